This is an optimization exercise on Yosys and OpenROAD, whose aim is small area, a short achievable clock period and few clock cycles per item, not a production implementation. RTL that was checked went through simulation tests only; none was proved equivalent to the original. Runs are listed by start time; runs that overlapped did not see each other's results, and the first one shown may already differ from the original design. The series may have gaps, and a smaller design here may also do less where the tests do not look. No functional check of the RTL was part of runs 6, 9, 10, 15, 16, 21 and 25. Power figures rest on the tool's default switching activity, not on a simulated workload.

==> design.v <==
module full_adder (
  input  in1,
  input  in2,
  input  cin,
  output sum,
  output cout
);
  assign sum  = in1 ^ in2 ^ cin;
  assign cout = (in1 & in2) | (in1 & cin) | (in2 & cin);
endmodule
module ripple_carry_adder #(
  parameter BUS_WIDTH = 32
) (
  input                  add_sub_b,
  input                  sign,
  input  [BUS_WIDTH-1:0] in1,
  input  [BUS_WIDTH-1:0] in2,
  output [BUS_WIDTH-1:0] out,
  output                 z,
  output                 n,
  output                 c,
  output                 v
);
  wire [BUS_WIDTH:0] carry;
  assign carry[0] = add_sub_b;
  assign z        = ~(|out);
  assign n        = (sign) ? out[BUS_WIDTH-1] : 1'b0;
  assign c        = carry[BUS_WIDTH];
  assign v        = (sign) ? carry[BUS_WIDTH] ^ carry[BUS_WIDTH-1] : 1'b0;
  genvar i;
  generate
    for (i = 0; i < BUS_WIDTH; i = i + 1) begin : rca_slice
      full_adder fa (
        .cin (carry[i]),
        .in1 (in1[i]),
        .in2 (in2[i] ^ add_sub_b),
        .sum (out[i]),
        .cout(carry[i+1])
      );
    end
  endgenerate
endmodule
module restoring_divider #(
  parameter DIV_WIDTH = 16
) (
  input                      clk,
  input                      rst_n,
  input                      start,
  input                      sign,
  input      [DIV_WIDTH-1:0] in1,
  input      [DIV_WIDTH-1:0] in2,
  output     [DIV_WIDTH-1:0] q,
  output     [DIV_WIDTH-1:0] r,
  output reg                 ready
);
  localparam IDLE = 'd0, STARTING = 'd1, LOADING = 'd2, RUNNING = 'd3;
  reg  [DIV_WIDTH-1:0] a_reg;
  reg  [DIV_WIDTH-1:0] b_reg;
  reg  [DIV_WIDTH-1:0] q_cnt;
  wire [DIV_WIDTH-1:0] a_mux;
  wire [DIV_WIDTH-1:0] sub_out;
  wire sub_flag_z, sub_flag_n, sub_flag_c, sub_flag_v;
  wire in1_sign, in2_sign;
  reg [1:0] state, next_state;
  reg a_sel;
  reg a_reg_en, b_reg_en;
  wire add_sub;
  reg q_cnt_en, q_cnt_rst;
  wire q_neg;
  reg  stop;
  ripple_carry_adder #(
    .BUS_WIDTH(DIV_WIDTH)
  ) rca (
    .add_sub_b(~add_sub),
    .sign     (sign),
    .in1      (a_reg),
    .in2      (b_reg),
    .out      (sub_out),
    .z        (sub_flag_z),
    .n        (sub_flag_n),
    .c        (sub_flag_c),
    .v        (sub_flag_v)
  );
  assign a_mux    = a_sel ? in1 : sub_out;
  assign in1_sign = in1[DIV_WIDTH-1];
  assign in2_sign = in2[DIV_WIDTH-1];
  assign q        = q_neg ? ~(q_cnt) + 1 : q_cnt;
  assign r        = a_reg;
  always @(posedge clk) begin
    if (a_reg_en) a_reg <= a_mux;
    if (b_reg_en) b_reg <= in2;
    if (q_cnt_en) q_cnt <= q_cnt + 1;
    if (q_cnt_rst) q_cnt <= 'd0;
    if (rst_n == 'b0) begin
      a_reg <= 0;
      b_reg <= 0;
      q_cnt <= 0;
    end
  end
  assign add_sub = (sign) ? (in1_sign ^ in2_sign) : 'b0;
  assign q_neg   = (sign) ? (in1_sign ^ in2_sign) : 'b0;
  always @(*) begin
    stop      = 1;
    ready     = 0;
    a_sel     = 0;
    a_reg_en  = 0;
    b_reg_en  = 0;
    q_cnt_rst = 0;
    q_cnt_en  = 0;
    case (state)
      IDLE: begin
        stop      = 1;
        ready     = 1;
        a_sel     = 0;
        a_reg_en  = 0;
        b_reg_en  = 0;
        q_cnt_rst = 0;
        q_cnt_en  = 0;
      end
      STARTING: begin
        q_cnt_rst = 1;
        ready     = 0;
      end
      LOADING: begin
        a_sel     = 1;
        a_reg_en  = 1;
        b_reg_en  = 1;
        q_cnt_rst = 0;
      end
      RUNNING: begin
        b_reg_en = 0;
        a_sel    = 0;
        stop     = (sign) ? (in1_sign ? (sub_flag_v | (~sub_flag_n & ~sub_flag_z)) : sub_flag_n) : ~sub_flag_c;
        ready    = stop;
        q_cnt_en = ~stop;
        a_reg_en = ~stop;
      end
    endcase
  end
  always @(posedge clk) begin
    state <= next_state;
    if (rst_n == 'b0) begin
      state <= IDLE;
    end
  end
  always @(*) begin
    next_state = state;
    case (state)
      IDLE: begin
        if (start) next_state = STARTING;
      end
      STARTING: begin
        if (start == 'b0) next_state = LOADING;
      end
      LOADING: begin
        next_state = RUNNING;
      end
      RUNNING: begin
        if (ready) next_state = IDLE;
      end
    endcase
  end
endmodule
==> run.sh <==
#!/bin/bash
# synth_recipe.tcl (not shown) runs the flow's synth.tcl, then flattens the netlist and writes it again
# the make line also repeats each setting of config.mk as NAME=value (left out here)
make -C /OpenROAD-flow-scripts/flow DESIGN_CONFIG=/design/flow/config.mk WORK_HOME=/design/flow/orfs CLKGATE_MAP_FILE= SYNTH_SCRIPT=/design/flow/synth_recipe.tcl finish
==> config.mk <==
export PLATFORM = sky130hd
export DESIGN_NAME = restoring_divider
export DESIGN_NICKNAME = restoring_divider
export VERILOG_FILES = /design/flow/design.v
export SDC_FILE = /design/flow/constraint.sdc
export NUM_CORES = 4
export LEC_CHECK = 0
export CAP_MARGIN = 20
export CORE_MARGIN = 2
export CORE_UTILIZATION = 40
export SLEW_MARGIN = 20
==> constraint.sdc <==
create_clock -name core_clock -period 15.0 [get_ports {clk}]
set_input_delay 3.0000 -clock core_clock [delete_from_list [all_inputs] [get_ports {clk}]]
set_output_delay 3.0000 -clock core_clock [all_outputs]
set_load 0.01 [all_outputs]
==> run_results.csv, run 1 <==
group,metric,value,unit
grt,antenna_found_initial,0,
cts,cts_tree,"built",
timing,tns,0,ps
grt,grt_usage,17.6,%
cts,insertion_delay,310,ps
synthesis,ys_types,46,
setup_path,start_kind,"input port",
die,row_count,33,
setup_path,slowest_stage,"clkdlybuf4s50_1",
synthesis,synth-seq-cells,50,
pwr,p_leak,1.43,nW
synthesis,synth_warnings,1,
timing,relSlewSlack,39.6,%
setup_path,critPathTopFamily,"adder cells",
pwr,power,0.539,mW
routing,avgRoutedWirePerCell,15.1,µm
timing,rsz0062_at_grt,"no",
setup_path,endpoint_kind,"output pin",
run_status,status,"timing/DRC/antenna clean",
die,pin_count,69,
setup_path,critPathKind,"in -> out",
grt,grt_max_degree,61,
setup_path,crit_fanout,26,
pwr,powerDensity,130,mW/mm²
final_layout,drive_gt1_share,4.77,%
synthesis,syn_inst,407,
synthesis,synth-main-ff-cell,"dfxtp_1",
pwr,ir_drop,66.0,µV
timing,finalCriticalPeriod,14200,ps
run,cap_violations,0,
cts,path_clk_slew,90,ps
timing,drv_slew,0,
cts,clockBufferDepth,2,
timing,final_hold_viol_count,0,
setup_path,arrival,11200,ps
synthesis,async_flop_share,0,%
cts,cts.sinks,50,
setup_path,worstPathRequired,12000,ps
timing,tightest_slew,905,ps
cts,htreeDepth,2,
routing,via_count,2986,
synthesis,syn_area,0.00345,mm²
placement,gp_congestion,0.840,
final_layout,finalInstanceArea,0.00414,mm²
setup_path,path_buf_inv,5,
cts,cts_setup_buffers,0,
synthesis,synth_edf_count,0,
routing,viasPerCell,5.48,
placement,postPlaceCellArea,0.00406,mm²
die,die_h,96.9,µm
final_layout,fin_nets,498,
grt,grt_pass1_wl,13.6,mm
timing,fmax,70.4,MHz
die,dieArea,0.00940,mm²
final_layout,fillers,820,
final_layout,n_antenna_cell,0,
timing,whs,495,ps
setup_path,cp_slowest_stage_delay,570,ps
grt,overflow,0,
timing,final.period_utilization,94.7,%
die,initial_utilization,41.6,%
cts,cts-root-buf,"clkbuf_8",
min_path,hold_path.class,"reg -> reg",
timing,finalSetupViolations,0,
timing,skew,12.1,ps
routing,drt_wl_total,8.23,mm
synthesis,seq_area_frac_synth,29.0,%
placement,port_buffers,68,
routing,antenna_left,0,
cts,cts_hold_buffers,0,
routing,route.detailed.drc,0,
routing,firstDrtPassIters,4,
synthesis,avgSynthCellArea,8.49,µm²
die,die_x,96.9,µm
placement,dp_hpwl,5.94,mm
cts,cts_made_buffers,5,
grt,grt_pass1_vias,2871,
final_layout,syn_to_final_growth,19.8,%
setup_path,worst_path_most_repeated_cell,"fa_1",
routing,drt_iter0_drc,131,
die,core_area,0.00830,mm²
cts,ctsResizeCount,0,
## worst paths after layout
check                                from   endpoint  slack (ps)  cells after the start
worst max-delay path              in1[15]      ready         800                     26
worst min-delay path            q_cnt[15]  q_cnt[15]         490                      2
worst max register to register   b_reg[0]   q_cnt[3]        7100                     23
worst min register to register  q_cnt[15]  q_cnt[15]         490                      2
## cell families after synthesis
family,count (synthesis),synth area share [%]
AOI/OAI and AO/OA,70,13.8
xor gates and xnor gates,32,8.11
adders and majority gates,21,10.9
buffers and inverters,71,10.1
DFF,50,29.0
muxes,20,5.83
and+or+nand+nor,143,22.3
## synth_stat cells (all sizes together) (8+ instances only)
master,count,share of area (%)
a21oi,11,1.6
buf,21,4.6
clkbuf,27,2.9
dfxtp,50,29
fa,15,8.7
inv,22,2.4
mux2i,19,5.5
nand2,19,2.1
nand3,34,4.9
nand4,16,2.9
nor2,25,2.9
nor2b,18,3.3
o211ai,12,2.6
o21ai,16,2.3
o31ai,8,1.7
or4,10,2.2
xnor2,24,6.1
xor2,8,2.0
## layer usage
layer | share of wire (%) | global-route usage, % | wire length (µm)
met5 | 0 | 0 | 0
met4 | 1.2 | 5.20 | 97
met3 | 3.6 | 2.96 | 293
met2 | 49 | 31.1 | 4070
met1 | 46 | 22.1 | 3770
## area by class of cell
type	instances	area (µm²)	area share [%]
Clock buffer	6	82.6	2.00
Tap cell	105	131	3.18
Inverter	23	86.3	2.09
Multi-Input combinational cell	286	2110	51.0
Timing Repair Buffer	75	728	17.6
Sequential cell	50	1000	24.2
## stage by stage
step / setup slack [ps] / util (%) / cells
6_report: 797 / 49.9 / 545
2_1_floorplan: 1640 / - / 407
3_3_place_gp: 896 / 48.9 / 539
4_1_cts: 753 / 49.9 / 545
3_5_place_dp: 763 / 48.9 / 539
5_1_grt: 427 / 49.9 / 545
## worst register-to-register path: cells and delay by family, from the launching register on
family          cells  cell delay [ps]
fa+ha+maj          14             5170
flops               1              380
compound gates      3              900
mux                 1              240
simple gates        2              630
buf+inv             3              480
## power breakdown
part	total [mW]	switching, mW	leakage, nW	internal, mW
Clock	0.0800	0.0443	0.0431	0.0357
Combinational	0.286	0.160	0.979	0.127
Sequential	0.173	0.0196	0.405	0.153
Total	0.539	0.223	1.43	0.316
## layout by cell type, fill, tap and decap left out, types with 7 or more instances in the layout
cell type        count
mux2i_1             19
o211ai_1            12
xor2_1               8
o31ai_1              8
nand3_1             34
dfxtp_1             50
or4_1               10
nor2_1              24
o21ai_0             14
clkdlybuf4s50_1     67
inv_1               22
xnor2_1             24
a21oi_1             11
nand2_1             19
nor2b_1             18
fa_1                15
buf_4                7
nand4_1             16
Testbench counts, summed over its fixed seeds: cycles 939,129, items 1,600.
==> inputs of run 2 (changes only) <==
==> design.v (replaced) <==
module full_adder (
  input  in1,
  input  in2,
  input  cin,
  output sum,
  output cout
);
  assign sum  = in1 ^ in2 ^ cin;
  assign cout = (in1 & in2) | (in1 & cin) | (in2 & cin);
endmodule
module ripple_carry_adder #(
  parameter BUS_WIDTH = 32
) (
  input                  add_sub_b,
  input                  sign,
  input  [BUS_WIDTH-1:0] in1,
  input  [BUS_WIDTH-1:0] in2,
  output [BUS_WIDTH-1:0] out,
  output                 z,
  output                 n,
  output                 c,
  output                 v
);
  wire [BUS_WIDTH:0] carry;
  assign carry[0] = add_sub_b;
  assign z        = ~(|out);
  assign n        = (sign) ? out[BUS_WIDTH-1] : 1'b0;
  assign c        = carry[BUS_WIDTH];
  assign v        = (sign) ? carry[BUS_WIDTH] ^ carry[BUS_WIDTH-1] : 1'b0;
  genvar i;
  generate
    for (i = 0; i < BUS_WIDTH; i = i + 1) begin : rca_slice
      full_adder fa (
        .cin (carry[i]),
        .in1 (in1[i]),
        .in2 (in2[i] ^ add_sub_b),
        .sum (out[i]),
        .cout(carry[i+1])
      );
    end
  endgenerate
endmodule
module restoring_divider #(
  parameter DIV_WIDTH = 16
) (
  input                      clk,
  input                      rst_n,
  input                      start,
  input                      sign,
  input      [DIV_WIDTH-1:0] in1,
  input      [DIV_WIDTH-1:0] in2,
  output     [DIV_WIDTH-1:0] q,
  output     [DIV_WIDTH-1:0] r,
  output reg                 ready
);
  reg  [15:0] d_reg;      
  reg         aneg, bneg;
  reg  [15:0] r_reg;      
  reg  [15:0] a_reg;      
  reg  [4:0]  cnt;        
  reg         run, fix;
  reg         f_reg;      
  wire qneg = aneg ^ bneg;
  wire [18:0] x3 = {r_reg, a_reg[15:13]};
  reg  [15:0] tmask;
  integer j;
  always @(*) begin
    for (j = 0; j < 16; j = j + 1)
      tmask[j] = (j >= 14) ? 1'b1 : ~|(d_reg >> (j + 2));
  end
  wire skip = ~|x3[18:16] & ~|(x3[15:0] & tmask) & |d_reg[15:1] & (cnt <= 5'd12);
  wire [16:0] x   = skip ? {r_reg[12:0], a_reg[15:12]} : {r_reg, a_reg[15]};
  wire [17:0] z   = {1'b0, x} + {2'b11, ~d_reg} + {17'd0, ~bneg};
  wire        qb  = ~z[17];
  wire [4:0]  cnt_n = cnt + (skip ? 5'd4 : 5'd1);
  wire        z_ones = &z[16:0];
  wire        sp  = aneg & f_reg;
  always @(posedge clk) begin
    d_reg <= in2 ^ {16{sign & in2[15]}};
    aneg  <= sign & in1[15];
    bneg  <= sign & in2[15];
    if (!rst_n) begin
      ready <= 1'b1;
      run   <= 1'b0;
      fix   <= 1'b0;
    end else if (ready) begin
      if (start) begin
        ready <= 1'b0;
        run   <= 1'b1;
        cnt   <= 5'd0;
        r_reg <= 16'd0;
        a_reg <= in1 ^ {16{sign & in1[15]}};
      end
    end else if (run) begin
      r_reg <= qb ? z[15:0] : x[15:0];
      a_reg <= skip ? {a_reg[11:0], {3{qneg}}, qb ^ qneg} : {a_reg[14:0], qb ^ qneg};
      f_reg <= z_ones | (f_reg & x[0] & ~skip);
      cnt   <= cnt_n;
      if (cnt_n[4]) begin
        run   <= 1'b0;
        fix   <= aneg | bneg;
        ready <= ~(aneg | bneg);
      end
    end else if (fix) begin
      if (aneg) r_reg <= sp ? 16'd0 : ~r_reg;
      a_reg <= a_reg + {15'd0, sp ^ qneg};
      fix   <= 1'b0;
      ready <= 1'b1;
    end
  end
  assign q = a_reg;
  assign r = r_reg;
endmodule
==> run 2 against run 1 <==
Effect of this change:
- largest power group is now registers
- synthesized area rose by 29%
- worst hold slack improved by 8.8 ps
- utilization rose by 0.39 points
- cell area rose by 32%
- flip-flop and latch count rose by 9
- cell count rose by 31%
- sequential power rose by about 20%
- still clean on timing, DRC and antenna
- worst setup slack improved by 8700 ps
- global-route usage rose by 4.0 points
- critical path type is now reg -> reg
- non-clock buffer count fell by 4
- wire length rose by 49%
- die area rose by 28%
==> run_results.csv, run 2 <==
group,metric,value,unit
run_status,status,"timing/DRC/antenna clean",
cts,clockBufferDepth,2,
die,die_x,109,µm
timing,relSlewSlack,32.4,%
routing,viasPerCell,5.67,
placement,gp_congestion,0.889,
timing,final_hold_viol_count,0,
setup_path,endpoint_kind,"register",
synthesis,synth_warnings,1,
grt,grt_usage,21.7,%
timing,skew,6.58,ps
synthesis,synth-seq-cells,59,
synthesis,syn_inst,510,
final_layout,drive_gt1_share,7.13,%
synthesis,ys_types,59,
synthesis,synth-main-ff-cell,"edfxtp_1",
grt,grt_max_degree,32,
setup_path,crit_fanout,29,
cts,cts_hold_buffers,0,
timing,tightest_slew,1010,ps
timing,finalSetupViolations,0,
cts,ctsResizeCount,0,
synthesis,syn_area,0.00445,mm²
die,initial_utilization,41.0,%
timing,drv_slew,0,
cts,htreeDepth,3,
grt,antenna_found_initial,0,
timing,final.period_utilization,37.0,%
run,cap_violations,0,
setup_path,path_buf_inv,2,
final_layout,n_antenna_cell,0,
die,dieArea,0.0120,mm²
cts,cts_tree,"built",
final_layout,fillers,1041,
min_path,hold_path.class,"reg -> reg",
timing,whs,504,ps
die,core_area,0.0108,mm²
synthesis,synth_common_cells,"nand2_1 (59), edfxtp_1 (38), nor2_1 (35)",
cts,cts_setup_buffers,0,
setup_path,cp_slowest_stage_delay,890,ps
setup_path,slowest_stage,"o211a_1",
cts,cts.sinks,59,
routing,via_count,4054,
pwr,powerDensity,98.4,mW/mm²
cts,path_clk_slew,70,ps
setup_path,r2r_cells,17,
setup_path,arrival,5660,ps
synthesis,seq_area_frac_synth,35.1,%
timing,tns,0,ps
routing,route.detailed.drc,0,
routing,drt_iter0_drc,285,
pwr,p_leak,2.15,nW
setup_path,critPathKind,"reg -> reg",
grt,grt_pass1_wl,19.8,mm
die,row_count,38,
timing,finalCriticalPeriod,5550,ps
min_path,worstHoldStart,"fix",
final_layout,syn_to_final_growth,22.4,%
setup_path,crit_chain,"nor2b_1 -> o21ai_0 -> a21o_1 -> a211oi_1 -> o211a_1 -> inv_2 -> mux2i_1 -> inv_1 -> ha_1 -> nor2b_1 -> o31a_1 -> o21ai_2 -> a21oi_2 -> nor3b_1 -> nor2_1 -> and3_1 -> a211o_2",
setup_path,worstSetupStartpoint,"a_reg[13]",
die,die_h,109,µm
setup_path,r2r-start,"a_reg[13]",
cts,cts_made_buffers,9,
setup_path,worstPathRequired,15110,ps
setup_path,worst_path_most_repeated_cell,"nor2b_1",
pwr,ir_drop,48.3,µV
final_layout,fin_nets,629,
timing,rsz0062_at_grt,"no",
setup_path,critPathTopFamily,"compound AO/OA/AOI/OAI gates",
final_layout,layout_commonest_cell,"clkdlybuf4s50_1",
min_path,hold_depth,2,
routing,avgRoutedWirePerCell,17.2,µm
synthesis,yosys.area.top_type_share,25.7,%
routing,firstDrtPassIters,5,
synthesis,yosysMostFrequentCell,"nand2_1",
synthesis,avgSynthCellArea,8.72,µm²
routing,drt_wl_total,12.3,mm
routing,antenna_left,0,
synthesis,synth.area.top_cells,"edfxtp_1 (26%), dfxtp_1 (9.5%), xnor2_1 (6.7%)",
grt,grt_pass1_vias,3802,
synthesis,async_flop_share,0,%
die,pin_count,69,
synthesis,synth_edf_count,38,
grt,overflow,0,
cts,cts-root-buf,"clkbuf_8",
cts,insertion_delay,350,ps
synthesis,yosysTopAreaCell,"edfxtp_1",
setup_path,worstSetupPathDepth,17,
setup_path,start_kind,"register",
placement,port_buffers,68,
final_layout,layout_common_cells,"clkdlybuf4s50_1 (68), nand2_1 (59), edfxtp_1 (38)",
timing,fmax,180,MHz
placement,dp_hpwl,9.04,mm
==> run 2: cell types whose count changed after synthesis, moves of 14 or more <==
| cell | previous run | this run |
|---|---|---|
| edfxtp_1 | 0 | 38 |
| nand3_1 | 34 | 13 |
| buf_4 | 17 | 2 |
| dfxtp_1 | 50 | 21 |
| ha_1 | 6 | 21 |
| a21oi_1 | 11 | 31 |
| nand2_1 | 19 | 59 |
| clkbuf_1 | 27 | 13 |
| mux2i_1 | 19 | 4 |
==> run 2: kinds of logic (layout without fill, tap and decap cells) <==
| logic type | after synthesis | after routing | synth area share, % |
|---|---|---|---|
| mux | 12 | 12 | 2.93 |
| xor+xnor | 55 | 55 | 10.8 |
| buf+inv | 56 | 121 | 5.15 |
| fa+ha+maj | 23 | 23 | 6.81 |
| compound gates | 137 | 137 | 21.3 |
| flops | 59 | 59 | 35.1 |
| simple gates | 168 | 168 | 17.9 |
==> run 2: layout make-up <==
class                           count  area, µm²  area share [%]
Multi-Input combinational cell    395       2660            48.9
Clock inverter                      7       92.6            1.70
Tap cell                          140        175            3.22
Inverter                           34        128            2.34
Timing Repair Buffer               71        703            12.9
Sequential cell                    59       1560            28.7
Clock buffer                        9        124            2.27
==> run 2: final timing paths <==
kind	end	slack [ps]
max	r_reg[8]	9450
min	fix	500
max reg2reg	r_reg[8]	9450
min reg2reg	fix	500
==> run 2: through the flow <==
stage	total power, mW	worst slack [ps]	instances	util [%]	cell area, µm²
after detailed placement	0.372	9560	699	48.2	5230
after floorplan	0.316	10160	510	-	4450
after global routing	0.565	9050	715	50.2	5450
after CTS	0.537	9520	715	50.2	5450
after global placement	0.370	9710	699	48.2	5230
final	0.536	9450	715	50.2	5450
==> run 2: report_power, final <==
part	switching, mW	internal, mW	total [mW]
Sequential	0.0169	0.190	0.207
Combinational	0.0891	0.0746	0.164
Clock	0.0725	0.0929	0.165
Total	0.178	0.357	0.536
==> run 2: worst register-to-register path, delay by kind of cell (launching register included) <==
kind | cells | cell delay, ps
compound gates | 8 | 2400
fa+ha+maj | 1 | 280
buf+inv | 2 | 550
flops | 1 | 510
mux | 1 | 410
simple gates | 5 | 1170
==> run 2: layer usage <==
metal,share of wire (%),GRT usage [%]
met3,6.3,3.91
met5,0,0
met2,46,33.9
met4,1.5,6.42
met1,46,30.6
Testbench counts for the RTL of run 2, summed over its fixed seeds: cycles 18,668, items 1,600.
==> inputs of run 3 (changes only) <==
==> flow/run.sh (new file) <==
#!/bin/bash
# Standard ORFS layout, with timing repair aiming for 10 ns of setup slack
# (a tighter target than the 15 ns clock needs); the SDC is unchanged.
set -uo pipefail
bash standard.sh SETUP_SLACK_MARGIN=10 finish > flow_make.log 2>&1
==> standard.sh (new file) <==
#!/bin/bash
# synth_recipe.tcl (not shown) runs the flow's synth.tcl, then flattens the netlist and writes it again
# the make line also repeats each setting of config.mk as NAME=value (left out here)
make -C /OpenROAD-flow-scripts/flow DESIGN_CONFIG=/design/flow/config.mk WORK_HOME=/design/flow/orfs CLKGATE_MAP_FILE= SYNTH_SCRIPT=/design/flow/synth_recipe.tcl "${@:-finish}"
removed: run.sh
==> run 3 against run 2 <==
Effect of this change:
- via count increased by 1.4%
- clock power about the same
- clock skew about the same
- combinational power about the same
- largest cell class unchanged
- largest power group unchanged
==> run_results.csv, run 3 <==
group,metric,value,unit
placement,port_buffers,68,
synthesis,syn_area,0.00445,mm²
synthesis,synth_warnings,1,
final_layout,fin_util,50.5,%
timing,final.period_utilization,31.0,%
pwr,powerDensity,98.3,mW/mm²
die,core_area,0.0108,mm²
setup_path,worstPathRequired,15110,ps
cts,cts.sinks,59,
placement,gp_congestion,0.889,
synthesis,synth_common_cells,"nand2_1 (59), edfxtp_1 (38), nor2_1 (35)",
grt,overflow,0,
cts,insertion_delay,360,ps
synthesis,seq_area_frac_synth,35.1,%
synthesis,yosysMostFrequentCell,"nand2_1",
timing,rsz0062_at_grt,"no",
routing,firstDrtPassIters,5,
grt,grt_pass1_wl,19.8,mm
grt,antenna_found_initial,0,
final_layout,finalNonFillerCells,716,
final_layout,fin_nets,630,
final_layout,syn_to_final_growth,23.2,%
cts,htreeDepth,3,
cts,path_clk_slew,70,ps
final_layout,layout_common_cells,"clkdlybuf4s50_1 (68), nand2_1 (59), edfxtp_1 (38)",
final_layout,drive_gt1_share,8.16,%
placement,dp.cells,699,
routing,drt_iter0_drc,316,
die,initial_utilization,41.0,%
routing,via_count,4112,
timing,skew,6.79,ps
routing,drt_wl_total,12.6,mm
final_layout,layout_commonest_cell,"clkdlybuf4s50_1",
synthesis,ys_types,59,
timing,finalCriticalPeriod,4650,ps
synthesis,synth_edf_count,38,
synthesis,yosysTopAreaCell,"edfxtp_1",
timing,tns,0,ps
cts,cts_setup_buffers,0,
timing,relSlewSlack,32.7,%
routing,route.detailed.drc,0,
setup_path,crit_fanout,22,
run,cap_violations,0,
synthesis,synth-main-ff-cell,"edfxtp_1",
synthesis,synth-seq-cells,59,
setup_path,arrival,4760,ps
cts,cts_tree,"built",
grt,grt_usage,21.7,%
min_path,hold_path.class,"reg -> reg",
setup_path,critPathKind,"reg -> reg",
timing,fmax,215,MHz
timing,finalSetupViolations,0,
routing,antenna_left,0,
synthesis,async_flop_share,0,%
synthesis,synth.area.top_cells,"edfxtp_1 (26%), dfxtp_1 (9.5%), xnor2_1 (6.7%)",
routing,avgRoutedWirePerCell,17.6,µm
setup_path,endpoint_kind,"register",
die,row_count,38,
die,die_h,109,µm
cts,cts_made_buffers,9,
pwr,p_leak,2.16,nW
pwr,ir_drop,49.7,µV
die,die_x,109,µm
grt,grt_max_degree,32,
cts,clockBufferDepth,2,
synthesis,yosys.area.top_type_share,25.7,%
final_layout,n_antenna_cell,0,
die,dieArea,0.0120,mm²
grt,grt_pass1_vias,3799,
cts,cts-root-buf,"clkbuf_8",
run_status,status,"timing/DRC/antenna clean",
placement,dp_hpwl,9.04,mm
routing,viasPerCell,5.74,
timing,final_hold_viol_count,0,
synthesis,syn_inst,510,
setup_path,start_kind,"register",
synthesis,avgSynthCellArea,8.72,µm²
timing,drv_slew,0,
timing,tightest_slew,1010,ps
die,pin_count,69,
## run 3: worst max-delay path, cell delays in order (launching register included)
cell	delay [ps]
edfxtp_1	510
nor2b_1	150
o21ai_0	80
a21o_1	190
a211oi_2	360
o211a_4	340
inv_2	240
mux2i_1	350
inv_1	80
ha_1	280
nor2b_1	140
o31a_1	330
o21ai_2	240
a21oi_2	120
or3b_4	440
nand2_4	140
nor4_1	70
a211o_2	330
## run 3: repair_timing
| action | in CTS | in global routing |
|---|---|---|
| pin swaps | 0 | 1 |
| gates resized for setup | 2 | 5 |
| gates cloned | 0 | 1 |
| hold buffers | 0 | 0 |
| endpoints found under the setup margin | 18 | 17 |
## run 3: layout make-up
class,instances,area [µm²]
flip-flops and latches,59,1560
clock buffers,9,124
fillers,1036,5360
multi-input cells,396,2700
well taps,140,175
repair buffers,71,703
clock inverters,7,92.6
inverters,34,128
## run 3: logic make-up after synthesis
| kind of cell | after synthesis | synth area share (%) |
|---|---|---|
| and+or+nand+nor | 168 | 17.9 |
| AOI/OAI and AO/OA | 137 | 21.3 |
| DFF | 59 | 35.1 |
| buffers and inverters | 56 | 5.15 |
| xor gates and xnor gates | 55 | 10.8 |
| adders and majority gates | 23 | 6.81 |
| muxes | 12 | 2.93 |
## run 3: power by group
| part | switching, mW | internal, mW |
|---|---|---|
| clock network | 0.0732 | 0.0929 |
| logic | 0.0903 | 0.0753 |
| registers | 0.0170 | 0.190 |
| total | 0.181 | 0.358 |
## run 3: final timing paths
path / cells past startpoint / end / start / slack (ps)
hold / removal: 2 / fix / fix / 500
hold reg to reg: 2 / fix / fix / 500
setup / recovery: 17 / r_reg[9] / a_reg[13] / 10350
setup reg to reg: 17 / r_reg[9] / a_reg[13] / 10350
## run 3: layer usage
| layer | vias to the layer above | track usage (%) | share of wire [%] |
|---|---|---|---|
| met5 | - | 0 | 0 |
| met4 | 0 | 6.42 | 1.4 |
| met3 | 20 | 3.91 | 5.3 |
| met2 | 147 | 33.8 | 47 |
| met1 | 1967 | 30.6 | 47 |
| li1 | 1978 | - | - |
## run 3: through the flow
step           hold WS [ps]  worst slack, ps  instance area, µm²  power (mW)
3_5_place_dp            489             9560                5230       0.372
3_3_place_gp            478             9710                5230       0.370
4_1_cts                 498            10060                5450       0.537
6_report                502            10350                5480       0.539
2_1_floorplan           463            10160                4450       0.316
5_1_grt                 576            10070                5480       0.566
==> inputs of run 4 (changes only) <==
==> flow/run.sh (replaced) <==
#!/bin/bash
# Standard ORFS layout, with timing repair aiming for 11 ns of setup slack
# (a tighter target than the 15 ns clock needs); the SDC is unchanged.
set -uo pipefail
bash standard.sh SETUP_SLACK_MARGIN=11 finish > flow_make.log 2>&1
==> run 4 against run 3 <==
Effect of this change:
- still clean
- sequential power down 3%
- cell count up 13%
- synthesized area unchanged
- first-iteration DRC count up 24%
- flip-flop and latch count unchanged
- count of clock-buffer cells in the layout unchanged
- total power up 8.8%
==> run_results.csv, run 4 <==
group,metric,value,unit
timing,skew,14.3,ps
routing,route.detailed.drc,0,
final_layout,fin_nets,724,
die,pin_count,69,
timing,finalSetupViolations,0,
final_layout,layout_commonest_cell,"buf_4",
setup_path,start_kind,"register",
pwr,power,0.586,mW
synthesis,synth-compound-area-share,21.3,%
setup_path,worstPathRequired,15110,ps
setup_path,critPathKind,"reg -> reg",
setup_path,arrival,4450,ps
timing,final_hold_viol_count,0,
die,core_area,0.0108,mm²
run_status,status,"timing/DRC/antenna clean",
synthesis,synth-adder-area-share,6.81,%
final_layout,fin_util,60.9,%
cts,cts_tree,"built",
synthesis,yosys.area.top_type_share,25.7,%
synthesis,async_flop_share,0,%
grt,grt_max_degree,32,
die,die_x,109,µm
placement,pre_cts_slack,10040,ps
pwr,p_leak,2.79,nW
run,cap_violations,0,
die,dieArea,0.0120,mm²
cts,path_clk_slew,80,ps
grt,grt_usage,24.3,%
synthesis,synth.area.top_cells,"edfxtp_1 (26%), dfxtp_1 (9.5%), xnor2_1 (6.7%)",
setup_path,endpoint_kind,"register",
final_layout,fillers,932,
synthesis,synth-seq-cells,59,
synthesis,ys_types,59,
synthesis,synth_common_cells,"nand2_1 (59), edfxtp_1 (38), nor2_1 (35)",
timing,final.period_utilization,29.0,%
synthesis,seq_area_frac_synth,35.1,%
synthesis,synth-simple-area-share,17.9,%
routing,drt_wl_total,14.6,mm
setup_path,crit_chain,"buf_4 -> nor2b_2 -> o21ai_2 -> a21o_1 -> a211oi_2 -> o211a_1 -> buf_12 -> clkinv_16 -> mux2i_4 -> inv_1 -> ha_1 -> nor2b_4 -> o31a_1 -> o21ai_4 -> a21oi_4 -> or3b_4 -> nand2_8 -> buf_6 -> nor2_1 -> a211o_2",
timing,tightest_slew,1070,ps
setup_path,path_buf_inv,5,
die,initial_utilization,41.0,%
synthesis,yosysTopAreaCell,"edfxtp_1",
die,row_count,38,
pwr,ir_drop,43.1,µV
die,die_h,109,µm
routing,firstDrtPassIters,7,
timing,timing.final.ws_setup,10650,ps
cts,clockBufferDepth,2,
routing,antenna_left,0,
synthesis,avgSynthCellArea,8.72,µm²
routing,avgRoutedWirePerCell,18.1,µm
routing,viasPerCell,5.62,
synthesis,synth-xor-area-share,10.8,%
cts,cts_made_buffers,9,
placement,gp_congestion,0.902,
placement,port_buffers,68,
cts,cts-root-buf,"clkbuf_8",
grt,overflow,0,
setup_path,cp_slowest_stage_delay,480,ps
cts,insertion_delay,360,ps
cts,cts.sinks,59,
pwr,powerDensity,88.8,mW/mm²
min_path,hold_path.class,"reg -> reg",
routing,via_count,4551,
timing,rsz0062_at_grt,"yes",
final_layout,layout_common_cells,"buf_4 (74), nand2_1 (56), edfxtp_1 (38)",
synthesis,synth.mux.area_fraction,2.93,%
final_layout,drive_gt1_share,32.7,%
grt,grt_pass1_wl,22.4,mm
synthesis,synth_top_family_by_area,"compound AO/OA/AOI/OAI gates",
final_layout,n_antenna_cell,0,
setup_path,critPathTopFamily,"compound AO/OA/AOI/OAI gates",
synthesis,yosysMostFrequentCell,"nand2_1",
synthesis,syn_inst,510,
final_layout,syn_to_final_growth,48.5,%
timing,drv_slew,0,
placement,dp_hpwl,8.88,mm
setup_path,slowest_stage,"or3b_4",
synthesis,syn_area,0.00445,mm²
synthesis,synth-main-ff-cell,"edfxtp_1",
synthesis,synth_warnings,1,
timing,relSlewSlack,28.3,%
timing,tns,0,ps
synthesis,synth_edf_count,38,
setup_path,crit_fanout,6,
cts,htreeDepth,3,
timing,finalCriticalPeriod,4350,ps
timing,fmax,230,MHz
routing,drt_iter0_drc,392,
grt,antenna_found_initial,0,
grt,grt_pass1_vias,4351,
[run 4: cell counts after synthesis]
Identical to the previous run, type by type.
[run 4: timing repair]
action,4_1_cts,5_1_grt
setup buffers,67,24
hold buffers,0,0
resized for setup,183,58
setup endpoints to repair,118,46
gates cloned,5,0
pin swaps,17,33
[run 4: through the flow]
stage / hold slack (ps) / instances / instance area, µm²
after floorplan: 463 / 510 / 4470
after global placement: 485 / 698 / 5240
after detailed placement: 489 / 698 / 5240
after CTS: 498 / 786 / 6250
after global routing: 529 / 810 / 6610
final: 504 / 810 / 6610
[run 4: worst min-delay path, delay by kind of cell (launching register included)]
| family | cells | cell delay, ps |
|---|---|---|
| flops | 1 | 340 |
| simple gates | 1 | 60 |
| compound gates | 1 | 50 |
[run 4: path summary, 6_finish.rpt]
path                            slack [ps]  cells past startpoint      start        to
worst max-delay path                 10650                     20  a_reg[13]  r_reg[4]
worst min-delay path                   500                      2        fix       fix
worst max register to register       10650                     20  a_reg[13]  r_reg[4]
worst min register to register         500                      2        fix       fix
[run 4: where the power goes]
part           switching, mW  internal [mW]  leakage [nW]  total [mW]
Combinational          0.123          0.114          2.16       0.238
Sequential            0.0103          0.190         0.537       0.200
Clock                 0.0725         0.0761        0.0966       0.149
Total                  0.206          0.380          2.79       0.586
[run 4: cell families (layout without fill, tap and decap cells)]
family,Yosys count,count (layout)
simple gates,168,169
compound gates,137,137
flops,59,59
buf+inv,56,215
xor+xnor,55,55
fa+ha+maj,23,23
mux,12,12
[run 4: routing by layer]
layer | share of wire (%) | global-route usage (%) | routed length, µm | up-vias
met2 | 47 | 39.5 | 6940 | 186
met3 | 6.4 | 2.49 | 933 | 27
met5 | 0 | 0 | 0 | -
met4 | 2.1 | 7.50 | 306 | 0
li1 | - | - | - | 2160
met1 | 44 | 33.9 | 6470 | 2178
[run 4: area by class of cell]
cell class	count	area (µm²)	share of cell area, %
Sequential cell	59	1560	23.7
Timing Repair inverter	1	8.76	0.133
Clock buffer	9	124	1.88
Inverter	34	156	2.37
Tap cell	140	175	2.65
Multi-Input combinational cell	396	3040	46.0
Timing Repair Buffer	164	1470	22.2
Clock inverter	7	68.8	1.04
==> inputs of run 5 (changes only) <==
--- a/design.v
+++ b/design.v
@@ -61,15 +61,17 @@
   reg         run, fix;
   reg         f_reg;      
   wire qneg = aneg ^ bneg;
-  wire [18:0] x3 = {r_reg, a_reg[15:13]};
-  reg  [15:0] tmask;
+  wire [19:0] x4 = {r_reg, a_reg[15:12]};
+  reg  [15:0] tmask;      
   integer j;
   always @(*) begin
     for (j = 0; j < 16; j = j + 1)
-      tmask[j] = (j >= 14) ? 1'b1 : ~|(d_reg >> (j + 2));
+      tmask[j] = ~|(d_reg >> (j + 1));
   end
-  wire skip = ~|x3[18:16] & ~|(x3[15:0] & tmask) & |d_reg[15:1] & (cnt <= 5'd12);
-  wire [16:0] x   = skip ? {r_reg[12:0], a_reg[15:12]} : {r_reg, a_reg[15]};
+  wire hi_set  = |x4[19:16] | |(x4[15:0] & tmask);
+  wire lo_ones = &(x4[15:0] | tmask);
+  wire skip    = ~hi_set & ~lo_ones & ~cnt[4] & ~(cnt[3] & cnt[2] & (cnt[1] | cnt[0]));
+  wire [16:0] x   = {r_reg, a_reg[15]};
   wire [17:0] z   = {1'b0, x} + {2'b11, ~d_reg} + {17'd0, ~bneg};
   wire        qb  = ~z[17];
   wire [4:0]  cnt_n = cnt + (skip ? 5'd4 : 5'd1);
@@ -92,10 +94,16 @@
         a_reg <= in1 ^ {16{sign & in1[15]}};
       end
     end else if (run) begin
-      r_reg <= qb ? z[15:0] : x[15:0];
-      a_reg <= skip ? {a_reg[11:0], {3{qneg}}, qb ^ qneg} : {a_reg[14:0], qb ^ qneg};
-      f_reg <= z_ones | (f_reg & x[0] & ~skip);
-      cnt   <= cnt_n;
+      if (skip) begin
+        r_reg <= x4[15:0];
+        a_reg <= {a_reg[11:0], {4{qneg}}};
+        f_reg <= 1'b0;
+      end else begin
+        r_reg <= qb ? z[15:0] : x[15:0];
+        a_reg <= {a_reg[14:0], qb ^ qneg};
+        f_reg <= z_ones | (f_reg & x[0]);
+      end
+      cnt <= cnt_n;
       if (cnt_n[4]) begin
         run   <= 1'b0;
         fix   <= aneg | bneg;
==> flow/run.sh (replaced) <==
#!/bin/bash
# Standard ORFS layout, with timing repair aiming for 10.5 ns of setup slack
# (a tighter target than the 15 ns clock needs); the SDC is unchanged.
set -uo pipefail
bash standard.sh SETUP_SLACK_MARGIN=10.5 finish > flow_make.log 2>&1
==> run 5 against run 4 <==
Effect of this change:
- synthesized cell count down 8.6%
- clock skew about the same
- worst hold slack better by 5.4 ps
- wire length down 13%
- combinational power down 29%
- worst setup slack worse by 140 ps
- synthesized area down 3.7%
- highest routed layer unchanged
- still clean
- largest cell class unchanged
- non-clock buffer count down 67
- total power down 9.9%
==> run_results.csv, run 5 <==
group,metric,value,unit
setup_path,path_buf_inv,1,
routing,antenna_left,0,
cts,cts-root-buf,"clkbuf_8",
cts,cts.sinks,59,
cts,path_clk_slew,90,ps
cts,clockBufferDepth,2,
die,initial_utilization,41.3,%
setup_path,crit_fanout,7,
placement,dp_hpwl,8.73,mm
pwr,powerDensity,95.7,mW/mm²
grt,grt_usage,21.5,%
grt,grt_pass1_wl,19.5,mm
grt,antenna_found_initial,0,
synthesis,synth-seq-cells,59,
cts,htreeDepth,3,
synthesis,synth-xor-area-share,12.7,%
synthesis,synth.area.top_cells,"edfxtp_1 (27%), dfxtp_1 (9.8%), xnor2_1 (9.2%)",
final_layout,drive_gt1_share,11.6,%
final_layout,fin_nets,616,
timing,finalSetupViolations,0,
synthesis,async_flop_share,0,%
cts,cts_tree,"built",
pwr,p_leak,2.11,nW
synthesis,synth-adder-area-share,7.07,%
routing,viasPerCell,5.74,
die,dieArea,0.0116,mm²
final_layout,layout_common_cells,"clkdlybuf4s50_1 (67), xnor2_1 (45), edfxtp_1 (38)",
synthesis,synth-compound-area-share,21.1,%
synthesis,synth.mux.area_fraction,4.99,%
synthesis,yosysMostFrequentCell,"xnor2_1",
final_layout,n_antenna_cell,0,
timing,tightest_slew,1040,ps
setup_path,critPathTopFamily,"buffers and inverters",
synthesis,ys_types,62,
run_status,status,"timing/DRC/antenna clean",
synthesis,seq_area_frac_synth,36.4,%
die,die_h,108,µm
timing,tns,0,ps
placement,gp_congestion,0.881,
min_path,hold_path.class,"reg -> reg",
routing,drt_iter0_drc,270,
run,cap_violations,0,
final_layout,layout_commonest_cell,"clkdlybuf4s50_1",
setup_path,start_kind,"register",
synthesis,synth-main-ff-cell,"edfxtp_1",
cts,insertion_delay,350,ps
synthesis,syn_inst,466,
placement,dp.cells,654,
timing,relSlewSlack,30.4,%
setup_path,arrival,1480,ps
synthesis,yosys.area.top_type_share,26.6,%
grt,grt_max_degree,31,
final_layout,fin_util,53.2,%
synthesis,synth-simple-area-share,13.3,%
routing,via_count,4008,
timing,fmax,223,MHz
die,core_area,0.0104,mm²
pwr,ir_drop,56.5,µV
final_layout,syn_to_final_growth,28.8,%
synthesis,syn_area,0.00429,mm²
synthesis,avgSynthCellArea,9.20,µm²
timing,final_hold_viol_count,0,
setup_path,slowest_stage,"clkdlybuf4s50_1",
timing,rsz0062_at_grt,"no",
routing,route.detailed.drc,0,
cts,cts_hold_buffers,0,
synthesis,synth_edf_count,38,
die,row_count,37,
setup_path,endpoint_kind,"output pin",
routing,avgRoutedWirePerCell,18.3,µm
synthesis,synth_warnings,1,
die,pin_count,69,
placement,port_buffers,68,
routing,firstDrtPassIters,6,
synthesis,synth_top_family_by_area,"compound AO/OA/AOI/OAI gates",
routing,drt_wl_total,12.8,mm
synthesis,synth_common_cells,"xnor2_1 (45), edfxtp_1 (38), o21ai_0 (34)",
timing,final.period_utilization,29.9,%
cts,cts_made_buffers,9,
setup_path,cp_slowest_stage_delay,610,ps
setup_path,worstPathRequired,12000,ps
final_layout,finalNonFillerCells,698,
grt,overflow,0,
die,die_x,108,µm
timing,whs,509,ps
timing,skew,14.1,ps
timing,drv_slew,0,
setup_path,crit_chain,"clkdlybuf4s50_1",
synthesis,yosysTopAreaCell,"edfxtp_1",
setup_path,critPathKind,"reg -> out",
timing,finalCriticalPeriod,4480,ps
grt,grt_pass1_vias,3661,
run 5: kinds of logic (layout without fill, tap and decap cells):
group / count (synthesis) / in the layout
AO/OA/AOI/OAI: 139 / 140
AND/OR/NAND/NOR: 116 / 116
XOR/XNOR: 62 / 62
flip-flops: 59 / 59
buffers and inverters: 46 / 141
adder cells (fa/ha/maj): 23 / 23
multiplexers: 21 / 21
run 5: what timing repair did:
item / in CTS / in global routing
cloned: 0 / 1
setup buffers: 7 / 20
pin swaps: 1 / 0
setup endpoints to repair: 33 / 10
gates resized for setup: 3 / 1
run 5: layer usage:
metal	track usage, %	routed length, µm
met2	34.1	5910
met3	3.09	806
met4	6.32	240
met1	30.5	5820
met5	0	0
run 5: cell type report:
| class | count | area [µm²] |
|---|---|---|
| fillers | 977 | 4850 |
| multi-input cells | 362 | 2560 |
| flip-flops and latches | 59 | 1570 |
| repair buffers | 97 | 920 |
| well taps | 136 | 170 |
| clock buffers | 9 | 124 |
| inverters | 28 | 105 |
| clock inverters | 7 | 76.3 |
run 5: power breakdown:
group          internal [mW]  switching, mW  total, mW
Combinational         0.0817         0.0872      0.169
Clock                 0.0779         0.0757      0.154
Sequential             0.190         0.0163      0.206
Total                  0.349          0.179      0.529
run 5: final timing paths:
kind	from	end	slack [ps]	cells past startpoint
worst max register to register	r_reg[1]	fix	10960	16
worst min-delay path	fix	fix	510	2
worst max-delay path	a_reg[7]	q[7]	10520	1
worst min register to register	fix	fix	510	2
run 5: per-stage QoR:
step	total power, mW	setup slack, ps	instance area [µm²]
after detailed placement	0.366	10040	5080
after global placement	0.364	9850	5070
after CTS	0.522	10500	5350
after global routing	0.553	10500	5520
final	0.529	10520	5520
after floorplan	0.313	10690	4290
Testbench counts for the RTL of run 5, summed over its fixed seeds: cycles 18,830, items 1,600.
==> inputs of run 6 (changes only) <==
--- a/design.v
+++ b/design.v
@@ -53,34 +53,38 @@
   output     [DIV_WIDTH-1:0] r,
   output reg                 ready
 );
-  reg  [15:0] d_reg;      
+  reg  [15:0] b_reg;      
   reg         aneg, bneg;
   reg  [15:0] r_reg;      
   reg  [15:0] a_reg;      
-  reg  [4:0]  cnt;        
+  reg  [3:0]  cnt;        
   reg         run, fix;
   reg         f_reg;      
   wire qneg = aneg ^ bneg;
-  wire [19:0] x4 = {r_reg, a_reg[15:12]};
+  wire [15:0] d = b_reg;    
+  wire [19:0] x4 = {r_reg, a_reg[15:12] ^ {4{aneg}}};
   reg  [15:0] tmask;      
   integer j;
   always @(*) begin
     for (j = 0; j < 16; j = j + 1)
-      tmask[j] = ~|(d_reg >> (j + 1));
+      tmask[j] = ~|(d >> (j + 1));
   end
   wire hi_set  = |x4[19:16] | |(x4[15:0] & tmask);
   wire lo_ones = &(x4[15:0] | tmask);
-  wire skip    = ~hi_set & ~lo_ones & ~cnt[4] & ~(cnt[3] & cnt[2] & (cnt[1] | cnt[0]));
-  wire [16:0] x   = {r_reg, a_reg[15]};
-  wire [17:0] z   = {1'b0, x} + {2'b11, ~d_reg} + {17'd0, ~bneg};
+  wire skip    = ~hi_set & ~lo_ones & ~(cnt[3] & cnt[2] & (cnt[1] | cnt[0]));
+  wire [16:0] x   = {r_reg, a_reg[15] ^ aneg};
+  wire [17:0] z   = {1'b0, x} + {2'b11, ~d} + {17'd0, ~bneg};
   wire        qb  = ~z[17];
-  wire [4:0]  cnt_n = cnt + (skip ? 5'd4 : 5'd1);
+  wire [4:0]  cnt_n = {1'b0, cnt} + (skip ? 5'd4 : 5'd1);
   wire        z_ones = &z[16:0];
   wire        sp  = aneg & f_reg;
+  wire        needfix = aneg | bneg;
   always @(posedge clk) begin
-    d_reg <= in2 ^ {16{sign & in2[15]}};
+    b_reg <= in2 ^ {16{sign & in2[15]}};
     aneg  <= sign & in1[15];
     bneg  <= sign & in2[15];
+  end
+  always @(posedge clk) begin
     if (!rst_n) begin
       ready <= 1'b1;
       run   <= 1'b0;
@@ -89,11 +93,27 @@
       if (start) begin
         ready <= 1'b0;
         run   <= 1'b1;
-        cnt   <= 5'd0;
-        r_reg <= 16'd0;
-        a_reg <= in1 ^ {16{sign & in1[15]}};
       end
     end else if (run) begin
+      if (cnt_n[4]) begin
+        run   <= 1'b0;
+        fix   <= needfix;
+        ready <= ~needfix;
+      end
+    end else begin
+      fix   <= 1'b0;
+      ready <= 1'b1;
+    end
+  end
+  always @(posedge clk) begin
+    if (ready) begin
+      if (start) begin
+        cnt   <= 4'd0;
+        r_reg <= 16'd0;
+        a_reg <= in1;
+      end
+    end else if (run) begin
+      cnt <= cnt_n[3:0];
       if (skip) begin
         r_reg <= x4[15:0];
         a_reg <= {a_reg[11:0], {4{qneg}}};
@@ -103,17 +123,9 @@
         a_reg <= {a_reg[14:0], qb ^ qneg};
         f_reg <= z_ones | (f_reg & x[0]);
       end
-      cnt <= cnt_n;
-      if (cnt_n[4]) begin
-        run   <= 1'b0;
-        fix   <= aneg | bneg;
-        ready <= ~(aneg | bneg);
-      end
-    end else if (fix) begin
+    end else begin
       if (aneg) r_reg <= sp ? 16'd0 : ~r_reg;
       a_reg <= a_reg + {15'd0, sp ^ qneg};
-      fix   <= 1'b0;
-      ready <= 1'b1;
     end
   end
   assign q = a_reg;
==> run 6 against run 5 <==
Effect of this change:
- critical endpoint is now r[4]
- cell area up 1.1%
- count of clock-buffer cells in the layout grew 3
- clock skew rose by 1.0 ps
- worst hold slack better by 2.4 ps
- sequential share of layout area is 1.3 points lower
- largest cell class unchanged
- global-route usage is 1.3 points higher
- wire length rose by 2.6%
==> run_results.csv, run 6 <==
group,metric,value,unit
timing,rsz0062_at_grt,"no",
grt,grt_usage,22.8,%
routing,antenna_left,0,
grt,overflow,0,
synthesis,synth-xor-area-share,8.83,%
routing,drt_iter0_drc,320,
setup_path,path_buf_inv,1,
placement,dp_hpwl,9.47,mm
grt,antenna_found_initial,0,
synthesis,synth_warnings,1,
synthesis,synth.area.top_cells,"edfxtp_1 (25%), dfxtp_1 (9.0%), xnor2_1 (6.7%)",
final_layout,fin_util,51.3,%
min_path,hold_path.class,"reg -> reg",
routing,avgRoutedWirePerCell,18.1,µm
cts,cts-root-buf,"clkbuf_8",
timing,final.period_utilization,30.0,%
cts,clockBufferDepth,2,
timing,finalSetupViolations,0,
final_layout,n_antenna_cell,0,
synthesis,synth-compound-area-share,24.3,%
synthesis,yosysMostFrequentCell,"edfxtp_1",
timing,finalCriticalPeriod,4490,ps
final_layout,fillers,1055,
cts,htreeDepth,3,
synthesis,synth-main-ff-cell,"edfxtp_1",
setup_path,worstPathRequired,12000,ps
cts,cts_made_buffers,9,
synthesis,seq_area_frac_synth,33.9,%
final_layout,layout_common_cells,"clkdlybuf4s50_1 (68), edfxtp_1 (37), a21oi_1 (35)",
routing,drt_wl_total,13.1,mm
final_layout,syn_to_final_growth,25.1,%
pwr,ir_drop,42.6,µV
final_layout,layout_commonest_cell,"clkdlybuf4s50_1",
synthesis,synth-seq-cells,57,
timing,drv_slew,0,
synthesis,synth_edf_count,37,
synthesis,avgSynthCellArea,8.82,µm²
synthesis,synth_common_cells,"edfxtp_1 (37), a21oi_1 (35), nor2_1 (34), xnor2_1 (34), nand2_1 (31)",
grt,grt_max_degree,38,
die,die_x,110,µm
routing,firstDrtPassIters,5,
setup_path,cp_slowest_stage_delay,610,ps
synthesis,syn_inst,506,
timing,relSlewSlack,42.7,%
placement,gp_congestion,0.941,
die,die_h,110,µm
setup_path,crit_fanout,7,
synthesis,async_flop_share,0,%
synthesis,yosysTopAreaCell,"edfxtp_1",
grt,grtUsageMet2,37.7,%
synthesis,syn_area,0.00446,mm²
placement,port_buffers,68,
setup_path,start_kind,"register",
pwr,p_leak,2.10,nW
setup_path,critPathTopFamily,"buffers and inverters",
die,dieArea,0.0120,mm²
synthesis,synth-adder-area-share,6.78,%
final_layout,drive_gt1_share,8.90,%
synthesis,ys_types,72,
grt,gr-usage-met3,3.14,%
synthesis,synth_top_family_by_area,"compound AO/OA/AOI/OAI gates",
die,pin_count,69,
timing,final_hold_viol_count,0,
grt,busiest_layer,"met2",
run,cap_violations,0,
run_status,status,"timing/DRC/antenna clean",
final_layout,register_area,0.00151,mm²
die,initial_utilization,41.0,%
grt,grt_pass1_wl,21.2,mm
die,core_area,0.0109,mm²
timing,fmax,223,MHz
setup_path,critPathKind,"reg -> out",
cts,insertion_delay,340,ps
cts,cts.sinks,57,
die,row_count,38,
timing,skew,15.1,ps
timing,tightest_slew,854,ps
routing,viasPerCell,5.82,
setup_path,slowest_stage,"clkdlybuf4s50_1",
cts,cts_tree,"built",
setup_path,endpoint_kind,"output pin",
pwr,powerDensity,108,mW/mm²
final_layout,fin_nets,638,
setup_path,crit_chain,"clkdlybuf4s50_1",
routing,route.detailed.drc,0,
cts,path_clk_slew,70,ps
grt,use_met1,30.4,%
synthesis,synth.mux.area_fraction,3.17,%
synthesis,synth-simple-area-share,18.0,%
routing,via_count,4214,
final_layout,multi_input_area,0.00274,mm²
timing,tns,0,ps
setup_path,arrival,1490,ps
grt,grt_pass1_vias,4139,
synthesis,yosys.area.top_type_share,24.9,%
-- run 6: cell count changes after synthesis, sizes merged, moves of 6 or more --
cell / change
nand3: +14
a21o: -9
a211o: +6
a31oi: +12
o211ai: +8
xor2: -6
xnor2: -11
clkbuf: +7
o21ai: -10
-- run 6: area by class of cell --
| class | instances | area share [%] |
|---|---|---|
| clock buffers | 12 | 3.18 |
| clock inverters | 4 | 0.538 |
| inverters | 25 | 1.68 |
| multi-input cells | 397 | 49.1 |
| flip-flops and latches | 57 | 27.1 |
| well taps | 140 | 3.14 |
| repair buffers | 89 | 15.2 |
-- run 6: kinds of logic after synthesis --
| group | Yosys count |
|---|---|
| compound gates | 161 |
| xor+xnor | 45 |
| fa+ha+maj | 23 |
| buf+inv | 52 |
| flops | 57 |
| mux | 14 |
| simple gates | 154 |
-- run 6: tightest hold or removal path: cells and delay by family (launching register included) --
kind | cells | cell delay (ps)
flip-flops | 1 | 330
AND/OR/NAND/NOR | 1 | 70
AO/OA/AOI/OAI | 1 | 70
-- run 6: per-stage QoR --
stage                     power, mW  cells  instance area, µm²  setup WS (ps)  hold slack [ps]
after detailed placement      0.440    688                5200           9680              496
after floorplan               0.365    506                4470          10540              466
after CTS                     0.594    711                5470          10500              508
final                         0.600    724                5580          10510              512
after global placement        0.438    688                5200           9710              491
after global routing          0.637    724                5580          10500              525
-- run 6: what timing repair did --
item / in CTS / in global routing
endpoints found under the setup margin: 24 / 23
hold buffers: 0 / 0
gates resized for setup: 3 / 0
buffers inserted: 7 / 13
-- run 6: where the power goes --
part           switching, mW  internal [mW]  total (mW)  leakage [nW]
clock network         0.0678         0.0812       0.149         0.108
logic                  0.130          0.109       0.238          1.45
registers             0.0251          0.188       0.213         0.541
-- run 6: per-layer routing --
metal / vias to the layer above / part of all wire [%]
met4: 0 / 2.9
met1: 2004 / 47
li1: 2073 / -
met5: - / 0
met3: 24 / 3.4
met2: 113 / 47
-- run 6: worst paths after layout --
check / start / endpoint / slack [ps] / cells past startpoint
hold reg to reg: run / run / 510 / 2
setup reg to reg: aneg / r_reg[7] / 10940 / 10
setup / recovery: r_reg[4] / r[4] / 10510 / 1
hold / removal: run / run / 510 / 2
==> inputs of run 7 (changes only) <==
==> design.v: back to that of run 5 <==
==> flow/run.sh (replaced) <==
#!/bin/bash
# Standard ORFS layout (standard.sh, standard synthesis), with two
# layout choices: plain buf_1 cells as the port buffers, and timing repair
# aiming for 10.5 ns of setup slack (a tighter target than the 15 ns clock
# needs). The SDC and clock period are unchanged. make's output goes to
# flow_make.log; each ORFS step keeps its own log under orfs/logs.
set -uo pipefail
bash standard.sh "BUFFER_PORTS_ARGS=-buffer_cell sky130_fd_sc_hd__buf_1" SETUP_SLACK_MARGIN=10.5  finish > flow_make.log 2>&1
==> run 7 against run 6 <==
Effect of this change:
- total power shrank 20%
- die area down 3.9%
- worst setup slack better by 300 ps
- largest power group is now registers
==> run_results.csv, run 7 <==
group,metric,value,unit
run_status,status,"timing/DRC/antenna clean",
synthesis,avgSynthCellArea,9.20,µm²
synthesis,seq_area_frac_synth,36.4,%
setup_path,start_kind,"register",
routing,drt_wl_total,12.3,mm
routing,firstDrtPassIters,5,
setup_path,cp-endpoint,"ready",
setup_path,critPathTopFamily,"flip-flops",
setup_path,endpoint_kind,"output pin",
grt,grt_max_degree,31,
pwr,power,0.480,mW
cts,ctsResizeCount,0,
timing,final_hold_viol_count,0,
timing,tightest_slew,890,ps
min_path,hold_path.class,"reg -> reg",
placement,port_buffers,68,
timing,finalCriticalPeriod,4190,ps
synthesis,synth_edf_count,38,
setup_path,worstSetupPathDepth,1,
setup_path,arrival,1190,ps
die,die_h,108,µm
timing,rsz0062_at_grt,"no",
synthesis,ys_types,62,
die,dieArea,0.0116,mm²
final_layout,fin_nets,590,
run,cap_violations,0,
grt,antenna_found_initial,0,
timing,whs,510,ps
routing,drt_iter0_drc,283,
pwr,p_leak,1.76,nW
grt,use_met1,29.8,%
grt,overflow,0,
synthesis,synth-main-ff-cell,"edfxtp_1",
final_layout,syn_to_final_growth,12.6,%
timing,skew,7.57,ps
routing,route.detailed.drc,0,
timing,fmax,239,MHz
timing,relSlewSlack,40.5,%
grt,busiest_layer,"met2",
final_layout,drive_gt1_share,6.53,%
routing,via_count,3859,
cts,insertion_delay,360,ps
synthesis,yosysTopAreaCell,"edfxtp_1",
synthesis,synth.area.top_cells,"edfxtp_1 (27%), dfxtp_1 (9.8%), xnor2_1 (9.2%)",
cts,cts.sinks,59,
die,core_area,0.0104,mm²
setup_path,path_buf_inv,1,
cts,htreeDepth,3,
setup_path,worstPathRequired,12000,ps
setup_path,critPathKind,"reg -> out",
cts,cts-root-buf,"clkbuf_8",
pwr,powerDensity,99.4,mW/mm²
die,pin_count,69,
grt,gr-usage-met3,3.39,%
setup_path,crit_fanout,25,
routing,avgRoutedWirePerCell,18.3,µm
cts,cts_tree,"built",
cts,cts_setup_buffers,0,
grt,grtUsageMet2,33.3,%
setup_path,slowest_stage,"dfxtp_2",
min_path,hold_depth,2,
pwr,ir_drop,45.3,µV
timing,final.period_utilization,28.0,%
die,die_x,108,µm
cts,path_clk_slew,70,ps
setup_path,r2r_slack,10990,ps
die,initial_utilization,41.3,%
cts,cts_hold_buffers,0,
final_layout,layout_common_cells,"buf_1 (68), xnor2_1 (45), edfxtp_1 (38)",
grt,grt_usage,21.6,%
cts,clockBufferDepth,2,
synthesis,synth_warnings,1,
final_layout,layout_commonest_cell,"buf_1",
final_layout,n_antenna_cell,0,
setup_path,r2r-end,"fix",
die,row_count,37,
timing,finalSetupViolations,0,
placement,gp_congestion,0.869,
timing,tns,0,ps
placement,dp_hpwl,8.68,mm
synthesis,syn_area,0.00429,mm²
cts,cts_made_buffers,9,
synthesis,synth-seq-cells,59,
synthesis,yosysMostFrequentCell,"xnor2_1",
setup_path,cp_slowest_stage_delay,640,ps
grt,grt_pass1_wl,19.4,mm
routing,antenna_left,0,
synthesis,syn_inst,466,
synthesis,yosys.area.top_type_share,26.6,%
synthesis,synth_common_cells,"xnor2_1 (45), edfxtp_1 (38), o21ai_0 (34)",
grt,grt_pass1_vias,3745,
setup_path,r2r-start,"d_reg[14]",
routing,viasPerCell,5.74,
timing,drv_slew,0,
setup_path,r2r_cells,15,
synthesis,async_flop_share,0,%
setup_path,crit_chain,"buf_1",
setup_path,worstSetupStartpoint,"ready",
[run 7: cell types whose count changed after synthesis, moves of 4 or more]
cell      before  now
nand3_1       27   13
a31oi_1       16    4
xnor2_1       34   45
a21o_1         1   10
o211ai_1      11    3
o21ai_0       26   34
clkbuf_1      18   11
a211o_1        6    0
nor3_1         7    1
xor2_1        11   17
inv_1         22   27
mux2i_1       13   18
a31o_2         1    5
o22ai_1       16   12
[run 7: how the worst min path moves through the flow]
stage	start	end	slack, ps
6_report	fix	fix	510
5_1_grt	fix	fix	560
4_1_cts	fix	fix	510
3_5_place_dp	fix	fix	500
3_3_place_gp	fix	fix	490
2_1_floorplan	fix	fix	470
[run 7: logic make-up (layout without fill, tap and decap cells)]
group / after synthesis / count (layout) / synth area share (%)
AO/OA/AOI/OAI: 139 / 140 / 21.1
AND/OR/NAND/NOR: 116 / 116 / 13.3
XOR/XNOR: 62 / 62 / 12.7
flip-flops: 59 / 59 / 36.4
buffers and inverters: 46 / 115 / 4.41
adder cells (fa/ha/maj): 23 / 23 / 7.07
multiplexers: 21 / 21 / 4.99
[run 7: final cells by class]
cell class / count / area, µm²
fill: 1044 / 5540
multi-input combinational: 362 / 2550
sequential: 59 / 1560
timing repair buffer: 71 / 278
tap: 136 / 170
clock buffer: 10 / 128
inverter: 28 / 105
clock inverter: 6 / 32.5
[run 7: metal layers]
metal,up-vias,share of wire [%]
met3,19,6.2
met4,0,1.8
met1,1859,46
met2,134,46
li1,1847,-
met5,-,0
[run 7: metrics by stage]
| step | utilization (%) | setup WS [ps] | instances | instance area (µm²) |
|---|---|---|---|---|
| after global routing | 46.5 | 10640 | 672 | 4830 |
| final | 46.5 | 10810 | 672 | 4830 |
| after detailed placement | 44.9 | 10440 | 655 | 4650 |
| after global placement | 44.9 | 10480 | 655 | 4650 |
| after CTS | 46.4 | 10510 | 671 | 4810 |
| after floorplan | - | 10690 | 466 | 4290 |
[run 7: where the power goes]
group,leakage (nW),switching [mW],internal (mW),total [mW]
logic,1.15,0.0805,0.0609,0.141
clock network,0.0771,0.0695,0.0582,0.128
registers,0.536,0.0206,0.190,0.211
total,1.76,0.171,0.309,0.480
Testbench counts for the RTL of run 7, summed over its fixed seeds: cycles 18,830, items 1,600.
==> inputs of run 8 (changes only) <==
==> flow/run.sh (replaced) <==
#!/bin/bash
# Standard ORFS layout (standard.sh, standard synthesis), with two
# layout choices: plain buf_1 cells as the port buffers, and timing repair
# aiming for 11 ns of setup slack (a tighter target than the 15 ns clock
# needs). The SDC and clock period are unchanged. make's output goes to
# flow_make.log; each ORFS step keeps its own log under orfs/logs.
set -uo pipefail
bash standard.sh "BUFFER_PORTS_ARGS=-buffer_cell sky130_fd_sc_hd__buf_1" SETUP_SLACK_MARGIN=11  finish > flow_make.log 2>&1
==> run 8 against run 7 <==
Effect of this change:
- still clean on timing, DRC and antenna
- wire length rose by 6.4%
- count of clock-buffer cells in the layout did not move
- sequential power fell by 5%
- first-iteration DRC count rose by 53%
- worst setup slack improved by 180 ps
- critical path type is now in -> reg
- critical endpoint is now a_reg[11]
- highest routed layer unchanged
==> run_results.csv, run 8 <==
group,metric,value,unit
run_status,status,"timing/DRC/antenna clean",
timing,drv_slew,0,
synthesis,synth_edf_count,38,
routing,antenna_left,0,
synthesis,seq_area_frac_synth,36.4,%
placement,port_buffers,68,
min_path,whs_endpoint,"fix",
timing,finalSetupViolations,0,
timing,timing.final.ws_setup,10990,ps
min_path,worstHoldStart,"fix",
pwr,ir_drop,65.2,µV
timing,tns,0,ps
synthesis,yosysTopAreaCell,"edfxtp_1",
placement,gp_congestion,0.839,
synthesis,yosysMostFrequentCell,"xnor2_1",
synthesis,synth.area.top_cells,"edfxtp_1 (27%), dfxtp_1 (9.8%), xnor2_1 (9.2%)",
timing,fmax,249,MHz
timing,final_hold_viol_count,0,
min_path,hold_path.class,"reg -> reg",
die,pin_count,69,
final_layout,layout_commonest_cell,"buf_1",
synthesis,synth-main-ff-cell,"edfxtp_1",
grt,overflow,0,
timing,tightest_slew,957,ps
routing,avgRoutedWirePerCell,18.5,µm
setup_path,r2r-start,"d_reg[14]",
synthesis,ys_types,62,
final_layout,layout_common_cells,"buf_1 (66), xnor2_1 (45), buf_4 (39)",
setup_path,start_kind,"input port",
cts,cts_tree,"built",
die,initial_utilization,41.3,%
die,core_area,0.0104,mm²
grt,grt_pass1_wl,20.1,mm
cts,insertion_delay,340,ps
run,cap_violations,0,
grt,grt_pass1_vias,3717,
die,die_h,108,µm
synthesis,synth-seq-cells,59,
routing,firstDrtPassIters,8,
pwr,powerDensity,102,mW/mm²
setup_path,critPathKind,"in -> reg",
routing,via_count,4020,
setup_path,worstPathRequired,15070,ps
timing,finalCriticalPeriod,4010,ps
timing,rsz0062_at_grt,"yes",
routing,route.detailed.drc,0,
min_path,hold_depth,2,
die,dieArea,0.0116,mm²
grt,antenna_found_initial,0,
synthesis,avgSynthCellArea,9.20,µm²
cts,cts_made_buffers,9,
cts,clockBufferDepth,2,
timing,final.period_utilization,26.7,%
cts,htreeDepth,3,
setup_path,endpoint_kind,"register",
setup_path,r2r-end,"fix",
timing,skew,14.1,ps
final_layout,n_antenna_cell,0,
grt,grt_usage,22.5,%
timing,relSlewSlack,36.0,%
synthesis,syn_area,0.00429,mm²
routing,viasPerCell,5.66,
setup_path,arrival,4080,ps
cts,cts-root-buf,"clkbuf_8",
cts,cts.sinks,59,
synthesis,async_flop_share,0,%
synthesis,syn_inst,466,
placement,dp_hpwl,8.52,mm
setup_path,r2r_cells,15,
synthesis,synth_common_cells,"xnor2_1 (45), edfxtp_1 (38), o21ai_0 (34)",
grt,grt_max_degree,26,
die,die_x,108,µm
pwr,p_leak,1.99,nW
final_layout,drive_gt1_share,13.9,%
placement,pre_cts_slack,10640,ps
setup_path,r2r_slack,11150,ps
die,row_count,37,
final_layout,fin_nets,628,
cts,path_clk_slew,80,ps
routing,drt_iter0_drc,433,
synthesis,synth_warnings,1,
synthesis,yosys.area.top_type_share,26.6,%
routing,drt_wl_total,13.1,mm
setup_path,crit_fanout,16,
final_layout,syn_to_final_growth,21.6,%
[run 8: cell counts after synthesis]
Identical to the previous run, type by type.
[run 8: worst max path at each step]
stage | cells past startpoint | from | slack (ps) | to
3_3_place_gp | 3 | rst_n | 10650 | a_reg[1]
4_1_cts | 1 | ready | 10930 | ready
2_1_floorplan | 2 | start | 11050 | r_reg[0]
5_1_grt | 5 | sign | 10910 | a_reg[11]
3_5_place_dp | 3 | rst_n | 10640 | a_reg[7]
6_report | 5 | sign | 10990 | a_reg[11]
[run 8: critical path, stage by stage]
cell	delay, ps
buf_1	190
nand2_2	350
xnor2_1	230
a22oi_1	180
o21ai_0	120
[run 8: what timing repair did]
| action | 4_1_cts | 5_1_grt |
|---|---|---|
| buffers inserted | 27 | 13 |
| gates resized for setup | 3 | 4 |
| hold buffers | 0 | 0 |
| endpoints found under the setup margin | 35 | 34 |
| cloned | 1 | 0 |
| pin swaps | 1 | 1 |
[run 8: kinds of logic after synthesis]
group                    count (synthesis)  synth area share [%]
XOR/XNOR                                62                  12.7
AO/OA/AOI/OAI                          139                  21.1
flip-flops                              59                  36.4
buffers and inverters                   46                  4.41
AND/OR/NAND/NOR                        116                  13.3
adder cells (fa/ha/maj)                 23                  7.07
multiplexers                            21                  4.99
[run 8: area by class of cell]
type,count,area (µm²)
multi-input cells,362,2570
clock buffers,10,128
repair buffers,109,582
clock inverters,6,88.8
inverters,28,108
flip-flops and latches,59,1570
fillers,1005,5160
well taps,136,170
[run 8: through the flow]
stage                     std cells  hold slack (ps)  power [mW]  cell area, µm²  utilization (%)
after global placement          653              491       0.350            4660             44.9
after detailed placement        653              512       0.353            4660             44.9
after CTS                       697              523       0.525            5090             49.1
after global routing            710              538       0.559            5210             50.3
final                           710              530       0.532            5210             50.3
after floorplan                 466              471       0.314            4320                -
[run 8: layer usage]
layer  global-route usage (%)  vias up  wire length (µm)  share of wire, %
met5                        0        -                 0                 0
met4                     8.42        0               323               2.5
met3                     4.18       25               809               6.2
met2                     34.9      147              6020                46
met1                     31.1     1928              5960                45
li1                         -     1920                 -                 -
[run 8: power breakdown]
part	total, mW	internal, mW	switching [mW]
registers	0.200	0.190	0.0107
logic	0.167	0.0713	0.0960
clock network	0.164	0.0939	0.0705
total	0.532	0.355	0.177
==> inputs of run 9 (changes only) <==
--- a/design.v
+++ b/design.v
@@ -57,11 +57,11 @@
   reg         aneg, bneg;
   reg  [15:0] r_reg;      
   reg  [15:0] a_reg;      
-  reg  [4:0]  cnt;        
+  reg  [3:0]  cnt;        
   reg         run, fix;
   reg         f_reg;      
   wire qneg = aneg ^ bneg;
-  wire [19:0] x4 = {r_reg, a_reg[15:12]};
+  wire [19:0] x4 = {r_reg, a_reg[15:12] ^ {4{aneg}}};
   reg  [15:0] tmask;      
   integer j;
   always @(*) begin
@@ -70,13 +70,15 @@
   end
   wire hi_set  = |x4[19:16] | |(x4[15:0] & tmask);
   wire lo_ones = &(x4[15:0] | tmask);
-  wire skip    = ~hi_set & ~lo_ones & ~cnt[4] & ~(cnt[3] & cnt[2] & (cnt[1] | cnt[0]));
-  wire [16:0] x   = {r_reg, a_reg[15]};
+  wire cnt_le12 = ~(cnt[3] & cnt[2] & (cnt[1] | cnt[0]));
+  wire skip    = ~hi_set & ~lo_ones & cnt_le12;
+  wire done    = skip ? (cnt == 4'd12) : (cnt == 4'd15);
+  wire [16:0] x   = {r_reg, a_reg[15] ^ aneg};
   wire [17:0] z   = {1'b0, x} + {2'b11, ~d_reg} + {17'd0, ~bneg};
   wire        qb  = ~z[17];
-  wire [4:0]  cnt_n = cnt + (skip ? 5'd4 : 5'd1);
   wire        z_ones = &z[16:0];
   wire        sp  = aneg & f_reg;
+  wire        needfix = aneg | bneg;
   always @(posedge clk) begin
     d_reg <= in2 ^ {16{sign & in2[15]}};
     aneg  <= sign & in1[15];
@@ -89,25 +91,26 @@
       if (start) begin
         ready <= 1'b0;
         run   <= 1'b1;
-        cnt   <= 5'd0;
+        cnt   <= 4'd0;
         r_reg <= 16'd0;
-        a_reg <= in1 ^ {16{sign & in1[15]}};
+        a_reg <= in1;
       end
     end else if (run) begin
       if (skip) begin
         r_reg <= x4[15:0];
         a_reg <= {a_reg[11:0], {4{qneg}}};
         f_reg <= 1'b0;
+        cnt   <= cnt + 4'd4;
       end else begin
         r_reg <= qb ? z[15:0] : x[15:0];
         a_reg <= {a_reg[14:0], qb ^ qneg};
         f_reg <= z_ones | (f_reg & x[0]);
+        cnt   <= cnt + 4'd1;
       end
-      cnt <= cnt_n;
-      if (cnt_n[4]) begin
+      if (done) begin
         run   <= 1'b0;
-        fix   <= aneg | bneg;
-        ready <= ~(aneg | bneg);
+        fix   <= needfix;
+        ready <= ~needfix;
       end
     end else if (fix) begin
       if (aneg) r_reg <= sp ? 16'd0 : ~r_reg;
==> flow/run.sh (replaced) <==
#!/bin/bash
# Standard ORFS layout (standard.sh, standard synthesis), with two
# layout choices: plain buf_1 cells as the port buffers, and timing repair
# aiming for 10.5 ns of setup slack (a tighter target than the 15 ns clock
# needs). The SDC and clock period are unchanged. make's output goes to
# flow_make.log; each ORFS step keeps its own log under orfs/logs.
set -uo pipefail
bash standard.sh "BUFFER_PORTS_ARGS=-buffer_cell sky130_fd_sc_hd__buf_1" SETUP_SLACK_MARGIN=10.5  finish > flow_make.log 2>&1
==> run 9 against run 8 <==
Effect of this change:
- still clean on timing, DRC and antenna
- sequential power grew 2%
- count of clock-buffer cells in the layout grew 3
- via count shrank 0.82%
- synthesized area grew 3.3%
- synthesized cell count grew 5.4%
- maximum frequency shrank 5.2%
- highest routed layer unchanged
==> run_results.csv, run 9 <==
group,metric,value,unit
run_status,status,"timing/DRC/antenna clean",
synthesis,synth_warnings,1,
timing,tns,0,ps
pwr,power,0.478,mW
setup_path,crit_chain,"buf_1",
cts,ctsResizeCount,0,
synthesis,async_flop_share,0,%
timing,finalCriticalPeriod,4230,ps
synthesis,ys_types,69,
pwr,p_leak,1.86,nW
grt,grt_usage,20.6,%
synthesis,synth-seq-cells,58,
pwr,pwr-share-clk,27.0,%
routing,viasPerCell,5.70,
synthesis,synth.area.top_cells,"edfxtp_1 (25%), dfxtp_1 (9.5%), xnor2_1 (6.7%)",
cts,cts_setup_buffers,0,
placement,dp_hpwl,8.76,mm
routing,antenna_left,0,
routing,route.detailed.drc,0,
grt,antenna_found_initial,0,
die,pin_count,69,
die,dieArea,0.0119,mm²
routing,drt_iter0_drc,265,
cts,cts_hold_buffers,0,
synthesis,synth_edf_count,37,
timing,fmax,236,MHz
setup_path,critPathTopFamily,"flip-flops",
die,die_h,109,µm
synthesis,seq_area_frac_synth,34.6,%
grt,grt_max_degree,30,
die,die_x,109,µm
pwr,p_comb_share,30.1,%
grt,overflow,0,
final_layout,fillers,1106,
final_layout,drive_gt1_share,6.61,%
setup_path,arrival,1230,ps
routing,drt_wl_total,11.8,mm
timing,final_hold_viol_count,0,
setup_path,start_kind,"register",
routing,firstDrtPassIters,5,
final_layout,syn_to_final_growth,12.5,%
synthesis,avgSynthCellArea,9.02,µm²
grt,use_met1,28.3,%
timing,finalSetupViolations,0,
setup_path,crit_fanout,15,
setup_path,cp_slowest_stage_delay,690,ps
synthesis,synth-main-ff-cell,"edfxtp_1",
final_layout,fin_nets,614,
setup_path,slowest_stage,"dfxtp_1",
placement,gp_congestion,0.829,
die,row_count,38,
pwr,p_sw,0.163,mW
cts,cts.sinks,58,
grt,grtUsageMet2,33.9,%
grt,grt_pass1_vias,3749,
timing,rsz0062_at_grt,"no",
die,initial_utilization,40.8,%
min_path,hold_path.class,"reg -> reg",
setup_path,endpoint_kind,"output pin",
final_layout,layout_commonest_cell,"buf_1",
cts,cts_tree,"built",
synthesis,syn_area,0.00443,mm²
grt,grt_pass1_wl,19.2,mm
final_layout,n_antenna_cell,0,
synthesis,synth_common_cells,"edfxtp_1 (37), nor2_1 (37), xnor2_1 (34)",
pwr,power.share.switching,34.2,%
synthesis,syn_inst,491,
cts,path_clk_slew,70,ps
routing,avgRoutedWirePerCell,16.8,µm
timing,tightest_slew,919,ps
run,cap_violations,0,
grt,gr-usage-met3,2.99,%
timing,final.period_utilization,28.2,%
cts,cts_made_buffers,9,
cts,cts-root-buf,"clkbuf_8",
routing,via_count,3987,
pwr,seq_power_share,42.9,%
setup_path,critPathKind,"reg -> out",
placement,port_buffers,68,
pwr,powerDensity,95.9,mW/mm²
timing,drv_slew,0,
synthesis,yosysTopAreaCell,"edfxtp_1",
pwr,ir_drop,47.3,µV
final_layout,layout_common_cells,"buf_1 (68), nor2_1 (37), edfxtp_1 (37)",
synthesis,yosys.area.top_type_share,25.1,%
pwr,p_int,0.314,mW
timing,relSlewSlack,37.1,%
grt,busiest_layer,"met2",
cts,htreeDepth,3,
cts,clockBufferDepth,2,
die,core_area,0.0108,mm²
cts,insertion_delay,340,ps
timing,skew,8.63,ps
setup_path,path_buf_inv,1,
setup_path,worstPathRequired,12000,ps
==> run 9: changes by cell type after synthesis, moves of 7 or more <==
cell and change:
a31oi_1 +8, xnor2_1 -11, o22ai_1 +7, mux2i_1 +8, o21ai_0 -13, a21o_1 -7
==> run 9: final cells by class <==
| class | instances | area (µm²) | share of cell area, % |
|---|---|---|---|
| clock inverter | 3 | 13.8 | 0.276 |
| sequential | 58 | 1530 | 30.8 |
| tap | 140 | 175 | 3.52 |
| clock buffer | 13 | 159 | 3.19 |
| timing repair buffer | 73 | 293 | 5.88 |
| inverter | 32 | 120 | 2.41 |
| multi-input combinational | 381 | 2690 | 54.0 |
==> run 9: power by group through the flow <==
stage                     combinational (mW)  clock, mW  sequential, mW
after detailed placement               0.142          0           0.208
after floorplan                        0.108          0           0.203
after global placement                 0.140          0           0.208
final                                  0.144      0.129           0.205
after global routing                   0.161      0.139           0.207
after CTS                              0.143      0.132           0.205
==> run 9: metal layers <==
metal	vias to the layer above	routed length [µm]
li1	1945	-
met2	99	5640
met4	0	146
met5	-	0
met1	1931	5420
met3	12	560
==> run 9: cells by family after synthesis <==
| family | Yosys count | synth area share, % |
|---|---|---|
| flops | 58 | 34.6 |
| xor+xnor | 48 | 9.50 |
| simple gates | 142 | 17.2 |
| buf+inv | 52 | 4.89 |
| mux | 28 | 6.39 |
| fa+ha+maj | 23 | 6.84 |
| compound gates | 140 | 20.5 |
==> run 9: worst paths after layout <==
check | endpoint | cells past startpoint | slack, ps | startpoint
hold reg to reg | ready | 2 | 530 | fix
setup / recovery | ready | 1 | 10770 | ready
setup reg to reg | r_reg[15] | 10 | 11150 | cnt[0]
hold / removal | ready | 2 | 530 | fix
==> run 9: stage by stage <==
step | util, % | instances | setup WS (ps) | hold slack, ps | cell area [µm²]
global route | 45.9 | 700 | 10730 | 592 | 4980
floorplan | - | 491 | 10690 | 462 | 4430
global placement | 44.3 | 683 | 10810 | 517 | 4800
detailed placement | 44.3 | 683 | 10780 | 503 | 4800
CTS | 45.9 | 699 | 10770 | 534 | 4970
finish | 45.9 | 700 | 10770 | 527 | 4980
==> inputs of run 10 (changes only) <==
--- a/design.v
+++ b/design.v
@@ -61,7 +61,7 @@
   reg         run, fix;
   reg         f_reg;      
   wire qneg = aneg ^ bneg;
-  wire [19:0] x4 = {r_reg, a_reg[15:12] ^ {4{aneg}}};
+  wire [19:0] x4 = {r_reg, a_reg[15:12]};
   reg  [15:0] tmask;      
   integer j;
   always @(*) begin
@@ -73,7 +73,7 @@
   wire cnt_le12 = ~(cnt[3] & cnt[2] & (cnt[1] | cnt[0]));
   wire skip    = ~hi_set & ~lo_ones & cnt_le12;
   wire done    = skip ? (cnt == 4'd12) : (cnt == 4'd15);
-  wire [16:0] x   = {r_reg, a_reg[15] ^ aneg};
+  wire [16:0] x   = {r_reg, a_reg[15]};
   wire [17:0] z   = {1'b0, x} + {2'b11, ~d_reg} + {17'd0, ~bneg};
   wire        qb  = ~z[17];
   wire        z_ones = &z[16:0];
@@ -93,7 +93,7 @@
         run   <= 1'b1;
         cnt   <= 4'd0;
         r_reg <= 16'd0;
-        a_reg <= in1;
+        a_reg <= in1 ^ {16{sign & in1[15]}};
       end
     end else if (run) begin
       if (skip) begin
==> run 10 against run 9 <==
Effect of this change:
- still clean
- wire length increased by 6.4%
- utilization increased by 2.1 points
- die area up 2.3%
- register-to-register slack got worse by 20 ps
- largest cell class unchanged
==> run_results.csv, run 10 <==
group,metric,value,unit
pwr,ir_drop,60.7,µV
routing,viasPerCell,5.70,
final_layout,layout_commonest_cell,"buf_1",
timing,relSlewSlack,37.0,%
run_status,status,"timing/DRC/antenna clean",
die,die_x,110,µm
routing,antenna_left,0,
routing,via_count,4061,
routing,route.detailed.drc,0,
synthesis,yosysTopAreaCell,"edfxtp_1",
cts,cts-root-buf,"clkbuf_16",
timing,final.period_utilization,28.3,%
synthesis,synth-main-ff-cell,"edfxtp_1",
final_layout,syn_to_final_growth,15.8,%
synthesis,synth_edf_count,37,
synthesis,synth-seq-cells,58,
synthesis,synth-xor-area-share,11.6,%
synthesis,yosysMostFrequentCell,"nand2_1",
setup_path,r2r_cells,10,
setup_path,start_kind,"input port",
setup_path,worstPathRequired,15080,ps
timing,rsz0062_at_grt,"no",
placement,dp_hpwl,9.32,mm
die,dieArea,0.0122,mm²
min_path,hold_path.class,"reg -> reg",
timing,whs,559,ps
grt,overflow,0,
timing,skew,7.06,ps
pwr,p_leak,1.95,nW
final_layout,register_area,0.00153,mm²
routing,highest_layer,"met4",
setup_path,r2r-end,"f_reg",
final_layout,n_antenna_cell,0,
synthesis,synth_common_cells,"nand2_1 (44), nor2_1 (43), edfxtp_1 (37)",
final_layout,fillers,1067,
timing,tns,0,ps
setup_path,cp-endpoint,"a_reg[9]",
synthesis,avgSynthCellArea,8.99,µm²
cts,path_clk_slew,50,ps
routing,avgRoutedWirePerCell,17.5,µm
die,die_h,110,µm
timing,tightest_slew,943,ps
cts,cts.sinks,58,
synthesis,synth-adder-area-share,6.68,%
routing,firstDrtPassIters,6,
die,row_count,38,
placement,gp_congestion,0.890,
synthesis,async_flop_share,0,%
cts,clockBufferDepth,2,
die,initial_utilization,41.4,%
final_layout,drive_gt1_share,7.68,%
grt,grt_pass1_vias,3983,
setup_path,r2r-start,"a_reg[15]",
final_layout,fin_util,48.0,%
routing,drt_iter0_drc,378,
synthesis,syn_inst,504,
cts,cts_hold_buffers,0,
placement,port_buffers,68,
synthesis,synth-compound-area-share,19.4,%
synthesis,seq_area_frac_synth,33.8,%
grt,antenna_found_initial,0,
synthesis,synth.mux.area_fraction,6.35,%
cts,cts_made_buffers,9,
synthesis,yosys.area.top_type_share,24.5,%
pwr,powerDensity,110,mW/mm²
cts,htreeDepth,3,
setup_path,crit_chain,"buf_1 -> nand2_1 -> xnor2_1 -> a221o_1",
timing,finalCriticalPeriod,4250,ps
timing,drv_slew,0,
synthesis,synth.area.top_cells,"edfxtp_1 (25%), dfxtp_1 (9.3%), xnor2_1 (6.2%)",
routing,wl_met1,5.60,mm
routing,wl_met2,5.83,mm
setup_path,r2r_slack,11130,ps
timing,final_hold_viol_count,0,
routing,drt_wl_total,12.5,mm
cts,insertion_delay,330,ps
grt,grt_usage,20.4,%
synthesis,synth_warnings,1,
setup_path,slowest_stage,"nand2_1",
timing,finalSetupViolations,0,
synthesis,synth-simple-area-share,17.8,%
timing,fmax,235,MHz
synthesis,syn_area,0.00453,mm²
setup_path,worstSetupStartpoint,"sign",
grt,grt_max_degree,35,
run,cap_violations,0,
cts,cts_tree,"built",
final_layout,fin_nets,627,
setup_path,cp_slowest_stage_delay,520,ps
routing,dr_wl_met3,718,µm
final_layout,layout_common_cells,"buf_1 (68), nand2_1 (44), nor2_1 (43)",
synthesis,ys_types,63,
setup_path,endpoint_kind,"register",
die,core_area,0.0109,mm²
grt,grt_pass1_wl,20.3,mm
die,pin_count,69,
synthesis,synth_top_family_by_area,"compound AO/OA/AOI/OAI gates",
setup_path,critPathKind,"in -> reg",
setup_path,arrival,4330,ps
setup_path,crit_fanout,16,
final_layout,multi_input_area,0.00284,mm²
run 10: cell count changes after synthesis, moves of 4 or more:
cell and change:
o21ai_0 +12, mux2_2 +4, o21ai_1 -6, mux2i_1 -7, a21oi_1 -6, o22ai_1 -9
nor2_1 +6, nor3_1 +5, xor2_1 +14, nand2_1 +11
run 10: logic make-up after synthesis:
family,after synthesis
xor+xnor,60
mux,27
compound gates,132
fa+ha+maj,23
simple gates,157
buf+inv,47
flops,58
run 10: worst max-delay path, delay by kind of cell:
kind | cells | cell delay, ps
simple gates | 1 | 520
buf+inv | 1 | 130
xor+xnor | 1 | 300
compound gates | 1 | 380
run 10: metrics by stage:
| stage | power (mW) | instance area (µm²) | worst slack, ps | cells |
|---|---|---|---|---|
| 2_1_floorplan | 0.323 | 4550 | 10500 | 504 |
| 5_1_grt | 0.606 | 5250 | 10650 | 713 |
| 4_1_cts | 0.576 | 5220 | 10580 | 712 |
| 3_5_place_dp | 0.366 | 4910 | 9950 | 696 |
| 6_report | 0.576 | 5250 | 10750 | 713 |
| 3_3_place_gp | 0.364 | 4910 | 9950 | 696 |
run 10: area by class of cell:
cell class | instances | share of cell area, %
Inverter | 29 | 2.07
Sequential cell | 58 | 29.2
Timing Repair Buffer | 71 | 5.53
Clock buffer | 11 | 4.81
Clock inverter | 5 | 1.00
Multi-Input combinational cell | 399 | 54.1
Tap cell | 140 | 3.34
run 10: where the power goes:
part           internal [mW]  switching [mW]  total, mW
clock                  0.136          0.0725      0.209
combinational         0.0672          0.0932      0.160
sequential             0.188          0.0190      0.207
total                  0.391           0.185      0.576
run 10: repair_timing:
item,in CTS,in global routing
setup endpoints to repair,16,16
gates resized for setup,1,0
buffers inserted,0,1
run 10: worst min path at each step:
stage               slack (ps)  depth (start not counted)  endpoint  start
floorplan                  490                          2       fix    fix
global placement           560                          2       fix    fix
detailed placement         550                          2       fix    fix
CTS                        560                          2       fix    fix
global route               570                          2       fix    fix
finish                     560                          2       fix    fix
run 10: per-layer routing:
| metal | vias to the layer above | global-route usage (%) |
|---|---|---|
| met4 | 0 | 8.92 |
| met2 | 154 | 32.8 |
| li1 | 1975 | - |
| met5 | - | 0 |
| met3 | 27 | 3.18 |
| met1 | 1905 | 27.3 |
==> inputs of run 11 (changes only) <==
--- a/design.v
+++ b/design.v
@@ -57,7 +57,7 @@
   reg         aneg, bneg;
   reg  [15:0] r_reg;      
   reg  [15:0] a_reg;      
-  reg  [3:0]  cnt;        
+  reg  [4:0]  cnt;        
   reg         run, fix;
   reg         f_reg;      
   wire qneg = aneg ^ bneg;
@@ -70,15 +70,13 @@
   end
   wire hi_set  = |x4[19:16] | |(x4[15:0] & tmask);
   wire lo_ones = &(x4[15:0] | tmask);
-  wire cnt_le12 = ~(cnt[3] & cnt[2] & (cnt[1] | cnt[0]));
-  wire skip    = ~hi_set & ~lo_ones & cnt_le12;
-  wire done    = skip ? (cnt == 4'd12) : (cnt == 4'd15);
+  wire skip    = ~hi_set & ~lo_ones & ~cnt[4] & ~(cnt[3] & cnt[2] & (cnt[1] | cnt[0]));
   wire [16:0] x   = {r_reg, a_reg[15]};
   wire [17:0] z   = {1'b0, x} + {2'b11, ~d_reg} + {17'd0, ~bneg};
   wire        qb  = ~z[17];
+  wire [4:0]  cnt_n = cnt + (skip ? 5'd4 : 5'd1);
   wire        z_ones = &z[16:0];
   wire        sp  = aneg & f_reg;
-  wire        needfix = aneg | bneg;
   always @(posedge clk) begin
     d_reg <= in2 ^ {16{sign & in2[15]}};
     aneg  <= sign & in1[15];
@@ -91,7 +89,7 @@
       if (start) begin
         ready <= 1'b0;
         run   <= 1'b1;
-        cnt   <= 4'd0;
+        cnt   <= 5'd0;
         r_reg <= 16'd0;
         a_reg <= in1 ^ {16{sign & in1[15]}};
       end
@@ -100,17 +98,16 @@
         r_reg <= x4[15:0];
         a_reg <= {a_reg[11:0], {4{qneg}}};
         f_reg <= 1'b0;
-        cnt   <= cnt + 4'd4;
       end else begin
         r_reg <= qb ? z[15:0] : x[15:0];
         a_reg <= {a_reg[14:0], qb ^ qneg};
         f_reg <= z_ones | (f_reg & x[0]);
-        cnt   <= cnt + 4'd1;
       end
-      if (done) begin
+      cnt <= cnt_n;
+      if (cnt_n[4]) begin
         run   <= 1'b0;
-        fix   <= needfix;
-        ready <= ~needfix;
+        fix   <= aneg | bneg;
+        ready <= ~(aneg | bneg);
       end
     end else if (fix) begin
       if (aneg) r_reg <= sp ? 16'd0 : ~r_reg;
==> flow/run.sh (replaced) <==
#!/bin/bash
# Standard ORFS layout (standard.sh, standard synthesis), with two
# layout choices: plain buf_1 cells as the port buffers, and timing repair
# aiming for 10.3 ns of setup slack (a tighter target than the 15 ns clock
# needs). The SDC and clock period are unchanged. make's output goes to
# flow_make.log; each ORFS step keeps its own log under orfs/logs.
set -uo pipefail
bash standard.sh "BUFFER_PORTS_ARGS=-buffer_cell sky130_fd_sc_hd__buf_1" SETUP_SLACK_MARGIN=10.3  finish > flow_make.log 2>&1
==> run 11 against run 10 <==
Effect of this change:
- cell area fell by 8.3%
- flip-flop and latch count rose by 1
- first-iteration DRC count fell by 34%
- non-clock buffer count did not move
- still clean on timing, DRC and antenna
- clock skew barely moved
- sequential power rose by 2%
- register-to-register slack got worse by 320 ps
- sequential share of layout area rose by 3.3 points
- combinational power fell by 12%
- die area fell by 5.2%
- worst setup slack got worse by 240 ps
==> run_results.csv, run 11 <==
group,metric,value,unit
run_status,status,"timing/DRC/antenna clean",
synthesis,synth.area.top_cells,"edfxtp_1 (27%), dfxtp_1 (9.8%), xnor2_1 (9.2%)",
routing,route.detailed.drc,0,
timing,rsz0062_at_grt,"no",
pwr,power,0.479,mW
die,die_x,108,µm
cts,htreeDepth,3,
timing,final.period_utilization,29.9,%
die,die_h,108,µm
final_layout,n_antenna_cell,0,
pwr,p_leak,1.76,nW
final_layout,syn_to_final_growth,12.4,%
cts,ctsResizeCount,0,
die,initial_utilization,41.3,%
grt,grt_max_degree,31,
synthesis,ys_types,62,
setup_path,arrival,1480,ps
cts,cts_hold_buffers,0,
final_layout,drive_gt1_share,6.36,%
routing,firstDrtPassIters,5,
placement,gp_congestion,0.869,
cts,cts_tree,"built",
run,cap_violations,0,
routing,antenna_left,0,
routing,avgRoutedWirePerCell,17.9,µm
pwr,powerDensity,99.5,mW/mm²
setup_path,cp_slowest_stage_delay,910,ps
cts,cts.sinks,59,
pwr,p_int,0.309,mW
setup_path,worstPathRequired,12000,ps
cts,cts_setup_buffers,0,
cts,insertion_delay,350,ps
setup_path,critPathTopFamily,"flip-flops",
die,row_count,37,
cts,cts_made_buffers,9,
pwr,power.share.switching,35.5,%
setup_path,start_kind,"register",
routing,highest_layer,"met4",
setup_path,slowest_stage,"dfxtp_1",
routing,via_count,3834,
cts,path_clk_slew,70,ps
timing,skew,7.13,ps
pwr,p_comb_share,29.5,%
grt,grt_usage,21.6,%
die,pin_count,69,
setup_path,critPathKind,"reg -> out",
timing,relSlewSlack,39.4,%
cts,cts-root-buf,"clkbuf_8",
cts,clockBufferDepth,2,
synthesis,synth-seq-cells,59,
routing,drt_wl_total,12.0,mm
final_layout,layout_common_cells,"buf_1 (68), xnor2_1 (45), edfxtp_1 (38)",
setup_path,endpoint_kind,"output pin",
routing,wl_met1,5.53,mm
routing,viasPerCell,5.71,
timing,tightest_slew,906,ps
synthesis,synth_warnings,1,
timing,drv_slew,0,
routing,dr_wl_met3,785,µm
synthesis,syn_area,0.00429,mm²
die,core_area,0.0104,mm²
synthesis,synth-main-ff-cell,"edfxtp_1",
synthesis,synth_common_cells,"xnor2_1 (45), edfxtp_1 (38), o21ai_0 (34)",
die,dieArea,0.0116,mm²
synthesis,yosys.area.top_type_share,26.6,%
synthesis,synth_edf_count,38,
synthesis,seq_area_frac_synth,36.4,%
final_layout,fin_nets,589,
timing,finalCriticalPeriod,4480,ps
synthesis,syn_inst,466,
pwr,seq_power_share,44.0,%
synthesis,avgSynthCellArea,9.20,µm²
setup_path,path_buf_inv,1,
grt,overflow,0,
placement,port_buffers,68,
pwr,p_sw,0.170,mW
grt,grt_pass1_wl,19.4,mm
synthesis,yosysMostFrequentCell,"xnor2_1",
timing,fmax,223,MHz
grt,antenna_found_initial,0,
synthesis,async_flop_share,0,%
min_path,hold_path.class,"reg -> reg",
routing,wl_met2,5.51,mm
placement,dp_hpwl,8.68,mm
synthesis,yosysTopAreaCell,"edfxtp_1",
pwr,ir_drop,45.2,µV
setup_path,crit_chain,"buf_1",
grt,grt_pass1_vias,3745,
pwr,pwr-share-clk,26.5,%
setup_path,crit_fanout,25,
timing,tns,0,ps
timing,final_hold_viol_count,0,
routing,drt_iter0_drc,249,
final_layout,layout_commonest_cell,"buf_1",
timing,finalSetupViolations,0,
-- run 11: changes by cell type in the layout (fill, tap and decap cells not counted), moves of 4 or more --
cell	change
a21o_1	+7
a21oi_1	+7
a31o_2	+4
a31oi_1	-6
clkbuf_16	-9
clkbuf_8	+7
nand2_1	-15
nor2_1	-11
nor3_1	-6
xnor2_1	+13
xor2_1	-11
-- run 11: power by group through the flow --
| stage | logic, mW | registers (mW) | clock network [mW] |
|---|---|---|---|
| after floorplan | 0.104 | 0.208 | 0 |
| after detailed placement | 0.139 | 0.214 | 0 |
| after CTS | 0.140 | 0.210 | 0.129 |
| after global routing | 0.157 | 0.213 | 0.135 |
| after global placement | 0.136 | 0.214 | 0 |
| final | 0.141 | 0.211 | 0.127 |
-- run 11: worst reg2reg max path, stage by stage (launching register included) --
cell	delay, ps
dfxtp_1	340
or4_4	560
nor3_2	270
nand4_1	210
a211oi_1	290
a31o_2	140
a311o_2	540
inv_2	430
ha_1	440
a21oi_1	150
nor2b_1	70
xnor2_1	120
nor2_1	250
nand2_1	90
o211ai_1	90
a21boi_0	100
-- run 11: final timing paths --
check | startpoint | to | slack [ps] | cells after the start
min reg2reg | fix | fix | 510 | 2
min | fix | fix | 510 | 2
max reg2reg | d_reg[14] | fix | 10810 | 15
max | ready | ready | 10520 | 1
-- run 11: logic make-up (layout without fill, tap and decap cells) --
family / Yosys count / count (layout) / synth area share, %
AO/OA/AOI/OAI: 139 / 139 / 21.1
AND/OR/NAND/NOR: 116 / 116 / 13.3
XOR/XNOR: 62 / 62 / 12.7
flip-flops: 59 / 59 / 36.4
buffers and inverters: 46 / 115 / 4.41
adder cells (fa/ha/maj): 23 / 23 / 7.07
multiplexers: 21 / 21 / 4.99
-- run 11: cell type report --
class,instances,area [µm²]
Sequential cell,59,1560
Clock inverter,6,32.5
Multi-Input combinational cell,361,2540
Timing Repair Buffer,71,278
Fill cell,1045,5560
Tap cell,136,170
Clock buffer,10,128
Inverter,28,105
-- run 11: per-layer routing --
metal / track usage, % / up-vias
li1: - / 1838
met3: 3.39 / 19
met5: 0 / -
met1: 29.8 / 1840
met4: 9.71 / 0
met2: 33.3 / 137
-- run 11: through the flow --
stage	utilization, %	hold WS, ps	area [µm²]	instances	worst slack [ps]
floorplan	-	471	4290	466	10690
global placement	44.9	492	4650	655	10480
detailed placement	44.9	496	4650	655	10440
CTS	46.4	507	4810	671	10510
global route	46.4	556	4810	671	10430
finish	46.4	510	4810	671	10520
Testbench counts for the RTL of run 11, summed over its fixed seeds: cycles 18,830, items 1,600.
==> inputs of run 12 (changes only) <==
==> flow/run.sh (replaced) <==
#!/bin/bash
# Standard ORFS layout (standard.sh, standard synthesis), with two
# layout choices: plain buf_1 cells as the port buffers, and timing repair
# aiming for 10.7 ns of setup slack (a tighter target than the 15 ns clock
# needs). The SDC and clock period are unchanged. make's output goes to
# flow_make.log; each ORFS step keeps its own log under orfs/logs.
set -uo pipefail
bash standard.sh "BUFFER_PORTS_ARGS=-buffer_cell sky130_fd_sc_hd__buf_1" SETUP_SLACK_MARGIN=10.7  finish > flow_make.log 2>&1
==> run 12 against run 11 <==
Effect of this change:
- still clean on timing, DRC and antenna
- critical path depth unchanged
- clock power barely moved
- global-route usage is the same
- worst hold slack barely moved
- clock skew grew 1.1 ps
- via count increased by 0.44%
- maximum frequency up 7.0%
- critical path type unchanged
- highest routed layer unchanged
==> run_results.csv, run 12 <==
group,metric,value,unit
routing,avgRoutedWirePerCell,18.3,µm
synthesis,synth_common_cells,"xnor2_1 (45), edfxtp_1 (38), o21ai_0 (34)",
routing,firstDrtPassIters,5,
setup_path,crit_fanout,25,
die,initial_utilization,41.3,%
cts,cts.sinks,59,
routing,viasPerCell,5.73,
routing,antenna_left,0,
die,pin_count,69,
grt,grt_pass1_wl,19.4,mm
synthesis,ys_types,62,
cts,insertion_delay,360,ps
synthesis,syn_inst,466,
die,die_x,108,µm
synthesis,syn_area,0.00429,mm²
final_layout,fin_nets,590,
timing,relSlewSlack,40.7,%
timing,finalCriticalPeriod,4190,ps
timing,final.period_utilization,27.9,%
synthesis,synth.area.top_cells,"edfxtp_1 (27%), dfxtp_1 (9.8%), xnor2_1 (9.2%)",
synthesis,async_flop_share,0,%
timing,skew,8.27,ps
grt,antenna_found_initial,0,
final_layout,layout_common_cells,"buf_1 (68), xnor2_1 (45), edfxtp_1 (38)",
placement,dp_hpwl,8.68,mm
routing,via_count,3851,
routing,route.detailed.drc,0,
timing,fmax,239,MHz
timing,final_hold_viol_count,0,
cts,htreeDepth,3,
die,core_area,0.0104,mm²
pwr,ir_drop,45.3,µV
synthesis,yosys.area.top_type_share,26.6,%
placement,gp_congestion,0.869,
setup_path,r2r_slack,11120,ps
cts,path_clk_slew,70,ps
cts,cts_made_buffers,9,
final_layout,layout_commonest_cell,"buf_1",
grt,grt_usage,21.6,%
cts,cts_hold_buffers,0,
pwr,powerDensity,99.3,mW/mm²
run_status,status,"timing/DRC/antenna clean",
pwr,p_leak,1.76,nW
setup_path,arrival,1190,ps
grt,overflow,0,
setup_path,slowest_stage,"dfxtp_2",
timing,drv_slew,0,
pwr,power,0.480,mW
final_layout,drive_gt1_share,6.72,%
setup_path,path_buf_inv,1,
synthesis,synth-main-ff-cell,"edfxtp_1",
grt,grt_max_degree,31,
placement,dp.cells,655,
setup_path,cp_slowest_stage_delay,630,ps
setup_path,worstPathRequired,12000,ps
die,dieArea,0.0116,mm²
cts,clockBufferDepth,2,
setup_path,critPathKind,"reg -> out",
cts,cts_tree,"built",
final_layout,syn_to_final_growth,12.7,%
synthesis,seq_area_frac_synth,36.4,%
die,row_count,37,
setup_path,crit_chain,"buf_1",
setup_path,endpoint_kind,"output pin",
cts,cts-root-buf,"clkbuf_8",
routing,drt_iter0_drc,299,
synthesis,synth_warnings,1,
timing,finalSetupViolations,0,
min_path,hold_path.class,"reg -> reg",
run,cap_violations,0,
final_layout,n_antenna_cell,0,
grt,grt_pass1_vias,3745,
timing,tightest_slew,887,ps
timing,tns,0,ps
synthesis,synth-seq-cells,59,
placement,port_buffers,68,
routing,drt_wl_total,12.3,mm
synthesis,yosysMostFrequentCell,"xnor2_1",
final_layout,finalNonFillerCells,672,
synthesis,yosysTopAreaCell,"edfxtp_1",
die,die_h,108,µm
synthesis,synth_edf_count,38,
synthesis,avgSynthCellArea,9.20,µm²
timing,rsz0062_at_grt,"no",
setup_path,start_kind,"register",
setup_path,critPathTopFamily,"flip-flops",
## run 12: cell count changes in the layout (fill, tap and decap cells not counted)
cell	previous run	this run
dfxtp_1	21	20
inv_2	1	0
a311o_1	1	2
dfxtp_2	0	1
inv_4	0	1
nand2_2	0	1
nand2_1	29	28
## run 12: path summary, 6_finish.rpt
path / start / end / cells after the start
max reg2reg: d_reg[14] / fix / 15
min: fix / fix / 2
max: ready / ready / 1
min reg2reg: fix / fix / 2
## run 12: power by group
part	switching (mW)	internal, mW
clock	0.0696	0.0582
combinational	0.0806	0.0609
sequential	0.0206	0.190
## run 12: metal layers
metal	global-route usage, %	share of wire [%]
met1	29.8	46
met2	33.3	46
met3	3.39	6.3
met5	0	0
met4	9.71	1.8
## run 12: repair_timing
item | CTS | global route
buffers inserted | 0 | 0
hold endpoints to repair | 0 | 0
resized for setup | 1 | 3
setup endpoints to repair | 1 | 5
cloned | 0 | 1
## run 12: cell families (layout without fill, tap and decap cells)
family / count (synthesis) / in the layout / synth area share (%)
AO/OA/AOI/OAI: 139 / 140 / 21.1
AND/OR/NAND/NOR: 116 / 116 / 13.3
XOR/XNOR: 62 / 62 / 12.7
flip-flops: 59 / 59 / 36.4
buffers and inverters: 46 / 115 / 4.41
adder cells (fa/ha/maj): 23 / 23 / 7.07
multiplexers: 21 / 21 / 4.99
## run 12: final cells by class
cell class / instances / area [µm²]
fillers: 1044 / 5540
repair buffers: 71 / 278
multi-input cells: 362 / 2550
clock buffers: 10 / 128
flip-flops and latches: 59 / 1560
well taps: 136 / 170
clock inverters: 6 / 32.5
inverters: 28 / 108
## run 12: per-stage QoR
| step | setup WS, ps | instance area, µm² | hold WS (ps) | util, % |
|---|---|---|---|---|
| 2_1_floorplan | 10690 | 4290 | 471 | - |
| 3_3_place_gp | 10480 | 4650 | 492 | 44.9 |
| 3_5_place_dp | 10440 | 4650 | 496 | 44.9 |
| 4_1_cts | 10800 | 4820 | 507 | 46.4 |
| 5_1_grt | 10750 | 4830 | 556 | 46.6 |
| 6_report | 10810 | 4830 | 510 | 46.6 |
==> inputs of run 13 (changes only) <==
--- a/flow/run.sh
+++ b/flow/run.sh
@@ -5,4 +5,4 @@
 # needs). The SDC and clock period are unchanged. make's output goes to
 # flow_make.log; each ORFS step keeps its own log under orfs/logs.
 set -uo pipefail
-bash standard.sh "BUFFER_PORTS_ARGS=-buffer_cell sky130_fd_sc_hd__buf_1" SETUP_SLACK_MARGIN=10.7  finish > flow_make.log 2>&1
+bash standard.sh "BUFFER_PORTS_ARGS=-buffer_cell sky130_fd_sc_hd__buf_1" SETUP_SLACK_MARGIN=10.7 CORE_UTILIZATION=60 finish > flow_make.log 2>&1
==> run 13 against run 12 <==
Effect of this change:
- still clean
- non-clock buffer count shrank 1
- first-iteration DRC count increased by 51%
- sequential power barely moved
- synthesized area unchanged
- clock power is essentially flat
- critical path depth did not move
- worst setup slack worse by 5.1 ps
- die area decreased by 32%
- critical path type unchanged
- largest cell class unchanged
- largest power group unchanged
==> run_results.csv, run 13 <==
group,metric,value,unit
final_layout,fillers,608,
timing,timing.final.ws_setup,10810,ps
synthesis,ys_types,62,
pwr,ir_drop,60.0,µV
final_layout,finalInstanceArea,0.00478,mm²
grt,grt_pass1_vias,3625,
synthesis,yosysTopAreaCell,"edfxtp_1",
setup_path,start_kind,"register",
synthesis,synth.area.top_cells,"edfxtp_1 (27%), dfxtp_1 (9.8%), xnor2_1 (9.2%)",
grt,grt_pass1_wl,18.0,mm
synthesis,syn_inst,466,
setup_path,crit_fanout,25,
min_path,hold_depth,2,
timing,finalCriticalPeriod,4190,ps
synthesis,synth-xor-area-share,12.7,%
final_layout,multi_input_area,0.00256,mm²
grt,busiest_layer,"met2",
setup_path,crit_chain,"buf_1",
run_status,status,"timing/DRC/antenna clean",
synthesis,avgSynthCellArea,9.20,µm²
die,dieArea,0.00783,mm²
setup_path,critPathTopFamily,"flip-flops",
timing,rsz0062_at_grt,"yes",
placement,gp_congestion,0.930,
pwr,seq_power_share,43.9,%
routing,antenna_left,0,
grt,grt_max_degree,31,
synthesis,synth-seq-cells,59,
synthesis,synth_warnings,1,
placement,postPlaceCellArea,0.00460,mm²
synthesis,syn_area,0.00429,mm²
die,pin_count,69,
synthesis,synth_top_family_by_area,"compound AO/OA/AOI/OAI gates",
synthesis,synth_common_cells,"xnor2_1 (45), edfxtp_1 (38), o21ai_0 (34)",
cts,insertion_delay,350,ps
synthesis,synth_edf_count,38,
pwr,pwr-share-clk,26.4,%
routing,avgRoutedWirePerCell,18.2,µm
pwr,p_leak,1.77,nW
die,row_count,30,
pwr,power.share.switching,35.3,%
routing,drt_wl_total,11.5,mm
synthesis,seq_area_frac_synth,36.4,%
final_layout,register_area,0.00156,mm²
placement,dp_hpwl,8.10,mm
pwr,powerDensity,100,mW/mm²
pwr,p_int,0.309,mW
routing,route.detailed.drc,0,
setup_path,arrival,1190,ps
cts,path_clk_slew,70,ps
min_path,hold_path.class,"reg -> reg",
timing,fmax,238,MHz
die,die_h,88.5,µm
final_layout,syn_to_final_growth,11.5,%
final_layout,layout_common_cells,"buf_1 (68), xnor2_1 (45), edfxtp_1 (38)",
setup_path,slowest_stage,"dfxtp_2",
pwr,p_sw,0.169,mW
cts,cts_made_buffers,9,
grt,use_met1,43.7,%
timing,final.period_utilization,28.0,%
timing,tns,0,ps
cts,cts_setup_buffers,0,
grt,antenna_found_initial,0,
grt,gr-usage-met3,4.76,%
grt,overflow,0,
synthesis,yosysMostFrequentCell,"xnor2_1",
final_layout,n_antenna_cell,0,
synthesis,synth-main-ff-cell,"edfxtp_1",
die,die_x,88.5,µm
final_layout,fin_nets,589,
die,initial_utilization,62.4,%
placement,dp.cells,614,
run,cap_violations,0,
final_layout,finalNonFillerCells,631,
placement,port_buffers,68,
synthesis,async_flop_share,0,%
setup_path,endpoint_kind,"output pin",
timing,drv_slew,0,
setup_path,path_buf_inv,1,
placement,pre_cts_slack,10380,ps
routing,via_count,3978,
pwr,p_comb_share,29.7,%
final_layout,fin_util,69.6,%
cts,clockBufferDepth,2,
synthesis,yosys.area.top_type_share,26.6,%
synthesis,synth-compound-area-share,21.1,%
grt,grtUsageMet2,44.0,%
setup_path,critPathKind,"reg -> out",
grt,grt_usage,29.8,%
cts,cts.sinks,59,
synthesis,synth-simple-area-share,13.3,%
setup_path,cp_slowest_stage_delay,640,ps
setup_path,r2r_cells,15,
cts,cts_tree,"built",
setup_path,worstPathRequired,12000,ps
timing,skew,14.6,ps
routing,drt_iter0_drc,452,
cts,htreeDepth,3,
routing,firstDrtPassIters,5,
timing,final_hold_viol_count,0,
timing,relSlewSlack,41.1,%
routing,viasPerCell,6.30,
final_layout,drive_gt1_share,6.92,%
synthesis,synth.mux.area_fraction,4.99,%
timing,finalSetupViolations,0,
die,core_area,0.00687,mm²
final_layout,layout_commonest_cell,"buf_1",
setup_path,worstSetupPathDepth,1,
timing,tightest_slew,880,ps
cts,cts-root-buf,"clkbuf_8",
synthesis,synth-adder-area-share,7.07,%
run 13: cell counts after synthesis:
Identical to the previous run, type by type.
run 13: worst paths after layout:
path,slack (ps),from,endpoint
hold / removal,520,fix,fix
hold reg to reg,520,fix,fix
setup / recovery,10810,ready,ready
setup reg to reg,10930,d_reg[15],fix
run 13: stage by stage:
stage | power, mW | hold slack (ps)
6_report | 0.478 | 522
5_1_grt | 0.502 | 563
4_1_cts | 0.473 | 531
3_5_place_dp | 0.351 | 519
3_3_place_gp | 0.347 | 505
2_1_floorplan | 0.313 | 471
run 13: final cells by class:
cell class | instances | share of cell area [%]
clock buffer | 10 | 2.67
clock inverter | 6 | 0.681
inverter | 28 | 2.20
multi-input combinational | 362 | 53.6
sequential | 59 | 32.7
tap | 96 | 2.51
timing repair buffer | 70 | 5.66
run 13: power by group through the flow:
stage               combinational [mW]  clock, mW  sequential [mW]
finish                           0.142      0.126            0.210
global route                     0.157      0.133            0.212
CTS                              0.139      0.125            0.209
detailed placement               0.138          0            0.213
global placement                 0.135          0            0.213
floorplan                        0.104          0            0.208
run 13: timing repair:
action,CTS,global route
gates cloned,0,1
gates resized for setup,1,1
endpoints found under the setup margin,1,24
pin swaps,0,1
hold buffers,0,0
run 13: layer usage:
layer	share of wire [%]	vias up
met2	45	223
met4	2.2	0
li1	-	1845
met1	43	1884
met3	9.2	26
met5	0	-
run 13: cells by family (layout without fill, tap and decap cells):
family                     count (synthesis)  in the layout
DFF                                       59             59
buffers and inverters                     46            114
AOI/OAI and AO/OA                        139            140
xor gates and xnor gates                  62             62
muxes                                     21             21
and+or+nand+nor                          116            116
adders and majority gates                 23             23
run 13: tightest hold or removal path: stages (launching register included):
cell,delay (ps)
dfxtp_1,340
nand2_1,60
a21boi_0,70
==> inputs of run 14 (changes only) <==
--- a/flow/run.sh
+++ b/flow/run.sh
@@ -5,4 +5,4 @@
 # needs). The SDC and clock period are unchanged. make's output goes to
 # flow_make.log; each ORFS step keeps its own log under orfs/logs.
 set -uo pipefail
-bash standard.sh "BUFFER_PORTS_ARGS=-buffer_cell sky130_fd_sc_hd__buf_1" SETUP_SLACK_MARGIN=10.7 CORE_UTILIZATION=60 finish > flow_make.log 2>&1
+bash standard.sh "BUFFER_PORTS_ARGS=-buffer_cell sky130_fd_sc_hd__buf_1" SETUP_SLACK_MARGIN=10.7 CTS_BUF_LIST=sky130_fd_sc_hd__clkbuf_4 finish > flow_make.log 2>&1
==> run 14 against run 13 <==
Effect of this change:
- first-iteration DRC count fell by 33%
- critical endpoint is now q[13]
- synthesized cell count unchanged
- worst hold slack worse by 6.9 ps
- die area up 48%
- sequential share of layout area grew 0.052 points
- total power decreased by 5.4%
- maximum frequency shrank 1.0%
- utilization decreased by 23 points
- flip-flop and latch count did not move
- combinational power about the same
- global-route usage shrank 8.4 points
- sequential power is essentially flat
==> run_results.csv, run 14 <==
group,metric,value,unit
synthesis,synth_edf_count,38,
pwr,power,0.452,mW
min_path,hold_depth,2,
cts,cts_made_buffers,9,
setup_path,crit_fanout,9,
setup_path,slowest_stage,"edfxtp_1",
timing,timing.final.ws_setup,10760,ps
placement,pre_cts_slack,10440,ps
routing,via_count,3874,
setup_path,worstPathRequired,12000,ps
synthesis,yosysTopAreaCell,"edfxtp_1",
setup_path,r2r-end,"fix",
min_path,whs_endpoint,"fix",
pwr,ir_drop,35.9,µV
cts,htreeDepth,3,
setup_path,r2r_slack,11100,ps
run_status,status,"timing/DRC/antenna clean",
timing,skew,15.4,ps
die,dieArea,0.0116,mm²
placement,gp_congestion,0.869,
timing,final_hold_viol_count,0,
die,initial_utilization,41.3,%
timing,finalCriticalPeriod,4240,ps
die,pin_count,69,
synthesis,ys_types,62,
final_layout,drive_gt1_share,6.72,%
grt,grt_pass1_wl,19.2,mm
timing,relSlewSlack,39.5,%
timing,finalSetupViolations,0,
synthesis,seq_area_frac_synth,36.4,%
synthesis,synth-xor-area-share,12.7,%
synthesis,synth_warnings,1,
routing,drt_iter0_drc,302,
cts,clockBufferDepth,2,
synthesis,synth-main-ff-cell,"edfxtp_1",
routing,avgRoutedWirePerCell,18.3,µm
timing,fmax,236,MHz
cts,insertion_delay,430,ps
cts,cts-root-buf,"clkbuf_4",
timing,tns,0,ps
final_layout,finalInstanceArea,0.00478,mm²
placement,dp_hpwl,8.68,mm
final_layout,n_antenna_cell,0,
synthesis,avgSynthCellArea,9.20,µm²
setup_path,critPathTopFamily,"flip-flops",
grt,grt_max_degree,31,
cts,cts_tree,"built",
die,row_count,37,
final_layout,fin_nets,590,
setup_path,endpoint_kind,"output pin",
synthesis,synth-simple-area-share,13.3,%
timing,final.period_utilization,28.3,%
grt,grt_pass1_vias,3700,
cts,cts.sinks,59,
routing,route.detailed.drc,0,
synthesis,yosys.area.top_type_share,26.6,%
setup_path,arrival,1240,ps
min_path,hold_path.class,"reg -> reg",
routing,antenna_left,0,
timing,tightest_slew,905,ps
synthesis,yosysMostFrequentCell,"xnor2_1",
grt,grt_usage,21.4,%
setup_path,critPathKind,"reg -> out",
synthesis,syn_inst,466,
synthesis,synth-compound-area-share,21.1,%
placement,port_buffers,68,
timing,drv_slew,0,
setup_path,r2r-start,"d_reg[15]",
synthesis,syn_area,0.00429,mm²
synthesis,synth.mux.area_fraction,4.99,%
run,cap_violations,0,
routing,drt_wl_total,12.3,mm
grt,overflow,0,
synthesis,async_flop_share,0,%
timing,rsz0062_at_grt,"no",
routing,viasPerCell,5.76,
setup_path,crit_chain,"buf_1",
final_layout,syn_to_final_growth,11.5,%
final_layout,fin_util,46.1,%
setup_path,r2r_cells,15,
final_layout,layout_commonest_cell,"buf_1",
synthesis,synth-adder-area-share,7.07,%
routing,firstDrtPassIters,7,
die,core_area,0.0104,mm²
pwr,powerDensity,94.6,mW/mm²
final_layout,layout_common_cells,"buf_1 (68), xnor2_1 (45), edfxtp_1 (38)",
die,die_x,108,µm
setup_path,cp_slowest_stage_delay,620,ps
synthesis,synth.area.top_cells,"edfxtp_1 (27%), dfxtp_1 (9.8%), xnor2_1 (9.2%)",
die,die_h,108,µm
synthesis,synth_top_family_by_area,"compound AO/OA/AOI/OAI gates",
setup_path,start_kind,"register",
placement,postPlaceCellArea,0.00465,mm²
synthesis,synth_common_cells,"xnor2_1 (45), edfxtp_1 (38), o21ai_0 (34)",
cts,path_clk_slew,110,ps
min_path,worstHoldStart,"fix",
grt,antenna_found_initial,0,
synthesis,synth-seq-cells,59,
pwr,p_leak,1.74,nW
setup_path,path_buf_inv,1,
## run 14: layout make-up
| class | instances | area [µm²] |
|---|---|---|
| Tap cell | 136 | 170 |
| Sequential cell | 59 | 1570 |
| Clock inverter | 6 | 32.5 |
| Multi-Input combinational cell | 362 | 2550 |
| Inverter | 28 | 108 |
| Timing Repair Buffer | 71 | 278 |
| Clock buffer | 10 | 75.1 |
| Fill cell | 1048 | 5590 |
## run 14: worst max path at each step
stage / start / to / slack [ps] / depth (start not counted)
floorplan: rst_n / r_reg[0] / 10690 / 2
global placement: sign / a_reg[11] / 10480 / 5
detailed placement: sign / a_reg[11] / 10440 / 5
CTS: ready / ready / 10710 / 1
global route: a_reg[13] / q[13] / 10750 / 1
finish: a_reg[13] / q[13] / 10760 / 1
## run 14: cell families (layout without fill, tap and decap cells)
group,after synthesis,count (layout)
AO/OA/AOI/OAI,139,140
XOR/XNOR,62,62
adder cells (fa/ha/maj),23,23
buffers and inverters,46,115
flip-flops,59,59
multiplexers,21,21
AND/OR/NAND/NOR,116,116
## run 14: through the flow
step / hold slack (ps) / cells
after floorplan: 471 / 466
after global placement: 492 / 655
after detailed placement: 496 / 655
after CTS: 513 / 671
after global routing: 562 / 672
final: 515 / 672
## run 14: power by group
part           total (mW)  internal, mW  switching [mW]
Sequential          0.210         0.190          0.0206
Combinational       0.141        0.0609          0.0802
Clock               0.101        0.0342          0.0665
## run 14: per-layer routing
metal / up-vias / GRT usage (%) / part of all wire [%]
met5: - / 0 / 0
met4: 0 / 9.16 / 1.9
met3: 24 / 3.27 / 6.0
met2: 134 / 33.1 / 46
met1: 1868 / 29.7 / 46
li1: 1848 / - / -
## run 14: what timing repair did
action | 4_1_cts | 5_1_grt
resized for setup | 1 | 3
cloned | 0 | 1
setup endpoints to repair | 1 | 5
hold buffers | 0 | 0
setup buffers | 0 | 0
==> inputs of run 15 (changes only) <==
--- a/design.v
+++ b/design.v
@@ -57,9 +57,10 @@
   reg         aneg, bneg;
   reg  [15:0] r_reg;      
   reg  [15:0] a_reg;      
-  reg  [4:0]  cnt;        
-  reg         run, fix;
+  reg  [3:0]  cnt;        
+  reg         run, fix;   
   reg         f_reg;      
+  wire idle = ~run & ~fix;
   wire qneg = aneg ^ bneg;
   wire [19:0] x4 = {r_reg, a_reg[15:12]};
   reg  [15:0] tmask;      
@@ -70,13 +71,15 @@
   end
   wire hi_set  = |x4[19:16] | |(x4[15:0] & tmask);
   wire lo_ones = &(x4[15:0] | tmask);
-  wire skip    = ~hi_set & ~lo_ones & ~cnt[4] & ~(cnt[3] & cnt[2] & (cnt[1] | cnt[0]));
+  wire cnt_le12 = ~(cnt[3] & cnt[2] & (cnt[1] | cnt[0]));
+  wire skip    = ~hi_set & ~lo_ones & cnt_le12;
+  wire done    = skip ? (cnt == 4'd12) : (cnt == 4'd15);
   wire [16:0] x   = {r_reg, a_reg[15]};
   wire [17:0] z   = {1'b0, x} + {2'b11, ~d_reg} + {17'd0, ~bneg};
   wire        qb  = ~z[17];
-  wire [4:0]  cnt_n = cnt + (skip ? 5'd4 : 5'd1);
   wire        z_ones = &z[16:0];
   wire        sp  = aneg & f_reg;
+  wire        needfix = aneg | bneg;
   always @(posedge clk) begin
     d_reg <= in2 ^ {16{sign & in2[15]}};
     aneg  <= sign & in1[15];
@@ -85,11 +88,11 @@
       ready <= 1'b1;
       run   <= 1'b0;
       fix   <= 1'b0;
-    end else if (ready) begin
+    end else if (idle) begin
       if (start) begin
         ready <= 1'b0;
         run   <= 1'b1;
-        cnt   <= 5'd0;
+        cnt   <= 4'd0;
         r_reg <= 16'd0;
         a_reg <= in1 ^ {16{sign & in1[15]}};
       end
@@ -98,18 +101,19 @@
         r_reg <= x4[15:0];
         a_reg <= {a_reg[11:0], {4{qneg}}};
         f_reg <= 1'b0;
+        cnt   <= cnt + 4'd4;
       end else begin
         r_reg <= qb ? z[15:0] : x[15:0];
         a_reg <= {a_reg[14:0], qb ^ qneg};
         f_reg <= z_ones | (f_reg & x[0]);
+        cnt   <= cnt + 4'd1;
       end
-      cnt <= cnt_n;
-      if (cnt_n[4]) begin
+      if (done) begin
         run   <= 1'b0;
-        fix   <= aneg | bneg;
-        ready <= ~(aneg | bneg);
+        fix   <= needfix;
+        ready <= ~needfix;
       end
-    end else if (fix) begin
+    end else begin
       if (aneg) r_reg <= sp ? 16'd0 : ~r_reg;
       a_reg <= a_reg + {15'd0, sp ^ qneg};
       fix   <= 1'b0;
--- a/flow/run.sh
+++ b/flow/run.sh
@@ -5,4 +5,4 @@
 # needs). The SDC and clock period are unchanged. make's output goes to
 # flow_make.log; each ORFS step keeps its own log under orfs/logs.
 set -uo pipefail
-bash standard.sh "BUFFER_PORTS_ARGS=-buffer_cell sky130_fd_sc_hd__buf_1" SETUP_SLACK_MARGIN=10.7 CTS_BUF_LIST=sky130_fd_sc_hd__clkbuf_4 finish > flow_make.log 2>&1
+bash standard.sh "BUFFER_PORTS_ARGS=-buffer_cell sky130_fd_sc_hd__buf_1" SETUP_SLACK_MARGIN=10.7  finish > flow_make.log 2>&1
==> run 15 against run 14 <==
Effect of this change:
- highest routed layer unchanged
- sequential share of layout area is 2.5 points lower
- cell area rose by 5.9%
- largest power group unchanged
- clock power up 34%
- first-iteration DRC count shrank 4.0%
- critical endpoint is now q[15]
- critical path type unchanged
- total power grew 15%
- sequential power is essentially flat
- via count rose by 4.9%
==> run_results.csv, run 15 <==
group,metric,value,unit
synthesis,avgSynthCellArea,8.55,µm²
placement,dp.cells,714,
grt,grt_pass1_wl,19.1,mm
setup_path,slowest_stage,"edfxtp_1",
final_layout,finalNonFillerCells,730,
timing,drv_slew,0,
timing,skew,13.3,ps
grt,grt_max_degree,38,
die,pin_count,69,
pwr,ir_drop,51.4,µV
synthesis,syn_area,0.00450,mm²
final_layout,n_antenna_cell,0,
setup_path,endpoint_kind,"output pin",
grt,grt_pass1_vias,3860,
synthesis,synth-main-ff-cell,"edfxtp_1",
synthesis,yosys.area.top_type_share,24.7,%
die,die_h,110,µm
setup_path,crit_fanout,8,
setup_path,crit_chain,"buf_1",
min_path,hold_depth,1,
synthesis,yosysMostFrequentCell,"nor2_1",
synthesis,synth_warnings,1,
grt,overflow,0,
die,die_x,110,µm
cts,cts-root-buf,"clkbuf_8",
timing,tns,0,ps
setup_path,worstPathRequired,12000,ps
cts,path_clk_slew,70,ps
timing,timing.final.ws_setup,10850,ps
die,initial_utilization,41.3,%
placement,pre_cts_slack,10180,ps
final_layout,syn_to_final_growth,12.5,%
routing,antenna_left,0,
timing,fmax,241,MHz
setup_path,critPathTopFamily,"flip-flops",
timing,relSlewSlack,51.4,%
placement,dp_hpwl,8.83,mm
routing,via_count,4063,
pwr,p_leak,1.90,nW
synthesis,ys_types,62,
timing,final_hold_viol_count,0,
routing,firstDrtPassIters,5,
die,core_area,0.0109,mm²
cts,htreeDepth,3,
synthesis,seq_area_frac_synth,34.0,%
cts,cts_tree,"built",
die,row_count,38,
setup_path,cp_slowest_stage_delay,600,ps
cts,clockBufferDepth,2,
setup_path,r2r_cells,11,
synthesis,async_flop_share,0,%
placement,port_buffers,68,
timing,tightest_slew,727,ps
synthesis,synth-seq-cells,58,
grt,antenna_found_initial,0,
setup_path,start_kind,"register",
routing,avgRoutedWirePerCell,16.2,µm
timing,final.period_utilization,27.7,%
cts,cts_made_buffers,9,
synthesis,synth.area.top_cells,"edfxtp_1 (25%), dfxtp_1 (9.3%), xnor2_1 (6.8%)",
synthesis,syn_inst,526,
timing,rsz0062_at_grt,"no",
synthesis,synth_common_cells,"nor2_1 (64), nand2_1 (58), edfxtp_1 (37)",
final_layout,layout_commonest_cell,"buf_1",
routing,drt_iter0_drc,290,
final_layout,drive_gt1_share,5.59,%
placement,gp_congestion,0.840,
pwr,power,0.520,mW
grt,grt_usage,20.4,%
final_layout,fin_nets,645,
setup_path,critPathKind,"reg -> out",
run_status,status,"timing/DRC/antenna clean",
routing,drt_wl_total,11.9,mm
cts,insertion_delay,350,ps
timing,finalSetupViolations,0,
cts,cts.sinks,58,
routing,viasPerCell,5.57,
min_path,hold_path.class,"reg -> reg",
run,cap_violations,0,
setup_path,worstSetupPathDepth,1,
synthesis,synth_edf_count,37,
setup_path,arrival,1150,ps
routing,route.detailed.drc,0,
die,dieArea,0.0121,mm²
final_layout,layout_common_cells,"buf_1 (68), nor2_1 (64), nand2_1 (57)",
setup_path,path_buf_inv,1,
synthesis,yosysTopAreaCell,"edfxtp_1",
pwr,powerDensity,103,mW/mm²
timing,finalCriticalPeriod,4150,ps
cts,cts_hold_buffers,0,
==> run 15: cell types whose count changed in the layout (fill, tap and decap cells not counted), moves of 8 or more <==
cell / change
nor2_1: +32
nand2_1: +28
a211oi_1: +25
o21ai_0: -21
mux2i_1: -15
a31oi_1: +14
o32ai_1: +11
clkbuf_4: -10
xnor2_1: -10
clkbuf_8: +9
xor2_1: +8
==> run 15: final timing paths <==
| path | startpoint | end | slack [ps] |
|---|---|---|---|
| hold reg to reg | run | run | 450 |
| setup reg to reg | a_reg[15] | f_reg | 10990 |
| hold / removal | run | run | 450 |
| setup / recovery | a_reg[15] | q[15] | 10850 |
==> run 15: logic make-up after synthesis <==
kind of cell / Yosys count / share of synthesized area (%)
buf+inv: 55 / 5.06
fa+ha+maj: 23 / 6.73
mux: 6 / 1.50
flops: 58 / 34.0
compound gates: 141 / 21.7
xor+xnor: 60 / 11.7
simple gates: 183 / 19.3
==> run 15: cell type report <==
type                    instances  area, µm²
clock buffers                  10        128
repair buffers                 73        300
inverters                      31        116
flip-flops and latches         58       1530
clock inverters                 5       46.3
well taps                     140        175
multi-input cells             413       2760
fillers                      1114       5830
==> run 15: routing by layer <==
layer  part of all wire [%]  track usage, %  vias to the layer above  wire (µm)
li1                       -               -                     2028          -
met1                     47            28.0                     1899       5570
met2                     47            33.0                      123       5530
met3                    5.2            2.70                       13        617
met4                    1.2            6.87                        0        141
met5                      0               0                        -          0
==> run 15: report_power, final <==
group / switching (mW) / total [mW] / internal (mW)
registers: 0.0229 / 0.212 / 0.189
logic: 0.0977 / 0.173 / 0.0748
clock network: 0.0616 / 0.135 / 0.0738
total: 0.182 / 0.520 / 0.338
==> run 15: per-stage QoR <==
step | utilization, % | hold slack (ps) | cell area (µm²)
after floorplan | - | 538 | 4500
after global placement | 44.6 | 430 | 4860
after detailed placement | 44.6 | 437 | 4860
after CTS | 46.3 | 446 | 5040
after global routing | 46.5 | 482 | 5060
final | 46.5 | 451 | 5060
==> run 15: repair_timing <==
| item | 4_1_cts | 5_1_grt |
|---|---|---|
| setup buffers | 0 | 0 |
| setup endpoints to repair | 34 | 3 |
| endpoints found under the hold margin | 0 | 0 |
| gates cloned | 0 | 0 |
| gates resized for setup | 2 | 2 |
==> inputs of run 16 (changes only) <==
==> flow/run.sh (replaced) <==
#!/bin/bash
# Standard ORFS layout (standard.sh, standard synthesis), with two
# layout choices: plain buf_1 cells as the port buffers, and timing repair
# aiming for 11 ns of setup slack (a tighter target than the 15 ns clock
# needs). The SDC and clock period are unchanged. make's output goes to
# flow_make.log; each ORFS step keeps its own log under orfs/logs.
set -uo pipefail
bash standard.sh "BUFFER_PORTS_ARGS=-buffer_cell sky130_fd_sc_hd__buf_1" SETUP_SLACK_MARGIN=11  finish > flow_make.log 2>&1
==> run 16 against run 15 <==
Effect of this change:
- utilization up 2.8 points
- wire length up 12%
- worst hold slack better by 49 ps
- count of clock-buffer cells in the layout unchanged
- total power up 4.8%
- clock skew down 4.5 ps
- die area unchanged
- combinational power up 17%
- via count up 7.6%
- non-clock buffer count up 37
- highest routed layer unchanged
- critical path type unchanged
- critical endpoint is now r[6]
- cell count up 5.5%
- clock power up 5%
==> run_results.csv, run 16 <==
group,metric,value,unit
run_status,status,"timing/DRC/antenna clean",
die,die_x,110,µm
final_layout,layout_common_cells,"nor2_1 (64), buf_1 (64), nand2_1 (57)",
synthesis,syn_inst,526,
timing,tightest_slew,729,ps
setup_path,critPathKind,"reg -> out",
cts,cts_hold_buffers,0,
synthesis,synth-main-ff-cell,"edfxtp_1",
die,die_h,110,µm
grt,grt_pass1_vias,4053,
routing,avgRoutedWirePerCell,17.2,µm
die,dieArea,0.0121,mm²
setup_path,crit_chain,"buf_1",
timing,relSlewSlack,51.3,%
placement,dp_hpwl,9.05,mm
timing,finalCriticalPeriod,4020,ps
setup_path,endpoint_kind,"output pin",
timing,finalSetupViolations,0,
placement,pre_cts_slack,10630,ps
setup_path,cp_slowest_stage_delay,500,ps
timing,drv_slew,0,
routing,wl_met2,5.99,mm
final_layout,syn_to_final_growth,19.4,%
synthesis,seq_area_frac_synth,34.0,%
cts,cts-root-buf,"clkbuf_8",
setup_path,critPathTopFamily,"flip-flops",
pwr,powerDensity,102,mW/mm²
final_layout,fin_nets,682,
min_path,hold_path.class,"reg -> reg",
setup_path,path_buf_inv,1,
synthesis,async_flop_share,0,%
setup_path,worstPathRequired,12000,ps
synthesis,synth.area.top_cells,"edfxtp_1 (25%), dfxtp_1 (9.3%), xnor2_1 (6.8%)",
timing,timing.final.ws_setup,10980,ps
synthesis,synth_warnings,1,
final_layout,fillers,1052,
timing,tns,0,ps
timing,fmax,249,MHz
die,core_area,0.0109,mm²
setup_path,r2r_slack,11220,ps
synthesis,synth_edf_count,37,
synthesis,yosysTopAreaCell,"edfxtp_1",
routing,antenna_left,0,
cts,cts_made_buffers,9,
routing,wl_met1,6.09,mm
routing,highest_layer,"met4",
timing,final_hold_viol_count,0,
pwr,ir_drop,50.1,µV
cts,cts.sinks,58,
grt,overflow,0,
grt,antenna_found_initial,0,
grt,grt_usage,22.7,%
placement,gp_congestion,0.822,
setup_path,slowest_stage,"edfxtp_1",
cts,clockBufferDepth,2,
cts,cts_tree,"built",
synthesis,synth-seq-cells,58,
die,row_count,38,
pwr,p_leak,2.10,nW
setup_path,arrival,1020,ps
routing,via_count,4373,
synthesis,yosys.area.top_type_share,24.7,%
die,initial_utilization,41.3,%
synthesis,synth_common_cells,"nor2_1 (64), nand2_1 (58), edfxtp_1 (37)",
routing,dr_wl_met3,951,µm
setup_path,crit_fanout,3,
run,cap_violations,0,
setup_path,start_kind,"register",
synthesis,yosysMostFrequentCell,"nor2_1",
timing,skew,8.87,ps
timing,final.period_utilization,26.8,%
synthesis,ys_types,62,
grt,grt_max_degree,38,
synthesis,syn_area,0.00450,mm²
timing,rsz0062_at_grt,"yes",
routing,viasPerCell,5.68,
cts,insertion_delay,350,ps
synthesis,avgSynthCellArea,8.55,µm²
routing,drt_iter0_drc,334,
grt,grt_pass1_wl,20.8,mm
final_layout,drive_gt1_share,12.4,%
cts,path_clk_slew,70,ps
routing,route.detailed.drc,0,
die,pin_count,69,
placement,port_buffers,68,
routing,drt_wl_total,13.3,mm
routing,firstDrtPassIters,5,
cts,htreeDepth,3,
[run 16: cell types whose count changed in the layout (fill, tap and decap cells not counted), sizes merged]
cell      before  now
clkinvlp       0    1
clkbuf        10   14
diode          0    2
buf           73  106
[run 16: per-layer routing]
metal	vias to the layer above	track usage, %
li1	2113	-
met1	2089	32.4
met2	154	33.7
met3	17	3.88
met4	0	9.58
met5	-	0
[run 16: what timing repair did]
item | in CTS | in global routing
gates resized for setup | 1 | 6
endpoints found under the setup margin | 30 | 49
buffers inserted | 32 | 5
[run 16: report_power, final]
| part | leakage, nW | switching (mW) | total (mW) | internal, mW |
|---|---|---|---|---|
| registers | 0.534 | 0.0125 | 0.201 | 0.189 |
| logic | 1.47 | 0.116 | 0.202 | 0.0856 |
| clock network | 0.0958 | 0.0667 | 0.142 | 0.0755 |
[run 16: final timing paths]
kind              startpoint    end  cells after the start
setup / recovery    r_reg[6]   r[6]                      1
hold / removal         ready  ready                      1
setup reg to reg   a_reg[15]  f_reg                     11
hold reg to reg        ready  ready                      1
[run 16: final cells by class]
type / instances / area [µm²] / area share [%]
Antenna cell: 2 / 5.00 / 0.0932
Clock buffer: 10 / 128 / 2.38
Clock inverter: 6 / 57.6 / 1.07
Inverter: 31 / 116 / 2.17
Multi-Input combinational cell: 413 / 2780 / 51.8
Sequential cell: 58 / 1530 / 28.5
Tap cell: 140 / 175 / 3.26
Timing Repair Buffer: 110 / 576 / 10.7
[run 16: cell families (layout without fill, tap and decap cells)]
kind of cell    Yosys count  count (layout)  synth area share (%)
fa+ha+maj                23              23                  6.73
simple gates            183             183                  19.3
other cells               0               2                     0
compound gates          141             141                  21.7
flops                    58              58                  34.0
xor+xnor                 60              60                  11.7
mux                       6               6                  1.50
buf+inv                  55             157                  5.06
[run 16: through the flow]
stage | power, mW | std cells | utilization [%] | hold slack (ps) | area (µm²)
after CTS | 0.542 | 763 | 48.8 | 506 | 5310
after global routing | 0.576 | 768 | 49.3 | 519 | 5370
final | 0.545 | 770 | 49.3 | 499 | 5370
after floorplan | 0.340 | 526 | - | 538 | 4520
after global placement | 0.384 | 715 | 44.9 | 482 | 4880
after detailed placement | 0.387 | 715 | 44.9 | 491 | 4880
==> inputs of run 17 (changes only) <==
--- a/design.v
+++ b/design.v
@@ -57,10 +57,9 @@
   reg         aneg, bneg;
   reg  [15:0] r_reg;      
   reg  [15:0] a_reg;      
-  reg  [3:0]  cnt;        
-  reg         run, fix;   
+  reg  [4:0]  cnt;        
+  reg         run, fix;
   reg         f_reg;      
-  wire idle = ~run & ~fix;
   wire qneg = aneg ^ bneg;
   wire [19:0] x4 = {r_reg, a_reg[15:12]};
   reg  [15:0] tmask;      
@@ -71,15 +70,13 @@
   end
   wire hi_set  = |x4[19:16] | |(x4[15:0] & tmask);
   wire lo_ones = &(x4[15:0] | tmask);
-  wire cnt_le12 = ~(cnt[3] & cnt[2] & (cnt[1] | cnt[0]));
-  wire skip    = ~hi_set & ~lo_ones & cnt_le12;
-  wire done    = skip ? (cnt == 4'd12) : (cnt == 4'd15);
+  wire skip    = ~hi_set & ~lo_ones & ~cnt[4] & ~(cnt[3] & cnt[2] & (cnt[1] | cnt[0]));
   wire [16:0] x   = {r_reg, a_reg[15]};
   wire [17:0] z   = {1'b0, x} + {2'b11, ~d_reg} + {17'd0, ~bneg};
   wire        qb  = ~z[17];
+  wire [4:0]  cnt_n = cnt + (skip ? 5'd4 : 5'd1);
   wire        z_ones = &z[16:0];
   wire        sp  = aneg & f_reg;
-  wire        needfix = aneg | bneg;
   always @(posedge clk) begin
     d_reg <= in2 ^ {16{sign & in2[15]}};
     aneg  <= sign & in1[15];
@@ -88,11 +85,11 @@
       ready <= 1'b1;
       run   <= 1'b0;
       fix   <= 1'b0;
-    end else if (idle) begin
+    end else if (ready) begin
       if (start) begin
         ready <= 1'b0;
         run   <= 1'b1;
-        cnt   <= 4'd0;
+        cnt   <= 5'd0;
         r_reg <= 16'd0;
         a_reg <= in1 ^ {16{sign & in1[15]}};
       end
@@ -101,19 +98,18 @@
         r_reg <= x4[15:0];
         a_reg <= {a_reg[11:0], {4{qneg}}};
         f_reg <= 1'b0;
-        cnt   <= cnt + 4'd4;
       end else begin
         r_reg <= qb ? z[15:0] : x[15:0];
         a_reg <= {a_reg[14:0], qb ^ qneg};
         f_reg <= z_ones | (f_reg & x[0]);
-        cnt   <= cnt + 4'd1;
       end
-      if (done) begin
+      cnt <= cnt_n;
+      if (cnt_n[4]) begin
         run   <= 1'b0;
-        fix   <= needfix;
-        ready <= ~needfix;
+        fix   <= aneg | bneg;
+        ready <= ~(aneg | bneg);
       end
-    end else begin
+    end else if (fix) begin
       if (aneg) r_reg <= sp ? 16'd0 : ~r_reg;
       a_reg <= a_reg + {15'd0, sp ^ qneg};
       fix   <= 1'b0;
==> flow/run.sh (replaced) <==
#!/bin/bash
# Standard ORFS layout (standard.sh, standard synthesis), with two
# layout choices: plain buf_1 cells as the port buffers, and timing repair
# aiming for 10.7 ns of setup slack (a tighter target than the 15 ns clock
# needs). The SDC and clock period are unchanged. make's output goes to
# flow_make.log; each ORFS step keeps its own log under orfs/logs.
set -uo pipefail
bash standard.sh "BUFFER_PORTS_ARGS=-buffer_cell sky130_fd_sc_hd__buf_1" SETUP_SLACK_MARGIN=10.7 CTS_CLUSTER_SIZE=64 CTS_CLUSTER_DIAMETER=300 finish > flow_make.log 2>&1
==> run 17 against run 16 <==
Effect of this change:
- still clean on timing, DRC and antenna
- worst hold slack gained 11 ps
- cell area shrank 10%
- first-iteration DRC count shrank 10%
- sequential power grew 5%
- flip-flop and latch count grew 1
- die area shrank 4.6%
- utilization shrank 2.7 points
- critical path type unchanged
- global-route usage shrank 1.1 points
- cell count shrank 13%
- maximum frequency shrank 4.1%
- register-to-register slack lost 100 ps
- critical endpoint is now ready
- wire length shrank 7.1%
==> run_results.csv, run 17 <==
group,metric,value,unit
run_status,status,"timing/DRC/antenna clean",
synthesis,synth_edf_count,38,
synthesis,syn_inst,466,
synthesis,yosysTopAreaCell,"edfxtp_1",
routing,drt_wl_total,12.3,mm
die,die_x,108,µm
grt,grt_pass1_wl,19.4,mm
final_layout,finalInstanceArea,0.00483,mm²
synthesis,async_flop_share,0,%
timing,finalSetupViolations,0,
placement,dp_hpwl,8.68,mm
timing,drv_slew,0,
timing,timing.final.ws_setup,10810,ps
placement,port_buffers,68,
routing,wl_met2,5.72,mm
synthesis,yosys.area.top_type_share,26.6,%
setup_path,start_kind,"register",
die,dieArea,0.0116,mm²
grt,overflow,0,
routing,dr_wl_met3,774,µm
cts,clockBufferDepth,2,
final_layout,fin_util,46.6,%
cts,cts_hold_buffers,0,
synthesis,ys_types,62,
synthesis,avgSynthCellArea,9.20,µm²
routing,route.detailed.drc,0,
synthesis,synth_warnings,1,
cts,insertion_delay,360,ps
setup_path,worstPathRequired,12000,ps
cts,cts_setup_buffers,0,
final_layout,finalNonFillerCells,672,
setup_path,critPathKind,"reg -> out",
cts,cts.sinks,59,
setup_path,critPathTopFamily,"flip-flops",
timing,tightest_slew,887,ps
timing,final.period_utilization,27.9,%
routing,avgRoutedWirePerCell,18.3,µm
setup_path,crit_fanout,25,
setup_path,cp_slowest_stage_delay,630,ps
cts,path_clk_slew,70,ps
synthesis,synth-main-ff-cell,"edfxtp_1",
synthesis,syn_area,0.00429,mm²
timing,rsz0062_at_grt,"no",
setup_path,r2r-start,"d_reg[14]",
synthesis,yosysMostFrequentCell,"xnor2_1",
setup_path,arrival,1190,ps
final_layout,drive_gt1_share,6.72,%
timing,skew,8.27,ps
placement,pre_cts_slack,10440,ps
cts,cts-root-buf,"clkbuf_8",
pwr,ir_drop,45.3,µV
grt,grt_pass1_vias,3745,
grt,grt_usage,21.6,%
final_layout,syn_to_final_growth,12.7,%
routing,firstDrtPassIters,5,
setup_path,r2r-end,"fix",
pwr,powerDensity,99.3,mW/mm²
run,cap_violations,0,
timing,relSlewSlack,40.7,%
routing,wl_met1,5.62,mm
placement,gp_congestion,0.869,
die,pin_count,69,
grt,antenna_found_initial,0,
final_layout,layout_common_cells,"buf_1 (68), xnor2_1 (45), edfxtp_1 (38)",
cts,htreeDepth,3,
setup_path,r2r_slack,11120,ps
min_path,hold_depth,2,
setup_path,endpoint_kind,"output pin",
die,initial_utilization,41.3,%
min_path,hold_path.class,"reg -> reg",
setup_path,r2r_cells,15,
timing,fmax,239,MHz
synthesis,seq_area_frac_synth,36.4,%
final_layout,fillers,1044,
timing,whs,510,ps
synthesis,synth_common_cells,"xnor2_1 (45), edfxtp_1 (38), o21ai_0 (34)",
setup_path,slowest_stage,"dfxtp_2",
final_layout,layout_commonest_cell,"buf_1",
placement,dp.cells,655,
cts,cts_made_buffers,9,
cts,cts_tree,"built",
placement,postPlaceCellArea,0.00465,mm²
timing,finalCriticalPeriod,4190,ps
min_path,whs_endpoint,"fix",
routing,viasPerCell,5.73,
final_layout,fin_nets,590,
pwr,power,0.480,mW
routing,via_count,3851,
min_path,worstHoldStart,"fix",
setup_path,crit_chain,"buf_1",
synthesis,synth-seq-cells,59,
grt,grt_max_degree,31,
die,row_count,37,
pwr,p_leak,1.76,nW
final_layout,n_antenna_cell,0,
timing,final_hold_viol_count,0,
routing,drt_iter0_drc,299,
routing,highest_layer,"met4",
setup_path,path_buf_inv,1,
routing,antenna_left,0,
synthesis,synth.area.top_cells,"edfxtp_1 (27%), dfxtp_1 (9.8%), xnor2_1 (9.2%)",
die,core_area,0.0104,mm²
die,die_h,108,µm
timing,tns,0,ps
run 17: how the worst max path moves through the flow:
stage | startpoint | to | slack, ps | cells after the start
after floorplan | rst_n | r_reg[0] | 10690 | 2
after detailed placement | sign | a_reg[11] | 10440 | 5
after CTS | ready | ready | 10800 | 1
after global placement | sign | a_reg[11] | 10480 | 5
after global routing | ready | ready | 10750 | 1
final | ready | ready | 10810 | 1
run 17: cells by family after synthesis:
logic type,count (synthesis),share of synthesized area [%]
muxes,21,4.99
DFF,59,36.4
adders and majority gates,23,7.07
and+or+nand+nor,116,13.3
xor gates and xnor gates,62,12.7
AOI/OAI and AO/OA,139,21.1
buffers and inverters,46,4.41
run 17: power by group:
part           switching, mW  total, mW  internal (mW)
Clock                 0.0696      0.128         0.0582
Sequential            0.0206      0.211          0.190
Combinational         0.0806      0.142         0.0609
run 17: final cells by class:
cell class              instances  area [µm²]  share of cell area [%]
inverters                      28         108                    2.23
well taps                     136         170                    3.52
clock inverters                 6        32.5                   0.673
multi-input cells             362        2550                    52.8
repair buffers                 71         278                    5.75
flip-flops and latches         59        1560                    32.3
clock buffers                  10         128                    2.64
run 17: layer usage:
metal  global-route usage (%)  vias up
li1                         -     1847
met1                     29.8     1850
met2                     33.3      135
met3                     3.39       19
met4                     9.71        0
met5                        0        -
run 17: repair_timing:
| item | 4_1_cts | 5_1_grt |
|---|---|---|
| setup endpoints to repair | 1 | 5 |
| resized for setup | 1 | 3 |
| gates cloned | 0 | 1 |
Testbench counts for the RTL of run 17, summed over its fixed seeds: cycles 18,830, items 1,600.
==> inputs of run 18 (changes only) <==
--- a/flow/run.sh
+++ b/flow/run.sh
@@ -5,4 +5,4 @@
 # needs). The SDC and clock period are unchanged. make's output goes to
 # flow_make.log; each ORFS step keeps its own log under orfs/logs.
 set -uo pipefail
-bash standard.sh "BUFFER_PORTS_ARGS=-buffer_cell sky130_fd_sc_hd__buf_1" SETUP_SLACK_MARGIN=10.7 CTS_CLUSTER_SIZE=64 CTS_CLUSTER_DIAMETER=300 finish > flow_make.log 2>&1
+bash standard.sh "BUFFER_PORTS_ARGS=-buffer_cell sky130_fd_sc_hd__buf_1" SETUP_SLACK_MARGIN=10.7 CTS_CLUSTER_SIZE=64 CTS_CLUSTER_DIAMETER=300 CTS_BUF_LIST=sky130_fd_sc_hd__clkbuf_16 finish > flow_make.log 2>&1
==> run 18 against run 17 <==
Effect of this change:
- still clean
- sequential share of layout area is 0.66 points lower
- cell area up 2.1%
- clock power up 44%
- total power rose by 12%
==> run_results.csv, run 18 <==
group,metric,value,unit
cts,insertion_delay,330,ps
timing,final_hold_viol_count,0,
synthesis,synth_edf_count,38,
setup_path,cp_slowest_stage_delay,630,ps
grt,overflow,0,
timing,tightest_slew,894,ps
timing,timing.final.ws_setup,10830,ps
grt,grt_max_degree,31,
die,pin_count,69,
synthesis,synth-seq-cells,59,
cts,cts_setup_buffers,0,
setup_path,r2r_slack,11140,ps
final_layout,fillers,1025,
cts,clockBufferDepth,2,
timing,skew,3.98,ps
timing,finalCriticalPeriod,4170,ps
synthesis,syn_area,0.00429,mm²
cts,cts.sinks,59,
routing,via_count,3837,
setup_path,slowest_stage,"dfxtp_2",
synthesis,synth-main-ff-cell,"edfxtp_1",
cts,path_clk_slew,50,ps
timing,relSlewSlack,40.2,%
setup_path,start_kind,"register",
min_path,whs_endpoint,"fix",
synthesis,synth.area.top_cells,"edfxtp_1 (27%), dfxtp_1 (9.8%), xnor2_1 (9.2%)",
setup_path,r2r-start,"d_reg[15]",
final_layout,syn_to_final_growth,15.1,%
cts,cts-root-buf,"clkbuf_16",
synthesis,async_flop_share,0,%
routing,drt_iter0_drc,288,
routing,viasPerCell,5.71,
routing,avgRoutedWirePerCell,18.1,µm
final_layout,layout_commonest_cell,"buf_1",
setup_path,worstPathRequired,12000,ps
synthesis,syn_inst,466,
grt,grt_pass1_vias,3716,
die,core_area,0.0104,mm²
die,die_x,108,µm
grt,grt_pass1_wl,19.3,mm
setup_path,arrival,1170,ps
final_layout,fin_nets,590,
timing,drv_slew,0,
final_layout,drive_gt1_share,6.72,%
run,cap_violations,0,
setup_path,critPathTopFamily,"flip-flops",
grt,antenna_found_initial,0,
cts,htreeDepth,3,
routing,drt_wl_total,12.2,mm
placement,dp_hpwl,8.68,mm
synthesis,yosysTopAreaCell,"edfxtp_1",
run_status,status,"timing/DRC/antenna clean",
die,initial_utilization,41.3,%
timing,fmax,240,MHz
setup_path,crit_chain,"buf_1",
setup_path,r2r_cells,15,
pwr,powerDensity,109,mW/mm²
final_layout,n_antenna_cell,0,
min_path,worstHoldStart,"fix",
cts,cts_tree,"built",
pwr,ir_drop,59.6,µV
die,row_count,37,
synthesis,synth_warnings,1,
final_layout,layout_common_cells,"buf_1 (68), xnor2_1 (45), edfxtp_1 (38)",
synthesis,synth_common_cells,"xnor2_1 (45), edfxtp_1 (38), o21ai_0 (34)",
setup_path,path_buf_inv,1,
placement,pre_cts_slack,10440,ps
synthesis,seq_area_frac_synth,36.4,%
pwr,p_leak,1.81,nW
die,dieArea,0.0116,mm²
placement,port_buffers,68,
synthesis,avgSynthCellArea,9.20,µm²
setup_path,crit_fanout,25,
timing,rsz0062_at_grt,"no",
die,die_h,108,µm
routing,route.detailed.drc,0,
setup_path,r2r-end,"fix",
synthesis,yosysMostFrequentCell,"xnor2_1",
timing,final.period_utilization,27.8,%
routing,firstDrtPassIters,5,
min_path,hold_depth,2,
timing,finalSetupViolations,0,
routing,antenna_left,0,
synthesis,yosys.area.top_type_share,26.6,%
setup_path,endpoint_kind,"output pin",
synthesis,ys_types,62,
setup_path,critPathKind,"reg -> out",
timing,tns,0,ps
min_path,hold_path.class,"reg -> reg",
cts,cts_made_buffers,9,
grt,grt_usage,21.5,%
placement,gp_congestion,0.869,
run 18: cell counts after synthesis:
No cell type changed its count.
run 18: area by class of cell:
class,count,area [µm²],area share (%)
clock inverters,7,36.3,0.736
well taps,136,170,3.45
inverters,28,108,2.18
flip-flops and latches,59,1560,31.7
repair buffers,71,278,5.63
multi-input cells,362,2550,51.8
clock buffers,9,225,4.57
run 18: logic make-up after synthesis:
family	synth area share, %
simple gates	13.3
compound gates	21.1
flops	36.4
buf+inv	4.41
xor+xnor	12.7
mux	4.99
fa+ha+maj	7.07
run 18: repair_timing:
action,CTS,global route
gates cloned,0,1
endpoints found under the setup margin,1,6
hold buffers,0,0
gates resized for setup,1,3
run 18: tightest hold or removal path: cells and delay by family, from the launching register on:
family | cells | cell delay (ps)
AOI/OAI and AO/OA | 1 | 70
DFF | 1 | 330
and+or+nand+nor | 1 | 60
run 18: worst max path at each step:
stage / startpoint / endpoint / slack [ps] / depth (start not counted)
2_1_floorplan: rst_n / r_reg[0] / 10690 / 2
3_3_place_gp: sign / a_reg[11] / 10480 / 5
3_5_place_dp: sign / a_reg[11] / 10440 / 5
4_1_cts: sign / a_reg[11] / 10790 / 5
5_1_grt: ready / ready / 10780 / 1
6_report: ready / ready / 10830 / 1
run 18: metal layers:
metal,GRT usage (%),part of all wire (%)
met2,33.3,46
met4,8.52,1.7
met5,0,0
met1,29.8,46
met3,3.57,6.2
run 18: power breakdown:
group	internal, mW	switching (mW)	leakage [nW]
clock	0.109	0.0753	0.127
combinational	0.0609	0.0800	1.15
sequential	0.190	0.0206	0.536
run 18: through the flow:
stage	cell area (µm²)	total power, mW	cells	hold slack [ps]	util (%)
after floorplan	4290	0.313	466	471	-
after global placement	4650	0.350	655	492	44.9
after detailed placement	4650	0.353	655	496	44.9
after CTS	4920	0.538	671	505	47.4
after global routing	4930	0.565	672	554	47.6
final	4930	0.536	672	508	47.6
==> inputs of run 19 (changes only) <==
--- a/design.v
+++ b/design.v
@@ -57,11 +57,12 @@
   reg         aneg, bneg;
   reg  [15:0] r_reg;      
   reg  [15:0] a_reg;      
-  reg  [4:0]  cnt;        
-  reg         run, fix;
+  reg  [3:0]  cnt;        
+  reg         run, fix;   
   reg         f_reg;      
+  wire idle = ~run & ~fix;
   wire qneg = aneg ^ bneg;
-  wire [19:0] x4 = {r_reg, a_reg[15:12]};
+  wire [19:0] x4 = {r_reg, a_reg[15:12] ^ {4{aneg}}};
   reg  [15:0] tmask;      
   integer j;
   always @(*) begin
@@ -70,13 +71,15 @@
   end
   wire hi_set  = |x4[19:16] | |(x4[15:0] & tmask);
   wire lo_ones = &(x4[15:0] | tmask);
-  wire skip    = ~hi_set & ~lo_ones & ~cnt[4] & ~(cnt[3] & cnt[2] & (cnt[1] | cnt[0]));
-  wire [16:0] x   = {r_reg, a_reg[15]};
+  wire cnt_le12 = ~(cnt[3] & cnt[2] & (cnt[1] | cnt[0]));
+  wire skip    = ~hi_set & ~lo_ones & cnt_le12;
+  wire done    = skip ? (cnt == 4'd12) : (cnt == 4'd15);
+  wire [16:0] x   = {r_reg, a_reg[15] ^ aneg};
   wire [17:0] z   = {1'b0, x} + {2'b11, ~d_reg} + {17'd0, ~bneg};
   wire        qb  = ~z[17];
-  wire [4:0]  cnt_n = cnt + (skip ? 5'd4 : 5'd1);
   wire        z_ones = &z[16:0];
   wire        sp  = aneg & f_reg;
+  wire        needfix = aneg | bneg;
   always @(posedge clk) begin
     d_reg <= in2 ^ {16{sign & in2[15]}};
     aneg  <= sign & in1[15];
@@ -85,31 +88,32 @@
       ready <= 1'b1;
       run   <= 1'b0;
       fix   <= 1'b0;
-    end else if (ready) begin
+    end else if (idle) begin
       if (start) begin
         ready <= 1'b0;
         run   <= 1'b1;
-        cnt   <= 5'd0;
+        cnt   <= 4'd0;
         r_reg <= 16'd0;
-        a_reg <= in1 ^ {16{sign & in1[15]}};
+        a_reg <= in1;
       end
     end else if (run) begin
       if (skip) begin
         r_reg <= x4[15:0];
         a_reg <= {a_reg[11:0], {4{qneg}}};
         f_reg <= 1'b0;
+        cnt   <= cnt + 4'd4;
       end else begin
         r_reg <= qb ? z[15:0] : x[15:0];
         a_reg <= {a_reg[14:0], qb ^ qneg};
         f_reg <= z_ones | (f_reg & x[0]);
+        cnt   <= cnt + 4'd1;
       end
-      cnt <= cnt_n;
-      if (cnt_n[4]) begin
+      if (done) begin
         run   <= 1'b0;
-        fix   <= aneg | bneg;
-        ready <= ~(aneg | bneg);
+        fix   <= needfix;
+        ready <= ~needfix;
       end
-    end else if (fix) begin
+    end else begin
       if (aneg) r_reg <= sp ? 16'd0 : ~r_reg;
       a_reg <= a_reg + {15'd0, sp ^ qneg};
       fix   <= 1'b0;
==> flow/run.sh (replaced) <==
#!/bin/bash
# Standard ORFS layout (standard.sh, standard synthesis), with two
# layout choices: plain buf_1 cells as the port buffers, and timing repair
# aiming for 10.9 ns of setup slack (a tighter target than the 15 ns clock
# needs). The SDC and clock period are unchanged. make's output goes to
# flow_make.log; each ORFS step keeps its own log under orfs/logs.
set -uo pipefail
bash standard.sh "BUFFER_PORTS_ARGS=-buffer_cell sky130_fd_sc_hd__buf_1" SETUP_SLACK_MARGIN=10.9  finish > flow_make.log 2>&1
==> run 19 against run 18 <==
Effect of this change:
- register-to-register slack improved by 50 ps
- clock power shrank 24%
- flip-flop and latch count shrank 1
- combinational power increased by 22%
- via count fell by 0.23%
- cell area up 1.6%
- total power is 2.9% lower
- wire length fell by 9.6%
- global-route usage down 1.9 points
- first-iteration DRC count fell by 22%
- die area increased by 0.34%
- maximum frequency rose by 2.4%
- critical endpoint is now r[6]
- highest routed layer unchanged
==> run_results.csv, run 19 <==
group,metric,value,unit
timing,finalCriticalPeriod,4070,ps
timing,final.period_utilization,27.2,%
synthesis,synth-simple-area-share,15.7,%
final_layout,layout_commonest_cell,"buf_1",
setup_path,r2r-end,"f_reg",
timing,fmax,246,MHz
final_layout,fin_util,48.3,%
grt,grt_pass1_wl,17.8,mm
synthesis,syn_inst,484,
timing,final_hold_viol_count,0,
pwr,powerDensity,104,mW/mm²
setup_path,r2r_cells,12,
setup_path,path_buf_inv,1,
synthesis,synth-adder-area-share,7.04,%
synthesis,syn_area,0.00430,mm²
die,die_x,108,µm
synthesis,yosysMostFrequentCell,"nor2_1",
die,core_area,0.0104,mm²
setup_path,start_kind,"register",
cts,cts_made_buffers,9,
cts,path_clk_slew,70,ps
setup_path,crit_chain,"buf_1",
placement,port_buffers,68,
synthesis,synth-seq-cells,58,
setup_path,cp_slowest_stage_delay,540,ps
routing,antenna_left,0,
synthesis,synth-main-ff-cell,"edfxtp_1",
pwr,power,0.521,mW
setup_path,critPathKind,"reg -> out",
setup_path,worstSetupStartpoint,"r_reg[6]",
synthesis,synth_top_family_by_area,"compound AO/OA/AOI/OAI gates",
final_layout,layout_common_cells,"buf_1 (68), nor2_1 (54), a21oi_1 (47)",
grt,grt_usage,19.6,%
synthesis,seq_area_frac_synth,35.6,%
grt,overflow,0,
timing,tns,0,ps
run_status,status,"timing/DRC/antenna clean",
timing,rsz0062_at_grt,"no",
routing,viasPerCell,5.44,
cts,cts_hold_buffers,0,
setup_path,endpoint_kind,"output pin",
die,row_count,37,
min_path,hold_path.class,"reg -> reg",
synthesis,yosys.area.top_type_share,25.8,%
synthesis,synth.area.top_cells,"edfxtp_1 (26%), dfxtp_1 (9.8%), xnor2_1 (7.9%)",
setup_path,worstSetupPathDepth,1,
timing,tightest_slew,796,ps
die,die_h,108,µm
routing,avgRoutedWirePerCell,15.6,µm
synthesis,ys_types,48,
run,cap_violations,0,
final_layout,n_antenna_cell,0,
routing,firstDrtPassIters,5,
pwr,p_leak,1.90,nW
die,dieArea,0.0116,mm²
routing,drt_wl_total,11.0,mm
pwr,ir_drop,34.5,µV
timing,skew,8.54,ps
placement,gp_congestion,0.834,
die,pin_count,69,
setup_path,crit_fanout,7,
cts,cts_tree,"built",
grt,grt_max_degree,46,
synthesis,synth-compound-area-share,16.8,%
final_layout,fillers,1047,
cts,htreeDepth,3,
synthesis,synth_common_cells,"nor2_1 (54), a21oi_1 (47), xnor2_1 (39)",
timing,whs,518,ps
synthesis,synth-xor-area-share,10.6,%
synthesis,synth_warnings,1,
grt,antenna_found_initial,0,
final_layout,syn_to_final_growth,16.6,%
cts,cts-root-buf,"clkbuf_8",
grt,grt_pass1_vias,3639,
setup_path,cp-endpoint,"r[6]",
setup_path,slowest_stage,"edfxtp_1",
routing,route.detailed.drc,0,
placement,dp_hpwl,7.98,mm
cts,clockBufferDepth,2,
setup_path,arrival,1070,ps
setup_path,r2r_slack,11190,ps
timing,relSlewSlack,46.8,%
cts,cts.sinks,58,
setup_path,critPathTopFamily,"flip-flops",
timing,drv_slew,0,
synthesis,synth_edf_count,37,
timing,finalSetupViolations,0,
setup_path,r2r-start,"aneg",
final_layout,fin_nets,622,
synthesis,avgSynthCellArea,8.89,µm²
routing,drt_iter0_drc,225,
synthesis,synth.mux.area_fraction,9.66,%
die,initial_utilization,41.5,%
setup_path,worstPathRequired,12000,ps
routing,via_count,3828,
synthesis,yosysTopAreaCell,"edfxtp_1",
final_layout,drive_gt1_share,10.0,%
synthesis,async_flop_share,0,%
cts,insertion_delay,340,ps
==> run 19: changes by cell type after synthesis, sizes merged, moves of 5 or more <==
| cell | before | now |
|---|---|---|
| a31o | 5 | 0 |
| a21oi | 33 | 48 |
| nor3 | 2 | 8 |
| mux2i | 18 | 28 |
| nor2 | 33 | 54 |
| xnor2 | 45 | 39 |
| mux2 | 3 | 12 |
| o21ai | 36 | 21 |
| a21o | 10 | 3 |
==> run 19: timing repair <==
item                                    4_1_cts  5_1_grt
gates resized for setup                       0        3
endpoints found under the setup margin        1       34
pin swaps                                     0        0
buffers inserted                              1       17
==> run 19: through the flow <==
stage | area [µm²] | std cells | setup WS (ps)
after floorplan | 4300 | 484 | 10960
after global placement | 4670 | 670 | 10610
after detailed placement | 4670 | 670 | 10570
after CTS | 4870 | 687 | 10910
after global routing | 5010 | 704 | 10900
final | 5010 | 704 | 10930
==> run 19: layer usage <==
layer | part of all wire, % | track usage, % | vias to the layer above
li1 | - | - | 1902
met1 | 46 | 25.5 | 1803
met2 | 47 | 31.9 | 109
met3 | 5.6 | 3.93 | 14
met4 | 1.4 | 7.51 | 0
met5 | 0 | 0 | -
==> run 19: cell type report <==
cell class	count	area, µm²	share of cell area (%)
multi-input cells	375	2600	51.8
flip-flops and latches	58	1530	30.6
repair buffers	88	405	8.09
well taps	136	170	3.39
clock buffers	12	165	3.29
inverters	31	116	2.32
clock inverters	4	25.0	0.499
==> run 19: worst min-delay path by stage <==
| stage | from | cells past startpoint | endpoint |
|---|---|---|---|
| 5_1_grt | ready | 2 | ready |
| 2_1_floorplan | ready | 2 | ready |
| 3_5_place_dp | ready | 2 | ready |
| 6_report | ready | 2 | ready |
| 4_1_cts | ready | 2 | ready |
| 3_3_place_gp | ready | 2 | ready |
==> run 19: kinds of logic (layout without fill, tap and decap cells) <==
kind of cell | count (synthesis) | in the layout
AND/OR/NAND/NOR | 142 | 142
AO/OA/AOI/OAI | 118 | 118
flip-flops | 58 | 58
XOR/XNOR | 52 | 52
buffers and inverters | 51 | 135
multiplexers | 40 | 40
adder cells (fa/ha/maj) | 23 | 23
==> run 19: where the power goes <==
part	total, mW	internal [mW]	switching [mW]	leakage, nW
Clock	0.139	0.0729	0.0662	0.0960
Sequential	0.209	0.189	0.0207	0.534
Combinational	0.172	0.0796	0.0928	1.27
Testbench counts for the RTL of run 19, summed over its fixed seeds: cycles 18,830, items 1,600.
==> inputs of run 20 (changes only) <==
==> flow/run.sh (replaced) <==
#!/bin/bash
# Standard ORFS layout (standard.sh, standard synthesis), with two
# layout choices: plain buf_1 cells as the port buffers, and timing repair
# aiming for 10.7 ns of setup slack (a tighter target than the 15 ns clock
# needs). The SDC and clock period are unchanged. make's output goes to
# flow_make.log; each ORFS step keeps its own log under orfs/logs.
set -uo pipefail
bash standard.sh "BUFFER_PORTS_ARGS=-buffer_cell sky130_fd_sc_hd__buf_1" SETUP_SLACK_MARGIN=10.7  finish > flow_make.log 2>&1
==> run 20 against run 19 <==
Effect of this change:
- maximum frequency shrank 0.66%
- die area is the same
- clock skew grew 5.5 ps
- largest cell class unchanged
- total power shrank 4.5%
==> run_results.csv, run 20 <==
group,metric,value,unit
run_status,status,"timing/DRC/antenna clean",
synthesis,async_flop_share,0,%
setup_path,crit_chain,"buf_1",
setup_path,worstPathRequired,12000,ps
cts,htreeDepth,3,
grt,grt_usage,19.2,%
grt,overflow,0,
final_layout,n_antenna_cell,0,
synthesis,syn_area,0.00430,mm²
timing,final.period_utilization,27.3,%
cts,cts_tree,"built",
grt,grt_max_degree,46,
setup_path,slowest_stage,"edfxtp_1",
pwr,power,0.498,mW
setup_path,critPathKind,"reg -> out",
die,dieArea,0.0116,mm²
die,die_x,108,µm
timing,finalCriticalPeriod,4100,ps
placement,gp_congestion,0.840,
synthesis,syn_inst,484,
pwr,powerDensity,103,mW/mm²
final_layout,syn_to_final_growth,12.8,%
setup_path,path_buf_inv,1,
final_layout,finalNonFillerCells,687,
synthesis,yosysMostFrequentCell,"nor2_1",
final_layout,drive_gt1_share,6.90,%
timing,final_hold_viol_count,0,
die,pin_count,69,
synthesis,yosysTopAreaCell,"edfxtp_1",
timing,relSlewSlack,45.4,%
run,cap_violations,0,
grt,grt_pass1_wl,17.4,mm
min_path,hold_path.class,"reg -> reg",
final_layout,fin_nets,605,
synthesis,synth_edf_count,37,
die,core_area,0.0104,mm²
routing,route.detailed.drc,0,
timing,fmax,244,MHz
setup_path,critPathTopFamily,"flip-flops",
pwr,p_leak,1.80,nW
synthesis,yosys.area.top_type_share,25.8,%
die,row_count,37,
timing,tns,0,ps
final_layout,fin_util,46.8,%
cts,path_clk_slew,70,ps
routing,antenna_left,0,
synthesis,synth-seq-cells,58,
timing,skew,14.0,ps
cts,cts_hold_buffers,0,
cts,clockBufferDepth,2,
final_layout,fillers,1061,
grt,grt_pass1_vias,3546,
placement,dp_hpwl,7.81,mm
routing,firstDrtPassIters,5,
synthesis,synth-main-ff-cell,"edfxtp_1",
timing,tightest_slew,817,ps
setup_path,crit_fanout,8,
synthesis,synth_warnings,1,
placement,dp.cells,671,
routing,via_count,3704,
final_layout,layout_common_cells,"buf_1 (68), nor2_1 (54), a21oi_1 (47)",
placement,port_buffers,68,
final_layout,layout_commonest_cell,"buf_1",
routing,drt_iter0_drc,208,
die,initial_utilization,41.5,%
routing,avgRoutedWirePerCell,15.4,µm
setup_path,endpoint_kind,"output pin",
pwr,ir_drop,39.5,µV
cts,cts.sinks,58,
synthesis,ys_types,48,
setup_path,start_kind,"register",
timing,finalSetupViolations,0,
synthesis,synth.area.top_cells,"edfxtp_1 (26%), dfxtp_1 (9.8%), xnor2_1 (7.9%)",
synthesis,avgSynthCellArea,8.89,µm²
synthesis,synth_common_cells,"nor2_1 (54), a21oi_1 (47), xnor2_1 (39)",
setup_path,cp_slowest_stage_delay,560,ps
setup_path,arrival,1100,ps
routing,viasPerCell,5.39,
timing,drv_slew,0,
cts,cts-root-buf,"clkbuf_8",
grt,antenna_found_initial,0,
die,die_h,108,µm
routing,drt_wl_total,10.6,mm
timing,rsz0062_at_grt,"no",
cts,insertion_delay,350,ps
cts,cts_made_buffers,9,
synthesis,seq_area_frac_synth,35.6,%
==> run 20: changes by cell type in the layout (fill, tap and decap cells not counted), sizes merged <==
cell / delta
clkinv: +1
buf: -17
clkbuf: -1
==> run 20: per-layer routing <==
layer / up-vias / GRT usage [%] / wire [µm]
met1: 1695 / 25.7 / 4860
met3: 23 / 4.00 / 693
met5: - / 0 / 0
li1: 1863 / - / -
met4: 0 / 7.14 / 223
met2: 123 / 30.4 / 4840
==> run 20: cells by family (layout without fill, tap and decap cells) <==
family | count (synthesis) | count (layout) | share of synthesized area (%)
adders and majority gates | 23 | 23 | 7.04
AOI/OAI and AO/OA | 118 | 118 | 16.8
muxes | 40 | 40 | 9.66
xor gates and xnor gates | 52 | 52 | 10.6
buffers and inverters | 51 | 118 | 4.57
DFF | 58 | 58 | 35.6
and+or+nand+nor | 142 | 142 | 15.7
==> run 20: worst reg2reg max path, cell delays in order (launching register included) <==
cell and delay [ps]:
dfxtp_1 440, xnor2_2 410, fa_1 270, inv_1 60, fa_1 410, a21o_1 200
a221oi_1 580, o211ai_1 190, a31oi_1 200, o21bai_1 90, xnor2_1 150, or4_1 580
a21oi_1 170
==> run 20: worst paths after layout <==
kind,from,end,slack [ps],cells past startpoint
hold reg to reg,ready,ready,540,2
hold / removal,ready,ready,540,2
setup / recovery,r_reg[0],r[0],10900,1
setup reg to reg,aneg,f_reg,11110,12
==> run 20: final cells by class <==
| class | instances | area, µm² | area share, % |
|---|---|---|---|
| multi-input combinational | 375 | 2590 | 53.4 |
| sequential | 58 | 1530 | 31.6 |
| timing repair buffer | 71 | 278 | 5.73 |
| tap | 136 | 170 | 3.51 |
| clock buffer | 11 | 131 | 2.71 |
| inverter | 31 | 116 | 2.40 |
| clock inverter | 5 | 31.3 | 0.645 |
==> run 20: metrics by stage <==
stage | hold slack [ps] | area [µm²] | setup WS, ps
floorplan | 530 | 4300 | 10740
global placement | 500 | 4680 | 10290
detailed placement | 531 | 4680 | 10290
CTS | 541 | 4840 | 10870
global route | 568 | 4850 | 10820
finish | 537 | 4850 | 10900
==> run 20: power by group <==
part | internal [mW] | leakage [nW] | switching (mW)
combinational | 0.0742 | 1.19 | 0.0887
clock | 0.0593 | 0.0831 | 0.0650
sequential | 0.189 | 0.533 | 0.0217
total | 0.322 | 1.80 | 0.175
==> run 20: what timing repair did <==
action	in CTS	in global routing
endpoints found under the setup margin	16	9
cloned	0	0
buffers inserted	0	0
resized for setup	1	2
==> inputs of run 21 (changes only) <==
--- a/design.v
+++ b/design.v
@@ -75,9 +75,9 @@
   wire skip    = ~hi_set & ~lo_ones & cnt_le12;
   wire done    = skip ? (cnt == 4'd12) : (cnt == 4'd15);
   wire [16:0] x   = {r_reg, a_reg[15] ^ aneg};
-  wire [17:0] z   = {1'b0, x} + {2'b11, ~d_reg} + {17'd0, ~bneg};
-  wire        qb  = ~z[17];
-  wire        z_ones = &z[16:0];
+  wire [16:0] z   = {1'b0, x[15:0]} + {1'b0, ~d_reg} + {16'd0, ~bneg};
+  wire        qb  = r_reg[15] | z[16];
+  wire        z_ones = ~qb & &z[15:0];    
   wire        sp  = aneg & f_reg;
   wire        needfix = aneg | bneg;
   always @(posedge clk) begin
==> run 21 against run 20 <==
Effect of this change:
- still clean on timing, DRC and antenna
- register-to-register slack got worse by 180 ps
- worst setup slack got worse by 59 ps
- utilization increased by 0.30 points
==> run_results.csv, run 21 <==
group,metric,value,unit
routing,drt_wl_total,12.5,mm
setup_path,r2r_cells,12,
final_layout,layout_commonest_cell,"buf_1",
routing,firstDrtPassIters,5,
die,die_x,112,µm
timing,fmax,240,MHz
placement,dp_hpwl,9.10,mm
die,dieArea,0.0126,mm²
run_status,status,"timing/DRC/antenna clean",
final_layout,syn_to_final_growth,14.7,%
routing,avgRoutedWirePerCell,17.1,µm
final_layout,fin_nets,644,
routing,via_count,4322,
run,cap_violations,0,
setup_path,path_buf_inv,1,
routing,route.detailed.drc,0,
min_path,hold_path.class,"reg -> reg",
routing,wl_met2,5.77,mm
die,row_count,39,
setup_path,r2r-start,"a_reg[15]",
synthesis,synth_edf_count,37,
timing,skew,5.86,ps
pwr,ir_drop,61.2,µV
synthesis,avgSynthCellArea,8.94,µm²
timing,whs,603,ps
timing,relSlewSlack,28.3,%
grt,grt_max_degree,40,
pwr,power,0.618,mW
setup_path,r2r-end,"r_reg[3]",
cts,cts_tree,"built",
synthesis,synth_warnings,1,
setup_path,critPathTopFamily,"flip-flops",
setup_path,cp_slowest_stage_delay,630,ps
die,core_area,0.0114,mm²
min_path,hold_depth,2,
placement,gp_congestion,0.891,
routing,drt_iter0_drc,326,
timing,final.period_utilization,27.7,%
synthesis,yosysTopAreaCell,"edfxtp_1",
cts,clockBufferDepth,2,
setup_path,arrival,1160,ps
min_path,whs_endpoint,"ready",
timing,drv_slew,0,
routing,wl_met1,5.67,mm
synthesis,yosysMostFrequentCell,"nor2_1",
synthesis,syn_area,0.00469,mm²
setup_path,worstPathRequired,12000,ps
synthesis,synth-main-ff-cell,"edfxtp_1",
synthesis,ys_types,75,
timing,final_hold_viol_count,0,
cts,cts.sinks,58,
final_layout,n_antenna_cell,0,
grt,overflow,0,
timing,rsz0062_at_grt,"no",
grt,antenna_found_initial,0,
synthesis,synth_common_cells,"nor2_1 (57), a21oi_1 (48), edfxtp_1 (37)",
routing,dr_wl_met3,769,µm
pwr,powerDensity,115,mW/mm²
synthesis,yosys.area.top_type_share,23.7,%
placement,port_buffers,68,
setup_path,crit_fanout,13,
grt,grt_pass1_vias,4043,
grt,grt_usage,19.7,%
timing,tns,0,ps
cts,htreeDepth,3,
die,die_h,112,µm
setup_path,worstSetupStartpoint,"a_reg[13]",
cts,insertion_delay,330,ps
synthesis,async_flop_share,0,%
final_layout,layout_common_cells,"buf_1 (68), nor2_1 (57), a21oi_1 (48)",
routing,viasPerCell,5.90,
grt,grt_pass1_wl,20.3,mm
die,initial_utilization,41.0,%
pwr,p_leak,1.98,nW
setup_path,critPathKind,"reg -> out",
timing,finalCriticalPeriod,4160,ps
cts,cts-root-buf,"clkbuf_16",
cts,path_clk_slew,50,ps
cts,cts_made_buffers,9,
timing,tightest_slew,1070,ps
routing,highest_layer,"met4",
routing,antenna_left,0,
synthesis,syn_inst,524,
min_path,worstHoldStart,"ready",
setup_path,crit_chain,"buf_1",
final_layout,drive_gt1_share,7.12,%
setup_path,endpoint_kind,"output pin",
die,pin_count,69,
setup_path,slowest_stage,"edfxtp_1",
synthesis,synth-seq-cells,58,
setup_path,r2r_slack,10930,ps
timing,finalSetupViolations,0,
synthesis,synth.area.top_cells,"edfxtp_1 (24%), dfxtp_1 (9.0%), xnor2_1 (6.4%)",
synthesis,seq_area_frac_synth,32.7,%
cts,cts_hold_buffers,0,
setup_path,start_kind,"register",
-- run 21: cell count changes in the layout (fill, tap and decap cells not counted), moves of 5 or more --
cell,delta
a21o_1,+6
xnor2_1,-5
clkbuf_16,+9
a31oi_1,-6
o21ai_0,-6
a211o_1,+5
clkbuf_8,-9
mux2_2,-9
a211oi_1,+6
nand2_1,-12
-- run 21: kinds of logic (layout without fill, tap and decap cells) --
family	after synthesis	count (layout)	share of synthesized area, %
AO/OA/AOI/OAI	149	150	22.5
XOR/XNOR	44	44	8.22
adder cells (fa/ha/maj)	23	23	6.46
buffers and inverters	56	121	5.26
flip-flops	58	58	32.7
multiplexers	33	33	7.15
AND/OR/NAND/NOR	161	161	17.7
-- run 21: worst max path at each step --
stage,end,cells after the start
floorplan,r_reg[0],2
global placement,r_reg[14],3
detailed placement,r_reg[10],3
CTS,r_reg[11],12
global route,r_reg[3],12
finish,q[13],1
-- run 21: power by group --
part / switching, mW / internal, mW / total, mW
Clock: 0.0728 / 0.145 / 0.218
Sequential: 0.0237 / 0.189 / 0.212
Combinational: 0.106 / 0.0820 / 0.188
Total: 0.202 / 0.416 / 0.618
-- run 21: layer usage --
layer | up-vias | global-route usage [%]
li1 | 2081 | -
met1 | 2049 | 27.6
met2 | 166 | 31.1
met3 | 26 | 3.40
met4 | 0 | 6.75
met5 | - | 0
-- run 21: area by class of cell --
| cell class | count | area (µm²) |
|---|---|---|
| Fill cell | 1135 | 6040 |
| Multi-Input combinational cell | 411 | 2930 |
| Sequential cell | 58 | 1530 |
| Timing Repair Buffer | 72 | 298 |
| Clock buffer | 11 | 233 |
| Tap cell | 143 | 179 |
| Inverter | 33 | 124 |
| Clock inverter | 5 | 77.6 |
-- run 21: timing repair --
action,in CTS,in global routing
resized for setup,1,2
pin swaps,1,1
endpoints found under the setup margin,24,17
buffers inserted,0,2
endpoints found under the hold margin,0,0
cloned,1,0
-- run 21: per-stage QoR --
step / cell area [µm²] / cells / util, % / setup slack [ps]
floorplan: 4690 / 524 / - / 10740
global placement: 5010 / 714 / 43.9 / 10310
detailed placement: 5010 / 714 / 43.9 / 10240
CTS: 5340 / 731 / 46.8 / 10770
global route: 5380 / 733 / 47.1 / 10730
finish: 5380 / 733 / 47.1 / 10840
-- run 21: worst reg2reg max path, stage by stage (launching register included) --
cell and delay (ps):
edfxtp_1 500, xnor2_2 280, fa_1 240, inv_1 60
fa_1 430, a211o_1 310, a211o_1 320, a2111o_1 390
a21o_1 270, a31oi_2 530, nor2_1 140, a211oi_2 210
o22ai_1 120
==> inputs of run 22 (changes only) <==
--- a/design.v
+++ b/design.v
@@ -75,9 +75,9 @@
   wire skip    = ~hi_set & ~lo_ones & cnt_le12;
   wire done    = skip ? (cnt == 4'd12) : (cnt == 4'd15);
   wire [16:0] x   = {r_reg, a_reg[15] ^ aneg};
-  wire [16:0] z   = {1'b0, x[15:0]} + {1'b0, ~d_reg} + {16'd0, ~bneg};
-  wire        qb  = r_reg[15] | z[16];
-  wire        z_ones = ~qb & &z[15:0];    
+  wire [17:0] z   = {1'b0, x} + {2'b11, ~d_reg} + {17'd0, ~bneg};
+  wire        qb  = ~z[17];
+  wire        z_ones = &z[16:0];
   wire        sp  = aneg & f_reg;
   wire        needfix = aneg | bneg;
   always @(posedge clk) begin
--- a/flow/run.sh
+++ b/flow/run.sh
@@ -5,4 +5,4 @@
 # needs). The SDC and clock period are unchanged. make's output goes to
 # flow_make.log; each ORFS step keeps its own log under orfs/logs.
 set -uo pipefail
-bash standard.sh "BUFFER_PORTS_ARGS=-buffer_cell sky130_fd_sc_hd__buf_1" SETUP_SLACK_MARGIN=10.7  finish > flow_make.log 2>&1
+bash standard.sh "BUFFER_PORTS_ARGS=-buffer_cell sky130_fd_sc_hd__buf_1" SETUP_SLACK_MARGIN=10.7 REMOVE_ABC_BUFFERS=1 finish > flow_make.log 2>&1
==> run 22 against run 21 <==
Effect of this change:
- synthesized area fell by 8.2%
- worst hold slack got worse by 66 ps
- global-route usage fell by 0.31 points
- critical path type unchanged
==> run_results.csv, run 22 <==
group,metric,value,unit
synthesis,synth_warnings,1,
setup_path,crit_chain,"buf_1",
cts,htreeDepth,3,
timing,finalSetupViolations,0,
die,core_area,0.0104,mm²
routing,route.detailed.drc,0,
pwr,p_leak,1.81,nW
cts,insertion_delay,350,ps
cts,cts.sinks,58,
setup_path,endpoint_kind,"output pin",
run,cap_violations,0,
routing,drt_iter0_drc,286,
run_status,status,"timing/DRC/antenna clean",
final_layout,register_area,0.00153,mm²
final_layout,finalNonFillerCells,687,
synthesis,syn_inst,484,
final_layout,multi_input_area,0.00259,mm²
final_layout,fillers,1053,
setup_path,critPathKind,"reg -> out",
die,pin_count,69,
timing,final.period_utilization,27.4,%
grt,antenna_found_initial,0,
routing,avgRoutedWirePerCell,16.0,µm
final_layout,layout_common_cells,"buf_1 (68), nor2_1 (54), a21oi_1 (47)",
synthesis,synth-main-ff-cell,"edfxtp_1",
setup_path,path_buf_inv,1,
synthesis,async_flop_share,0,%
die,die_h,108,µm
timing,relSlewSlack,38.7,%
synthesis,synth.area.top_cells,"edfxtp_1 (26%), dfxtp_1 (9.8%), xnor2_1 (7.9%)",
placement,dp_hpwl,8.15,mm
cts,cts_made_buffers,9,
final_layout,fin_util,47.0,%
die,die_x,108,µm
placement,dp.cells,671,
min_path,hold_path.class,"reg -> reg",
pwr,power,0.516,mW
final_layout,layout_commonest_cell,"buf_1",
synthesis,yosysTopAreaCell,"edfxtp_1",
final_layout,syn_to_final_growth,13.3,%
placement,port_buffers,68,
setup_path,crit_fanout,8,
cts,cts-root-buf,"clkbuf_8",
setup_path,worstPathRequired,12000,ps
pwr,ir_drop,44.4,µV
grt,grt_max_degree,46,
final_layout,n_antenna_cell,0,
setup_path,arrival,1110,ps
cts,path_clk_slew,70,ps
grt,grt_pass1_wl,17.6,mm
synthesis,yosysMostFrequentCell,"nor2_1",
timing,final_hold_viol_count,0,
synthesis,yosys.area.top_type_share,25.8,%
setup_path,critPathTopFamily,"flip-flops",
placement,gp_congestion,0.863,
synthesis,avgSynthCellArea,8.89,µm²
synthesis,synth_common_cells,"nor2_1 (54), a21oi_1 (47), xnor2_1 (39)",
die,dieArea,0.0116,mm²
grt,overflow,0,
synthesis,synth_edf_count,37,
routing,firstDrtPassIters,4,
synthesis,synth-seq-cells,58,
timing,skew,10.0,ps
final_layout,drive_gt1_share,6.72,%
synthesis,syn_area,0.00430,mm²
cts,cts_tree,"built",
routing,drt_wl_total,11.0,mm
synthesis,ys_types,48,
cts,cts_hold_buffers,0,
timing,drv_slew,0,
grt,grt_usage,19.4,%
timing,finalCriticalPeriod,4110,ps
setup_path,slowest_stage,"edfxtp_1",
timing,tns,0,ps
die,row_count,37,
routing,via_count,3721,
timing,fmax,243,MHz
final_layout,fin_nets,605,
grt,grt_pass1_vias,3499,
routing,antenna_left,0,
synthesis,seq_area_frac_synth,35.6,%
die,initial_utilization,41.5,%
pwr,powerDensity,106,mW/mm²
timing,rsz0062_at_grt,"no",
routing,viasPerCell,5.42,
cts,clockBufferDepth,2,
timing,tightest_slew,918,ps
setup_path,cp_slowest_stage_delay,570,ps
setup_path,start_kind,"register",
-- run 22: cells by family (layout without fill, tap and decap cells) --
logic type               after synthesis  after routing  synth area share, %
multiplexers                          40             40                 9.66
XOR/XNOR                              52             52                 10.6
flip-flops                            58             58                 35.6
buffers and inverters                 51            118                 4.57
adder cells (fa/ha/maj)               23             23                 7.04
AO/OA/AOI/OAI                        118            118                 16.8
AND/OR/NAND/NOR                      142            142                 15.7
-- run 22: power breakdown --
group	switching, mW	internal, mW
sequential	0.0219	0.189
combinational	0.0898	0.0742
clock	0.0660	0.0753
total	0.178	0.338
-- run 22: worst paths after layout --
check | end | slack, ps | from | depth (start not counted)
max | r[0] | 10890 | r_reg[0] | 1
min | ready | 540 | ready | 2
max reg2reg | f_reg | 11030 | aneg | 12
min reg2reg | ready | 540 | ready | 2
-- run 22: through the flow --
step / setup slack (ps) / area (µm²) / hold slack (ps)
after global routing: 10730 / 4870 / 566
final: 10890 / 4870 / 538
after floorplan: 10590 / 4220 / 530
after detailed placement: 10010 / 4680 / 525
after CTS: 10810 / 4860 / 537
after global placement: 10120 / 4680 / 497
-- run 22: area by class of cell --
cell class	count	area share, %
Clock buffer	10	2.62
Multi-Input combinational cell	375	53.2
Timing Repair Buffer	71	5.70
Clock inverter	6	1.18
Sequential cell	58	31.4
Inverter	31	2.39
Tap cell	136	3.49
-- run 22: repair_timing --
item,4_1_cts,5_1_grt
endpoints found under the setup margin,16,12
setup buffers,0,0
gates resized for setup,2,2
-- run 22: layer usage --
metal / GRT usage, % / vias to the layer above / share of wire, %
met1: 27.0 / 1757 / 48
met3: 3.33 / 17 / 4.1
met4: 6.50 / 0 / 1.6
li1: - / 1861 / -
met5: 0 / - / 0
met2: 30.6 / 86 / 47
Testbench counts for the RTL of run 22, summed over its fixed seeds: cycles 18,830, items 1,600.
==> inputs of run 23 (changes only) <==
==> flow/run.sh (replaced) <==
#!/bin/bash
# Standard ORFS layout (standard.sh, standard synthesis), with two
# layout choices: plain buf_1 cells as the port buffers, and timing repair
# aiming for 10.6 ns of setup slack (a tighter target than the 15 ns clock
# needs). The SDC and clock period are unchanged. make's output goes to
# flow_make.log; each ORFS step keeps its own log under orfs/logs.
set -uo pipefail
bash standard.sh "BUFFER_PORTS_ARGS=-buffer_cell sky130_fd_sc_hd__buf_1" SETUP_SLACK_MARGIN=10.6  finish > flow_make.log 2>&1
==> run 23 against run 22 <==
Effect of this change:
- still clean
- via count is 1.0% lower
- clock power is 11% lower
- register-to-register slack better by 70 ps
- sequential share of layout area is 0.16 points higher
- clock skew is 3.6 ps higher
- synthesized cell count stayed put
- cell area is 0.51% lower
- die area stayed put
- largest cell class unchanged
==> run_results.csv, run 23 <==
group,metric,value,unit
final_layout,drive_gt1_share,6.72,%
routing,viasPerCell,5.36,
timing,drv_slew,0,
grt,antenna_found_initial,0,
routing,antenna_left,0,
cts,insertion_delay,350,ps
final_layout,finalInstanceArea,0.00485,mm²
timing,tns,0,ps
grt,grt_pass1_vias,3546,
setup_path,start_kind,"register",
die,pin_count,69,
setup_path,endpoint_kind,"output pin",
placement,gp_congestion,0.840,
run,cap_violations,0,
final_layout,layout_common_cells,"buf_1 (68), nor2_1 (54), a21oi_1 (47)",
timing,tightest_slew,817,ps
routing,highest_layer,"met4",
setup_path,arrival,1100,ps
synthesis,yosys.area.top_type_share,25.8,%
cts,htreeDepth,3,
routing,drt_iter0_drc,221,
synthesis,avgSynthCellArea,8.89,µm²
routing,route.detailed.drc,0,
final_layout,n_antenna_cell,0,
pwr,powerDensity,103,mW/mm²
placement,port_buffers,68,
setup_path,worstSetupPathDepth,1,
cts,clockBufferDepth,2,
timing,fmax,244,MHz
synthesis,synth_edf_count,37,
cts,cts_tree,"built",
placement,postPlaceCellArea,0.00468,mm²
cts,path_clk_slew,70,ps
timing,finalSetupViolations,0,
routing,firstDrtPassIters,5,
grt,overflow,0,
die,die_h,108,µm
min_path,hold_path.class,"reg -> reg",
synthesis,synth_common_cells,"nor2_1 (54), a21oi_1 (47), xnor2_1 (39)",
timing,relSlewSlack,45.4,%
cts,cts_made_buffers,9,
placement,dp_hpwl,7.81,mm
timing,finalCriticalPeriod,4100,ps
cts,cts_hold_buffers,0,
final_layout,syn_to_final_growth,12.7,%
synthesis,syn_inst,484,
routing,wl_met1,4.90,mm
run_status,status,"timing/DRC/antenna clean",
setup_path,cp_slowest_stage_delay,560,ps
routing,drt_wl_total,10.6,mm
setup_path,path_buf_inv,1,
synthesis,yosysMostFrequentCell,"nor2_1",
synthesis,async_flop_share,0,%
synthesis,yosysTopAreaCell,"edfxtp_1",
timing,rsz0062_at_grt,"no",
cts,cts.sinks,58,
placement,dp.cells,671,
setup_path,critPathKind,"reg -> out",
synthesis,syn_area,0.00430,mm²
final_layout,fin_util,46.8,%
timing,whs,537,ps
die,initial_utilization,41.5,%
routing,avgRoutedWirePerCell,15.4,µm
min_path,hold_depth,2,
synthesis,synth-seq-cells,58,
synthesis,ys_types,48,
pwr,ir_drop,39.8,µV
grt,grt_max_degree,46,
setup_path,slowest_stage,"edfxtp_1",
synthesis,synth_warnings,1,
die,dieArea,0.0116,mm²
setup_path,crit_fanout,8,
timing,final_hold_viol_count,0,
final_layout,layout_commonest_cell,"buf_1",
routing,via_count,3683,
routing,wl_met2,4.86,mm
grt,grt_usage,19.2,%
cts,ctsResizeCount,0,
setup_path,crit_chain,"buf_1",
cts,cts_setup_buffers,0,
setup_path,critPathTopFamily,"flip-flops",
die,die_x,108,µm
routing,dr_wl_met3,633,µm
grt,grt_pass1_wl,17.4,mm
setup_path,r2r_cells,11,
die,row_count,37,
final_layout,fin_nets,605,
setup_path,worstPathRequired,12000,ps
timing,skew,13.6,ps
synthesis,synth.area.top_cells,"edfxtp_1 (26%), dfxtp_1 (9.8%), xnor2_1 (7.9%)",
die,core_area,0.0104,mm²
timing,final.period_utilization,27.4,%
synthesis,synth-main-ff-cell,"edfxtp_1",
pwr,p_leak,1.80,nW
cts,cts-root-buf,"clkbuf_8",
final_layout,finalNonFillerCells,687,
synthesis,seq_area_frac_synth,35.6,%
run 23: cell counts after synthesis:
Identical to the previous run, type by type.
run 23: report_power, final:
part           total [mW]  leakage (nW)  internal, mW  switching [mW]
registers           0.210         0.533         0.189          0.0217
logic               0.163          1.19        0.0743          0.0886
clock network       0.125        0.0831        0.0593          0.0654
total               0.498          1.80         0.322           0.176
run 23: metal layers:
metal / GRT usage, % / vias to the layer above
li1: - / 1865
met1: 25.7 / 1689
met2: 30.4 / 110
met3: 4.00 / 19
met4: 7.14 / 0
met5: 0 / -
run 23: final timing paths:
check | startpoint | end | slack [ps]
max | r_reg[0] | r[0] | 10900
min | ready | ready | 540
max reg2reg | aneg | r_reg[0] | 11100
min reg2reg | ready | ready | 540
run 23: kinds of logic (layout without fill, tap and decap cells):
group           Yosys count  after routing  synth area share, %
mux                      40             40                 9.66
flops                    58             58                 35.6
simple gates            142            142                 15.7
xor+xnor                 52             52                 10.6
fa+ha+maj                23             23                 7.04
buf+inv                  51            118                 4.57
compound gates          118            118                 16.8
run 23: per-stage QoR:
step | power [mW] | setup WS, ps
global route | 0.532 | 10670
global placement | 0.372 | 10290
finish | 0.498 | 10900
floorplan | 0.333 | 10740
CTS | 0.501 | 10680
detailed placement | 0.375 | 10290
run 23: layout make-up:
class / count / area, µm²
fill: 1061 / 5520
multi-input combinational: 375 / 2590
sequential: 58 / 1530
timing repair buffer: 71 / 278
tap: 136 / 170
clock buffer: 11 / 131
inverter: 31 / 116
clock inverter: 5 / 31.3
run 23: worst register-to-register path, cell delays in order, from the launching register on:
cell	delay, ps
dfxtp_1	590
xnor2_2	220
fa_1	450
nor2b_1	110
o21ai_0	100
o21ai_0	450
a22o_1	280
o211ai_1	140
nand2_1	580
mux2_2	410
mux2_2	270
o22ai_1	120
==> inputs of run 24 (changes only) <==
==> flow/run.sh (replaced) <==
#!/bin/bash
# Standard ORFS layout (standard.sh, standard synthesis), with two
# layout choices: plain buf_1 cells as the port buffers, and timing repair
# aiming for 10.8 ns of setup slack (a tighter target than the 15 ns clock
# needs). The SDC and clock period are unchanged. make's output goes to
# flow_make.log; each ORFS step keeps its own log under orfs/logs.
set -uo pipefail
bash standard.sh "BUFFER_PORTS_ARGS=-buffer_cell sky130_fd_sc_hd__buf_1" SETUP_SLACK_MARGIN=10.8  finish > flow_make.log 2>&1
==> run 24 against run 23 <==
Effect of this change:
- still clean
- combinational power is essentially flat
- critical path depth is the same
- first-iteration DRC count grew 5.0%
- worst setup slack lost 2.6 ps
- synthesized area is the same
- clock power grew 11%
- highest routed layer unchanged
==> run_results.csv, run 24 <==
group,metric,value,unit
cts,cts_hold_buffers,0,
setup_path,endpoint_kind,"output pin",
pwr,power.share.switching,34.6,%
setup_path,worstSetupPathDepth,1,
cts,htreeDepth,3,
timing,final_hold_viol_count,0,
min_path,hold_path.class,"reg -> reg",
setup_path,crit_chain,"buf_1",
setup_path,start_kind,"register",
synthesis,async_flop_share,0,%
cts,insertion_delay,340,ps
cts,clockBufferDepth,2,
die,initial_utilization,41.5,%
setup_path,cp_slowest_stage_delay,570,ps
timing,whs,517,ps
pwr,ir_drop,34.7,µV
final_layout,syn_to_final_growth,13.3,%
grt,antenna_found_initial,0,
setup_path,critPathKind,"reg -> out",
cts,path_clk_slew,70,ps
routing,route.detailed.drc,0,
final_layout,drive_gt1_share,7.09,%
routing,avgRoutedWirePerCell,15.6,µm
timing,finalSetupViolations,0,
routing,via_count,3740,
final_layout,finalInstanceArea,0.00487,mm²
grt,grt_max_degree,46,
synthesis,seq_area_frac_synth,35.6,%
die,pin_count,69,
min_path,whs_endpoint,"ready",
routing,firstDrtPassIters,4,
pwr,pwr-share-clk,27.1,%
synthesis,syn_inst,484,
setup_path,worstPathRequired,12000,ps
cts,cts_made_buffers,9,
placement,postPlaceCellArea,0.00467,mm²
setup_path,crit_fanout,8,
pwr,p_sw,0.177,mW
pwr,p_comb_share,31.9,%
timing,relSlewSlack,47.0,%
pwr,seq_power_share,41.0,%
setup_path,r2r_slack,11210,ps
synthesis,yosys.area.top_type_share,25.8,%
min_path,worstHoldStart,"ready",
final_layout,fin_util,47.0,%
run_status,status,"timing/DRC/antenna clean",
final_layout,layout_common_cells,"buf_1 (68), nor2_1 (54), a21oi_1 (47)",
die,dieArea,0.0116,mm²
synthesis,synth_warnings,1,
timing,final.period_utilization,27.4,%
setup_path,arrival,1110,ps
pwr,powerDensity,105,mW/mm²
timing,skew,9.39,ps
routing,drt_wl_total,10.7,mm
synthesis,synth_common_cells,"nor2_1 (54), a21oi_1 (47), xnor2_1 (39)",
grt,grt_pass1_wl,17.7,mm
synthesis,yosysMostFrequentCell,"nor2_1",
synthesis,avgSynthCellArea,8.89,µm²
placement,dp_hpwl,7.98,mm
synthesis,synth-main-ff-cell,"edfxtp_1",
die,row_count,37,
final_layout,fin_nets,604,
cts,cts.sinks,58,
setup_path,critPathTopFamily,"flip-flops",
synthesis,syn_area,0.00430,mm²
grt,overflow,0,
grt,grt_usage,19.5,%
setup_path,path_buf_inv,1,
pwr,p_int,0.336,mW
timing,tns,0,ps
die,die_h,108,µm
routing,drt_iter0_drc,232,
final_layout,layout_commonest_cell,"buf_1",
routing,viasPerCell,5.45,
cts,cts_tree,"built",
setup_path,worstSetupStartpoint,"r_reg[0]",
setup_path,slowest_stage,"edfxtp_1",
synthesis,synth.area.top_cells,"edfxtp_1 (26%), dfxtp_1 (9.8%), xnor2_1 (7.9%)",
placement,port_buffers,68,
timing,finalCriticalPeriod,4110,ps
synthesis,synth_edf_count,37,
synthesis,ys_types,48,
synthesis,synth-seq-cells,58,
timing,tightest_slew,794,ps
pwr,p_leak,1.81,nW
setup_path,r2r-end,"f_reg",
timing,drv_slew,0,
timing,fmax,244,MHz
setup_path,r2r-start,"aneg",
final_layout,n_antenna_cell,0,
run,cap_violations,0,
synthesis,yosysTopAreaCell,"edfxtp_1",
die,core_area,0.0104,mm²
placement,gp_congestion,0.834,
die,die_x,108,µm
timing,rsz0062_at_grt,"no",
grt,grt_pass1_vias,3639,
pwr,power,0.513,mW
routing,antenna_left,0,
min_path,hold_depth,2,
cts,cts-root-buf,"clkbuf_8",
setup_path,r2r_cells,12,
[run 24: cell counts after synthesis]
No cell type changed its count.
[run 24: power groups by stage]
stage / clock, mW / combinational [mW] / sequential, mW
6_report: 0.139 / 0.164 / 0.211
4_1_cts: 0.141 / 0.164 / 0.210
3_3_place_gp: 0 / 0.160 / 0.213
2_1_floorplan: 0 / 0.124 / 0.209
5_1_grt: 0.149 / 0.183 / 0.213
3_5_place_dp: 0 / 0.162 / 0.214
[run 24: tightest hold or removal path, cell delays in order (launching register included)]
cell and delay [ps]:
dfxtp_1 320, nand2b_1 70, a32oi_1 90
[run 24: area by class of cell]
cell class | count | area (µm²)
fill | 1059 | 5500
timing repair buffer | 70 | 270
sequential | 58 | 1530
inverter | 31 | 116
tap | 136 | 170
clock buffer | 12 | 165
multi-input combinational | 375 | 2590
clock inverter | 4 | 25.0
[run 24: worst max-delay path by stage]
stage / endpoint / slack (ps)
3_5_place_dp: r_reg[11] / 10570
2_1_floorplan: r_reg[0] / 10960
4_1_cts: r[0] / 10860
6_report: r[0] / 10890
3_3_place_gp: r_reg[11] / 10610
5_1_grt: r[3] / 10850
[run 24: per-stage QoR]
step / worst slack (ps) / cells
after floorplan: 10960 / 484
after global placement: 10610 / 670
after detailed placement: 10570 / 670
after CTS: 10860 / 686
after global routing: 10850 / 686
final: 10890 / 686
[run 24: cells by family after synthesis]
logic type | Yosys count | share of synthesized area, %
xor gates and xnor gates | 52 | 10.6
buffers and inverters | 51 | 4.57
DFF | 58 | 35.6
adders and majority gates | 23 | 7.04
muxes | 40 | 9.66
AOI/OAI and AO/OA | 118 | 16.8
and+or+nand+nor | 142 | 15.7
[run 24: repair_timing]
action / 4_1_cts / 5_1_grt
buffers inserted: 0 / 0
resized for setup: 0 / 2
hold endpoints to repair: 0 / 0
endpoints found under the setup margin: 0 / 10
[run 24: per-layer routing]
| layer | global-route usage, % | vias to the layer above | share of wire [%] |
|---|---|---|---|
| li1 | - | 1865 | - |
| met2 | 31.5 | 89 | 47 |
| met3 | 3.93 | 14 | 4.9 |
| met1 | 25.4 | 1772 | 47 |
| met5 | 0 | - | 0 |
| met4 | 7.51 | 0 | 1.4 |
==> inputs of run 25 (changes only) <==
--- a/design.v
+++ b/design.v
@@ -62,7 +62,8 @@
   reg         f_reg;      
   wire idle = ~run & ~fix;
   wire qneg = aneg ^ bneg;
-  wire [19:0] x4 = {r_reg, a_reg[15:12] ^ {4{aneg}}};
+  wire [3:0] abits = a_reg[15:12] ^ {4{aneg}};    
+  wire [19:0] x4 = {r_reg, abits};
   reg  [15:0] tmask;      
   integer j;
   always @(*) begin
@@ -73,11 +74,16 @@
   wire lo_ones = &(x4[15:0] | tmask);
   wire cnt_le12 = ~(cnt[3] & cnt[2] & (cnt[1] | cnt[0]));
   wire skip    = ~hi_set & ~lo_ones & cnt_le12;
-  wire done    = skip ? (cnt == 4'd12) : (cnt == 4'd15);
-  wire [16:0] x   = {r_reg, a_reg[15] ^ aneg};
-  wire [17:0] z   = {1'b0, x} + {2'b11, ~d_reg} + {17'd0, ~bneg};
-  wire        qb  = ~z[17];
-  wire        z_ones = &z[16:0];
+  wire [16:0] x1  = {r_reg, abits[3]};
+  wire [17:0] z1  = {1'b0, x1} + {2'b11, ~d_reg} + {17'd0, ~bneg};
+  wire        qb1 = ~z1[17];
+  wire        z1_ones = &z1[16:0];
+  wire [16:0] x2  = {r_reg[14:0], abits[3:2]};
+  wire [17:0] z2  = {1'b0, x2} + {2'b11, ~d_reg} + {17'd0, ~bneg};
+  wire        qb2 = ~z2[17];
+  wire        z2_ones = &z2[16:0];
+  wire        two = ~qb1 & (cnt != 4'd15);
+  wire        done = skip ? (cnt == 4'd12) : two ? (cnt == 4'd14) : (cnt == 4'd15);
   wire        sp  = aneg & f_reg;
   wire        needfix = aneg | bneg;
   always @(posedge clk) begin
@@ -102,10 +108,15 @@
         a_reg <= {a_reg[11:0], {4{qneg}}};
         f_reg <= 1'b0;
         cnt   <= cnt + 4'd4;
+      end else if (two) begin
+        r_reg <= qb2 ? z2[15:0] : x2[15:0];
+        a_reg <= {a_reg[13:0], qneg, qb2 ^ qneg};
+        f_reg <= z2_ones | (z1_ones & x2[0]);
+        cnt   <= cnt + 4'd2;
       end else begin
-        r_reg <= qb ? z[15:0] : x[15:0];
-        a_reg <= {a_reg[14:0], qb ^ qneg};
-        f_reg <= z_ones | (f_reg & x[0]);
+        r_reg <= qb1 ? z1[15:0] : x1[15:0];
+        a_reg <= {a_reg[14:0], qb1 ^ qneg};
+        f_reg <= z1_ones | (f_reg & x1[0]);
         cnt   <= cnt + 4'd1;
       end
       if (done) begin
==> flow/run.sh (replaced) <==
#!/bin/bash
# Standard ORFS layout (standard.sh, standard synthesis), with two
# layout choices: plain buf_1 cells as the port buffers, and timing repair
# aiming for 10.7 ns of setup slack (a tighter target than the 15 ns clock
# needs). The SDC and clock period are unchanged. make's output goes to
# flow_make.log; each ORFS step keeps its own log under orfs/logs.
set -uo pipefail
bash standard.sh "BUFFER_PORTS_ARGS=-buffer_cell sky130_fd_sc_hd__buf_1" SETUP_SLACK_MARGIN=10.7  finish > flow_make.log 2>&1
==> run 25 against run 24 <==
Effect of this change:
- synthesized area is 32% higher
- first-iteration DRC count grew 91%
- flip-flop and latch count stayed put
- largest cell class unchanged
- highest routed layer unchanged
- clock power grew 58%
- global-route usage increased by 3.6 points
- critical path type unchanged
- count of clock-buffer cells in the layout shrank 2
- utilization is 0.37 points lower
- cell area is 33% higher
- largest power group is now combinational cells
- die area up 30%
- combinational power up 98%
==> run_results.csv, run 25 <==
group,metric,value,unit
cts,cts_tree,"built",
final_layout,finalInstanceArea,0.00647,mm²
die,die_h,123,µm
timing,tns,0,ps
setup_path,crit_chain,"buf_1",
routing,firstDrtPassIters,5,
placement,gp_congestion,0.937,
synthesis,synth-main-ff-cell,"edfxtp_1",
setup_path,endpoint_kind,"output pin",
synthesis,synth_warnings,1,
die,dieArea,0.0151,mm²
synthesis,synth_common_cells,"nand2_1 (72), o21ai_0 (59), nor2_1 (51)",
cts,cts.sinks,58,
setup_path,critPathKind,"reg -> out",
timing,finalSetupViolations,0,
run_status,status,"timing/DRC/antenna clean",
die,core_area,0.0139,mm²
synthesis,yosysTopAreaCell,"edfxtp_1",
grt,antenna_found_initial,0,
final_layout,drive_gt1_share,5.53,%
setup_path,path_buf_inv,1,
die,die_x,123,µm
final_layout,layout_commonest_cell,"nand2_1",
setup_path,worstPathRequired,12000,ps
final_layout,layout_common_cells,"nand2_1 (72), buf_1 (68), o21ai_0 (59)",
synthesis,synth.area.top_cells,"edfxtp_1 (20%), ha_1 (8.2%), dfxtp_1 (7.4%)",
setup_path,critPathTopFamily,"flip-flops",
timing,final.period_utilization,27.8,%
cts,cts-root-buf,"clkbuf_16",
routing,antenna_left,0,
run,cap_violations,0,
setup_path,cp_slowest_stage_delay,640,ps
synthesis,yosys.area.top_type_share,19.6,%
synthesis,syn_inst,697,
setup_path,start_kind,"register",
routing,route.detailed.drc,0,
synthesis,synth_edf_count,37,
grt,overflow,0,
setup_path,crit_fanout,11,
routing,drt_wl_total,17.1,mm
routing,drt_iter0_drc,443,
synthesis,seq_area_frac_synth,27.0,%
timing,skew,8.39,ps
setup_path,arrival,1170,ps
min_path,hold_path.class,"reg -> reg",
timing,drv_slew,0,
final_layout,fin_util,46.6,%
placement,port_buffers,68,
cts,cts_made_buffers,9,
placement,pre_cts_slack,10450,ps
cts,insertion_delay,330,ps
pwr,ir_drop,50.6,µV
die,initial_utilization,40.8,%
timing,relSlewSlack,34.0,%
setup_path,r2r_slack,10870,ps
timing,final_hold_viol_count,0,
grt,grt_max_degree,71,
routing,via_count,5575,
timing,timing.final.ws_setup,10830,ps
routing,viasPerCell,5.94,
grt,grt_pass1_vias,5250,
placement,dp_hpwl,12.6,mm
cts,path_clk_slew,50,ps
grt,grt_usage,23.0,%
setup_path,slowest_stage,"edfxtp_1",
pwr,powerDensity,119,mW/mm²
timing,finalCriticalPeriod,4170,ps
die,pin_count,69,
final_layout,n_antenna_cell,0,
synthesis,syn_area,0.00566,mm²
final_layout,syn_to_final_growth,14.2,%
synthesis,yosysMostFrequentCell,"nand2_1",
cts,cts_hold_buffers,0,
pwr,p_leak,2.57,nW
pwr,power,0.768,mW
die,row_count,43,
timing,rsz0062_at_grt,"yes",
synthesis,synth-seq-cells,58,
synthesis,avgSynthCellArea,8.13,µm²
placement,postPlaceCellArea,0.00603,mm²
cts,htreeDepth,3,
synthesis,ys_types,63,
synthesis,async_flop_share,0,%
timing,fmax,240,MHz
grt,grt_pass1_wl,27.4,mm
timing,tightest_slew,990,ps
final_layout,fin_nets,831,
routing,avgRoutedWirePerCell,18.2,µm
cts,clockBufferDepth,2,
==> run 25: cells by family after synthesis <==
group	count (synthesis)	synth area share [%]
buf+inv	71	5.06
simple gates	220	19.0
flops	58	27.0
compound gates	220	25.4
fa+ha+maj	41	9.59
xor+xnor	64	9.90
mux	23	4.09
==> run 25: path summary, 6_finish.rpt <==
check,cells past startpoint,start,to
setup / recovery,1,r_reg[8],r[8]
hold / removal,2,ready,ready
setup reg to reg,13,a_reg[14],f_reg
hold reg to reg,2,ready,ready
==> run 25: layer usage <==
metal | wire length (µm) | vias up | share of wire [%] | track usage, %
met5 | 0 | - | 0 | 0
met4 | 286 | 0 | 1.7 | 6.89
met3 | 870 | 25 | 5.1 | 3.83
met2 | 8010 | 156 | 47 | 37.8
met1 | 7950 | 2711 | 46 | 31.1
li1 | - | 2683 | - | -
==> run 25: layout make-up <==
| type | count | area (µm²) |
|---|---|---|
| flip-flops and latches | 58 | 1530 |
| clock buffers | 10 | 229 |
| fillers | 1416 | 7410 |
| repair buffers | 83 | 384 |
| inverters | 34 | 128 |
| multi-input cells | 568 | 3890 |
| clock inverters | 6 | 81.3 |
| well taps | 180 | 225 |
==> run 25: what timing repair did <==
item | in CTS | in global routing
endpoints found under the hold margin | 0 | 0
gates resized for setup | 0 | 6
setup buffers | 0 | 11
setup endpoints to repair | 0 | 52
==> run 25: stage by stage <==
step           std cells  hold slack [ps]
2_1_floorplan        697              541
3_3_place_gp         912              510
3_5_place_dp         912              543
4_1_cts              928              550
5_1_grt              939              582
6_report             939              550
==> run 25: power by group <==
group          switching, mW  internal (mW)
logic                  0.189          0.135
clock network         0.0757          0.144
registers             0.0319          0.192
==> inputs of run 26 (changes only) <==
--- a/design.v
+++ b/design.v
@@ -62,8 +62,7 @@
   reg         f_reg;      
   wire idle = ~run & ~fix;
   wire qneg = aneg ^ bneg;
-  wire [3:0] abits = a_reg[15:12] ^ {4{aneg}};    
-  wire [19:0] x4 = {r_reg, abits};
+  wire [19:0] x4 = {r_reg, a_reg[15:12] ^ {4{aneg}}};
   reg  [15:0] tmask;      
   integer j;
   always @(*) begin
@@ -74,19 +73,16 @@
   wire lo_ones = &(x4[15:0] | tmask);
   wire cnt_le12 = ~(cnt[3] & cnt[2] & (cnt[1] | cnt[0]));
   wire skip    = ~hi_set & ~lo_ones & cnt_le12;
-  wire [16:0] x1  = {r_reg, abits[3]};
-  wire [17:0] z1  = {1'b0, x1} + {2'b11, ~d_reg} + {17'd0, ~bneg};
-  wire        qb1 = ~z1[17];
-  wire        z1_ones = &z1[16:0];
-  wire [16:0] x2  = {r_reg[14:0], abits[3:2]};
-  wire [17:0] z2  = {1'b0, x2} + {2'b11, ~d_reg} + {17'd0, ~bneg};
-  wire        qb2 = ~z2[17];
-  wire        z2_ones = &z2[16:0];
-  wire        two = ~qb1 & (cnt != 4'd15);
-  wire        done = skip ? (cnt == 4'd12) : two ? (cnt == 4'd14) : (cnt == 4'd15);
+  wire done    = skip ? (cnt == 4'd12) : (cnt == 4'd15);
+  wire [16:0] x   = {r_reg, a_reg[15] ^ aneg};
+  wire [17:0] z   = {1'b0, x} + {2'b11, ~d_reg} + {17'd0, ~bneg};
+  wire        qb  = ~z[17];
+  wire        z_ones = &z[16:0];
   wire        sp  = aneg & f_reg;
   wire        needfix = aneg | bneg;
   always @(posedge clk) begin
+    cnt   <= run ? cnt + (skip ? 4'd4 : 4'd1) : 4'd0;
+    f_reg <= ~skip & (z_ones | (f_reg & x[0]));
     d_reg <= in2 ^ {16{sign & in2[15]}};
     aneg  <= sign & in1[15];
     bneg  <= sign & in2[15];
@@ -98,7 +94,6 @@
       if (start) begin
         ready <= 1'b0;
         run   <= 1'b1;
-        cnt   <= 4'd0;
         r_reg <= 16'd0;
         a_reg <= in1;
       end
@@ -106,18 +101,9 @@
       if (skip) begin
         r_reg <= x4[15:0];
         a_reg <= {a_reg[11:0], {4{qneg}}};
-        f_reg <= 1'b0;
-        cnt   <= cnt + 4'd4;
-      end else if (two) begin
-        r_reg <= qb2 ? z2[15:0] : x2[15:0];
-        a_reg <= {a_reg[13:0], qneg, qb2 ^ qneg};
-        f_reg <= z2_ones | (z1_ones & x2[0]);
-        cnt   <= cnt + 4'd2;
       end else begin
-        r_reg <= qb1 ? z1[15:0] : x1[15:0];
-        a_reg <= {a_reg[14:0], qb1 ^ qneg};
-        f_reg <= z1_ones | (f_reg & x1[0]);
-        cnt   <= cnt + 4'd1;
+        r_reg <= qb ? z[15:0] : x[15:0];
+        a_reg <= {a_reg[14:0], qb ^ qneg};
       end
       if (done) begin
         run   <= 1'b0;
==> run 26 against run 25 <==
Effect of this change:
- cell area fell by 26%
- maximum frequency grew 1.7%
- wire length fell by 37%
- still clean
- total power decreased by 35%
- die area shrank 24%
==> run_results.csv, run 26 <==
group,metric,value,unit
cts,path_clk_slew,70,ps
final_layout,layout_common_cells,"buf_1 (68), nor2_1 (61), a21oi_1 (52)",
setup_path,endpoint_kind,"output pin",
setup_path,crit_chain,"buf_1",
synthesis,syn_area,0.00425,mm²
timing,skew,7.15,ps
synthesis,yosys.area.top_type_share,22.6,%
placement,postPlaceCellArea,0.00463,mm²
cts,cts.sinks,58,
synthesis,synth_common_cells,"nor2_1 (61), a21oi_1 (53), xnor2_1 (38)",
synthesis,synth_edf_count,32,
final_layout,fillers,1063,
die,row_count,37,
die,pin_count,69,
final_layout,syn_to_final_growth,13.3,%
routing,firstDrtPassIters,4,
placement,port_buffers,68,
timing,whs,464,ps
die,initial_utilization,41.2,%
synthesis,synth-main-ff-cell,"edfxtp_1",
final_layout,layout_commonest_cell,"buf_1",
final_layout,drive_gt1_share,4.65,%
timing,tightest_slew,909,ps
grt,grt_pass1_wl,17.7,mm
min_path,hold_path.class,"reg -> reg",
synthesis,avgSynthCellArea,8.67,µm²
timing,timing.final.ws_setup,10900,ps
placement,dp_hpwl,8.06,mm
synthesis,yosysMostFrequentCell,"nor2_1",
grt,grt_max_degree,52,
grt,grt_pass1_vias,3596,
placement,pre_cts_slack,10540,ps
routing,drt_iter0_drc,263,
routing,route.detailed.drc,0,
die,die_h,107,µm
routing,antenna_left,0,
cts,htreeDepth,3,
synthesis,yosysTopAreaCell,"edfxtp_1",
synthesis,synth.area.top_cells,"edfxtp_1 (23%), dfxtp_1 (12%), xnor2_1 (7.8%)",
synthesis,ys_types,53,
pwr,ir_drop,35.9,µV
setup_path,crit_fanout,9,
synthesis,syn_inst,490,
setup_path,critPathTopFamily,"flip-flops",
routing,avgRoutedWirePerCell,15.6,µm
final_layout,fin_util,46.6,%
run,cap_violations,0,
die,dieArea,0.0115,mm²
grt,overflow,0,
routing,dr_wl_met3,530,µm
cts,insertion_delay,340,ps
timing,rsz0062_at_grt,"no",
routing,via_count,3849,
setup_path,slowest_stage,"edfxtp_1",
timing,tns,0,ps
timing,fmax,244,MHz
timing,final.period_utilization,27.3,%
die,core_area,0.0103,mm²
routing,wl_met2,5.16,mm
pwr,power,0.499,mW
setup_path,critPathKind,"reg -> out",
min_path,hold_depth,2,
placement,gp_congestion,0.897,
die,die_x,107,µm
setup_path,start_kind,"register",
final_layout,fin_nets,613,
setup_path,arrival,1100,ps
setup_path,path_buf_inv,1,
setup_path,worstSetupPathDepth,1,
final_layout,n_antenna_cell,0,
pwr,powerDensity,104,mW/mm²
final_layout,finalNonFillerCells,695,
setup_path,r2r_slack,11080,ps
synthesis,synth_warnings,1,
routing,highest_layer,"met4",
placement,dp.cells,679,
pwr,p_leak,1.76,nW
setup_path,cp_slowest_stage_delay,570,ps
routing,wl_met1,5.07,mm
setup_path,worstPathRequired,12000,ps
cts,clockBufferDepth,2,
cts,cts-root-buf,"clkbuf_8",
cts,ctsResizeCount,0,
cts,cts_setup_buffers,0,
cts,cts_tree,"built",
final_layout,finalInstanceArea,0.00481,mm²
run_status,status,"timing/DRC/antenna clean",
synthesis,seq_area_frac_synth,34.9,%
routing,viasPerCell,5.54,
setup_path,r2r_cells,12,
synthesis,async_flop_share,0,%
cts,cts_hold_buffers,0,
routing,drt_wl_total,10.8,mm
timing,finalSetupViolations,0,
cts,cts_made_buffers,9,
timing,final_hold_viol_count,0,
grt,grt_usage,19.4,%
grt,antenna_found_initial,0,
timing,drv_slew,0,
timing,finalCriticalPeriod,4100,ps
timing,relSlewSlack,39.4,%
synthesis,synth-seq-cells,58,
## run 26: worst paths after layout
check,startpoint,to
setup reg to reg,r_reg[15],ready
setup / recovery,r_reg[1],r[1]
hold / removal,f_reg,f_reg
hold reg to reg,f_reg,f_reg
## run 26: routing by layer
metal / GRT usage, % / up-vias
met5: 0 / -
met4: 6.59 / 0
met3: 3.34 / 6
met2: 30.8 / 107
met1: 26.8 / 1831
li1: - / 1905
## run 26: logic make-up after synthesis
kind of cell | count (synthesis) | synth area share, %
multiplexers | 21 | 5.04
XOR/XNOR | 51 | 11.0
AND/OR/NAND/NOR | 143 | 15.9
AO/OA/AOI/OAI | 146 | 21.5
flip-flops | 58 | 34.9
buffers and inverters | 48 | 4.65
adder cells (fa/ha/maj) | 23 | 7.13
## run 26: worst reg2reg max path, delay by kind of cell, from the launching register on
| family | cells | cell delay (ps) |
|---|---|---|
| DFF | 1 | 480 |
| adders and majority gates | 1 | 370 |
| AOI/OAI and AO/OA | 6 | 1230 |
| and+or+nand+nor | 3 | 880 |
| buffers and inverters | 2 | 850 |
## run 26: layout make-up
| class | count | area (µm²) | share of cell area (%) |
|---|---|---|---|
| Clock buffer | 10 | 128 | 2.65 |
| Clock inverter | 6 | 57.6 | 1.20 |
| Timing Repair Buffer | 72 | 285 | 5.93 |
| Tap cell | 136 | 170 | 3.54 |
| Sequential cell | 58 | 1480 | 30.8 |
| Multi-Input combinational cell | 384 | 2580 | 53.6 |
| Inverter | 29 | 109 | 2.26 |
## run 26: report_power, final
| group | internal (mW) | switching (mW) | total [mW] |
|---|---|---|---|
| Sequential | 0.185 | 0.0194 | 0.204 |
| Clock | 0.0753 | 0.0640 | 0.139 |
| Combinational | 0.0680 | 0.0877 | 0.156 |
Testbench counts for the RTL of run 26, summed over its fixed seeds: cycles 18,830, items 1,600.
==> inputs of run 27 (changes only) <==
--- a/flow/run.sh
+++ b/flow/run.sh
@@ -5,4 +5,4 @@
 # needs). The SDC and clock period are unchanged. make's output goes to
 # flow_make.log; each ORFS step keeps its own log under orfs/logs.
 set -uo pipefail
-bash standard.sh "BUFFER_PORTS_ARGS=-buffer_cell sky130_fd_sc_hd__buf_1" SETUP_SLACK_MARGIN=10.7  finish > flow_make.log 2>&1
+bash standard.sh "BUFFER_PORTS_ARGS=-buffer_cell sky130_fd_sc_hd__buf_1" SETUP_SLACK_MARGIN=10.7 CORE_UTILIZATION=60 PLACE_DENSITY=0.8 finish > flow_make.log 2>&1
==> run 27 against run 26 <==
Effect of this change:
- synthesized cell count unchanged
- flip-flop and latch count unchanged
- highest routed layer unchanged
- critical endpoint unchanged
- clock skew increased by 8.1 ps
- sequential power about the same
- combinational power about the same
- non-clock buffer count unchanged
==> run_results.csv, run 27 <==
group,metric,value,unit
cts,cts_hold_buffers,0,
grt,gr-usage-met3,4.52,%
synthesis,synth-seq-cells,58,
final_layout,layout_commonest_cell,"buf_1",
cts,clockBufferDepth,2,
timing,relSlewSlack,42.8,%
routing,drt_wl_total,10.7,mm
min_path,whs_endpoint,"f_reg",
grt,antenna_found_initial,0,
grt,busiest_layer,"met2",
pwr,pwr-share-clk,33.5,%
routing,via_count,3950,
run_status,status,"timing/DRC/antenna clean",
setup_path,r2r_cells,12,
die,core_area,0.00683,mm²
timing,timing.final.ws_setup,10900,ps
cts,cts_made_buffers,9,
setup_path,endpoint_kind,"output pin",
setup_path,start_kind,"register",
routing,avgRoutedWirePerCell,16.3,µm
pwr,p_sw,0.181,mW
setup_path,crit_fanout,9,
pwr,seq_power_share,37.4,%
cts,path_clk_slew,80,ps
synthesis,syn_inst,490,
placement,gp_congestion,0.892,
cts,ctsResizeCount,0,
setup_path,r2r_slack,11100,ps
grt,use_met1,40.2,%
setup_path,crit_chain,"buf_1",
timing,final.period_utilization,27.4,%
setup_path,slowest_stage,"edfxtp_1",
cts,insertion_delay,350,ps
grt,grt_pass1_wl,17.3,mm
grt,grtUsageMet2,44.1,%
routing,firstDrtPassIters,5,
timing,finalSetupViolations,0,
synthesis,yosys.area.top_type_share,22.6,%
pwr,p_comb_share,29.1,%
cts,htreeDepth,3,
synthesis,syn_area,0.00425,mm²
pwr,p_leak,1.79,nW
final_layout,finalNonFillerCells,655,
routing,antenna_left,0,
final_layout,layout_common_cells,"buf_1 (68), nor2_1 (61), a21oi_1 (52)",
die,pin_count,69,
final_layout,n_antenna_cell,0,
timing,drv_slew,0,
min_path,hold_depth,2,
cts,cts.sinks,58,
min_path,worstHoldStart,"f_reg",
grt,overflow,0,
pwr,ir_drop,73.2,µV
pwr,powerDensity,113,mW/mm²
placement,pre_cts_slack,10540,ps
timing,fmax,244,MHz
final_layout,syn_to_final_growth,13.6,%
routing,route.detailed.drc,0,
setup_path,r2r-start,"aneg",
synthesis,async_flop_share,0,%
pwr,p_int,0.365,mW
grt,grt_usage,28.5,%
pwr,power.share.switching,33.2,%
setup_path,cp_slowest_stage_delay,570,ps
synthesis,ys_types,53,
synthesis,avgSynthCellArea,8.67,µm²
routing,drt_iter0_drc,273,
final_layout,drive_gt1_share,5.19,%
grt,grt_pass1_vias,3688,
final_layout,finalInstanceArea,0.00483,mm²
synthesis,synth_common_cells,"nor2_1 (61), a21oi_1 (53), xnor2_1 (38)",
die,die_x,88.2,µm
run,cap_violations,0,
placement,port_buffers,68,
grt,grt_max_degree,52,
timing,tightest_slew,858,ps
setup_path,worstPathRequired,12000,ps
placement,postPlaceCellArea,0.00458,mm²
setup_path,critPathKind,"reg -> out",
timing,final_hold_viol_count,0,
die,die_h,88.2,µm
die,row_count,30,
setup_path,path_buf_inv,1,
min_path,hold_path.class,"reg -> reg",
cts,cts_tree,"built",
synthesis,synth_warnings,1,
timing,skew,15.2,ps
die,dieArea,0.00777,mm²
timing,rsz0062_at_grt,"no",
timing,tns,0,ps
placement,dp.cells,639,
routing,viasPerCell,6.03,
synthesis,synth_edf_count,32,
setup_path,critPathTopFamily,"flip-flops",
setup_path,arrival,1100,ps
timing,whs,457,ps
timing,finalCriticalPeriod,4100,ps
final_layout,fin_nets,613,
synthesis,synth-main-ff-cell,"edfxtp_1",
cts,cts_setup_buffers,0,
synthesis,yosysTopAreaCell,"edfxtp_1",
die,initial_utilization,62.2,%
synthesis,yosysMostFrequentCell,"nor2_1",
setup_path,r2r-end,"ready",
synthesis,seq_area_frac_synth,34.9,%
synthesis,synth.area.top_cells,"edfxtp_1 (23%), dfxtp_1 (12%), xnor2_1 (7.8%)",
placement,dp_hpwl,7.58,mm
cts,cts-root-buf,"clkbuf_8",
run 27: stage by stage:
stage               power (mW)  util [%]
floorplan                0.323         -
global placement         0.356      67.0
detailed placement       0.361      67.0
CTS                      0.544      70.6
global route             0.573      70.6
finish                   0.546      70.6
run 27: worst reg2reg max path, stage by stage (launching register included):
cell and delay [ps]:
dfxtp_1 500, xor2_1 340, inv_1 210, a221o_1 400, nor4b_1 500, a211oi_4 110, buf_4 320, inv_1 370
ha_1 330, nor2_1 260, o21a_1 160, nor2_1 50, a211o_1 260
run 27: logic make-up (layout without fill, tap and decap cells):
family          count (synthesis)  after routing  share of synthesized area [%]
flops                          58             58                           34.9
simple gates                  143            143                           15.9
mux                            21             21                           5.04
xor+xnor                       51             51                           11.0
fa+ha+maj                      23             23                           7.13
buf+inv                        48            117                           4.65
compound gates                146            146                           21.5
run 27: worst max path at each step:
stage            end  cells after the start  slack [ps]  startpoint
2_1_floorplan  ready                      5       10940       start
3_3_place_gp   ready                      6       10650       rst_n
3_5_place_dp   ready                      6       10540       rst_n
4_1_cts         r[8]                      1       10900    r_reg[8]
5_1_grt        ready                      6       10790       rst_n
6_report        r[1]                      1       10900    r_reg[1]
run 27: power by group through the flow:
stage,Combinational (mW),Sequential (mW),Clock (mW)
floorplan,0.118,0.204,0
global placement,0.150,0.206,0
detailed placement,0.154,0.207,0
CTS,0.157,0.204,0.184
global route,0.175,0.206,0.191
finish,0.159,0.204,0.183
run 27: final cells by class:
class / count / area (µm²)
inverter: 29 / 109
timing repair buffer: 72 / 285
clock buffer: 9 / 124
tap: 96 / 120
multi-input combinational: 384 / 2580
fill: 584 / 2010
sequential: 58 / 1480
clock inverter: 7 / 125
run 27: layer usage:
layer	wire length [µm]	vias up	part of all wire, %
li1	-	1908	-
met1	4770	1835	45
met2	4920	183	46
met3	757	24	7.1
met4	199	0	1.9
met5	0	-	0
==> inputs of run 28 (changes only) <==
--- a/flow/run.sh
+++ b/flow/run.sh
@@ -5,4 +5,4 @@
 # needs). The SDC and clock period are unchanged. make's output goes to
 # flow_make.log; each ORFS step keeps its own log under orfs/logs.
 set -uo pipefail
-bash standard.sh "BUFFER_PORTS_ARGS=-buffer_cell sky130_fd_sc_hd__buf_1" SETUP_SLACK_MARGIN=10.7 CORE_UTILIZATION=60 PLACE_DENSITY=0.8 finish > flow_make.log 2>&1
+bash standard.sh "BUFFER_PORTS_ARGS=-buffer_cell sky130_fd_sc_hd__buf_1" SETUP_SLACK_MARGIN=10.7 GPL_TIMING_DRIVEN=1 finish > flow_make.log 2>&1
==> run 28 against run 27 <==
Effect of this change:
- worst hold slack improved by 6.6 ps
- cell count grew 6.1%
- first-iteration DRC count down 3.7%
- flip-flop and latch count is the same
- die area grew 48%
- worst setup slack gained 1.7 ps
- synthesized area unchanged
- critical endpoint unchanged
- synthesized cell count is the same
==> run_results.csv, run 28 <==
group,metric,value,unit
die,initial_utilization,41.2,%
synthesis,ys_types,53,
die,die_x,107,µm
routing,via_count,3849,
synthesis,synth-seq-cells,58,
placement,port_buffers,68,
synthesis,synth_warnings,1,
timing,final_hold_viol_count,0,
setup_path,critPathKind,"reg -> out",
cts,cts_tree,"built",
final_layout,layout_commonest_cell,"buf_1",
grt,grt_usage,19.4,%
pwr,powerDensity,104,mW/mm²
grt,overflow,0,
die,die_h,107,µm
synthesis,seq_area_frac_synth,34.9,%
grt,grt_pass1_vias,3596,
final_layout,syn_to_final_growth,13.3,%
placement,dp.cells,679,
timing,tns,0,ps
routing,drt_wl_total,10.8,mm
routing,drt_iter0_drc,263,
synthesis,async_flop_share,0,%
pwr,p_int,0.328,mW
timing,rsz0062_at_grt,"no",
setup_path,critPathTopFamily,"flip-flops",
final_layout,finalNonFillerCells,695,
pwr,p_sw,0.171,mW
die,dieArea,0.0115,mm²
cts,htreeDepth,3,
cts,cts_made_buffers,9,
final_layout,n_antenna_cell,0,
cts,insertion_delay,340,ps
pwr,p_leak,1.76,nW
routing,firstDrtPassIters,4,
cts,path_clk_slew,70,ps
timing,final.period_utilization,27.3,%
cts,ctsResizeCount,0,
pwr,seq_power_share,40.9,%
grt,antenna_found_initial,0,
setup_path,crit_chain,"buf_1",
synthesis,synth.area.top_cells,"edfxtp_1 (23%), dfxtp_1 (12%), xnor2_1 (7.8%)",
pwr,ir_drop,35.9,µV
setup_path,worstPathRequired,12000,ps
synthesis,syn_area,0.00425,mm²
run_status,status,"timing/DRC/antenna clean",
setup_path,endpoint_kind,"output pin",
synthesis,yosysMostFrequentCell,"nor2_1",
routing,avgRoutedWirePerCell,15.6,µm
synthesis,synth-main-ff-cell,"edfxtp_1",
synthesis,yosys.area.top_type_share,22.6,%
synthesis,synth_edf_count,32,
run,cap_violations,0,
final_layout,layout_common_cells,"buf_1 (68), nor2_1 (61), a21oi_1 (52)",
synthesis,yosysTopAreaCell,"edfxtp_1",
synthesis,synth_common_cells,"nor2_1 (61), a21oi_1 (53), xnor2_1 (38)",
setup_path,arrival,1100,ps
pwr,pwr-share-clk,27.9,%
cts,clockBufferDepth,2,
timing,finalSetupViolations,0,
timing,finalCriticalPeriod,4100,ps
placement,gp_congestion,0.897,
routing,viasPerCell,5.54,
timing,relSlewSlack,39.4,%
final_layout,fin_util,46.6,%
setup_path,crit_fanout,9,
cts,cts-root-buf,"clkbuf_8",
final_layout,drive_gt1_share,4.65,%
cts,cts_setup_buffers,0,
timing,tightest_slew,909,ps
min_path,hold_path.class,"reg -> reg",
routing,antenna_left,0,
setup_path,cp_slowest_stage_delay,570,ps
final_layout,fin_nets,613,
die,core_area,0.0103,mm²
cts,cts_hold_buffers,0,
synthesis,syn_inst,490,
cts,cts.sinks,58,
pwr,p_comb_share,31.2,%
grt,grt_pass1_wl,17.7,mm
setup_path,path_buf_inv,1,
grt,grt_max_degree,52,
timing,drv_slew,0,
placement,dp_hpwl,8.06,mm
timing,fmax,244,MHz
setup_path,slowest_stage,"edfxtp_1",
setup_path,start_kind,"register",
die,row_count,37,
timing,skew,7.15,ps
synthesis,avgSynthCellArea,8.67,µm²
routing,route.detailed.drc,0,
die,pin_count,69,
pwr,power.share.switching,34.3,%
## run 28: cell types whose count changed in the layout (fill, tap and decap cells not counted), sizes merged
cell | before | now
bufinv | 3 | 1
clkinvlp | 0 | 2
inv | 31 | 29
clkbuf | 9 | 10
clkinv | 2 | 3
## run 28: worst register-to-register path, stage by stage (launching register included)
cell	delay, ps
edfxtp_1	480
or4_1	570
a211oi_1	260
o311a_1	230
o31ai_1	130
a211oi_4	190
buf_4	480
inv_1	370
ha_1	370
nor2_1	270
o21a_1	160
nor2_1	40
a211o_1	260
## run 28: routing by layer
layer,up-vias,GRT usage (%),wire [µm]
met3,6,3.34,530
met4,0,6.59,74
li1,1905,-,-
met2,107,30.8,5160
met1,1831,26.8,5070
met5,-,0,0
## run 28: cell type report
cell class,instances,area [µm²]
clock inverters,6,57.6
inverters,29,109
fillers,1063,5510
clock buffers,10,128
well taps,136,170
multi-input cells,384,2580
flip-flops and latches,58,1480
repair buffers,72,285
## run 28: metrics by stage
step / cell area (µm²) / power, mW / hold WS (ps) / worst slack, ps
finish: 4810 / 0.499 / 464 / 10900
global route: 4810 / 0.532 / 482 / 10750
CTS: 4810 / 0.503 / 464 / 10870
detailed placement: 4630 / 0.363 / 455 / 10540
global placement: 4630 / 0.360 / 447 / 10570
floorplan: 4250 / 0.323 / 432 / 10940
## run 28: path summary, 6_finish.rpt
kind / cells after the start / to / slack [ps] / from
min: 2 / f_reg / 460 / f_reg
max: 1 / r[1] / 10900 / r_reg[1]
max reg2reg: 12 / ready / 11080 / r_reg[15]
min reg2reg: 2 / f_reg / 460 / f_reg
## run 28: power by group through the flow
stage | registers (mW) | logic [mW] | clock network, mW
final | 0.204 | 0.156 | 0.139
after global placement | 0.207 | 0.153 | 0
after floorplan | 0.204 | 0.118 | 0
after global routing | 0.206 | 0.175 | 0.150
after detailed placement | 0.208 | 0.156 | 0
after CTS | 0.204 | 0.156 | 0.143
## run 28: logic make-up (layout without fill, tap and decap cells)
kind of cell / count (synthesis) / after routing / share of synthesized area [%]
compound gates: 146 / 146 / 21.5
simple gates: 143 / 143 / 15.9
flops: 58 / 58 / 34.9
xor+xnor: 51 / 51 / 11.0
buf+inv: 48 / 117 / 4.65
fa+ha+maj: 23 / 23 / 7.13
mux: 21 / 21 / 5.04
==> inputs of run 29 (changes only) <==
--- a/flow/run.sh
+++ b/flow/run.sh
@@ -5,4 +5,4 @@
 # needs). The SDC and clock period are unchanged. make's output goes to
 # flow_make.log; each ORFS step keeps its own log under orfs/logs.
 set -uo pipefail
-bash standard.sh "BUFFER_PORTS_ARGS=-buffer_cell sky130_fd_sc_hd__buf_1" SETUP_SLACK_MARGIN=10.7 GPL_TIMING_DRIVEN=1 finish > flow_make.log 2>&1
+bash standard.sh "BUFFER_PORTS_ARGS=-buffer_cell sky130_fd_sc_hd__buf_1" SETUP_SLACK_MARGIN=10.7 SLEW_MARGIN=0 CAP_MARGIN=0 finish > flow_make.log 2>&1
==> run 29 against run 28 <==
Effect of this change:
- still clean on timing, DRC and antenna
- worst setup slack is the same
- total power unchanged
- cell count unchanged
- cell area did not move
- clock skew did not move
- global-route usage is the same
- die area unchanged
- largest power group unchanged
- highest routed layer unchanged
==> run_results.csv, run 29 <==
group,metric,value,unit
run_status,status,"timing/DRC/antenna clean",
final_layout,syn_to_final_growth,13.3,%
placement,gp_congestion,0.897,
routing,drt_iter0_drc,263,
synthesis,yosysMostFrequentCell,"nor2_1",
die,pin_count,69,
timing,fmax,244,MHz
grt,grt_max_degree,52,
grt,grt_usage,19.4,%
setup_path,critPathKind,"reg -> out",
synthesis,synth-main-ff-cell,"edfxtp_1",
timing,tns,0,ps
synthesis,syn_area,0.00425,mm²
grt,grtUsageMet2,30.8,%
final_layout,fin_nets,613,
final_layout,layout_commonest_cell,"buf_1",
run,cap_violations,0,
setup_path,critPathTopFamily,"flip-flops",
cts,clockBufferDepth,2,
synthesis,yosys.area.top_type_share,22.6,%
final_layout,fillers,1063,
synthesis,async_flop_share,0,%
synthesis,synth-seq-cells,58,
pwr,p_leak,1.76,nW
synthesis,avgSynthCellArea,8.67,µm²
synthesis,synth-compound-area-share,21.5,%
cts,insertion_delay,340,ps
grt,busiest_layer,"met2",
timing,skew,7.15,ps
timing,drv_slew,0,
cts,cts_hold_buffers,0,
synthesis,synth-adder-area-share,7.13,%
cts,path_clk_slew,70,ps
setup_path,cp_slowest_stage_delay,570,ps
timing,finalCriticalPeriod,4100,ps
timing,timing.final.ws_setup,10900,ps
synthesis,synth_edf_count,32,
placement,port_buffers,68,
routing,viasPerCell,5.54,
synthesis,synth_common_cells,"nor2_1 (61), a21oi_1 (53), xnor2_1 (38)",
min_path,hold_depth,2,
synthesis,synth_top_family_by_area,"compound AO/OA/AOI/OAI gates",
final_layout,drive_gt1_share,4.65,%
grt,grt_pass1_vias,3596,
routing,via_count,3849,
synthesis,synth-xor-area-share,11.0,%
synthesis,seq_area_frac_synth,34.9,%
timing,finalSetupViolations,0,
final_layout,fin_util,46.6,%
cts,cts_made_buffers,9,
die,die_h,107,µm
final_layout,layout_common_cells,"buf_1 (68), nor2_1 (61), a21oi_1 (52)",
cts,cts.sinks,58,
cts,cts_setup_buffers,0,
placement,pre_cts_slack,10540,ps
synthesis,yosysTopAreaCell,"edfxtp_1",
synthesis,synth.area.top_cells,"edfxtp_1 (23%), dfxtp_1 (12%), xnor2_1 (7.8%)",
grt,gr-usage-met3,3.34,%
setup_path,slowest_stage,"edfxtp_1",
die,initial_utilization,41.2,%
timing,final.period_utilization,27.3,%
setup_path,crit_fanout,9,
routing,firstDrtPassIters,4,
setup_path,worstPathRequired,12000,ps
grt,antenna_found_initial,0,
grt,grt_pass1_wl,17.7,mm
timing,relSlewSlack,39.4,%
placement,dp_hpwl,8.06,mm
setup_path,path_buf_inv,1,
min_path,hold_path.class,"reg -> reg",
setup_path,r2r_cells,12,
cts,cts_tree,"built",
timing,final_hold_viol_count,0,
routing,antenna_left,0,
routing,avgRoutedWirePerCell,15.6,µm
setup_path,endpoint_kind,"output pin",
die,dieArea,0.0115,mm²
routing,drt_wl_total,10.8,mm
routing,route.detailed.drc,0,
die,die_x,107,µm
cts,htreeDepth,3,
setup_path,start_kind,"register",
final_layout,n_antenna_cell,0,
pwr,powerDensity,104,mW/mm²
synthesis,synth-simple-area-share,15.9,%
die,core_area,0.0103,mm²
pwr,ir_drop,35.9,µV
timing,tightest_slew,909,ps
die,row_count,37,
setup_path,arrival,1100,ps
cts,cts-root-buf,"clkbuf_8",
grt,use_met1,26.8,%
cts,ctsResizeCount,0,
final_layout,multi_input_area,0.00258,mm²
synthesis,synth.mux.area_fraction,5.04,%
synthesis,syn_inst,490,
setup_path,worstSetupPathDepth,1,
synthesis,ys_types,53,
setup_path,crit_chain,"buf_1",
grt,overflow,0,
timing,rsz0062_at_grt,"no",
final_layout,register_area,0.00148,mm²
synthesis,synth_warnings,1,
-- run 29: cell counts after synthesis --
No cell type changed its count.
-- run 29: per-layer routing --
metal	vias to the layer above	share of wire, %	wire [µm]
met5	-	0	0
met4	0	0.68	74
met3	6	4.9	530
met2	107	48	5160
met1	1831	47	5070
li1	1905	-	-
-- run 29: final timing paths --
path	end	slack (ps)	start
worst max-delay path	r[1]	10900	r_reg[1]
worst max register to register	ready	11080	r_reg[15]
worst min-delay path	f_reg	460	f_reg
worst min register to register	f_reg	460	f_reg
-- run 29: power by group --
| part | leakage [nW] | internal, mW | switching (mW) |
|---|---|---|---|
| clock | 0.0874 | 0.0753 | 0.0640 |
| sequential | 0.525 | 0.185 | 0.0194 |
| combinational | 1.14 | 0.0680 | 0.0877 |
| total | 1.76 | 0.328 | 0.171 |
-- run 29: cell type report --
type,count,area share (%)
Inverter,29,2.26
Multi-Input combinational cell,384,53.6
Clock inverter,6,1.20
Sequential cell,58,30.8
Tap cell,136,3.54
Clock buffer,10,2.65
Timing Repair Buffer,72,5.93
-- run 29: logic make-up (layout without fill, tap and decap cells) --
kind of cell,after synthesis,count (layout)
adders and majority gates,23,23
muxes,21,21
buffers and inverters,48,117
AOI/OAI and AO/OA,146,146
and+or+nand+nor,143,143
DFF,58,58
xor gates and xnor gates,51,51
-- run 29: through the flow --
| stage | power, mW | cells | hold WS, ps | cell area [µm²] |
|---|---|---|---|---|
| finish | 0.499 | 695 | 464 | 4810 |
| global route | 0.532 | 695 | 482 | 4810 |
| CTS | 0.503 | 695 | 464 | 4810 |
| detailed placement | 0.363 | 679 | 455 | 4630 |
| global placement | 0.360 | 679 | 447 | 4630 |
| floorplan | 0.323 | 490 | 432 | 4250 |
-- run 29: tightest hold or removal path: stages, from the launching register on --
cell and delay, ps:
dfxtp_1 310, nand2_1 50, a21oi_1 60

-- re-timing with driven ports --
The results above use ideal ports. As a check the final layouts listed here were re-extracted and re-timed, cells and wires unchanged.
Step 1 (the two cells are an assumption about what drives the block):
set clk [get_ports {clk}]
set_driving_cell -lib_cell sky130_fd_sc_hd__clkbuf_16 $clk
set_driving_cell -lib_cell sky130_fd_sc_hd__buf_2 [delete_from_list [all_inputs] $clk]
Step 2 adds t to the input delays and takes it off the output delays; t is the mean of the earliest and latest rising clock arrival at the registers after step 1. Input paths then give back, and output paths get back, about the clock's delay inside the block.
a / b / c = ideal / step 1 / step 2; a / b = the first two.
| run | t (ns) | slack for setup (ns) | worst hold slack (ns) | worst setup path at the end | worst register clock-pin slew, ns |
|---|---|---|---|---|---|
| run 1 | 0.339 | 0.797 / 0.775 / 0.775 | 0.495 / 0.495 / 0.495 | input to output | 0.09 / 0.09 |
| run 2 | 0.382 | 9.450 / 9.450 / 9.450 | 0.504 / 0.504 / 0.504 | register to register | 0.08 / 0.08 |
| run 3 | 0.387 | 10.353 / 10.353 / 10.206 | 0.502 / 0.502 / 0.502 | input to register | 0.08 / 0.08 |
| run 4 | 0.381 | 10.653 / 10.653 / 10.653 | 0.504 / 0.504 / 0.504 | register to register | 0.08 / 0.08 |
| run 5 | 0.375 | 10.517 / 10.481 / 10.338 | 0.509 / 0.509 / 0.509 | input to register | 0.09 / 0.09 |
| run 6 | 0.364 | 10.507 / 10.471 / 10.394 | 0.512 / 0.512 / 0.512 | input to register | 0.08 / 0.08 |
| run 7 | 0.386 | 10.807 / 10.773 / 10.442 | 0.510 / 0.510 / 0.510 | input to register | 0.07 / 0.07 |
| run 8 | 0.370 | 10.989 / 10.991 / 10.629 | 0.530 / 0.530 / 0.530 | input to register | 0.08 / 0.08 |
| run 9 | 0.372 | 10.767 / 10.731 / 10.753 | 0.527 / 0.527 / 0.527 | input to register | 0.07 / 0.07 |
| run 10 | 0.365 | 10.751 / 10.762 / 10.397 | 0.559 / 0.559 / 0.559 | input to register | 0.05 / 0.05 |
| run 11 | 0.384 | 10.515 / 10.481 / 10.426 | 0.510 / 0.510 / 0.510 | input to register | 0.07 / 0.07 |
| run 12 | 0.386 | 10.810 / 10.776 / 10.707 | 0.510 / 0.510 / 0.510 | input to register | 0.08 / 0.08 |
| run 13 | 0.372 | 10.805 / 10.775 / 10.503 | 0.522 / 0.522 / 0.522 | input to register | 0.08 / 0.08 |
| run 14 | 0.452 | 10.762 / 10.730 / 10.439 | 0.515 / 0.515 / 0.515 | input to register | 0.11 / 0.11 |
| run 15 | 0.373 | 10.849 / 10.817 / 10.526 | 0.451 / 0.451 / 0.451 | input to register | 0.07 / 0.07 |
| run 16 | 0.380 | 10.983 / 10.952 / 10.726 | 0.499 / 0.499 / 0.499 | input to register | 0.07 / 0.07 |
| run 17 | 0.386 | 10.810 / 10.776 / 10.707 | 0.510 / 0.510 / 0.510 | input to register | 0.08 / 0.08 |
| run 18 | 0.366 | 10.832 / 10.795 / 10.690 | 0.508 / 0.508 / 0.508 | input to register | 0.05 / 0.05 |
| run 19 | 0.371 | 10.927 / 10.894 / 10.723 | 0.518 / 0.518 / 0.518 | input to register | 0.07 / 0.07 |
| run 20 | 0.379 | 10.900 / 10.866 / 10.622 | 0.537 / 0.537 / 0.537 | input to register | 0.07 / 0.07 |
| run 21 | 0.360 | 10.841 / 10.803 / 10.584 | 0.603 / 0.603 / 0.603 | input to register | 0.05 / 0.05 |
| run 22 | 0.374 | 10.885 / 10.853 / 10.534 | 0.538 / 0.538 / 0.538 | input to register | 0.07 / 0.07 |
| run 23 | 0.382 | 10.897 / 10.863 / 10.628 | 0.537 / 0.537 / 0.537 | input to register | 0.07 / 0.07 |
| run 24 | 0.369 | 10.894 / 10.861 / 10.583 | 0.517 / 0.517 / 0.517 | input to register | 0.07 / 0.07 |
| run 25 | 0.370 | 10.827 / 10.787 / 10.766 | 0.550 / 0.550 / 0.550 | input to register | 0.06 / 0.06 |
| run 26 | 0.369 | 10.898 / 10.864 / 10.554 | 0.464 / 0.464 / 0.464 | input to register | 0.07 / 0.07 |
| run 27 | 0.369 | 10.896 / 10.865 / 10.536 | 0.457 / 0.457 / 0.457 | input to register | 0.08 / 0.08 |
| run 28 | 0.369 | 10.898 / 10.864 / 10.554 | 0.464 / 0.464 / 0.464 | input to register | 0.07 / 0.07 |
| run 29 | 0.369 | 10.898 / 10.864 / 10.554 | 0.464 / 0.464 / 0.464 | input to register | 0.07 / 0.07 |
After both steps setup and hold are still met in every run listed. For run 7, which loses most, drivers alone change the setup slack by -0.034 ns; drivers and shift together by -0.365 ns.
